This design comes from an exercise in tuning for small area and a short achievable clock period on the open sky130 flow, not from production work. Function was checked by simulation only, so behaviour that the tests miss may differ from the original. The runs stand in the order in which they began. Some may have run side by side, so a run need not build on the results above it, and the first need not be the original design. The series may have gaps, and a smaller design here may also do less where the tests do not look. Power is estimated from default activity; no workload was simulated.

[flow/config.mk]
export PLATFORM = sky130hd
export DESIGN_NAME = formula
export DESIGN_NICKNAME = formula
export VERILOG_FILES = /design/flow/design.v
export SDC_FILE = /design/flow/constraint.sdc
export NUM_CORES = 4
export LEC_CHECK = 0
export ABC_CLOCK_PERIOD_IN_PS = 7000
export CAP_MARGIN = 20
export CORE_MARGIN = 2
export CORE_UTILIZATION = 40
export SETUP_SLACK_MARGIN = 0.2
export SLEW_MARGIN = 20
[flow/constraint.sdc]
create_clock -name core_clock -period 8.0 [get_ports {clk}]
set_input_delay 1.6000 -clock core_clock [delete_from_list [all_inputs] [get_ports {clk}]]
set_output_delay 1.6000 -clock core_clock [all_outputs]
set_load 0.01 [all_outputs]
[flow/design.v]
module formula #(
    parameter int N = 32  
) (
    input logic clk,
    input logic rstn,
    input logic i_valid,
    input logic signed [N-1 : 0] a,
    input logic signed [N-1 : 0] b,
    input logic signed [N-1 : 0] c,
    input logic signed [N-1 : 0] d,
    output logic o_valid,
    output logic signed [N-1 : 0] q
);
    localparam int N_SUB1 =     N + 1;   
    localparam int N_MUL1 =     N + 2;   
    localparam int N_ADD1 =     N + 2;   
    localparam int N_MUL2 = 2 * N + 3;   
    localparam int N_MUL3 =     N + 2;   
    localparam int N_SUB2 = 2 * N + 4;   
    localparam int N_DIV  = 2 * N + 3;   
    localparam signed [N-1:0] MAX_VAL =  (1 << (N - 1)) - 1;
    localparam signed [N-1:0] MIN_VAL = -(1 << (N - 1));
    logic valid2;
    logic valid3;
    logic valid4;
    logic valid5;
    logic valid6;
    logic signed [N_SUB1-1:0] w_sub1;
    logic signed [N_MUL1-1:0] w_mul1;
    logic signed [N_MUL3-1:0] w_mul3;
    assign w_sub1 = a - b;
    assign w_mul1 = 3 * c;
    assign w_mul3 = 4 * d;
    logic signed [N_MUL1-1:0] r_mul1;
    logic signed [N_SUB1-1:0] r1_sub1;
    logic signed [N_MUL3-1:0] r1_mul3;
    always_ff @(posedge clk) begin
        if (!rstn) begin
            r1_sub1 <= '0;
            r_mul1  <= '0;
            r1_mul3 <= '0;
            valid2  <= '0;
        end else begin
            r1_sub1 <= w_sub1;
            r_mul1  <= w_mul1;
            r1_mul3 <= w_mul3;
            valid2  <= i_valid;
        end
    end
    logic signed [N_ADD1-1:0] w_add1;
    assign w_add1 = r_mul1 + N_ADD1'(1);
    logic signed [N_ADD1-1:0] r_add1;
    logic signed [N_SUB1-1:0] r2_sub1;
    logic signed [N_MUL3-1:0] r2_mul3;
    always_ff @(posedge clk) begin
        if (!rstn) begin
            r2_sub1 <= '0;
            r_add1  <= '0;
            r2_mul3 <= '0;
            valid3  <= '0;
        end else begin
            r2_sub1 <= r1_sub1;
            r_add1  <= w_add1;
            r2_mul3 <= r1_mul3;
            valid3  <= valid2;
        end
    end
    logic signed [N_MUL2-1:0]  w_mul2;
    assign w_mul2 = r2_sub1 * r_add1;
    logic signed [N_MUL2-1:0] r_mul2;
    logic signed [N_MUL3-1:0] r3_mul3;
    always_ff @(posedge clk) begin
        if (!rstn) begin
            r_mul2  <= '0;
            r3_mul3 <= '0;
            valid4  <= '0;
        end else begin
            r_mul2  <= w_mul2;
            r3_mul3 <= r2_mul3;
            valid4  <= valid3;
        end
    end
    logic signed [N_SUB2-1:0] w_sub2;
    assign w_sub2 = {{N_SUB2-N_MUL2{r_mul2[N_MUL2-1]}}, r_mul2} -
                    {{N_SUB2-N_MUL3{r3_mul3[N_MUL3-1]}}, r3_mul3};
    logic signed [N_SUB2-1:0] r_sub2;
    always_ff @(posedge clk) begin
        if (!rstn) begin
            r_sub2 <= '0;
            valid5 <= '0;
        end else begin
            r_sub2 <= w_sub2;
            valid5 <= valid4;
        end
    end
    logic signed [N_DIV-1:0] w_div;
    assign w_div = r_sub2 >>> 1;
	 logic signed [N_DIV-1:0] r_div;
    always_ff @(posedge clk) begin
        if (!rstn) begin
            r_div  <= '0;
            valid6 <= '0;
        end else begin
            r_div  <= w_div;
            valid6 <= valid5;
        end
    end
    logic signed [N-1:0] saturated_q;
    always_comb begin
        if (r_div > MAX_VAL) begin
            saturated_q = MAX_VAL;
        end else if (r_div < MIN_VAL) begin
            saturated_q = MIN_VAL;
        end else begin
            saturated_q = r_div[N-1:0];
        end
    end
    assign q = saturated_q;
    assign o_valid = valid6;
endmodule
[flow/run.sh]
#!/bin/bash
# synth_recipe.tcl (not shown) runs the flow's synth.tcl, then flattens the netlist and writes it again
# the make line also repeats each setting of config.mk as NAME=value (left out here)
make -C /OpenROAD-flow-scripts/flow DESIGN_CONFIG=/design/flow/config.mk WORK_HOME=/design/flow/orfs CLKGATE_MAP_FILE= SYNTH_SCRIPT=/design/flow/synth_recipe.tcl finish
==> run notes, run 1 <==
Final Setup Violations 0; Tightest Hold Check Type reg2reg; f_max 131 MHz; die width 388 µm; CP required 8560 ps; Chip Height 388 µm; Hold WS 426 ps; status finished clean; final hold vios 0; gr usage total 0.215; Cell Rows 140; Post-Syn Nets 8084; share of post-route cells with drive strength above 1 0.0841; Reg area 8790 µm²; largest net degree at the start of global routing 124; Total Nets Final 8314; Avg Inst Size Synth 9.22 µm²; top cell types by occurrence after synthesis inv_1 (1202), fa_1 (1179), and2_1 (807); vias in the first global route 46.6k; max incr delay on CP 600 ps; clock latency on the worst-skew pair 640 ps; total number of vias 43.4k; clk sink count 435; CTS H-tree depth 2; maximum vdd drop 0.187 mV; Clock Root Buffer clkbuf_16; final critical-path required period 7640 ps; RePlAce Congestion 0.904; Synth cell types 75; DR pass1 iterations 5; ys async rst share 0; CTS Hold Bufs 0; drt drc 0; register bit count reported by yosys 435; TNS Setup 0 ps; final-report max-slew violation count 0; multi-input logic area 45100 µm²; first-pass GRT wire length 255000 µm; PwrDens 194 nW/µm²; synthesized instance count 6396; Yosys top cell area share 0.400; CTS tree yes; port bufs 163; crit path DAT 8210 ps; Worst-path clk slew 70 ps; CORE AREA 146000 µm²; max-cap violations 0; routed length per instance 19.4 µm; Critical Path Most Common Cell fa_1; simple-gate share of the synthesized area 0.180; most common cell in the netlist inv_1; grt total ovfl 0; Layout area overhead 15.3%; vias per std cell 5.06; Slowest-stage cell, CP fa_1; I/O Pins 164; drt initial violations 2326; Leakage 0.0335 µW; number of synthesized flops with an enable pin 0; Synth area leaders fa_1 (40%), dfxtp_1 (15%), and2_1 (8.6%), ha_1 (8.0%), inv_1 (7.6%); xor/xnor share of the synthesized area 0.0282; Longest Clk Path Bufs 3; RSZ-0062 raised after global routing true; Post-Synth Adder-Cell Area 0.480; Yosys top cell by area fa_1; post-synthesis sequential area ratio 0.148; cell area after synthesis 59000 µm²; WS Path Type reg2reg; DP HPWL 129000 µm; slew margin rel. 0.370; mux share of post-synthesis cell area 0.000509; ys flop type dfxtp_1; starting density of the core 0.404; startpoint class of the critical path register; DRT antenna net count 0; period utilization 0.955; total wire length 167000 µm; TritonCTS buffer count 48; fill count 14.1k; Final Skew 25.8 ps; Compound-Gate Fraction of Synth Area 0.0673; CP delay by family, top adder cells; combinational family with the most area after synthesis adder cells; Slew @ Worst Pin 945 ps; critical path capture point type register; CP Buf/Inv Count 7; die area 151000 µm²; initial antenna violation count 10; synthesis warning total 1; Crit Path Max Fanout 8
-- cells by family after synthesis --
| family | after synthesis |
|---|---|
| AOI/OAI and AO/OA | 602 |
| adders and majority gates | 1557 |
| and+or+nand+nor | 2097 |
| xor gates and xnor gates | 190 |
| muxes | 3 |
| buffers and inverters | 1512 |
| DFF | 435 |
-- final cells by class --
cell class,count,share of cell area
well taps,1917,0.0353
diodes,6,0.000221
flip-flops and latches,435,0.129
multi-input cells,4449,0.664
inverters,1202,0.0665
clock inverters,23,0.00550
repair buffers,490,0.0795
clock buffers,63,0.0200
-- cell usage in the layout, fill, tap and decap left out, drive strengths merged, types with 7 or more instances in the layout --
cell / n
nand4: 46
nor3b: 8
nand3: 53
a2111oi: 8
or2: 7
xnor2: 89
or3: 18
clkdlybuf4s50: 162
xor2: 101
a21oi: 174
and2: 808
nor4: 16
or4: 8
nand2b: 36
o21bai: 21
o21ai: 106
inv: 1204
a211oi: 27
a31oi: 18
nand2: 698
o31ai: 16
nor3: 46
buf: 309
clkbuf: 82
fa: 1179
nor2: 282
a21o: 120
o211ai: 22
clkinv: 11
bufinv: 7
dfxtp: 435
o21a: 22
and3: 38
ha: 378
nor2b: 22
-- routing by layer --
| layer | track usage | vias to the layer above | share of wire |
|---|---|---|---|
| li1 | - | 19800 | - |
| met1 | 0.273 | 22200 | 0.40 |
| met3 | 0.0217 | 312 | 0.057 |
| met5 | 0 | - | 0.00026 |
| met4 | 0.0631 | 6 | 0.043 |
| met2 | 0.387 | 1114 | 0.50 |
-- path summary, 6_finish.rpt --
check             startpoint    endpoint  slack [ps]  depth (start not counted)
setup / recovery  r_add1[19]  r_mul2[65]         360                         26
hold / removal    r_sub2[61]   r_div[60]         430                          1
setup reg to reg  r_add1[19]  r_mul2[65]         360                         26
hold reg to reg   r_sub2[61]   r_div[60]         430                          1
-- metrics by stage --
stage	area (µm²)	setup slack, ps	utilization	power [µW]	std cells
after floorplan	59000	310	-	7830	6396
after global placement	64800	-107	0.443	10400	8441
after detailed placement	64800	-224	0.443	10400	8441
after global routing	68000	129	0.465	14300	8581
after CTS	66600	167	0.456	12900	8528
final	68000	356	0.466	13200	8585
-- power by group --
group / internal (µW) / switching (µW) / leakage, µW
Combinational: 3450 / 4550 / 0.0290
Sequential: 2590 / 195 / 0.00361
Clock: 1440 / 984 / 0.000849
Total: 7470 / 5730 / 0.0335
-- registers in the layout, indices dropped and copies added (netlist names) --
signal   cells
valid6       1
r_add1      34
r3_mul3     32
r2_mul3     32
valid4       1
r2_sub1     33
valid5       1
r1_mul3     32
valid3       1
valid2       1
r_mul1      34
r_mul2      66
r_sub2      67
r_div       67
r1_sub1     33
-- what timing repair did --
action / 4_1_cts / 5_1_grt
setup endpoints to repair: 12 / 26
pin swaps: 8 / 86
resized for setup: 23 / 158
setup buffers: 1 / 33
gates cloned: 0 / 18
==> run 2, diff against run 1 <==
==> flow/design.v (replaced) <==
module formula #(
    parameter int N = 32  
) (
    input logic clk,
    input logic rstn,
    input logic i_valid,
    input logic signed [N-1 : 0] a,
    input logic signed [N-1 : 0] b,
    input logic signed [N-1 : 0] c,
    input logic signed [N-1 : 0] d,
    output logic o_valid,
    output logic signed [N-1 : 0] q
);
    logic [4:1] v;
    always_ff @(posedge clk) begin
        if (!rstn) v <= '0;
        else v <= {v[3:1], i_valid};
    end
    assign o_valid = v[4];
    logic [32:0] s_w, s_r;
    logic [33:0] x_w;
    logic [34:0] xe;
    logic [16:0] one_w, two_w, neg_w, one_r, two_r, neg_r;
    logic [31:0] d_r;
    assign s_w = {a[31], a} - {b[31], b};
    assign x_w = {{2{c[31]}}, c} + {c[31], c, 1'b0} + 34'd1;
    assign xe = {x_w, 1'b0};
    for (genvar k = 0; k < 17; k++) begin : g_enc
        assign one_w[k] = xe[2*k+1] ^ xe[2*k];
        assign two_w[k] = (xe[2*k+2] & ~xe[2*k+1] & ~xe[2*k]) | (~xe[2*k+2] & xe[2*k+1] & xe[2*k]);
        assign neg_w[k] = xe[2*k+2];
    end
    always_ff @(posedge clk) begin
        s_r   <= s_w;
        d_r   <= d;
        one_r <= one_w;
        two_r <= two_w;
        neg_r <= neg_w;
    end
    logic [33:0] se;
    assign se = {s_r[32], s_r};
    logic [33:0] pp [17];
    for (genvar k = 0; k < 17; k++) begin : g_pp
        assign pp[k] = (({34{one_r[k]}} & se) | ({34{two_r[k]}} & {se[32:0], 1'b0})) ^ {34{neg_r[k]}};
    end
    logic t1, t2, t3, t4, t5, t6, t7, t8, t9, t10, t11, t12, t13, t14, t15, t16, t17, t18, t19, t20, t21, t22, t23, t24, t25, t26, t27, t28, t29, t30, t31, t32, t33, t34, t35, t36, t37, t38, t39, t40, t41, t42, t43, t44, t45, t46, t47, t48, t49, t50, t51, t52, t53, t54, t55, t56, t57, t58, t59, t60, t61, t62, t63, t64, t65, t66, t67, t68, t69, t70, t71, t72, t73, t74, t75, t76, t77, t78, t79, t80, t81, t82, t83, t84, t85, t86, t87, t88, t89, t90, t91, t92, t93, t94, t95, t96, t97, t98, t99, t100, t101, t102, t103, t104, t105, t106, t107, t108, t109, t110, t111, t112, t113, t114, t115, t116, t117, t118, t119, t120, t121, t122, t123, t124, t125, t126, t127, t128, t129, t130, t131, t132, t133, t134, t135, t136, t137, t138, t139, t140, t141, t142, t143, t144, t145, t146, t147, t148, t149, t150, t151, t152, t153, t154, t155, t156, t157, t158, t159, t160, t161, t162, t163, t164, t165, t166, t167, t168, t169, t170, t171, t172, t173, t174, t175, t176, t177, t178, t179, t180, t181, t182, t183, t184, t185, t186, t187, t188, t189, t190, t191, t192, t193, t194, t195, t196, t197, t198, t199, t200, t201, t202, t203, t204, t205, t206, t207, t208, t209, t210, t211, t212, t213, t214, t215, t216, t217, t218, t219, t220, t221, t222, t223, t224, t225, t226, t227, t228, t229, t230, t231, t232, t233, t234, t235, t236, t237, t238, t239, t240, t241, t242, t243, t244, t245, t246, t247, t248, t249, t250, t251, t252, t253, t254, t255, t256, t257, t258, t259, t260, t261, t262, t263, t264, t265, t266, t267, t268, t269, t270, t271, t272, t273, t274, t275, t276, t277, t278, t279, t280, t281, t282, t283, t284, t285, t286, t287, t288, t289, t290, t291, t292, t293, t294, t295, t296, t297, t298, t299, t300, t301, t302, t303, t304, t305, t306, t307, t308, t309, t310, t311, t312, t313, t314, t315, t316, t317, t318, t319, t320, t321, t322, t323, t324, t325, t326, t327, t328, t329, t330, t331, t332, t333, t334, t335, t336, t337, t338, t339, t340, t341, t342, t343, t344, t345, t346, t347, t348, t349, t350, t351, t352, t353, t354, t355, t356, t357, t358, t359, t360, t361, t362, t363, t364, t365, t366, t367, t368, t369, t370, t371, t372, t373, t374, t375, t376, t377, t378, t379, t380, t381, t382, t383, t384, t385, t386, t387, t388, t389, t390, t391, t392, t393, t394, t395, t396, t397, t398, t399, t400, t401, t402, t403, t404, t405, t406, t407, t408, t409, t410, t411, t412, t413, t414, t415, t416, t417, t418, t419, t420, t421, t422, t423, t424, t425, t426, t427, t428, t429, t430, t431, t432, t433, t434, t435, t436, t437, t438, t439, t440, t441, t442, t443, t444, t445, t446, t447, t448, t449, t450, t451, t452, t453, t454, t455, t456, t457, t458, t459, t460, t461, t462, t463, t464, t465, t466, t467, t468, t469, t470, t471, t472, t473, t474, t475, t476, t477, t478, t479, t480, t481, t482, t483, t484, t485, t486, t487, t488, t489, t490, t491, t492, t493, t494, t495, t496, t497, t498, t499, t500, t501, t502, t503, t504, t505, t506, t507, t508, t509, t510, t511, t512, t513, t514, t515, t516, t517, t518, t519, t520, t521, t522, t523, t524, t525, t526, t527, t528, t529, t530, t531, t532, t533, t534, t535, t536, t537, t538, t539, t540, t541, t542, t543, t544, t545, t546, t547, t548, t549, t550, t551, t552, t553, t554, t555, t556, t557, t558, t559, t560, t561, t562, t563, t564, t565, t566, t567, t568, t569, t570, t571, t572, t573, t574, t575, t576, t577, t578, t579, t580, t581, t582, t583, t584, t585, t586, t587, t588, t589, t590, t591, t592, t593, t594, t595, t596, t597, t598, t599, t600, t601, t602, t603, t604, t605, t606, t607, t608, t609, t610, t611, t612, t613, t614, t615, t616, t617, t618, t619, t620, t621, t622, t623, t624, t625, t626, t627, t628, t629, t630, t631, t632, t633, t634, t635, t636, t637, t638, t639, t640, t641, t642, t643, t644, t645, t646, t647, t648, t649, t650, t651, t652, t653, t654, t655, t656, t657, t658, t659, t660, t661, t662, t663, t664, t665, t666, t667, t668, t669, t670, t671, t672, t673, t674, t675, t676, t677, t678, t679, t680, t681, t682, t683, t684, t685, t686, t687, t688, t689, t690, t691, t692, t693, t694, t695, t696, t697, t698, t699, t700, t701, t702, t703, t704, t705, t706, t707, t708, t709, t710, t711, t712, t713, t714, t715, t716, t717, t718, t719, t720, t721, t722, t723, t724, t725, t726, t727, t728, t729, t730, t731, t732, t733, t734, t735, t736, t737, t738, t739, t740, t741, t742, t743, t744, t745, t746, t747, t748, t749, t750, t751, t752, t753, t754, t755, t756, t757, t758, t759, t760, t761, t762, t763, t764, t765, t766, t767, t768, t769, t770, t771, t772, t773, t774, t775, t776, t777, t778, t779, t780, t781, t782, t783, t784, t785, t786, t787, t788, t789, t790, t791, t792, t793, t794, t795, t796, t797, t798, t799, t800, t801, t802, t803, t804, t805, t806, t807, t808, t809, t810, t811, t812, t813, t814, t815, t816, t817, t818, t819, t820, t821, t822, t823, t824, t825, t826, t827, t828, t829, t830, t831, t832, t833, t834, t835, t836, t837, t838, t839, t840, t841, t842, t843, t844, t845, t846, t847, t848, t849, t850, t851, t852, t853, t854, t855, t856, t857, t858, t859, t860, t861, t862, t863, t864, t865, t866, t867, t868, t869, t870, t871, t872, t873, t874, t875, t876, t877, t878, t879, t880, t881, t882, t883, t884, t885, t886, t887, t888, t889, t890, t891, t892, t893, t894, t895, t896, t897, t898, t899, t900, t901, t902, t903, t904, t905, t906, t907, t908, t909, t910, t911, t912, t913, t914, t915, t916, t917, t918, t919, t920, t921, t922, t923, t924, t925, t926, t927, t928, t929, t930, t931, t932, t933, t934, t935, t936, t937, t938, t939, t940, t941, t942, t943, t944, t945, t946, t947, t948, t949, t950, t951, t952, t953, t954, t955, t956, t957, t958, t959, t960, t961, t962, t963, t964, t965, t966, t967, t968, t969, t970, t971, t972, t973, t974, t975, t976, t977, t978, t979, t980, t981, t982, t983, t984, t985, t986, t987, t988, t989, t990, t991, t992, t993, t994, t995, t996, t997, t998, t999, t1000, t1001, t1002, t1003, t1004, t1005, t1006, t1007, t1008, t1009, t1010, t1011, t1012, t1013, t1014, t1015, t1016, t1017, t1018, t1019, t1020, t1021, t1022, t1023, t1024, t1025, t1026, t1027, t1028, t1029, t1030, t1031, t1032, t1033, t1034, t1035, t1036, t1037, t1038, t1039, t1040, t1041, t1042, t1043, t1044, t1045, t1046, t1047, t1048, t1049, t1050, t1051, t1052, t1053, t1054, t1055, t1056, t1057, t1058, t1059, t1060, t1061, t1062, t1063, t1064, t1065, t1066, t1067, t1068, t1069, t1070, t1071, t1072, t1073, t1074, t1075, t1076, t1077, t1078, t1079, t1080, t1081, t1082, t1083, t1084, t1085, t1086, t1087, t1088, t1089, t1090, t1091, t1092, t1093, t1094, t1095, t1096, t1097, t1098, t1099, t1100, t1101, t1102, t1103, t1104, t1105, t1106, t1107, t1108, t1109, t1110, t1111, t1112, t1113, t1114, t1115, t1116, t1117, t1118, t1119, t1120;
    assign t1 = pp[0][2] ^ pp[1][0] ^ neg_r[1];
    assign t2 = (pp[0][2] & pp[1][0]) | (pp[0][2] & neg_r[1]) | (pp[1][0] & neg_r[1]);
    assign t3 = pp[0][3] ^ pp[1][1] ^ ~d_r[1];
    assign t4 = (pp[0][3] & pp[1][1]) | (pp[0][3] & ~d_r[1]) | (pp[1][1] & ~d_r[1]);
    assign t5 = pp[0][4] ^ pp[1][2] ^ pp[2][0];
    assign t6 = (pp[0][4] & pp[1][2]) | (pp[0][4] & pp[2][0]) | (pp[1][2] & pp[2][0]);
    assign t7 = pp[0][5] ^ pp[1][3] ^ pp[2][1];
    assign t8 = (pp[0][5] & pp[1][3]) | (pp[0][5] & pp[2][1]) | (pp[1][3] & pp[2][1]);
    assign t9 = pp[0][6] ^ pp[1][4] ^ pp[2][2];
    assign t10 = (pp[0][6] & pp[1][4]) | (pp[0][6] & pp[2][2]) | (pp[1][4] & pp[2][2]);
    assign t11 = pp[3][0] ^ neg_r[3] ^ ~d_r[4];
    assign t12 = (pp[3][0] & neg_r[3]) | (pp[3][0] & ~d_r[4]) | (neg_r[3] & ~d_r[4]);
    assign t13 = pp[0][7] ^ pp[1][5] ^ pp[2][3];
    assign t14 = (pp[0][7] & pp[1][5]) | (pp[0][7] & pp[2][3]) | (pp[1][5] & pp[2][3]);
    assign t15 = pp[0][8] ^ pp[1][6] ^ pp[2][4];
    assign t16 = (pp[0][8] & pp[1][6]) | (pp[0][8] & pp[2][4]) | (pp[1][6] & pp[2][4]);
    assign t17 = pp[3][2] ^ pp[4][0] ^ neg_r[4];
    assign t18 = (pp[3][2] & pp[4][0]) | (pp[3][2] & neg_r[4]) | (pp[4][0] & neg_r[4]);
    assign t19 = pp[0][9] ^ pp[1][7] ^ pp[2][5];
    assign t20 = (pp[0][9] & pp[1][7]) | (pp[0][9] & pp[2][5]) | (pp[1][7] & pp[2][5]);
    assign t21 = pp[3][3] ^ pp[4][1] ^ ~d_r[7];
    assign t22 = (pp[3][3] & pp[4][1]) | (pp[3][3] & ~d_r[7]) | (pp[4][1] & ~d_r[7]);
    assign t23 = pp[0][10] ^ pp[1][8] ^ pp[2][6];
    assign t24 = (pp[0][10] & pp[1][8]) | (pp[0][10] & pp[2][6]) | (pp[1][8] & pp[2][6]);
    assign t25 = pp[3][4] ^ pp[4][2] ^ pp[5][0];
    assign t26 = (pp[3][4] & pp[4][2]) | (pp[3][4] & pp[5][0]) | (pp[4][2] & pp[5][0]);
    assign t27 = pp[0][11] ^ pp[1][9] ^ pp[2][7];
    assign t28 = (pp[0][11] & pp[1][9]) | (pp[0][11] & pp[2][7]) | (pp[1][9] & pp[2][7]);
    assign t29 = pp[3][5] ^ pp[4][3] ^ pp[5][1];
    assign t30 = (pp[3][5] & pp[4][3]) | (pp[3][5] & pp[5][1]) | (pp[4][3] & pp[5][1]);
    assign t31 = pp[0][12] ^ pp[1][10] ^ pp[2][8];
    assign t32 = (pp[0][12] & pp[1][10]) | (pp[0][12] & pp[2][8]) | (pp[1][10] & pp[2][8]);
    assign t33 = pp[3][6] ^ pp[4][4] ^ pp[5][2];
    assign t34 = (pp[3][6] & pp[4][4]) | (pp[3][6] & pp[5][2]) | (pp[4][4] & pp[5][2]);
    assign t35 = pp[6][0] ^ neg_r[6] ^ ~d_r[10];
    assign t36 = (pp[6][0] & neg_r[6]) | (pp[6][0] & ~d_r[10]) | (neg_r[6] & ~d_r[10]);
    assign t37 = pp[0][13] ^ pp[1][11] ^ pp[2][9];
    assign t38 = (pp[0][13] & pp[1][11]) | (pp[0][13] & pp[2][9]) | (pp[1][11] & pp[2][9]);
    assign t39 = pp[3][7] ^ pp[4][5] ^ pp[5][3];
    assign t40 = (pp[3][7] & pp[4][5]) | (pp[3][7] & pp[5][3]) | (pp[4][5] & pp[5][3]);
    assign t41 = pp[0][14] ^ pp[1][12] ^ pp[2][10];
    assign t42 = (pp[0][14] & pp[1][12]) | (pp[0][14] & pp[2][10]) | (pp[1][12] & pp[2][10]);
    assign t43 = pp[3][8] ^ pp[4][6] ^ pp[5][4];
    assign t44 = (pp[3][8] & pp[4][6]) | (pp[3][8] & pp[5][4]) | (pp[4][6] & pp[5][4]);
    assign t45 = pp[6][2] ^ pp[7][0] ^ neg_r[7];
    assign t46 = (pp[6][2] & pp[7][0]) | (pp[6][2] & neg_r[7]) | (pp[7][0] & neg_r[7]);
    assign t47 = pp[0][15] ^ pp[1][13] ^ pp[2][11];
    assign t48 = (pp[0][15] & pp[1][13]) | (pp[0][15] & pp[2][11]) | (pp[1][13] & pp[2][11]);
    assign t49 = pp[3][9] ^ pp[4][7] ^ pp[5][5];
    assign t50 = (pp[3][9] & pp[4][7]) | (pp[3][9] & pp[5][5]) | (pp[4][7] & pp[5][5]);
    assign t51 = pp[6][3] ^ pp[7][1] ^ ~d_r[13];
    assign t52 = (pp[6][3] & pp[7][1]) | (pp[6][3] & ~d_r[13]) | (pp[7][1] & ~d_r[13]);
    assign t53 = pp[0][16] ^ pp[1][14] ^ pp[2][12];
    assign t54 = (pp[0][16] & pp[1][14]) | (pp[0][16] & pp[2][12]) | (pp[1][14] & pp[2][12]);
    assign t55 = pp[3][10] ^ pp[4][8] ^ pp[5][6];
    assign t56 = (pp[3][10] & pp[4][8]) | (pp[3][10] & pp[5][6]) | (pp[4][8] & pp[5][6]);
    assign t57 = pp[6][4] ^ pp[7][2] ^ pp[8][0];
    assign t58 = (pp[6][4] & pp[7][2]) | (pp[6][4] & pp[8][0]) | (pp[7][2] & pp[8][0]);
    assign t59 = pp[0][17] ^ pp[1][15] ^ pp[2][13];
    assign t60 = (pp[0][17] & pp[1][15]) | (pp[0][17] & pp[2][13]) | (pp[1][15] & pp[2][13]);
    assign t61 = pp[3][11] ^ pp[4][9] ^ pp[5][7];
    assign t62 = (pp[3][11] & pp[4][9]) | (pp[3][11] & pp[5][7]) | (pp[4][9] & pp[5][7]);
    assign t63 = pp[6][5] ^ pp[7][3] ^ pp[8][1];
    assign t64 = (pp[6][5] & pp[7][3]) | (pp[6][5] & pp[8][1]) | (pp[7][3] & pp[8][1]);
    assign t65 = pp[0][18] ^ pp[1][16] ^ pp[2][14];
    assign t66 = (pp[0][18] & pp[1][16]) | (pp[0][18] & pp[2][14]) | (pp[1][16] & pp[2][14]);
    assign t67 = pp[3][12] ^ pp[4][10] ^ pp[5][8];
    assign t68 = (pp[3][12] & pp[4][10]) | (pp[3][12] & pp[5][8]) | (pp[4][10] & pp[5][8]);
    assign t69 = pp[6][6] ^ pp[7][4] ^ pp[8][2];
    assign t70 = (pp[6][6] & pp[7][4]) | (pp[6][6] & pp[8][2]) | (pp[7][4] & pp[8][2]);
    assign t71 = pp[9][0] ^ neg_r[9] ^ ~d_r[16];
    assign t72 = (pp[9][0] & neg_r[9]) | (pp[9][0] & ~d_r[16]) | (neg_r[9] & ~d_r[16]);
    assign t73 = pp[0][19] ^ pp[1][17] ^ pp[2][15];
    assign t74 = (pp[0][19] & pp[1][17]) | (pp[0][19] & pp[2][15]) | (pp[1][17] & pp[2][15]);
    assign t75 = pp[3][13] ^ pp[4][11] ^ pp[5][9];
    assign t76 = (pp[3][13] & pp[4][11]) | (pp[3][13] & pp[5][9]) | (pp[4][11] & pp[5][9]);
    assign t77 = pp[6][7] ^ pp[7][5] ^ pp[8][3];
    assign t78 = (pp[6][7] & pp[7][5]) | (pp[6][7] & pp[8][3]) | (pp[7][5] & pp[8][3]);
    assign t79 = pp[0][20] ^ pp[1][18] ^ pp[2][16];
    assign t80 = (pp[0][20] & pp[1][18]) | (pp[0][20] & pp[2][16]) | (pp[1][18] & pp[2][16]);
    assign t81 = pp[3][14] ^ pp[4][12] ^ pp[5][10];
    assign t82 = (pp[3][14] & pp[4][12]) | (pp[3][14] & pp[5][10]) | (pp[4][12] & pp[5][10]);
    assign t83 = pp[6][8] ^ pp[7][6] ^ pp[8][4];
    assign t84 = (pp[6][8] & pp[7][6]) | (pp[6][8] & pp[8][4]) | (pp[7][6] & pp[8][4]);
    assign t85 = pp[9][2] ^ pp[10][0] ^ neg_r[10];
    assign t86 = (pp[9][2] & pp[10][0]) | (pp[9][2] & neg_r[10]) | (pp[10][0] & neg_r[10]);
    assign t87 = pp[0][21] ^ pp[1][19] ^ pp[2][17];
    assign t88 = (pp[0][21] & pp[1][19]) | (pp[0][21] & pp[2][17]) | (pp[1][19] & pp[2][17]);
    assign t89 = pp[3][15] ^ pp[4][13] ^ pp[5][11];
    assign t90 = (pp[3][15] & pp[4][13]) | (pp[3][15] & pp[5][11]) | (pp[4][13] & pp[5][11]);
    assign t91 = pp[6][9] ^ pp[7][7] ^ pp[8][5];
    assign t92 = (pp[6][9] & pp[7][7]) | (pp[6][9] & pp[8][5]) | (pp[7][7] & pp[8][5]);
    assign t93 = pp[9][3] ^ pp[10][1] ^ ~d_r[19];
    assign t94 = (pp[9][3] & pp[10][1]) | (pp[9][3] & ~d_r[19]) | (pp[10][1] & ~d_r[19]);
    assign t95 = pp[0][22] ^ pp[1][20] ^ pp[2][18];
    assign t96 = (pp[0][22] & pp[1][20]) | (pp[0][22] & pp[2][18]) | (pp[1][20] & pp[2][18]);
    assign t97 = pp[3][16] ^ pp[4][14] ^ pp[5][12];
    assign t98 = (pp[3][16] & pp[4][14]) | (pp[3][16] & pp[5][12]) | (pp[4][14] & pp[5][12]);
    assign t99 = pp[6][10] ^ pp[7][8] ^ pp[8][6];
    assign t100 = (pp[6][10] & pp[7][8]) | (pp[6][10] & pp[8][6]) | (pp[7][8] & pp[8][6]);
    assign t101 = pp[9][4] ^ pp[10][2] ^ pp[11][0];
    assign t102 = (pp[9][4] & pp[10][2]) | (pp[9][4] & pp[11][0]) | (pp[10][2] & pp[11][0]);
    assign t103 = pp[0][23] ^ pp[1][21] ^ pp[2][19];
    assign t104 = (pp[0][23] & pp[1][21]) | (pp[0][23] & pp[2][19]) | (pp[1][21] & pp[2][19]);
    assign t105 = pp[3][17] ^ pp[4][15] ^ pp[5][13];
    assign t106 = (pp[3][17] & pp[4][15]) | (pp[3][17] & pp[5][13]) | (pp[4][15] & pp[5][13]);
    assign t107 = pp[6][11] ^ pp[7][9] ^ pp[8][7];
    assign t108 = (pp[6][11] & pp[7][9]) | (pp[6][11] & pp[8][7]) | (pp[7][9] & pp[8][7]);
    assign t109 = pp[9][5] ^ pp[10][3] ^ pp[11][1];
    assign t110 = (pp[9][5] & pp[10][3]) | (pp[9][5] & pp[11][1]) | (pp[10][3] & pp[11][1]);
    assign t111 = pp[0][24] ^ pp[1][22] ^ pp[2][20];
    assign t112 = (pp[0][24] & pp[1][22]) | (pp[0][24] & pp[2][20]) | (pp[1][22] & pp[2][20]);
    assign t113 = pp[3][18] ^ pp[4][16] ^ pp[5][14];
    assign t114 = (pp[3][18] & pp[4][16]) | (pp[3][18] & pp[5][14]) | (pp[4][16] & pp[5][14]);
    assign t115 = pp[6][12] ^ pp[7][10] ^ pp[8][8];
    assign t116 = (pp[6][12] & pp[7][10]) | (pp[6][12] & pp[8][8]) | (pp[7][10] & pp[8][8]);
    assign t117 = pp[9][6] ^ pp[10][4] ^ pp[11][2];
    assign t118 = (pp[9][6] & pp[10][4]) | (pp[9][6] & pp[11][2]) | (pp[10][4] & pp[11][2]);
    assign t119 = pp[12][0] ^ neg_r[12] ^ ~d_r[22];
    assign t120 = (pp[12][0] & neg_r[12]) | (pp[12][0] & ~d_r[22]) | (neg_r[12] & ~d_r[22]);
    assign t121 = pp[0][25] ^ pp[1][23] ^ pp[2][21];
    assign t122 = (pp[0][25] & pp[1][23]) | (pp[0][25] & pp[2][21]) | (pp[1][23] & pp[2][21]);
    assign t123 = pp[3][19] ^ pp[4][17] ^ pp[5][15];
    assign t124 = (pp[3][19] & pp[4][17]) | (pp[3][19] & pp[5][15]) | (pp[4][17] & pp[5][15]);
    assign t125 = pp[6][13] ^ pp[7][11] ^ pp[8][9];
    assign t126 = (pp[6][13] & pp[7][11]) | (pp[6][13] & pp[8][9]) | (pp[7][11] & pp[8][9]);
    assign t127 = pp[9][7] ^ pp[10][5] ^ pp[11][3];
    assign t128 = (pp[9][7] & pp[10][5]) | (pp[9][7] & pp[11][3]) | (pp[10][5] & pp[11][3]);
    assign t129 = pp[0][26] ^ pp[1][24] ^ pp[2][22];
    assign t130 = (pp[0][26] & pp[1][24]) | (pp[0][26] & pp[2][22]) | (pp[1][24] & pp[2][22]);
    assign t131 = pp[3][20] ^ pp[4][18] ^ pp[5][16];
    assign t132 = (pp[3][20] & pp[4][18]) | (pp[3][20] & pp[5][16]) | (pp[4][18] & pp[5][16]);
    assign t133 = pp[6][14] ^ pp[7][12] ^ pp[8][10];
    assign t134 = (pp[6][14] & pp[7][12]) | (pp[6][14] & pp[8][10]) | (pp[7][12] & pp[8][10]);
    assign t135 = pp[9][8] ^ pp[10][6] ^ pp[11][4];
    assign t136 = (pp[9][8] & pp[10][6]) | (pp[9][8] & pp[11][4]) | (pp[10][6] & pp[11][4]);
    assign t137 = pp[12][2] ^ pp[13][0] ^ neg_r[13];
    assign t138 = (pp[12][2] & pp[13][0]) | (pp[12][2] & neg_r[13]) | (pp[13][0] & neg_r[13]);
    assign t139 = pp[0][27] ^ pp[1][25] ^ pp[2][23];
    assign t140 = (pp[0][27] & pp[1][25]) | (pp[0][27] & pp[2][23]) | (pp[1][25] & pp[2][23]);
    assign t141 = pp[3][21] ^ pp[4][19] ^ pp[5][17];
    assign t142 = (pp[3][21] & pp[4][19]) | (pp[3][21] & pp[5][17]) | (pp[4][19] & pp[5][17]);
    assign t143 = pp[6][15] ^ pp[7][13] ^ pp[8][11];
    assign t144 = (pp[6][15] & pp[7][13]) | (pp[6][15] & pp[8][11]) | (pp[7][13] & pp[8][11]);
    assign t145 = pp[9][9] ^ pp[10][7] ^ pp[11][5];
    assign t146 = (pp[9][9] & pp[10][7]) | (pp[9][9] & pp[11][5]) | (pp[10][7] & pp[11][5]);
    assign t147 = pp[12][3] ^ pp[13][1] ^ ~d_r[25];
    assign t148 = (pp[12][3] & pp[13][1]) | (pp[12][3] & ~d_r[25]) | (pp[13][1] & ~d_r[25]);
    assign t149 = pp[0][28] ^ pp[1][26] ^ pp[2][24];
    assign t150 = (pp[0][28] & pp[1][26]) | (pp[0][28] & pp[2][24]) | (pp[1][26] & pp[2][24]);
    assign t151 = pp[3][22] ^ pp[4][20] ^ pp[5][18];
    assign t152 = (pp[3][22] & pp[4][20]) | (pp[3][22] & pp[5][18]) | (pp[4][20] & pp[5][18]);
    assign t153 = pp[6][16] ^ pp[7][14] ^ pp[8][12];
    assign t154 = (pp[6][16] & pp[7][14]) | (pp[6][16] & pp[8][12]) | (pp[7][14] & pp[8][12]);
    assign t155 = pp[9][10] ^ pp[10][8] ^ pp[11][6];
    assign t156 = (pp[9][10] & pp[10][8]) | (pp[9][10] & pp[11][6]) | (pp[10][8] & pp[11][6]);
    assign t157 = pp[12][4] ^ pp[13][2] ^ pp[14][0];
    assign t158 = (pp[12][4] & pp[13][2]) | (pp[12][4] & pp[14][0]) | (pp[13][2] & pp[14][0]);
    assign t159 = pp[0][29] ^ pp[1][27] ^ pp[2][25];
    assign t160 = (pp[0][29] & pp[1][27]) | (pp[0][29] & pp[2][25]) | (pp[1][27] & pp[2][25]);
    assign t161 = pp[3][23] ^ pp[4][21] ^ pp[5][19];
    assign t162 = (pp[3][23] & pp[4][21]) | (pp[3][23] & pp[5][19]) | (pp[4][21] & pp[5][19]);
    assign t163 = pp[6][17] ^ pp[7][15] ^ pp[8][13];
    assign t164 = (pp[6][17] & pp[7][15]) | (pp[6][17] & pp[8][13]) | (pp[7][15] & pp[8][13]);
    assign t165 = pp[9][11] ^ pp[10][9] ^ pp[11][7];
    assign t166 = (pp[9][11] & pp[10][9]) | (pp[9][11] & pp[11][7]) | (pp[10][9] & pp[11][7]);
    assign t167 = pp[12][5] ^ pp[13][3] ^ pp[14][1];
    assign t168 = (pp[12][5] & pp[13][3]) | (pp[12][5] & pp[14][1]) | (pp[13][3] & pp[14][1]);
    assign t169 = pp[0][30] ^ pp[1][28] ^ pp[2][26];
    assign t170 = (pp[0][30] & pp[1][28]) | (pp[0][30] & pp[2][26]) | (pp[1][28] & pp[2][26]);
    assign t171 = pp[3][24] ^ pp[4][22] ^ pp[5][20];
    assign t172 = (pp[3][24] & pp[4][22]) | (pp[3][24] & pp[5][20]) | (pp[4][22] & pp[5][20]);
    assign t173 = pp[6][18] ^ pp[7][16] ^ pp[8][14];
    assign t174 = (pp[6][18] & pp[7][16]) | (pp[6][18] & pp[8][14]) | (pp[7][16] & pp[8][14]);
    assign t175 = pp[9][12] ^ pp[10][10] ^ pp[11][8];
    assign t176 = (pp[9][12] & pp[10][10]) | (pp[9][12] & pp[11][8]) | (pp[10][10] & pp[11][8]);
    assign t177 = pp[12][6] ^ pp[13][4] ^ pp[14][2];
    assign t178 = (pp[12][6] & pp[13][4]) | (pp[12][6] & pp[14][2]) | (pp[13][4] & pp[14][2]);
    assign t179 = pp[15][0] ^ neg_r[15] ^ ~d_r[28];
    assign t180 = (pp[15][0] & neg_r[15]) | (pp[15][0] & ~d_r[28]) | (neg_r[15] & ~d_r[28]);
    assign t181 = pp[0][31] ^ pp[1][29] ^ pp[2][27];
    assign t182 = (pp[0][31] & pp[1][29]) | (pp[0][31] & pp[2][27]) | (pp[1][29] & pp[2][27]);
    assign t183 = pp[3][25] ^ pp[4][23] ^ pp[5][21];
    assign t184 = (pp[3][25] & pp[4][23]) | (pp[3][25] & pp[5][21]) | (pp[4][23] & pp[5][21]);
    assign t185 = pp[6][19] ^ pp[7][17] ^ pp[8][15];
    assign t186 = (pp[6][19] & pp[7][17]) | (pp[6][19] & pp[8][15]) | (pp[7][17] & pp[8][15]);
    assign t187 = pp[9][13] ^ pp[10][11] ^ pp[11][9];
    assign t188 = (pp[9][13] & pp[10][11]) | (pp[9][13] & pp[11][9]) | (pp[10][11] & pp[11][9]);
    assign t189 = pp[12][7] ^ pp[13][5] ^ pp[14][3];
    assign t190 = (pp[12][7] & pp[13][5]) | (pp[12][7] & pp[14][3]) | (pp[13][5] & pp[14][3]);
    assign t191 = pp[0][32] ^ pp[1][30] ^ pp[2][28];
    assign t192 = (pp[0][32] & pp[1][30]) | (pp[0][32] & pp[2][28]) | (pp[1][30] & pp[2][28]);
    assign t193 = pp[3][26] ^ pp[4][24] ^ pp[5][22];
    assign t194 = (pp[3][26] & pp[4][24]) | (pp[3][26] & pp[5][22]) | (pp[4][24] & pp[5][22]);
    assign t195 = pp[6][20] ^ pp[7][18] ^ pp[8][16];
    assign t196 = (pp[6][20] & pp[7][18]) | (pp[6][20] & pp[8][16]) | (pp[7][18] & pp[8][16]);
    assign t197 = pp[9][14] ^ pp[10][12] ^ pp[11][10];
    assign t198 = (pp[9][14] & pp[10][12]) | (pp[9][14] & pp[11][10]) | (pp[10][12] & pp[11][10]);
    assign t199 = pp[12][8] ^ pp[13][6] ^ pp[14][4];
    assign t200 = (pp[12][8] & pp[13][6]) | (pp[12][8] & pp[14][4]) | (pp[13][6] & pp[14][4]);
    assign t201 = pp[15][2] ^ pp[16][0] ^ neg_r[16];
    assign t202 = (pp[15][2] & pp[16][0]) | (pp[15][2] & neg_r[16]) | (pp[16][0] & neg_r[16]);
    assign t203 = ~pp[0][33] ^ pp[1][31] ^ pp[2][29];
    assign t204 = (~pp[0][33] & pp[1][31]) | (~pp[0][33] & pp[2][29]) | (pp[1][31] & pp[2][29]);
    assign t205 = pp[3][27] ^ pp[4][25] ^ pp[5][23];
    assign t206 = (pp[3][27] & pp[4][25]) | (pp[3][27] & pp[5][23]) | (pp[4][25] & pp[5][23]);
    assign t207 = pp[6][21] ^ pp[7][19] ^ pp[8][17];
    assign t208 = (pp[6][21] & pp[7][19]) | (pp[6][21] & pp[8][17]) | (pp[7][19] & pp[8][17]);
    assign t209 = pp[9][15] ^ pp[10][13] ^ pp[11][11];
    assign t210 = (pp[9][15] & pp[10][13]) | (pp[9][15] & pp[11][11]) | (pp[10][13] & pp[11][11]);
    assign t211 = pp[12][9] ^ pp[13][7] ^ pp[14][5];
    assign t212 = (pp[12][9] & pp[13][7]) | (pp[12][9] & pp[14][5]) | (pp[13][7] & pp[14][5]);
    assign t213 = pp[15][3] ^ pp[16][1] ^ d_r[31];
    assign t214 = (pp[15][3] & pp[16][1]) | (pp[15][3] & d_r[31]) | (pp[16][1] & d_r[31]);
    assign t215 = pp[1][32] ^ pp[2][30] ^ pp[3][28];
    assign t216 = (pp[1][32] & pp[2][30]) | (pp[1][32] & pp[3][28]) | (pp[2][30] & pp[3][28]);
    assign t217 = pp[4][26] ^ pp[5][24] ^ pp[6][22];
    assign t218 = (pp[4][26] & pp[5][24]) | (pp[4][26] & pp[6][22]) | (pp[5][24] & pp[6][22]);
    assign t219 = pp[7][20] ^ pp[8][18] ^ pp[9][16];
    assign t220 = (pp[7][20] & pp[8][18]) | (pp[7][20] & pp[9][16]) | (pp[8][18] & pp[9][16]);
    assign t221 = pp[10][14] ^ pp[11][12] ^ pp[12][10];
    assign t222 = (pp[10][14] & pp[11][12]) | (pp[10][14] & pp[12][10]) | (pp[11][12] & pp[12][10]);
    assign t223 = pp[13][8] ^ pp[14][6] ^ pp[15][4];
    assign t224 = (pp[13][8] & pp[14][6]) | (pp[13][8] & pp[15][4]) | (pp[14][6] & pp[15][4]);
    assign t225 = ~pp[1][33] ^ pp[2][31] ^ pp[3][29];
    assign t226 = (~pp[1][33] & pp[2][31]) | (~pp[1][33] & pp[3][29]) | (pp[2][31] & pp[3][29]);
    assign t227 = pp[4][27] ^ pp[5][25] ^ pp[6][23];
    assign t228 = (pp[4][27] & pp[5][25]) | (pp[4][27] & pp[6][23]) | (pp[5][25] & pp[6][23]);
    assign t229 = pp[7][21] ^ pp[8][19] ^ pp[9][17];
    assign t230 = (pp[7][21] & pp[8][19]) | (pp[7][21] & pp[9][17]) | (pp[8][19] & pp[9][17]);
    assign t231 = pp[10][15] ^ pp[11][13] ^ pp[12][11];
    assign t232 = (pp[10][15] & pp[11][13]) | (pp[10][15] & pp[12][11]) | (pp[11][13] & pp[12][11]);
    assign t233 = pp[13][9] ^ pp[14][7] ^ pp[15][5];
    assign t234 = (pp[13][9] & pp[14][7]) | (pp[13][9] & pp[15][5]) | (pp[14][7] & pp[15][5]);
    assign t235 = pp[2][32] ^ pp[3][30] ^ pp[4][28];
    assign t236 = (pp[2][32] & pp[3][30]) | (pp[2][32] & pp[4][28]) | (pp[3][30] & pp[4][28]);
    assign t237 = pp[5][26] ^ pp[6][24] ^ pp[7][22];
    assign t238 = (pp[5][26] & pp[6][24]) | (pp[5][26] & pp[7][22]) | (pp[6][24] & pp[7][22]);
    assign t239 = pp[8][20] ^ pp[9][18] ^ pp[10][16];
    assign t240 = (pp[8][20] & pp[9][18]) | (pp[8][20] & pp[10][16]) | (pp[9][18] & pp[10][16]);
    assign t241 = pp[11][14] ^ pp[12][12] ^ pp[13][10];
    assign t242 = (pp[11][14] & pp[12][12]) | (pp[11][14] & pp[13][10]) | (pp[12][12] & pp[13][10]);
    assign t243 = pp[14][8] ^ pp[15][6] ^ pp[16][4];
    assign t244 = (pp[14][8] & pp[15][6]) | (pp[14][8] & pp[16][4]) | (pp[15][6] & pp[16][4]);
    assign t245 = ~pp[2][33] ^ pp[3][31] ^ pp[4][29];
    assign t246 = (~pp[2][33] & pp[3][31]) | (~pp[2][33] & pp[4][29]) | (pp[3][31] & pp[4][29]);
    assign t247 = pp[5][27] ^ pp[6][25] ^ pp[7][23];
    assign t248 = (pp[5][27] & pp[6][25]) | (pp[5][27] & pp[7][23]) | (pp[6][25] & pp[7][23]);
    assign t249 = pp[8][21] ^ pp[9][19] ^ pp[10][17];
    assign t250 = (pp[8][21] & pp[9][19]) | (pp[8][21] & pp[10][17]) | (pp[9][19] & pp[10][17]);
    assign t251 = pp[11][15] ^ pp[12][13] ^ pp[13][11];
    assign t252 = (pp[11][15] & pp[12][13]) | (pp[11][15] & pp[13][11]) | (pp[12][13] & pp[13][11]);
    assign t253 = pp[14][9] ^ pp[15][7] ^ pp[16][5];
    assign t254 = (pp[14][9] & pp[15][7]) | (pp[14][9] & pp[16][5]) | (pp[15][7] & pp[16][5]);
    assign t255 = pp[3][32] ^ pp[4][30] ^ pp[5][28];
    assign t256 = (pp[3][32] & pp[4][30]) | (pp[3][32] & pp[5][28]) | (pp[4][30] & pp[5][28]);
    assign t257 = pp[6][26] ^ pp[7][24] ^ pp[8][22];
    assign t258 = (pp[6][26] & pp[7][24]) | (pp[6][26] & pp[8][22]) | (pp[7][24] & pp[8][22]);
    assign t259 = pp[9][20] ^ pp[10][18] ^ pp[11][16];
    assign t260 = (pp[9][20] & pp[10][18]) | (pp[9][20] & pp[11][16]) | (pp[10][18] & pp[11][16]);
    assign t261 = pp[12][14] ^ pp[13][12] ^ pp[14][10];
    assign t262 = (pp[12][14] & pp[13][12]) | (pp[12][14] & pp[14][10]) | (pp[13][12] & pp[14][10]);
    assign t263 = pp[15][8] ^ pp[16][6] ^ 1'b1;
    assign t264 = (pp[15][8] & pp[16][6]) | (pp[15][8] & 1'b1) | (pp[16][6] & 1'b1);
    assign t265 = ~pp[3][33] ^ pp[4][31] ^ pp[5][29];
    assign t266 = (~pp[3][33] & pp[4][31]) | (~pp[3][33] & pp[5][29]) | (pp[4][31] & pp[5][29]);
    assign t267 = pp[6][27] ^ pp[7][25] ^ pp[8][23];
    assign t268 = (pp[6][27] & pp[7][25]) | (pp[6][27] & pp[8][23]) | (pp[7][25] & pp[8][23]);
    assign t269 = pp[9][21] ^ pp[10][19] ^ pp[11][17];
    assign t270 = (pp[9][21] & pp[10][19]) | (pp[9][21] & pp[11][17]) | (pp[10][19] & pp[11][17]);
    assign t271 = pp[12][15] ^ pp[13][13] ^ pp[14][11];
    assign t272 = (pp[12][15] & pp[13][13]) | (pp[12][15] & pp[14][11]) | (pp[13][13] & pp[14][11]);
    assign t273 = pp[4][32] ^ pp[5][30] ^ pp[6][28];
    assign t274 = (pp[4][32] & pp[5][30]) | (pp[4][32] & pp[6][28]) | (pp[5][30] & pp[6][28]);
    assign t275 = pp[7][26] ^ pp[8][24] ^ pp[9][22];
    assign t276 = (pp[7][26] & pp[8][24]) | (pp[7][26] & pp[9][22]) | (pp[8][24] & pp[9][22]);
    assign t277 = pp[10][20] ^ pp[11][18] ^ pp[12][16];
    assign t278 = (pp[10][20] & pp[11][18]) | (pp[10][20] & pp[12][16]) | (pp[11][18] & pp[12][16]);
    assign t279 = pp[13][14] ^ pp[14][12] ^ pp[15][10];
    assign t280 = (pp[13][14] & pp[14][12]) | (pp[13][14] & pp[15][10]) | (pp[14][12] & pp[15][10]);
    assign t281 = ~pp[4][33] ^ pp[5][31] ^ pp[6][29];
    assign t282 = (~pp[4][33] & pp[5][31]) | (~pp[4][33] & pp[6][29]) | (pp[5][31] & pp[6][29]);
    assign t283 = pp[7][27] ^ pp[8][25] ^ pp[9][23];
    assign t284 = (pp[7][27] & pp[8][25]) | (pp[7][27] & pp[9][23]) | (pp[8][25] & pp[9][23]);
    assign t285 = pp[10][21] ^ pp[11][19] ^ pp[12][17];
    assign t286 = (pp[10][21] & pp[11][19]) | (pp[10][21] & pp[12][17]) | (pp[11][19] & pp[12][17]);
    assign t287 = pp[13][15] ^ pp[14][13] ^ pp[15][11];
    assign t288 = (pp[13][15] & pp[14][13]) | (pp[13][15] & pp[15][11]) | (pp[14][13] & pp[15][11]);
    assign t289 = pp[5][32] ^ pp[6][30] ^ pp[7][28];
    assign t290 = (pp[5][32] & pp[6][30]) | (pp[5][32] & pp[7][28]) | (pp[6][30] & pp[7][28]);
    assign t291 = pp[8][26] ^ pp[9][24] ^ pp[10][22];
    assign t292 = (pp[8][26] & pp[9][24]) | (pp[8][26] & pp[10][22]) | (pp[9][24] & pp[10][22]);
    assign t293 = pp[11][20] ^ pp[12][18] ^ pp[13][16];
    assign t294 = (pp[11][20] & pp[12][18]) | (pp[11][20] & pp[13][16]) | (pp[12][18] & pp[13][16]);
    assign t295 = pp[14][14] ^ pp[15][12] ^ pp[16][10];
    assign t296 = (pp[14][14] & pp[15][12]) | (pp[14][14] & pp[16][10]) | (pp[15][12] & pp[16][10]);
    assign t297 = ~pp[5][33] ^ pp[6][31] ^ pp[7][29];
    assign t298 = (~pp[5][33] & pp[6][31]) | (~pp[5][33] & pp[7][29]) | (pp[6][31] & pp[7][29]);
    assign t299 = pp[8][27] ^ pp[9][25] ^ pp[10][23];
    assign t300 = (pp[8][27] & pp[9][25]) | (pp[8][27] & pp[10][23]) | (pp[9][25] & pp[10][23]);
    assign t301 = pp[11][21] ^ pp[12][19] ^ pp[13][17];
    assign t302 = (pp[11][21] & pp[12][19]) | (pp[11][21] & pp[13][17]) | (pp[12][19] & pp[13][17]);
    assign t303 = pp[14][15] ^ pp[15][13] ^ pp[16][11];
    assign t304 = (pp[14][15] & pp[15][13]) | (pp[14][15] & pp[16][11]) | (pp[15][13] & pp[16][11]);
    assign t305 = pp[6][32] ^ pp[7][30] ^ pp[8][28];
    assign t306 = (pp[6][32] & pp[7][30]) | (pp[6][32] & pp[8][28]) | (pp[7][30] & pp[8][28]);
    assign t307 = pp[9][26] ^ pp[10][24] ^ pp[11][22];
    assign t308 = (pp[9][26] & pp[10][24]) | (pp[9][26] & pp[11][22]) | (pp[10][24] & pp[11][22]);
    assign t309 = pp[12][20] ^ pp[13][18] ^ pp[14][16];
    assign t310 = (pp[12][20] & pp[13][18]) | (pp[12][20] & pp[14][16]) | (pp[13][18] & pp[14][16]);
    assign t311 = pp[15][14] ^ pp[16][12] ^ 1'b1;
    assign t312 = (pp[15][14] & pp[16][12]) | (pp[15][14] & 1'b1) | (pp[16][12] & 1'b1);
    assign t313 = ~pp[6][33] ^ pp[7][31] ^ pp[8][29];
    assign t314 = (~pp[6][33] & pp[7][31]) | (~pp[6][33] & pp[8][29]) | (pp[7][31] & pp[8][29]);
    assign t315 = pp[9][27] ^ pp[10][25] ^ pp[11][23];
    assign t316 = (pp[9][27] & pp[10][25]) | (pp[9][27] & pp[11][23]) | (pp[10][25] & pp[11][23]);
    assign t317 = pp[12][21] ^ pp[13][19] ^ pp[14][17];
    assign t318 = (pp[12][21] & pp[13][19]) | (pp[12][21] & pp[14][17]) | (pp[13][19] & pp[14][17]);
    assign t319 = pp[7][32] ^ pp[8][30] ^ pp[9][28];
    assign t320 = (pp[7][32] & pp[8][30]) | (pp[7][32] & pp[9][28]) | (pp[8][30] & pp[9][28]);
    assign t321 = pp[10][26] ^ pp[11][24] ^ pp[12][22];
    assign t322 = (pp[10][26] & pp[11][24]) | (pp[10][26] & pp[12][22]) | (pp[11][24] & pp[12][22]);
    assign t323 = pp[13][20] ^ pp[14][18] ^ pp[15][16];
    assign t324 = (pp[13][20] & pp[14][18]) | (pp[13][20] & pp[15][16]) | (pp[14][18] & pp[15][16]);
    assign t325 = ~pp[7][33] ^ pp[8][31] ^ pp[9][29];
    assign t326 = (~pp[7][33] & pp[8][31]) | (~pp[7][33] & pp[9][29]) | (pp[8][31] & pp[9][29]);
    assign t327 = pp[10][27] ^ pp[11][25] ^ pp[12][23];
    assign t328 = (pp[10][27] & pp[11][25]) | (pp[10][27] & pp[12][23]) | (pp[11][25] & pp[12][23]);
    assign t329 = pp[13][21] ^ pp[14][19] ^ pp[15][17];
    assign t330 = (pp[13][21] & pp[14][19]) | (pp[13][21] & pp[15][17]) | (pp[14][19] & pp[15][17]);
    assign t331 = pp[8][32] ^ pp[9][30] ^ pp[10][28];
    assign t332 = (pp[8][32] & pp[9][30]) | (pp[8][32] & pp[10][28]) | (pp[9][30] & pp[10][28]);
    assign t333 = pp[11][26] ^ pp[12][24] ^ pp[13][22];
    assign t334 = (pp[11][26] & pp[12][24]) | (pp[11][26] & pp[13][22]) | (pp[12][24] & pp[13][22]);
    assign t335 = pp[14][20] ^ pp[15][18] ^ pp[16][16];
    assign t336 = (pp[14][20] & pp[15][18]) | (pp[14][20] & pp[16][16]) | (pp[15][18] & pp[16][16]);
    assign t337 = ~pp[8][33] ^ pp[9][31] ^ pp[10][29];
    assign t338 = (~pp[8][33] & pp[9][31]) | (~pp[8][33] & pp[10][29]) | (pp[9][31] & pp[10][29]);
    assign t339 = pp[11][27] ^ pp[12][25] ^ pp[13][23];
    assign t340 = (pp[11][27] & pp[12][25]) | (pp[11][27] & pp[13][23]) | (pp[12][25] & pp[13][23]);
    assign t341 = pp[14][21] ^ pp[15][19] ^ pp[16][17];
    assign t342 = (pp[14][21] & pp[15][19]) | (pp[14][21] & pp[16][17]) | (pp[15][19] & pp[16][17]);
    assign t343 = pp[9][32] ^ pp[10][30] ^ pp[11][28];
    assign t344 = (pp[9][32] & pp[10][30]) | (pp[9][32] & pp[11][28]) | (pp[10][30] & pp[11][28]);
    assign t345 = pp[12][26] ^ pp[13][24] ^ pp[14][22];
    assign t346 = (pp[12][26] & pp[13][24]) | (pp[12][26] & pp[14][22]) | (pp[13][24] & pp[14][22]);
    assign t347 = pp[15][20] ^ pp[16][18] ^ 1'b1;
    assign t348 = (pp[15][20] & pp[16][18]) | (pp[15][20] & 1'b1) | (pp[16][18] & 1'b1);
    assign t349 = ~pp[9][33] ^ pp[10][31] ^ pp[11][29];
    assign t350 = (~pp[9][33] & pp[10][31]) | (~pp[9][33] & pp[11][29]) | (pp[10][31] & pp[11][29]);
    assign t351 = pp[12][27] ^ pp[13][25] ^ pp[14][23];
    assign t352 = (pp[12][27] & pp[13][25]) | (pp[12][27] & pp[14][23]) | (pp[13][25] & pp[14][23]);
    assign t353 = pp[10][32] ^ pp[11][30] ^ pp[12][28];
    assign t354 = (pp[10][32] & pp[11][30]) | (pp[10][32] & pp[12][28]) | (pp[11][30] & pp[12][28]);
    assign t355 = pp[13][26] ^ pp[14][24] ^ pp[15][22];
    assign t356 = (pp[13][26] & pp[14][24]) | (pp[13][26] & pp[15][22]) | (pp[14][24] & pp[15][22]);
    assign t357 = ~pp[10][33] ^ pp[11][31] ^ pp[12][29];
    assign t358 = (~pp[10][33] & pp[11][31]) | (~pp[10][33] & pp[12][29]) | (pp[11][31] & pp[12][29]);
    assign t359 = pp[13][27] ^ pp[14][25] ^ pp[15][23];
    assign t360 = (pp[13][27] & pp[14][25]) | (pp[13][27] & pp[15][23]) | (pp[14][25] & pp[15][23]);
    assign t361 = pp[11][32] ^ pp[12][30] ^ pp[13][28];
    assign t362 = (pp[11][32] & pp[12][30]) | (pp[11][32] & pp[13][28]) | (pp[12][30] & pp[13][28]);
    assign t363 = pp[14][26] ^ pp[15][24] ^ pp[16][22];
    assign t364 = (pp[14][26] & pp[15][24]) | (pp[14][26] & pp[16][22]) | (pp[15][24] & pp[16][22]);
    assign t365 = ~pp[11][33] ^ pp[12][31] ^ pp[13][29];
    assign t366 = (~pp[11][33] & pp[12][31]) | (~pp[11][33] & pp[13][29]) | (pp[12][31] & pp[13][29]);
    assign t367 = pp[14][27] ^ pp[15][25] ^ pp[16][23];
    assign t368 = (pp[14][27] & pp[15][25]) | (pp[14][27] & pp[16][23]) | (pp[15][25] & pp[16][23]);
    assign t369 = pp[12][32] ^ pp[13][30] ^ pp[14][28];
    assign t370 = (pp[12][32] & pp[13][30]) | (pp[12][32] & pp[14][28]) | (pp[13][30] & pp[14][28]);
    assign t371 = pp[15][26] ^ pp[16][24] ^ 1'b1;
    assign t372 = (pp[15][26] & pp[16][24]) | (pp[15][26] & 1'b1) | (pp[16][24] & 1'b1);
    assign t373 = ~pp[12][33] ^ pp[13][31] ^ pp[14][29];
    assign t374 = (~pp[12][33] & pp[13][31]) | (~pp[12][33] & pp[14][29]) | (pp[13][31] & pp[14][29]);
    assign t375 = pp[13][32] ^ pp[14][30] ^ pp[15][28];
    assign t376 = (pp[13][32] & pp[14][30]) | (pp[13][32] & pp[15][28]) | (pp[14][30] & pp[15][28]);
    assign t377 = ~pp[13][33] ^ pp[14][31] ^ pp[15][29];
    assign t378 = (~pp[13][33] & pp[14][31]) | (~pp[13][33] & pp[15][29]) | (pp[14][31] & pp[15][29]);
    assign t379 = pp[14][32] ^ pp[15][30] ^ pp[16][28];
    assign t380 = (pp[14][32] & pp[15][30]) | (pp[14][32] & pp[16][28]) | (pp[15][30] & pp[16][28]);
    assign t381 = ~pp[14][33] ^ pp[15][31] ^ pp[16][29];
    assign t382 = (~pp[14][33] & pp[15][31]) | (~pp[14][33] & pp[16][29]) | (pp[15][31] & pp[16][29]);
    assign t383 = pp[15][32] ^ pp[16][30] ^ 1'b1;
    assign t384 = (pp[15][32] & pp[16][30]) | (pp[15][32] & 1'b1) | (pp[16][30] & 1'b1);
    assign t385 = ~d_r[0] ^ 1'b1 ^ t1;
    assign t386 = (~d_r[0] & 1'b1) | (~d_r[0] & t1) | (1'b1 & t1);
    assign t387 = neg_r[2] ^ ~d_r[2] ^ t5;
    assign t388 = (neg_r[2] & ~d_r[2]) | (neg_r[2] & t5) | (~d_r[2] & t5);
    assign t389 = ~d_r[3] ^ t7 ^ t6;
    assign t390 = (~d_r[3] & t7) | (~d_r[3] & t6) | (t7 & t6);
    assign t391 = t9 ^ t11 ^ t8;
    assign t392 = (t9 & t11) | (t9 & t8) | (t11 & t8);
    assign t393 = pp[3][1] ^ ~d_r[5] ^ t13;
    assign t394 = (pp[3][1] & ~d_r[5]) | (pp[3][1] & t13) | (~d_r[5] & t13);
    assign t395 = ~d_r[6] ^ t15 ^ t17;
    assign t396 = (~d_r[6] & t15) | (~d_r[6] & t17) | (t15 & t17);
    assign t397 = t19 ^ t21 ^ t16;
    assign t398 = (t19 & t21) | (t19 & t16) | (t21 & t16);
    assign t399 = neg_r[5] ^ ~d_r[8] ^ t23;
    assign t400 = (neg_r[5] & ~d_r[8]) | (neg_r[5] & t23) | (~d_r[8] & t23);
    assign t401 = t25 ^ t20 ^ t22;
    assign t402 = (t25 & t20) | (t25 & t22) | (t20 & t22);
    assign t403 = ~d_r[9] ^ t27 ^ t29;
    assign t404 = (~d_r[9] & t27) | (~d_r[9] & t29) | (t27 & t29);
    assign t405 = t31 ^ t33 ^ t35;
    assign t406 = (t31 & t33) | (t31 & t35) | (t33 & t35);
    assign t407 = pp[6][1] ^ ~d_r[11] ^ t37;
    assign t408 = (pp[6][1] & ~d_r[11]) | (pp[6][1] & t37) | (~d_r[11] & t37);
    assign t409 = t39 ^ t32 ^ t34;
    assign t410 = (t39 & t32) | (t39 & t34) | (t32 & t34);
    assign t411 = ~d_r[12] ^ t41 ^ t43;
    assign t412 = (~d_r[12] & t41) | (~d_r[12] & t43) | (t41 & t43);
    assign t413 = t45 ^ t38 ^ t40;
    assign t414 = (t45 & t38) | (t45 & t40) | (t38 & t40);
    assign t415 = t47 ^ t49 ^ t51;
    assign t416 = (t47 & t49) | (t47 & t51) | (t49 & t51);
    assign t417 = t42 ^ t44 ^ t46;
    assign t418 = (t42 & t44) | (t42 & t46) | (t44 & t46);
    assign t419 = neg_r[8] ^ ~d_r[14] ^ t53;
    assign t420 = (neg_r[8] & ~d_r[14]) | (neg_r[8] & t53) | (~d_r[14] & t53);
    assign t421 = t55 ^ t57 ^ t48;
    assign t422 = (t55 & t57) | (t55 & t48) | (t57 & t48);
    assign t423 = ~d_r[15] ^ t59 ^ t61;
    assign t424 = (~d_r[15] & t59) | (~d_r[15] & t61) | (t59 & t61);
    assign t425 = t63 ^ t54 ^ t56;
    assign t426 = (t63 & t54) | (t63 & t56) | (t54 & t56);
    assign t427 = t65 ^ t67 ^ t69;
    assign t428 = (t65 & t67) | (t65 & t69) | (t67 & t69);
    assign t429 = t71 ^ t60 ^ t62;
    assign t430 = (t71 & t60) | (t71 & t62) | (t60 & t62);
    assign t431 = pp[9][1] ^ ~d_r[17] ^ t73;
    assign t432 = (pp[9][1] & ~d_r[17]) | (pp[9][1] & t73) | (~d_r[17] & t73);
    assign t433 = t75 ^ t77 ^ t66;
    assign t434 = (t75 & t77) | (t75 & t66) | (t77 & t66);
    assign t435 = t68 ^ t70 ^ t72;
    assign t436 = (t68 & t70) | (t68 & t72) | (t70 & t72);
    assign t437 = ~d_r[18] ^ t79 ^ t81;
    assign t438 = (~d_r[18] & t79) | (~d_r[18] & t81) | (t79 & t81);
    assign t439 = t83 ^ t85 ^ t74;
    assign t440 = (t83 & t85) | (t83 & t74) | (t85 & t74);
    assign t441 = t87 ^ t89 ^ t91;
    assign t442 = (t87 & t89) | (t87 & t91) | (t89 & t91);
    assign t443 = t93 ^ t80 ^ t82;
    assign t444 = (t93 & t80) | (t93 & t82) | (t80 & t82);
    assign t445 = neg_r[11] ^ ~d_r[20] ^ t95;
    assign t446 = (neg_r[11] & ~d_r[20]) | (neg_r[11] & t95) | (~d_r[20] & t95);
    assign t447 = t97 ^ t99 ^ t101;
    assign t448 = (t97 & t99) | (t97 & t101) | (t99 & t101);
    assign t449 = t88 ^ t90 ^ t92;
    assign t450 = (t88 & t90) | (t88 & t92) | (t90 & t92);
    assign t451 = ~d_r[21] ^ t103 ^ t105;
    assign t452 = (~d_r[21] & t103) | (~d_r[21] & t105) | (t103 & t105);
    assign t453 = t107 ^ t109 ^ t96;
    assign t454 = (t107 & t109) | (t107 & t96) | (t109 & t96);
    assign t455 = t98 ^ t100 ^ t102;
    assign t456 = (t98 & t100) | (t98 & t102) | (t100 & t102);
    assign t457 = t111 ^ t113 ^ t115;
    assign t458 = (t111 & t113) | (t111 & t115) | (t113 & t115);
    assign t459 = t117 ^ t119 ^ t104;
    assign t460 = (t117 & t119) | (t117 & t104) | (t119 & t104);
    assign t461 = t106 ^ t108 ^ t110;
    assign t462 = (t106 & t108) | (t106 & t110) | (t108 & t110);
    assign t463 = pp[12][1] ^ ~d_r[23] ^ t121;
    assign t464 = (pp[12][1] & ~d_r[23]) | (pp[12][1] & t121) | (~d_r[23] & t121);
    assign t465 = t123 ^ t125 ^ t127;
    assign t466 = (t123 & t125) | (t123 & t127) | (t125 & t127);
    assign t467 = t112 ^ t114 ^ t116;
    assign t468 = (t112 & t114) | (t112 & t116) | (t114 & t116);
    assign t469 = ~d_r[24] ^ t129 ^ t131;
    assign t470 = (~d_r[24] & t129) | (~d_r[24] & t131) | (t129 & t131);
    assign t471 = t133 ^ t135 ^ t137;
    assign t472 = (t133 & t135) | (t133 & t137) | (t135 & t137);
    assign t473 = t122 ^ t124 ^ t126;
    assign t474 = (t122 & t124) | (t122 & t126) | (t124 & t126);
    assign t475 = t139 ^ t141 ^ t143;
    assign t476 = (t139 & t141) | (t139 & t143) | (t141 & t143);
    assign t477 = t145 ^ t147 ^ t130;
    assign t478 = (t145 & t147) | (t145 & t130) | (t147 & t130);
    assign t479 = t132 ^ t134 ^ t136;
    assign t480 = (t132 & t134) | (t132 & t136) | (t134 & t136);
    assign t481 = neg_r[14] ^ ~d_r[26] ^ t149;
    assign t482 = (neg_r[14] & ~d_r[26]) | (neg_r[14] & t149) | (~d_r[26] & t149);
    assign t483 = t151 ^ t153 ^ t155;
    assign t484 = (t151 & t153) | (t151 & t155) | (t153 & t155);
    assign t485 = t157 ^ t140 ^ t142;
    assign t486 = (t157 & t140) | (t157 & t142) | (t140 & t142);
    assign t487 = t144 ^ t146 ^ t148;
    assign t488 = (t144 & t146) | (t144 & t148) | (t146 & t148);
    assign t489 = ~d_r[27] ^ t159 ^ t161;
    assign t490 = (~d_r[27] & t159) | (~d_r[27] & t161) | (t159 & t161);
    assign t491 = t163 ^ t165 ^ t167;
    assign t492 = (t163 & t165) | (t163 & t167) | (t165 & t167);
    assign t493 = t150 ^ t152 ^ t154;
    assign t494 = (t150 & t152) | (t150 & t154) | (t152 & t154);
    assign t495 = t169 ^ t171 ^ t173;
    assign t496 = (t169 & t171) | (t169 & t173) | (t171 & t173);
    assign t497 = t175 ^ t177 ^ t179;
    assign t498 = (t175 & t177) | (t175 & t179) | (t177 & t179);
    assign t499 = t160 ^ t162 ^ t164;
    assign t500 = (t160 & t162) | (t160 & t164) | (t162 & t164);
    assign t501 = pp[15][1] ^ ~d_r[29] ^ t181;
    assign t502 = (pp[15][1] & ~d_r[29]) | (pp[15][1] & t181) | (~d_r[29] & t181);
    assign t503 = t183 ^ t185 ^ t187;
    assign t504 = (t183 & t185) | (t183 & t187) | (t185 & t187);
    assign t505 = t189 ^ t170 ^ t172;
    assign t506 = (t189 & t170) | (t189 & t172) | (t170 & t172);
    assign t507 = t174 ^ t176 ^ t178;
    assign t508 = (t174 & t176) | (t174 & t178) | (t176 & t178);
    assign t509 = ~d_r[30] ^ t191 ^ t193;
    assign t510 = (~d_r[30] & t191) | (~d_r[30] & t193) | (t191 & t193);
    assign t511 = t195 ^ t197 ^ t199;
    assign t512 = (t195 & t197) | (t195 & t199) | (t197 & t199);
    assign t513 = t201 ^ t182 ^ t184;
    assign t514 = (t201 & t182) | (t201 & t184) | (t182 & t184);
    assign t515 = t186 ^ t188 ^ t190;
    assign t516 = (t186 & t188) | (t186 & t190) | (t188 & t190);
    assign t517 = t203 ^ t205 ^ t207;
    assign t518 = (t203 & t205) | (t203 & t207) | (t205 & t207);
    assign t519 = t209 ^ t211 ^ t213;
    assign t520 = (t209 & t211) | (t209 & t213) | (t211 & t213);
    assign t521 = t192 ^ t194 ^ t196;
    assign t522 = (t192 & t194) | (t192 & t196) | (t194 & t196);
    assign t523 = t198 ^ t200 ^ t202;
    assign t524 = (t198 & t200) | (t198 & t202) | (t200 & t202);
    assign t525 = pp[16][2] ^ 1'b1 ^ t215;
    assign t526 = (pp[16][2] & 1'b1) | (pp[16][2] & t215) | (1'b1 & t215);
    assign t527 = t217 ^ t219 ^ t221;
    assign t528 = (t217 & t219) | (t217 & t221) | (t219 & t221);
    assign t529 = t223 ^ t204 ^ t206;
    assign t530 = (t223 & t204) | (t223 & t206) | (t204 & t206);
    assign t531 = t208 ^ t210 ^ t212;
    assign t532 = (t208 & t210) | (t208 & t212) | (t210 & t212);
    assign t533 = pp[16][3] ^ t225 ^ t227;
    assign t534 = (pp[16][3] & t225) | (pp[16][3] & t227) | (t225 & t227);
    assign t535 = t229 ^ t231 ^ t233;
    assign t536 = (t229 & t231) | (t229 & t233) | (t231 & t233);
    assign t537 = t216 ^ t218 ^ t220;
    assign t538 = (t216 & t218) | (t216 & t220) | (t218 & t220);
    assign t539 = 1'b1 ^ t235 ^ t237;
    assign t540 = (1'b1 & t235) | (1'b1 & t237) | (t235 & t237);
    assign t541 = t239 ^ t241 ^ t243;
    assign t542 = (t239 & t241) | (t239 & t243) | (t241 & t243);
    assign t543 = t226 ^ t228 ^ t230;
    assign t544 = (t226 & t228) | (t226 & t230) | (t228 & t230);
    assign t545 = t245 ^ t247 ^ t249;
    assign t546 = (t245 & t247) | (t245 & t249) | (t247 & t249);
    assign t547 = t251 ^ t253 ^ t236;
    assign t548 = (t251 & t253) | (t251 & t236) | (t253 & t236);
    assign t549 = t238 ^ t240 ^ t242;
    assign t550 = (t238 & t240) | (t238 & t242) | (t240 & t242);
    assign t551 = t255 ^ t257 ^ t259;
    assign t552 = (t255 & t257) | (t255 & t259) | (t257 & t259);
    assign t553 = t261 ^ t263 ^ t246;
    assign t554 = (t261 & t263) | (t261 & t246) | (t263 & t246);
    assign t555 = t248 ^ t250 ^ t252;
    assign t556 = (t248 & t250) | (t248 & t252) | (t250 & t252);
    assign t557 = pp[15][9] ^ pp[16][7] ^ t265;
    assign t558 = (pp[15][9] & pp[16][7]) | (pp[15][9] & t265) | (pp[16][7] & t265);
    assign t559 = t267 ^ t269 ^ t271;
    assign t560 = (t267 & t269) | (t267 & t271) | (t269 & t271);
    assign t561 = t256 ^ t258 ^ t260;
    assign t562 = (t256 & t258) | (t256 & t260) | (t258 & t260);
    assign t563 = pp[16][8] ^ 1'b1 ^ t273;
    assign t564 = (pp[16][8] & 1'b1) | (pp[16][8] & t273) | (1'b1 & t273);
    assign t565 = t275 ^ t277 ^ t279;
    assign t566 = (t275 & t277) | (t275 & t279) | (t277 & t279);
    assign t567 = t266 ^ t268 ^ t270;
    assign t568 = (t266 & t268) | (t266 & t270) | (t268 & t270);
    assign t569 = pp[16][9] ^ t281 ^ t283;
    assign t570 = (pp[16][9] & t281) | (pp[16][9] & t283) | (t281 & t283);
    assign t571 = t285 ^ t287 ^ t274;
    assign t572 = (t285 & t287) | (t285 & t274) | (t287 & t274);
    assign t573 = t276 ^ t278 ^ t280;
    assign t574 = (t276 & t278) | (t276 & t280) | (t278 & t280);
    assign t575 = 1'b1 ^ t289 ^ t291;
    assign t576 = (1'b1 & t289) | (1'b1 & t291) | (t289 & t291);
    assign t577 = t293 ^ t295 ^ t282;
    assign t578 = (t293 & t295) | (t293 & t282) | (t295 & t282);
    assign t579 = t284 ^ t286 ^ t288;
    assign t580 = (t284 & t286) | (t284 & t288) | (t286 & t288);
    assign t581 = t297 ^ t299 ^ t301;
    assign t582 = (t297 & t299) | (t297 & t301) | (t299 & t301);
    assign t583 = t303 ^ t290 ^ t292;
    assign t584 = (t303 & t290) | (t303 & t292) | (t290 & t292);
    assign t585 = t305 ^ t307 ^ t309;
    assign t586 = (t305 & t307) | (t305 & t309) | (t307 & t309);
    assign t587 = t311 ^ t298 ^ t300;
    assign t588 = (t311 & t298) | (t311 & t300) | (t298 & t300);
    assign t589 = pp[15][15] ^ pp[16][13] ^ t313;
    assign t590 = (pp[15][15] & pp[16][13]) | (pp[15][15] & t313) | (pp[16][13] & t313);
    assign t591 = t315 ^ t317 ^ t306;
    assign t592 = (t315 & t317) | (t315 & t306) | (t317 & t306);
    assign t593 = t308 ^ t310 ^ t312;
    assign t594 = (t308 & t310) | (t308 & t312) | (t310 & t312);
    assign t595 = pp[16][14] ^ 1'b1 ^ t319;
    assign t596 = (pp[16][14] & 1'b1) | (pp[16][14] & t319) | (1'b1 & t319);
    assign t597 = t321 ^ t323 ^ t314;
    assign t598 = (t321 & t323) | (t321 & t314) | (t323 & t314);
    assign t599 = pp[16][15] ^ t325 ^ t327;
    assign t600 = (pp[16][15] & t325) | (pp[16][15] & t327) | (t325 & t327);
    assign t601 = t329 ^ t320 ^ t322;
    assign t602 = (t329 & t320) | (t329 & t322) | (t320 & t322);
    assign t603 = 1'b1 ^ t331 ^ t333;
    assign t604 = (1'b1 & t331) | (1'b1 & t333) | (t331 & t333);
    assign t605 = t335 ^ t326 ^ t328;
    assign t606 = (t335 & t326) | (t335 & t328) | (t326 & t328);
    assign t607 = t337 ^ t339 ^ t341;
    assign t608 = (t337 & t339) | (t337 & t341) | (t339 & t341);
    assign t609 = t332 ^ t334 ^ t336;
    assign t610 = (t332 & t334) | (t332 & t336) | (t334 & t336);
    assign t611 = t343 ^ t345 ^ t347;
    assign t612 = (t343 & t345) | (t343 & t347) | (t345 & t347);
    assign t613 = t338 ^ t340 ^ t342;
    assign t614 = (t338 & t340) | (t338 & t342) | (t340 & t342);
    assign t615 = pp[15][21] ^ pp[16][19] ^ t349;
    assign t616 = (pp[15][21] & pp[16][19]) | (pp[15][21] & t349) | (pp[16][19] & t349);
    assign t617 = t351 ^ t344 ^ t346;
    assign t618 = (t351 & t344) | (t351 & t346) | (t344 & t346);
    assign t619 = pp[16][20] ^ 1'b1 ^ t353;
    assign t620 = (pp[16][20] & 1'b1) | (pp[16][20] & t353) | (1'b1 & t353);
    assign t621 = t355 ^ t350 ^ t352;
    assign t622 = (t355 & t350) | (t355 & t352) | (t350 & t352);
    assign t623 = pp[16][21] ^ t357 ^ t359;
    assign t624 = (pp[16][21] & t357) | (pp[16][21] & t359) | (t357 & t359);
    assign t625 = 1'b1 ^ t361 ^ t363;
    assign t626 = (1'b1 & t361) | (1'b1 & t363) | (t361 & t363);
    assign t627 = t365 ^ t367 ^ t362;
    assign t628 = (t365 & t367) | (t365 & t362) | (t367 & t362);
    assign t629 = t369 ^ t371 ^ t366;
    assign t630 = (t369 & t371) | (t369 & t366) | (t371 & t366);
    assign t631 = pp[15][27] ^ pp[16][25] ^ t373;
    assign t632 = (pp[15][27] & pp[16][25]) | (pp[15][27] & t373) | (pp[16][25] & t373);
    assign t633 = pp[16][26] ^ 1'b1 ^ t375;
    assign t634 = (pp[16][26] & 1'b1) | (pp[16][26] & t375) | (1'b1 & t375);
    assign t635 = pp[16][27] ^ t377 ^ t376;
    assign t636 = (pp[16][27] & t377) | (pp[16][27] & t376) | (t377 & t376);
    assign t637 = 1'b1 ^ t379 ^ t378;
    assign t638 = (1'b1 & t379) | (1'b1 & t378) | (t379 & t378);
    assign t639 = ~pp[15][33] ^ pp[16][31] ^ t384;
    assign t640 = (~pp[15][33] & pp[16][31]) | (~pp[15][33] & t384) | (pp[16][31] & t384);
    assign t641 = t3 ^ t2 ^ t386;
    assign t642 = (t3 & t2) | (t3 & t386) | (t2 & t386);
    assign t643 = t10 ^ t12 ^ t393;
    assign t644 = (t10 & t12) | (t10 & t393) | (t12 & t393);
    assign t645 = t14 ^ t395 ^ t394;
    assign t646 = (t14 & t395) | (t14 & t394) | (t395 & t394);
    assign t647 = t18 ^ t397 ^ t396;
    assign t648 = (t18 & t397) | (t18 & t396) | (t397 & t396);
    assign t649 = t399 ^ t401 ^ t398;
    assign t650 = (t399 & t401) | (t399 & t398) | (t401 & t398);
    assign t651 = t24 ^ t26 ^ t403;
    assign t652 = (t24 & t26) | (t24 & t403) | (t26 & t403);
    assign t653 = t28 ^ t30 ^ t405;
    assign t654 = (t28 & t30) | (t28 & t405) | (t30 & t405);
    assign t655 = t36 ^ t407 ^ t409;
    assign t656 = (t36 & t407) | (t36 & t409) | (t407 & t409);
    assign t657 = t411 ^ t413 ^ t408;
    assign t658 = (t411 & t413) | (t411 & t408) | (t413 & t408);
    assign t659 = t415 ^ t417 ^ t412;
    assign t660 = (t415 & t417) | (t415 & t412) | (t417 & t412);
    assign t661 = t50 ^ t52 ^ t419;
    assign t662 = (t50 & t52) | (t50 & t419) | (t52 & t419);
    assign t663 = t421 ^ t416 ^ t418;
    assign t664 = (t421 & t416) | (t421 & t418) | (t416 & t418);
    assign t665 = t58 ^ t423 ^ t425;
    assign t666 = (t58 & t423) | (t58 & t425) | (t423 & t425);
    assign t667 = t64 ^ t427 ^ t429;
    assign t668 = (t64 & t427) | (t64 & t429) | (t427 & t429);
    assign t669 = t431 ^ t433 ^ t435;
    assign t670 = (t431 & t433) | (t431 & t435) | (t433 & t435);
    assign t671 = t76 ^ t78 ^ t437;
    assign t672 = (t76 & t78) | (t76 & t437) | (t78 & t437);
    assign t673 = t439 ^ t432 ^ t434;
    assign t674 = (t439 & t432) | (t439 & t434) | (t432 & t434);
    assign t675 = t84 ^ t86 ^ t441;
    assign t676 = (t84 & t86) | (t84 & t441) | (t86 & t441);
    assign t677 = t443 ^ t438 ^ t440;
    assign t678 = (t443 & t438) | (t443 & t440) | (t438 & t440);
    assign t679 = t94 ^ t445 ^ t447;
    assign t680 = (t94 & t445) | (t94 & t447) | (t445 & t447);
    assign t681 = t449 ^ t442 ^ t444;
    assign t682 = (t449 & t442) | (t449 & t444) | (t442 & t444);
    assign t683 = t451 ^ t453 ^ t455;
    assign t684 = (t451 & t453) | (t451 & t455) | (t453 & t455);
    assign t685 = t446 ^ t448 ^ t450;
    assign t686 = (t446 & t448) | (t446 & t450) | (t448 & t450);
    assign t687 = t457 ^ t459 ^ t461;
    assign t688 = (t457 & t459) | (t457 & t461) | (t459 & t461);
    assign t689 = t452 ^ t454 ^ t456;
    assign t690 = (t452 & t454) | (t452 & t456) | (t454 & t456);
    assign t691 = t118 ^ t120 ^ t463;
    assign t692 = (t118 & t120) | (t118 & t463) | (t120 & t463);
    assign t693 = t465 ^ t467 ^ t458;
    assign t694 = (t465 & t467) | (t465 & t458) | (t467 & t458);
    assign t695 = t128 ^ t469 ^ t471;
    assign t696 = (t128 & t469) | (t128 & t471) | (t469 & t471);
    assign t697 = t473 ^ t464 ^ t466;
    assign t698 = (t473 & t464) | (t473 & t466) | (t464 & t466);
    assign t699 = t138 ^ t475 ^ t477;
    assign t700 = (t138 & t475) | (t138 & t477) | (t475 & t477);
    assign t701 = t479 ^ t470 ^ t472;
    assign t702 = (t479 & t470) | (t479 & t472) | (t470 & t472);
    assign t703 = t481 ^ t483 ^ t485;
    assign t704 = (t481 & t483) | (t481 & t485) | (t483 & t485);
    assign t705 = t487 ^ t476 ^ t478;
    assign t706 = (t487 & t476) | (t487 & t478) | (t476 & t478);
    assign t707 = t156 ^ t158 ^ t489;
    assign t708 = (t156 & t158) | (t156 & t489) | (t158 & t489);
    assign t709 = t491 ^ t493 ^ t482;
    assign t710 = (t491 & t493) | (t491 & t482) | (t493 & t482);
    assign t711 = t484 ^ t486 ^ t488;
    assign t712 = (t484 & t486) | (t484 & t488) | (t486 & t488);
    assign t713 = t166 ^ t168 ^ t495;
    assign t714 = (t166 & t168) | (t166 & t495) | (t168 & t495);
    assign t715 = t497 ^ t499 ^ t490;
    assign t716 = (t497 & t499) | (t497 & t490) | (t499 & t490);
    assign t717 = t492 ^ t494;
    assign t718 = t492 & t494;
    assign t719 = t180 ^ t501 ^ t503;
    assign t720 = (t180 & t501) | (t180 & t503) | (t501 & t503);
    assign t721 = t505 ^ t507 ^ t496;
    assign t722 = (t505 & t507) | (t505 & t496) | (t507 & t496);
    assign t723 = t498 ^ t500;
    assign t724 = t498 & t500;
    assign t725 = t509 ^ t511 ^ t513;
    assign t726 = (t509 & t511) | (t509 & t513) | (t511 & t513);
    assign t727 = t515 ^ t502 ^ t504;
    assign t728 = (t515 & t502) | (t515 & t504) | (t502 & t504);
    assign t729 = t506 ^ t508;
    assign t730 = t506 & t508;
    assign t731 = t517 ^ t519 ^ t521;
    assign t732 = (t517 & t519) | (t517 & t521) | (t519 & t521);
    assign t733 = t523 ^ t510 ^ t512;
    assign t734 = (t523 & t510) | (t523 & t512) | (t510 & t512);
    assign t735 = t514 ^ t516;
    assign t736 = t514 & t516;
    assign t737 = t214 ^ t525 ^ t527;
    assign t738 = (t214 & t525) | (t214 & t527) | (t525 & t527);
    assign t739 = t529 ^ t531 ^ t518;
    assign t740 = (t529 & t531) | (t529 & t518) | (t531 & t518);
    assign t741 = t520 ^ t522 ^ t524;
    assign t742 = (t520 & t522) | (t520 & t524) | (t522 & t524);
    assign t743 = t222 ^ t224 ^ t533;
    assign t744 = (t222 & t224) | (t222 & t533) | (t224 & t533);
    assign t745 = t535 ^ t537 ^ t526;
    assign t746 = (t535 & t537) | (t535 & t526) | (t537 & t526);
    assign t747 = t528 ^ t530 ^ t532;
    assign t748 = (t528 & t530) | (t528 & t532) | (t530 & t532);
    assign t749 = t232 ^ t234 ^ t539;
    assign t750 = (t232 & t234) | (t232 & t539) | (t234 & t539);
    assign t751 = t541 ^ t543 ^ t534;
    assign t752 = (t541 & t543) | (t541 & t534) | (t543 & t534);
    assign t753 = t536 ^ t538;
    assign t754 = t536 & t538;
    assign t755 = t244 ^ t545 ^ t547;
    assign t756 = (t244 & t545) | (t244 & t547) | (t545 & t547);
    assign t757 = t549 ^ t540 ^ t542;
    assign t758 = (t549 & t540) | (t549 & t542) | (t540 & t542);
    assign t759 = t254 ^ t551 ^ t553;
    assign t760 = (t254 & t551) | (t254 & t553) | (t551 & t553);
    assign t761 = t555 ^ t546 ^ t548;
    assign t762 = (t555 & t546) | (t555 & t548) | (t546 & t548);
    assign t763 = t262 ^ t264 ^ t557;
    assign t764 = (t262 & t264) | (t262 & t557) | (t264 & t557);
    assign t765 = t559 ^ t561 ^ t552;
    assign t766 = (t559 & t561) | (t559 & t552) | (t561 & t552);
    assign t767 = t272 ^ t563 ^ t565;
    assign t768 = (t272 & t563) | (t272 & t565) | (t563 & t565);
    assign t769 = t567 ^ t558 ^ t560;
    assign t770 = (t567 & t558) | (t567 & t560) | (t558 & t560);
    assign t771 = t569 ^ t571 ^ t573;
    assign t772 = (t569 & t571) | (t569 & t573) | (t571 & t573);
    assign t773 = t564 ^ t566 ^ t568;
    assign t774 = (t564 & t566) | (t564 & t568) | (t566 & t568);
    assign t775 = t575 ^ t577 ^ t579;
    assign t776 = (t575 & t577) | (t575 & t579) | (t577 & t579);
    assign t777 = t570 ^ t572 ^ t574;
    assign t778 = (t570 & t572) | (t570 & t574) | (t572 & t574);
    assign t779 = t294 ^ t296 ^ t581;
    assign t780 = (t294 & t296) | (t294 & t581) | (t296 & t581);
    assign t781 = t583 ^ t576 ^ t578;
    assign t782 = (t583 & t576) | (t583 & t578) | (t576 & t578);
    assign t783 = t302 ^ t304 ^ t585;
    assign t784 = (t302 & t304) | (t302 & t585) | (t304 & t585);
    assign t785 = t587 ^ t582 ^ t584;
    assign t786 = (t587 & t582) | (t587 & t584) | (t582 & t584);
    assign t787 = t589 ^ t591 ^ t593;
    assign t788 = (t589 & t591) | (t589 & t593) | (t591 & t593);
    assign t789 = t316 ^ t318 ^ t595;
    assign t790 = (t316 & t318) | (t316 & t595) | (t318 & t595);
    assign t791 = t597 ^ t590 ^ t592;
    assign t792 = (t597 & t590) | (t597 & t592) | (t590 & t592);
    assign t793 = t324 ^ t599 ^ t601;
    assign t794 = (t324 & t599) | (t324 & t601) | (t599 & t601);
    assign t795 = t330 ^ t603 ^ t605;
    assign t796 = (t330 & t603) | (t330 & t605) | (t603 & t605);
    assign t797 = t607 ^ t609 ^ t604;
    assign t798 = (t607 & t609) | (t607 & t604) | (t609 & t604);
    assign t799 = t611 ^ t613 ^ t608;
    assign t800 = (t611 & t613) | (t611 & t608) | (t613 & t608);
    assign t801 = t348 ^ t615 ^ t617;
    assign t802 = (t348 & t615) | (t348 & t617) | (t615 & t617);
    assign t803 = t619 ^ t621 ^ t616;
    assign t804 = (t619 & t621) | (t619 & t616) | (t621 & t616);
    assign t805 = t354 ^ t356 ^ t623;
    assign t806 = (t354 & t356) | (t354 & t623) | (t356 & t623);
    assign t807 = t358 ^ t360 ^ t625;
    assign t808 = (t358 & t360) | (t358 & t625) | (t360 & t625);
    assign t809 = t364 ^ t627 ^ t626;
    assign t810 = (t364 & t627) | (t364 & t626) | (t627 & t626);
    assign t811 = t368 ^ t629 ^ t628;
    assign t812 = (t368 & t629) | (t368 & t628) | (t629 & t628);
    assign t813 = t370 ^ t372 ^ t631;
    assign t814 = (t370 & t372) | (t370 & t631) | (t372 & t631);
    assign t815 = t374 ^ t633 ^ t632;
    assign t816 = (t374 & t633) | (t374 & t632) | (t633 & t632);
    assign t817 = t381 ^ t380 ^ t638;
    assign t818 = (t381 & t380) | (t381 & t638) | (t380 & t638);
    assign t819 = pp[16][32] ^ 1'b1 ^ t640;
    assign t820 = (pp[16][32] & 1'b1) | (pp[16][32] & t640) | (1'b1 & t640);
    assign t821 = t4 ^ t387 ^ t642;
    assign t822 = (t4 & t387) | (t4 & t642) | (t387 & t642);
    assign t823 = t400 ^ t402 ^ t651;
    assign t824 = (t400 & t402) | (t400 & t651) | (t402 & t651);
    assign t825 = t404 ^ t653 ^ t652;
    assign t826 = (t404 & t653) | (t404 & t652) | (t653 & t652);
    assign t827 = t406 ^ t655 ^ t654;
    assign t828 = (t406 & t655) | (t406 & t654) | (t655 & t654);
    assign t829 = t410 ^ t657 ^ t656;
    assign t830 = (t410 & t657) | (t410 & t656) | (t657 & t656);
    assign t831 = t414 ^ t659 ^ t658;
    assign t832 = (t414 & t659) | (t414 & t658) | (t659 & t658);
    assign t833 = t661 ^ t663 ^ t660;
    assign t834 = (t661 & t663) | (t661 & t660) | (t663 & t660);
    assign t835 = t420 ^ t422 ^ t665;
    assign t836 = (t420 & t422) | (t420 & t665) | (t422 & t665);
    assign t837 = t424 ^ t426 ^ t667;
    assign t838 = (t424 & t426) | (t424 & t667) | (t426 & t667);
    assign t839 = t428 ^ t430 ^ t669;
    assign t840 = (t428 & t430) | (t428 & t669) | (t430 & t669);
    assign t841 = t436 ^ t671 ^ t673;
    assign t842 = (t436 & t671) | (t436 & t673) | (t671 & t673);
    assign t843 = t675 ^ t677 ^ t672;
    assign t844 = (t675 & t677) | (t675 & t672) | (t677 & t672);
    assign t845 = t679 ^ t681 ^ t676;
    assign t846 = (t679 & t681) | (t679 & t676) | (t681 & t676);
    assign t847 = t683 ^ t685 ^ t680;
    assign t848 = (t683 & t685) | (t683 & t680) | (t685 & t680);
    assign t849 = t687 ^ t689 ^ t684;
    assign t850 = (t687 & t689) | (t687 & t684) | (t689 & t684);
    assign t851 = t460 ^ t462 ^ t691;
    assign t852 = (t460 & t462) | (t460 & t691) | (t462 & t691);
    assign t853 = t693 ^ t688 ^ t690;
    assign t854 = (t693 & t688) | (t693 & t690) | (t688 & t690);
    assign t855 = t468 ^ t695 ^ t697;
    assign t856 = (t468 & t695) | (t468 & t697) | (t695 & t697);
    assign t857 = t692 ^ t694;
    assign t858 = t692 & t694;
    assign t859 = t474 ^ t699 ^ t701;
    assign t860 = (t474 & t699) | (t474 & t701) | (t699 & t701);
    assign t861 = t696 ^ t698;
    assign t862 = t696 & t698;
    assign t863 = t480 ^ t703 ^ t705;
    assign t864 = (t480 & t703) | (t480 & t705) | (t703 & t705);
    assign t865 = t700 ^ t702;
    assign t866 = t700 & t702;
    assign t867 = t707 ^ t709 ^ t711;
    assign t868 = (t707 & t709) | (t707 & t711) | (t709 & t711);
    assign t869 = t704 ^ t706;
    assign t870 = t704 & t706;
    assign t871 = t713 ^ t715 ^ t717;
    assign t872 = (t713 & t715) | (t713 & t717) | (t715 & t717);
    assign t873 = t708 ^ t710 ^ t712;
    assign t874 = (t708 & t710) | (t708 & t712) | (t710 & t712);
    assign t875 = t719 ^ t721 ^ t723;
    assign t876 = (t719 & t721) | (t719 & t723) | (t721 & t723);
    assign t877 = t714 ^ t716 ^ t718;
    assign t878 = (t714 & t716) | (t714 & t718) | (t716 & t718);
    assign t879 = t725 ^ t727 ^ t729;
    assign t880 = (t725 & t727) | (t725 & t729) | (t727 & t729);
    assign t881 = t720 ^ t722 ^ t724;
    assign t882 = (t720 & t722) | (t720 & t724) | (t722 & t724);
    assign t883 = t731 ^ t733 ^ t735;
    assign t884 = (t731 & t733) | (t731 & t735) | (t733 & t735);
    assign t885 = t726 ^ t728 ^ t730;
    assign t886 = (t726 & t728) | (t726 & t730) | (t728 & t730);
    assign t887 = t737 ^ t739 ^ t741;
    assign t888 = (t737 & t739) | (t737 & t741) | (t739 & t741);
    assign t889 = t732 ^ t734 ^ t736;
    assign t890 = (t732 & t734) | (t732 & t736) | (t734 & t736);
    assign t891 = t743 ^ t745 ^ t747;
    assign t892 = (t743 & t745) | (t743 & t747) | (t745 & t747);
    assign t893 = t738 ^ t740 ^ t742;
    assign t894 = (t738 & t740) | (t738 & t742) | (t740 & t742);
    assign t895 = t749 ^ t751 ^ t753;
    assign t896 = (t749 & t751) | (t749 & t753) | (t751 & t753);
    assign t897 = t744 ^ t746 ^ t748;
    assign t898 = (t744 & t746) | (t744 & t748) | (t746 & t748);
    assign t899 = t544 ^ t755 ^ t757;
    assign t900 = (t544 & t755) | (t544 & t757) | (t755 & t757);
    assign t901 = t750 ^ t752 ^ t754;
    assign t902 = (t750 & t752) | (t750 & t754) | (t752 & t754);
    assign t903 = t550 ^ t759 ^ t761;
    assign t904 = (t550 & t759) | (t550 & t761) | (t759 & t761);
    assign t905 = t756 ^ t758;
    assign t906 = t756 & t758;
    assign t907 = t554 ^ t556 ^ t763;
    assign t908 = (t554 & t556) | (t554 & t763) | (t556 & t763);
    assign t909 = t765 ^ t760 ^ t762;
    assign t910 = (t765 & t760) | (t765 & t762) | (t760 & t762);
    assign t911 = t562 ^ t767 ^ t769;
    assign t912 = (t562 & t767) | (t562 & t769) | (t767 & t769);
    assign t913 = t764 ^ t766;
    assign t914 = t764 & t766;
    assign t915 = t771 ^ t773 ^ t768;
    assign t916 = (t771 & t773) | (t771 & t768) | (t773 & t768);
    assign t917 = t775 ^ t777 ^ t772;
    assign t918 = (t775 & t777) | (t775 & t772) | (t777 & t772);
    assign t919 = t580 ^ t779 ^ t781;
    assign t920 = (t580 & t779) | (t580 & t781) | (t779 & t781);
    assign t921 = t783 ^ t785 ^ t780;
    assign t922 = (t783 & t785) | (t783 & t780) | (t785 & t780);
    assign t923 = t586 ^ t588 ^ t787;
    assign t924 = (t586 & t588) | (t586 & t787) | (t588 & t787);
    assign t925 = t594 ^ t789 ^ t791;
    assign t926 = (t594 & t789) | (t594 & t791) | (t789 & t791);
    assign t927 = t596 ^ t598 ^ t793;
    assign t928 = (t596 & t598) | (t596 & t793) | (t598 & t793);
    assign t929 = t600 ^ t602 ^ t795;
    assign t930 = (t600 & t602) | (t600 & t795) | (t602 & t795);
    assign t931 = t606 ^ t797 ^ t796;
    assign t932 = (t606 & t797) | (t606 & t796) | (t797 & t796);
    assign t933 = t610 ^ t799 ^ t798;
    assign t934 = (t610 & t799) | (t610 & t798) | (t799 & t798);
    assign t935 = t612 ^ t614 ^ t801;
    assign t936 = (t612 & t614) | (t612 & t801) | (t614 & t801);
    assign t937 = t618 ^ t803 ^ t802;
    assign t938 = (t618 & t803) | (t618 & t802) | (t803 & t802);
    assign t939 = t620 ^ t622 ^ t805;
    assign t940 = (t620 & t622) | (t620 & t805) | (t622 & t805);
    assign t941 = t624 ^ t807 ^ t806;
    assign t942 = (t624 & t807) | (t624 & t806) | (t807 & t806);
    assign t943 = t630 ^ t813 ^ t812;
    assign t944 = (t630 & t813) | (t630 & t812) | (t813 & t812);
    assign t945 = t635 ^ t634 ^ t816;
    assign t946 = (t635 & t634) | (t635 & t816) | (t634 & t816);
    assign t947 = t383 ^ t382 ^ t818;
    assign t948 = (t383 & t382) | (t383 & t818) | (t382 & t818);
    logic [180:0] m_w, m_r;
    assign m_w = {t820, ~pp[16][33], t819, t948, t639, t947, t817, t946, t636, t637, t945, t944, t814, t815, t943, t810, t811, t942, t808, t809, t940, t941, t938, t939, t804, t936, t937, t934, t935, t800, t932, t933, t930, t931, t928, t929, t794, t926, t927, t792, t790, t924, t925, t788, t922, t923, t786, t784, t920, t921, t782, t918, t919, t778, t776, t916, t917, t774, t914, t912, t915, t770, t910, t908, t913, t911, t906, t904, t909, t907, t902, t900, t905, t903, t898, t896, t901, t899, t894, t892, t897, t895, t890, t888, t893, t891, t886, t884, t889, t887, t882, t880, t885, t883, t878, t876, t881, t879, t874, t872, t877, t875, t870, t868, t873, t871, t866, t864, t869, t867, t862, t860, t865, t863, t858, t856, t861, t859, t854, t852, t857, t855, t850, t853, t851, t848, t849, t686, t846, t847, t682, t844, t845, t678, t842, t843, t674, t840, t841, t670, t838, t839, t668, t836, t837, t666, t834, t835, t664, t662, t832, t833, t830, t831, t828, t829, t826, t827, t824, t825, t823, t650, t648, t649, t646, t647, t644, t645, t643, t392, t390, t391, t822, t388, t389, t821, t641, t385, pp[0][1], neg_r[0], pp[0][0]};
    always_ff @(posedge clk) m_r <= m_w;
    assign t949 = m_r[6] ^ m_r[7] ^ m_r[8];
    assign t950 = (m_r[6] & m_r[7]) | (m_r[6] & m_r[8]) | (m_r[7] & m_r[8]);
    assign t951 = m_r[31] ^ m_r[32] ^ m_r[33];
    assign t952 = (m_r[31] & m_r[32]) | (m_r[31] & m_r[33]) | (m_r[32] & m_r[33]);
    assign t953 = m_r[35] ^ m_r[36] ^ m_r[37];
    assign t954 = (m_r[35] & m_r[36]) | (m_r[35] & m_r[37]) | (m_r[36] & m_r[37]);
    assign t955 = m_r[38] ^ m_r[39] ^ m_r[40];
    assign t956 = (m_r[38] & m_r[39]) | (m_r[38] & m_r[40]) | (m_r[39] & m_r[40]);
    assign t957 = m_r[41] ^ m_r[42] ^ m_r[43];
    assign t958 = (m_r[41] & m_r[42]) | (m_r[41] & m_r[43]) | (m_r[42] & m_r[43]);
    assign t959 = m_r[44] ^ m_r[45] ^ m_r[46];
    assign t960 = (m_r[44] & m_r[45]) | (m_r[44] & m_r[46]) | (m_r[45] & m_r[46]);
    assign t961 = m_r[47] ^ m_r[48] ^ m_r[49];
    assign t962 = (m_r[47] & m_r[48]) | (m_r[47] & m_r[49]) | (m_r[48] & m_r[49]);
    assign t963 = m_r[50] ^ m_r[51] ^ m_r[52];
    assign t964 = (m_r[50] & m_r[51]) | (m_r[50] & m_r[52]) | (m_r[51] & m_r[52]);
    assign t965 = m_r[53] ^ m_r[54] ^ m_r[55];
    assign t966 = (m_r[53] & m_r[54]) | (m_r[53] & m_r[55]) | (m_r[54] & m_r[55]);
    assign t967 = m_r[56] ^ m_r[57] ^ m_r[58];
    assign t968 = (m_r[56] & m_r[57]) | (m_r[56] & m_r[58]) | (m_r[57] & m_r[58]);
    assign t969 = m_r[59] ^ m_r[60] ^ m_r[61];
    assign t970 = (m_r[59] & m_r[60]) | (m_r[59] & m_r[61]) | (m_r[60] & m_r[61]);
    assign t971 = m_r[63] ^ m_r[64] ^ m_r[65];
    assign t972 = (m_r[63] & m_r[64]) | (m_r[63] & m_r[65]) | (m_r[64] & m_r[65]);
    assign t973 = m_r[67] ^ m_r[68] ^ m_r[69];
    assign t974 = (m_r[67] & m_r[68]) | (m_r[67] & m_r[69]) | (m_r[68] & m_r[69]);
    assign t975 = m_r[71] ^ m_r[72] ^ m_r[73];
    assign t976 = (m_r[71] & m_r[72]) | (m_r[71] & m_r[73]) | (m_r[72] & m_r[73]);
    assign t977 = m_r[75] ^ m_r[76] ^ m_r[77];
    assign t978 = (m_r[75] & m_r[76]) | (m_r[75] & m_r[77]) | (m_r[76] & m_r[77]);
    assign t979 = m_r[79] ^ m_r[80] ^ m_r[81];
    assign t980 = (m_r[79] & m_r[80]) | (m_r[79] & m_r[81]) | (m_r[80] & m_r[81]);
    assign t981 = m_r[83] ^ m_r[84] ^ m_r[85];
    assign t982 = (m_r[83] & m_r[84]) | (m_r[83] & m_r[85]) | (m_r[84] & m_r[85]);
    assign t983 = m_r[87] ^ m_r[88] ^ m_r[89];
    assign t984 = (m_r[87] & m_r[88]) | (m_r[87] & m_r[89]) | (m_r[88] & m_r[89]);
    assign t985 = m_r[91] ^ m_r[92] ^ m_r[93];
    assign t986 = (m_r[91] & m_r[92]) | (m_r[91] & m_r[93]) | (m_r[92] & m_r[93]);
    assign t987 = m_r[95] ^ m_r[96] ^ m_r[97];
    assign t988 = (m_r[95] & m_r[96]) | (m_r[95] & m_r[97]) | (m_r[96] & m_r[97]);
    assign t989 = m_r[99] ^ m_r[100] ^ m_r[101];
    assign t990 = (m_r[99] & m_r[100]) | (m_r[99] & m_r[101]) | (m_r[100] & m_r[101]);
    assign t991 = m_r[103] ^ m_r[104] ^ m_r[105];
    assign t992 = (m_r[103] & m_r[104]) | (m_r[103] & m_r[105]) | (m_r[104] & m_r[105]);
    assign t993 = m_r[107] ^ m_r[108] ^ m_r[109];
    assign t994 = (m_r[107] & m_r[108]) | (m_r[107] & m_r[109]) | (m_r[108] & m_r[109]);
    assign t995 = m_r[111] ^ m_r[112] ^ m_r[113];
    assign t996 = (m_r[111] & m_r[112]) | (m_r[111] & m_r[113]) | (m_r[112] & m_r[113]);
    assign t997 = m_r[115] ^ m_r[116] ^ m_r[117];
    assign t998 = (m_r[115] & m_r[116]) | (m_r[115] & m_r[117]) | (m_r[116] & m_r[117]);
    assign t999 = m_r[119] ^ m_r[120] ^ m_r[121];
    assign t1000 = (m_r[119] & m_r[120]) | (m_r[119] & m_r[121]) | (m_r[120] & m_r[121]);
    assign t1001 = m_r[123] ^ m_r[124] ^ m_r[125];
    assign t1002 = (m_r[123] & m_r[124]) | (m_r[123] & m_r[125]) | (m_r[124] & m_r[125]);
    assign t1003 = m_r[126] ^ m_r[127] ^ m_r[128];
    assign t1004 = (m_r[126] & m_r[127]) | (m_r[126] & m_r[128]) | (m_r[127] & m_r[128]);
    assign t1005 = m_r[130] ^ m_r[131] ^ m_r[132];
    assign t1006 = (m_r[130] & m_r[131]) | (m_r[130] & m_r[132]) | (m_r[131] & m_r[132]);
    assign t1007 = m_r[133] ^ m_r[134] ^ m_r[135];
    assign t1008 = (m_r[133] & m_r[134]) | (m_r[133] & m_r[135]) | (m_r[134] & m_r[135]);
    assign t1009 = m_r[137] ^ m_r[138] ^ m_r[139];
    assign t1010 = (m_r[137] & m_r[138]) | (m_r[137] & m_r[139]) | (m_r[138] & m_r[139]);
    assign t1011 = m_r[140] ^ m_r[141] ^ m_r[142];
    assign t1012 = (m_r[140] & m_r[141]) | (m_r[140] & m_r[142]) | (m_r[141] & m_r[142]);
    assign t1013 = m_r[144] ^ m_r[145] ^ m_r[146];
    assign t1014 = (m_r[144] & m_r[145]) | (m_r[144] & m_r[146]) | (m_r[145] & m_r[146]);
    assign t1015 = m_r[151] ^ m_r[152] ^ m_r[153];
    assign t1016 = (m_r[151] & m_r[152]) | (m_r[151] & m_r[153]) | (m_r[152] & m_r[153]);
    assign t1017 = m_r[156] ^ m_r[157] ^ m_r[158];
    assign t1018 = (m_r[156] & m_r[157]) | (m_r[156] & m_r[158]) | (m_r[157] & m_r[158]);
    assign t1019 = m_r[161] ^ m_r[162] ^ m_r[163];
    assign t1020 = (m_r[161] & m_r[162]) | (m_r[161] & m_r[163]) | (m_r[162] & m_r[163]);
    assign t1021 = m_r[167] ^ m_r[168] ^ m_r[169];
    assign t1022 = (m_r[167] & m_r[168]) | (m_r[167] & m_r[169]) | (m_r[168] & m_r[169]);
    assign t1023 = m_r[171] ^ m_r[172] ^ m_r[173];
    assign t1024 = (m_r[171] & m_r[172]) | (m_r[171] & m_r[173]) | (m_r[172] & m_r[173]);
    assign t1025 = m_r[9] ^ m_r[10] ^ t950;
    assign t1026 = (m_r[9] & m_r[10]) | (m_r[9] & t950) | (m_r[10] & t950);
    assign t1027 = m_r[11] ^ m_r[12];
    assign t1028 = m_r[11] & m_r[12];
    assign t1029 = m_r[13] ^ m_r[14];
    assign t1030 = m_r[13] & m_r[14];
    assign t1031 = m_r[15] ^ m_r[16];
    assign t1032 = m_r[15] & m_r[16];
    assign t1033 = m_r[17] ^ m_r[18];
    assign t1034 = m_r[17] & m_r[18];
    assign t1035 = m_r[19] ^ m_r[20];
    assign t1036 = m_r[19] & m_r[20];
    assign t1037 = m_r[21] ^ m_r[22];
    assign t1038 = m_r[21] & m_r[22];
    assign t1039 = m_r[23] ^ m_r[24];
    assign t1040 = m_r[23] & m_r[24];
    assign t1041 = m_r[25] ^ m_r[26];
    assign t1042 = m_r[25] & m_r[26];
    assign t1043 = m_r[27] ^ m_r[28];
    assign t1044 = m_r[27] & m_r[28];
    assign t1045 = m_r[29] ^ m_r[30];
    assign t1046 = m_r[29] & m_r[30];
    assign t1047 = m_r[34] ^ t951;
    assign t1048 = m_r[34] & t951;
    assign t1049 = t953 ^ t952;
    assign t1050 = t953 & t952;
    assign t1051 = t955 ^ t954;
    assign t1052 = t955 & t954;
    assign t1053 = t957 ^ t956;
    assign t1054 = t957 & t956;
    assign t1055 = t959 ^ t958;
    assign t1056 = t959 & t958;
    assign t1057 = t961 ^ t960;
    assign t1058 = t961 & t960;
    assign t1059 = t963 ^ t962;
    assign t1060 = t963 & t962;
    assign t1061 = t965 ^ t964;
    assign t1062 = t965 & t964;
    assign t1063 = t967 ^ t966;
    assign t1064 = t967 & t966;
    assign t1065 = m_r[62] ^ t969 ^ t968;
    assign t1066 = (m_r[62] & t969) | (m_r[62] & t968) | (t969 & t968);
    assign t1067 = m_r[66] ^ t971 ^ t970;
    assign t1068 = (m_r[66] & t971) | (m_r[66] & t970) | (t971 & t970);
    assign t1069 = m_r[70] ^ t973 ^ t972;
    assign t1070 = (m_r[70] & t973) | (m_r[70] & t972) | (t973 & t972);
    assign t1071 = m_r[74] ^ t975 ^ t974;
    assign t1072 = (m_r[74] & t975) | (m_r[74] & t974) | (t975 & t974);
    assign t1073 = m_r[78] ^ t977 ^ t976;
    assign t1074 = (m_r[78] & t977) | (m_r[78] & t976) | (t977 & t976);
    assign t1075 = m_r[82] ^ t979 ^ t978;
    assign t1076 = (m_r[82] & t979) | (m_r[82] & t978) | (t979 & t978);
    assign t1077 = m_r[86] ^ t981 ^ t980;
    assign t1078 = (m_r[86] & t981) | (m_r[86] & t980) | (t981 & t980);
    assign t1079 = m_r[90] ^ t983 ^ t982;
    assign t1080 = (m_r[90] & t983) | (m_r[90] & t982) | (t983 & t982);
    assign t1081 = m_r[94] ^ t985 ^ t984;
    assign t1082 = (m_r[94] & t985) | (m_r[94] & t984) | (t985 & t984);
    assign t1083 = m_r[98] ^ t987 ^ t986;
    assign t1084 = (m_r[98] & t987) | (m_r[98] & t986) | (t987 & t986);
    assign t1085 = m_r[102] ^ t989 ^ t988;
    assign t1086 = (m_r[102] & t989) | (m_r[102] & t988) | (t989 & t988);
    assign t1087 = m_r[106] ^ t991 ^ t990;
    assign t1088 = (m_r[106] & t991) | (m_r[106] & t990) | (t991 & t990);
    assign t1089 = m_r[110] ^ t993 ^ t992;
    assign t1090 = (m_r[110] & t993) | (m_r[110] & t992) | (t993 & t992);
    assign t1091 = m_r[114] ^ t995 ^ t994;
    assign t1092 = (m_r[114] & t995) | (m_r[114] & t994) | (t995 & t994);
    assign t1093 = m_r[118] ^ t997 ^ t996;
    assign t1094 = (m_r[118] & t997) | (m_r[118] & t996) | (t997 & t996);
    assign t1095 = m_r[122] ^ t999 ^ t998;
    assign t1096 = (m_r[122] & t999) | (m_r[122] & t998) | (t999 & t998);
    assign t1097 = t1001 ^ t1000;
    assign t1098 = t1001 & t1000;
    assign t1099 = m_r[129] ^ t1003 ^ t1002;
    assign t1100 = (m_r[129] & t1003) | (m_r[129] & t1002) | (t1003 & t1002);
    assign t1101 = t1005 ^ t1004;
    assign t1102 = t1005 & t1004;
    assign t1103 = m_r[136] ^ t1007 ^ t1006;
    assign t1104 = (m_r[136] & t1007) | (m_r[136] & t1006) | (t1007 & t1006);
    assign t1105 = t1009 ^ t1008;
    assign t1106 = t1009 & t1008;
    assign t1107 = m_r[143] ^ t1011 ^ t1010;
    assign t1108 = (m_r[143] & t1011) | (m_r[143] & t1010) | (t1011 & t1010);
    assign t1109 = t1013 ^ t1012;
    assign t1110 = t1013 & t1012;
    assign t1111 = m_r[147] ^ m_r[148] ^ t1014;
    assign t1112 = (m_r[147] & m_r[148]) | (m_r[147] & t1014) | (m_r[148] & t1014);
    assign t1113 = m_r[149] ^ m_r[150];
    assign t1114 = m_r[149] & m_r[150];
    assign t1115 = m_r[154] ^ m_r[155] ^ t1016;
    assign t1116 = (m_r[154] & m_r[155]) | (m_r[154] & t1016) | (m_r[155] & t1016);
    assign t1117 = m_r[159] ^ m_r[160] ^ t1018;
    assign t1118 = (m_r[159] & m_r[160]) | (m_r[159] & t1018) | (m_r[160] & t1018);
    assign t1119 = m_r[164] ^ m_r[165] ^ t1020;
    assign t1120 = (m_r[164] & m_r[165]) | (m_r[164] & t1020) | (m_r[165] & t1020);
    logic [65:0] ra, rb, t;
    assign ra = {m_r[179], m_r[178], m_r[176], m_r[175], m_r[174], t1023, m_r[170], t1021, m_r[166], t1119, t1019, t1117, t1017, t1115, t1015, t1113, t1111, t1109, t1107, t1105, t1103, t1101, t1099, t1097, t1095, t1093, t1091, t1089, t1087, t1085, t1083, t1081, t1079, t1077, t1075, t1073, t1071, t1069, t1067, t1065, t1063, t1061, t1059, t1057, t1055, t1053, t1051, t1049, t1047, t1045, t1043, t1041, t1039, t1037, t1035, t1033, t1031, t1029, t1027, t1025, t949, m_r[5], m_r[4], m_r[3], m_r[2], m_r[0]};
    assign rb = {m_r[180], 1'b0, m_r[177], 1'b0, t1024, 1'b0, t1022, 1'b0, t1120, 1'b0, t1118, 1'b0, t1116, 1'b0, t1114, t1112, t1110, t1108, t1106, t1104, t1102, t1100, t1098, t1096, t1094, t1092, t1090, t1088, t1086, t1084, t1082, t1080, t1078, t1076, t1074, t1072, t1070, t1068, t1066, t1064, t1062, t1060, t1058, t1056, t1054, t1052, t1050, t1048, t1046, t1044, t1042, t1040, t1038, t1036, t1034, t1032, t1030, t1028, t1026, 1'b0, 1'b0, 1'b0, 1'b0, 1'b0, 1'b0, m_r[1]};
    assign t = ra + rb;
    logic [32:0] lo;
    assign lo = {1'b0, ra[31:0]} + {1'b0, rb[31:0]};
    logic [33:0] hx, hy, hp, hg, ho;
    assign hx = ra[65:32];
    assign hy = rb[65:32];
    assign hp = hx ^ hy;
    assign hg = hx & hy;
    assign ho = hx | hy;
    logic all_p, eq_0, eq_m2, in_range;
    assign all_p = &hp;
    assign eq_0 = ~hp[0] & (&(ho[32:0] ~^ hp[33:1]));
    assign eq_m2 = ~hp[0] & (ho[0] ~^ ~hp[1]) & (&(hg[32:1] ~^ ~hp[33:2]));
    assign in_range = all_p | (lo[32] ? eq_m2 : eq_0);
    logic ovf, sgn;
    assign ovf = ~in_range;
    assign sgn = t[65];
    logic [31:0] t_r;
    logic ovf_r, sgn_r;
    always_ff @(posedge clk) begin
        t_r   <= t[32:1];
        ovf_r <= ovf;
        sgn_r <= sgn;
    end
    logic [31:0] q_w, q_r;
    assign q_w = ovf_r ? {sgn_r, {31{~sgn_r}}} : t_r;
    always_ff @(posedge clk) q_r <= q_w;
    assign q = q_r;
endmodule
==> run notes, run 2 <==
status finished clean (unchanged); CORE AREA 94900 µm² (was 146000 µm²); Crit Path Max Fanout 27 (was 8); I/O Pins 164 (unchanged); Resize count post-CTS 0 (was 23); gr usage total 0.247 (was 0.215); routed length per instance 23.3 µm (was 19.4 µm); most common cell in the netlist inv_1 (unchanged); final critical-path required period 4470 ps (was 7640 ps); CP startpoint neg_r[11] (was r_add1[19]); crit path DAT 4940 ps (was 8210 ps); share of post-route cells with drive strength above 1 0.0523 (was 0.0841); worst slack, placed 3110 ps (was -224 ps); combinational family with the most area after synthesis adder cells (unchanged); DR pass1 iterations 8 (was 5); drt drc 0 (unchanged); initial antenna violation count 1 (was 10); cell area after synthesis 38300 µm² (was 59000 µm²); Chip Height 313 µm (was 388 µm); Reg-to-Reg Start neg_r[11] (was r_add1[19]); first-pass GRT wire length 186000 µm (was 255000 µm); die area 98200 µm² (was 151000 µm²); gr busiest metal met2 (unchanged); xor/xnor share of the synthesized area 0.161 (was 0.0282); Total Nets Final 4767 (was 8314); Final Setup Violations 0 (unchanged); Slew @ Worst Pin 1240 ps (was 945 ps); die width 313 µm (was 388 µm); antenna cell count 0 (was 6); final-report max-slew violation count 0 (unchanged); total number of vias 29.5k (was 43.4k); RePlAce Congestion 0.868 (was 0.904); starting density of the core 0.403 (was 0.404); drt initial violations 3244 (was 2326); vias in the first global route 30.6k (was 46.6k); total wire length 122000 µm (was 167000 µm); slew margin rel. 0.174 (was 0.370); Layout area overhead 9.85% (was 15.3%); Yosys top cell area share 0.266 (was 0.400); RSZ-0062 raised after global routing false (was true); post-synthesis sequential area ratio 0.192 (was 0.148); HP Start v[3] (was r_sub2[61]); register bit count reported by yosys 367 (was 435); max reg flops 181; ys flop type dfxtp_1 (unchanged); largest register by flop count m_r; Final Skew 14.1 ps (was 25.8 ps); Synth area leaders fa_1 (27%), dfxtp_1 (19%), a22oi_1 (11%), xor2_1 (9.7%), ha_1 (6.6%) (was fa_1 (40%), dfxtp_1 (15%), and2_1 (8.6%), ha_1 (8.0%), inv_1 (7.6%)); mux share of post-synthesis cell area 0.00438 (was 0.000509); Avg Inst Size Synth 9.48 µm² (was 9.22 µm²); Compound-Gate Fraction of Synth Area 0.167 (was 0.0673); met1 GRT Util 0.327 (was 0.273); f_max 224 MHz (was 131 MHz); port bufs 163 (unchanged); critical path capture point type register (unchanged); Post-Synth Adder-Cell Area 0.332 (was 0.480); grt total ovfl 0 (unchanged); Tightest Hold Check Type reg2reg (unchanged); synthesized instance count 4038 (was 6396); CTS H-tree depth 2 (unchanged); CTS Hold Bufs 0 (unchanged); postcts setup bufs 0 (was 1); post-layout util 0.443 (was 0.466); Post-Syn Nets 4879 (was 8084); leading cell type in the layout, fill and taps excluded inv_1 (unchanged); Clock Root Buffer clkbuf_16 (unchanged); setup ws final 3530 ps (was 356 ps); Final Instance Count excl. Fillers 5225 (was 8585); startpoint class of the critical path register (unchanged); top flop regs m_r: 181 flops, s_r: 33 flops (was r_div: 67 flops, r_sub2: 67 flops, r_mul2: 66 flops); Placed Instances 5145 (was 8441); clock latency on the worst-skew pair 600 ps (was 640 ps); simple-gate share of the synthesized area 0.0462 (was 0.180); DP HPWL 76300 µm (was 129000 µm); synthesis warning total 2 (was 1); Synth cell types 75 (unchanged); DRT antenna net count 0 (unchanged); Cell Rows 113 (was 140); CP required 8460 ps (was 8560 ps); Worst-path clk slew 60 ps (was 70 ps); Yosys top cell by area fa_1 (unchanged); top cell types by occurrence after synthesis inv_1 (633), a22oi_1 (544), fa_1 (508) (was inv_1 (1202), fa_1 (1179), and2_1 (807)); TNS Setup 0 ps (unchanged); met2 Use GR 0.368 (was 0.387); max-cap violations 0 (unchanged); met3 track demand over resource 0.0827 (was 0.0217); CTS tree yes (unchanged); clk sink count 367 (was 435); most frequent cells in the layout inv_1 (633), a22oi_1 (544), fa_1 (508), xor2_1 (423), dfxtp_1 (303) (was inv_1 (1186), fa_1 (1160), and2_1 (799), nand2_1 (695), dfxtp_1 (406)); final hold vios 0 (unchanged); vias per std cell 5.64 (was 5.06); ys async rst share 0 (unchanged); Longest Clk Path Bufs 3 (unchanged); WS Path Type reg2reg (unchanged); period utilization 0.559 (was 0.955); number of synthesized flops with an enable pin 0 (unchanged); largest net degree at the start of global routing 36 (was 124); TritonCTS buffer count 44 (was 48)
==> run 2: cell types whose count changed after synthesis, moves of 80 or more <==
cell,delta
a21oi_1,-86
xnor2_1,+193
xor2_1,+322
nand2_1,-600
a21o_1,-80
and2_1,-796
nor2_1,-216
a22oi_1,+544
fa_1,-671
inv_1,-569
ha_1,-176
==> run 2: worst paths after layout <==
kind | end | slack (ps) | cells after the start
worst max-delay path | m_r[75] | 3530 | 7
worst min register to register | v[4] | 420 | 1
worst max register to register | m_r[75] | 3530 | 7
worst min-delay path | v[4] | 420 | 1
==> run 2: logic make-up (layout without fill, tap and decap cells) <==
kind of cell / after synthesis / after routing
XOR/XNOR: 705 / 705
AO/OA/AOI/OAI: 897 / 897
buffers and inverters: 996 / 918
AND/OR/NAND/NOR: 347 / 347
flip-flops: 367 / 367
adder cells (fa/ha/maj): 710 / 710
multiplexers: 16 / 16
==> run 2: metrics by stage <==
stage	area (µm²)	hold slack (ps)
5_1_grt	42000	452
6_report	42000	423
3_5_place_dp	40500	423
2_1_floorplan	38300	329
3_3_place_gp	40500	412
4_1_cts	42000	430
==> run 2: layer usage <==
metal,vias up,share of wire
met5,-,0
met4,0,0.046
met3,430,0.12
met2,1768,0.42
met1,14300,0.41
li1,13000,-
==> run 2: worst max-delay path, cell delays in order, from the launching register on <==
cell and delay, ps:
dfxtp_1 1020, inv_2 740, xnor2_1 410, fa_1 490
fa_1 550, fa_1 560, inv_1 80, fa_1 490
==> run 2: cell type report <==
| class | count | area (µm²) |
|---|---|---|
| repair buffers | 202 | 1920 |
| inverters | 636 | 2390 |
| multi-input cells | 2675 | 27200 |
| clock inverters | 25 | 323 |
| clock buffers | 55 | 1210 |
| well taps | 1265 | 1580 |
| flip-flops and latches | 367 | 7430 |
| fillers | 9145 | 52800 |
Power of run 2 is left out: the tool's default activity adds up to more than one toggle a clock period on the data nets, which glitch-free logic cannot reach.
==> run 3, diff against run 2 <==
--- a/flow/config.mk
+++ b/flow/config.mk
@@ -9,5 +9,5 @@
 export CAP_MARGIN = 20
 export CORE_MARGIN = 2
 export CORE_UTILIZATION = 40
-export SETUP_SLACK_MARGIN = 0.2
+export SETUP_SLACK_MARGIN = 4.5
 export SLEW_MARGIN = 20
==> run notes, run 3 <==
largest net degree at the start of global routing 36 (unchanged); DRT antenna net count 0 (unchanged); share of post-route cells with drive strength above 1 0.121 (was 0.0523); Avg Inst Size Synth 9.48 µm² (unchanged); DP HPWL 76000 µm (was 76300 µm); Synth area leaders fa_1 (27%), dfxtp_1 (19%), a22oi_1 (11%), xor2_1 (9.7%), ha_1 (6.6%) (unchanged); CORE AREA 94900 µm² (unchanged); WS Path Type reg2reg (unchanged); Layout area overhead 17.4% (was 9.85%); Worst-path clk slew 70 ps (was 60 ps); routed length per instance 25.4 µm (was 23.3 µm); TritonCTS buffer count 46 (was 44); top cell types by occurrence after synthesis inv_1 (633), a22oi_1 (544), fa_1 (508) (unchanged); Final Setup Violations 0 (unchanged); TNS Setup 0 ps (unchanged); clk sink count 367 (unchanged); final hold vios 0 (unchanged); RSZ-0062 raised after global routing true (was false); Yosys top cell by area fa_1 (unchanged); synthesis warning total 2 (unchanged); number of synthesized flops with an enable pin 0 (unchanged); register bit count reported by yosys 367 (unchanged); final-report max-slew violation count 0 (unchanged); status finished clean (unchanged); Longest Clk Path Bufs 3 (unchanged); RePlAce Congestion 0.864 (was 0.868); first-pass GRT wire length 190000 µm (was 186000 µm); port bufs 163 (unchanged); f_max 281 MHz (was 224 MHz); clock latency on the worst-skew pair 630 ps (was 600 ps); DR pass1 iterations 7 (was 8); fill count 8796 (was 9145); Final Skew 57.3 ps (was 14.1 ps); CP required 8470 ps (was 8460 ps); most frequent cells in the layout inv_1 (625), a22oi_1 (543), fa_1 (496), xor2_1 (421), dfxtp_1 (303) (was inv_1 (633), a22oi_1 (544), fa_1 (508), xor2_1 (423), dfxtp_1 (303)); total wire length 135000 µm (was 122000 µm); max reg flops 181 (unchanged); CTS H-tree depth 2 (unchanged); crit path DAT 4030 ps (was 4940 ps); synthesized instance count 4038 (unchanged); Chip Height 313 µm (unchanged); drt initial violations 3488 (was 3244); drt drc 0 (unchanged); cell area after synthesis 38300 µm² (unchanged); die width 313 µm (unchanged); Post-Syn Nets 4879 (unchanged); Crit Path Max Fanout 33 (was 27); I/O Pins 164 (unchanged); CTS tree yes (unchanged); period utilization 0.446 (was 0.559); post-synthesis sequential area ratio 0.192 (unchanged); Cell Rows 113 (unchanged); Tightest Hold Check Type reg2reg (unchanged); final critical-path required period 3560 ps (was 4470 ps); Slew @ Worst Pin 688 ps (was 1240 ps); Clock Root Buffer clkbuf_16 (unchanged); Total Nets Final 4871 (was 4767); vias per std cell 5.79 (was 5.64); critical path capture point type register (unchanged); vias in the first global route 31.0k (was 30.6k); ys flop type dfxtp_1 (unchanged); starting density of the core 0.403 (unchanged); initial antenna violation count 1 (unchanged); top flop regs m_r: 181 flops, s_r: 33 flops (unchanged); ys async rst share 0 (unchanged); largest register by flop count m_r (unchanged); grt total ovfl 0 (unchanged); slew margin rel. 0.537 (was 0.174); leading cell type in the layout, fill and taps excluded inv_1 (unchanged); die area 98200 µm² (unchanged); max-cap violations 0 (unchanged); Yosys top cell area share 0.266 (unchanged); startpoint class of the critical path register (unchanged); total number of vias 30.9k (was 29.5k); Synth cell types 75 (unchanged); gr usage total 0.252 (was 0.247); most common cell in the netlist inv_1 (unchanged); CTS Hold Bufs 0 (unchanged)
## run 3: cell counts after synthesis
No cell type changed its count.
## run 3: what timing repair did
item,in CTS,in global routing
pin swaps,51,90
endpoints found under the hold margin,0,0
buffers inserted,33,60
setup endpoints to repair,175,94
resized for setup,217,174
## run 3: worst paths after layout
| check | start | endpoint | slack [ps] | cells after the start |
|---|---|---|---|---|
| worst max-delay path | two_r[7] | m_r[54] | 4440 | 7 |
| worst min-delay path | t_r[10] | q_r[10] | 430 | 2 |
| worst max register to register | two_r[7] | m_r[54] | 4440 | 7 |
| worst min register to register | t_r[10] | q_r[10] | 430 | 2 |
## run 3: metrics by stage
step                       util  setup WS (ps)  hold slack, ps  std cells  area [µm²]
final                     0.474           4440             432       5334       44900
after global routing      0.474           4400             447       5333       44900
after CTS                 0.458           4440             434       5273       43500
after detailed placement  0.431           3140             420       5154       40900
after global placement    0.431           3200             412       5154       40900
after floorplan               -           4160             329       4038       38600
## run 3: final cells by class
| cell class | count | area, µm² | share of cell area |
|---|---|---|---|
| Antenna cell | 1 | 2.50 | 0.0000557 |
| Clock buffer | 57 | 1330 | 0.0295 |
| Clock inverter | 29 | 322 | 0.00716 |
| Inverter | 636 | 2400 | 0.0534 |
| Multi-Input combinational cell | 2675 | 28400 | 0.632 |
| Sequential cell | 367 | 7520 | 0.167 |
| Tap cell | 1265 | 1580 | 0.0352 |
| Timing Repair Buffer | 304 | 3390 | 0.0755 |
## run 3: per-layer routing
metal / up-vias / wire length (µm) / share of wire / GRT usage
met3: 578 / 18900 / 0.14 / 0.0786
met1: 15000 / 51100 / 0.38 / 0.334
met5: - / 0 / 0 / 0
met2: 2122 / 57100 / 0.42 / 0.385
met4: 0 / 8210 / 0.061 / 0.0997
li1: 13200 / - / - / -
## run 3: cells by family (layout without fill, tap and decap cells)
kind of cell / Yosys count / count (layout) / synth area share
muxes: 16 / 16 / 0.00438
DFF: 367 / 367 / 0.192
xor gates and xnor gates: 705 / 705 / 0.161
adders and majority gates: 710 / 710 / 0.332
other: 0 / 1 / 0
buffers and inverters: 996 / 1026 / 0.0979
AOI/OAI and AO/OA: 897 / 897 / 0.167
and+or+nand+nor: 347 / 347 / 0.0462
## run 3: critical path: stages, from the launching register on
cell,delay (ps)
dfxtp_4,770
a22oi_1,180
xor2_1,190
fa_1,530
fa_1,670
inv_1,100
fa_1,510
fa_1,470
Power of run 3 is left out for the same reason.
==> run 4, diff against run 3 <==
==> flow/flow/run.sh (new file) <==
#!/bin/bash
# Own flow: the standard synthesis, then a polarity pass on the full adders
# (flow/fapol.py, which only removes or moves inverters and swaps gates for
# their complemented twins; registers are untouched), then the standard layout.
set -euo pipefail
W=$(pwd)
R=$W/orfs/results/$FLOW_PLATFORM/formula/base
bash standard.sh synth > $W/synth.log 2>&1
cp $R/1_2_yosys.v $W/1_2_yosys.std.v
FAPOL_MOVES=2000000 python3 $W/flow/fapol.py $W/1_2_yosys.std.v $W/1_2_yosys.pol.v > $W/fapol.log 2>&1
cp $W/1_2_yosys.pol.v $R/1_2_yosys.v
rm -f $R/1_synth.odb $R/1_synth.sdc
bash standard.sh finish > $W/finish.log 2>&1
==> flow/flow/fapol.py (new file) <==
#!/usr/bin/env python3
"""Remove inverters between full adders in a mapped sky130hd netlist.

A full adder is self-dual: FA(~a, ~b, ~c) = (~sum, ~cout).  Yosys's extract_fa
picks input/output polarities for each full adder on its own, which leaves
inverters between adders.  This pass chooses, for every fa cell, whether to use
it in complemented form (its inputs and outputs all inverted) so that as few
signals as possible need an inverted copy, then rebuilds the inverters.
Registers and every other cell are left as they are.

usage: fapol.py IN.v OUT.v
"""
import re, sys, os, collections
sys.path.insert(0, os.path.dirname(os.path.abspath(__file__)))
import twins as twmod
LIB = os.environ.get('LIB', '/OpenROAD-flow-scripts/flow/platforms/sky130hd/lib/sky130_fd_sc_hd__tt_025C_1v80.lib')
DONT = set(os.environ.get('DONT_USE', '').split())
TW, _ = twmod.twins(LIB)
def twin_ok(t):
    n = t.replace('sky130_fd_sc_hd__', '')
    if n not in TW: return False
    if re.match(r'(buf|clk|dly|inv|ebuf|einv|lpflow|probe|conb)', n): return False
    if 'sky130_fd_sc_hd__' + TW[n][0] in DONT: return False
    return True
INV_AREA = 3.7536

src = open(sys.argv[1]).read()
m = re.search(r'^module .*?;\n', src, re.S | re.M)
head_end = m.end()
cell_re = re.compile(r'^\s*(sky130_fd_sc_hd__\w+)\s+(\S+)\s*\((.*?)\);\n', re.S | re.M)
pin_re = re.compile(r'\.(\w+)\(\s*((?:\\\S+\s)|[^()]*?)\s*\)')

cells = []
first = None
last = None
for cm in cell_re.finditer(src):
    if first is None: first = cm.start()
    last = cm.end()
    pins = [(p, n.strip()) for p, n in pin_re.findall(cm.group(3))]
    cells.append([cm.group(1), cm.group(2), pins])
pre = src[:first]
post = src[last:]
assert 'assign' not in src[first:last]

OUT = {'X', 'Y', 'Q', 'Q_N', 'SUM', 'COUT', 'HI', 'LO'}
def is_inv(t):
    return re.match(r'sky130_fd_sc_hd__(clk)?inv_\d+$', t) is not None
def is_fa(t):
    return re.match(r'sky130_fd_sc_hd__fa_\d+$', t) is not None

# driver of each net
drv = {}
for i, (t, n, pins) in enumerate(cells):
    for p, net in pins:
        if p in OUT:
            drv[net] = (i, p)

# root of a net through inverters: (root net, parity)
def root(net):
    par = 0
    seen = 0
    while net in drv and is_inv(cells[drv[net][0]][0]):
        ci = drv[net][0]
        net = dict(cells[ci][2])['A']
        par ^= 1
        seen += 1
        assert seen < 1000
    return net, par

# consumers: (cell index, pin) with (root, parity); skip inverters themselves
cons = collections.defaultdict(list)   # root -> list of [ci, pin, parity]
ports_out = set()
for i, (t, n, pins) in enumerate(cells):
    if is_inv(t): continue
    for p, net in pins:
        if p in OUT: continue
        r, par = root(net)
        cons[r].append([i, p, par])
# output ports / nets read outside cells: any net with no cell load but used as a port
outs = re.findall(r'^\s*output\s+(?:\[(\d+):(\d+)\]\s+)?(\w+);', src[:first], re.M)
port_nets = []
for hi, lo, name in outs:
    if hi:
        for k in range(int(lo), int(hi) + 1):
            port_nets.append(f'{name}[{k}]')
    else:
        port_nets.append(name)
for pn in port_nets:
    r, par = root(pn)
    cons[r].append([None, pn, par])

fa_ids = [i for i, c in enumerate(cells) if is_fa(c[0])]
tw_ids = [i for i, c in enumerate(cells) if twin_ok(c[0])]
flip = {i: 0 for i in fa_ids + tw_ids}
tw_delta = {i: TW[cells[i][0].replace('sky130_fd_sc_hd__', '')][3] for i in tw_ids}
fa_set = set(fa_ids)
# roots touched by each fa
fa_in_roots = {}
for i in fa_ids:
    fa_in_roots[i] = [root(net)[0] for p, net in cells[i][2] if p not in OUT]
fa_out_roots = {i: [net for p, net in cells[i][2] if p in OUT] for i in fa_ids}
for i in tw_ids:
    fa_in_roots[i] = []
    fa_out_roots[i] = [net for p, net in cells[i][2] if p in OUT]

def root_flip(r):
    if r in drv:
        ci = drv[r][0]
        if ci in flip: return flip[ci]
    return 0

def need_inv(r):
    """1 if some consumer of root r needs the value opposite to what r carries"""
    sf = root_flip(r)
    for ci, p, par in cons[r]:
        want = par ^ (flip.get(ci, 0) if ci in fa_set else 0)
        if want ^ sf:
            return 1
    return 0

def local_cost(i):
    rs = set(fa_in_roots[i]) | set(fa_out_roots[i])
    return INV_AREA * sum(need_inv(r) for r in rs) + (tw_delta[i] if i in tw_delta and flip[i] else 0)

before = sum(need_inv(r) for r in cons)
import random, math
random.seed(1)
nodes = fa_ids + tw_ids
moves = int(os.environ.get('FAPOL_MOVES', '400000'))
T0, T1 = 6.0, 0.05
for mv in range(moves):
    T = T0 * (T1 / T0) ** (mv / moves)
    i = random.choice(nodes)
    c0 = local_cost(i)
    flip[i] ^= 1
    d = local_cost(i) - c0
    if d > 1e-9 and random.random() >= math.exp(-d / T):
        flip[i] ^= 1
for it in range(20):
    changed = 0
    for i in nodes:
        c0 = local_cost(i)
        flip[i] ^= 1
        c1 = local_cost(i)
        if c1 < c0 - 1e-6:
            changed += 1
        else:
            flip[i] ^= 1
    if not changed: break
after = sum(need_inv(r) for r in cons)
ninv_before = sum(1 for c in cells if is_inv(c[0]))
sys.stderr.write(f'fapol: {len(fa_ids)} fa, {len(tw_ids)} twins, {sum(flip[i] for i in fa_ids)} fa flipped, {sum(flip[i] for i in tw_ids)} twins flipped, area delta {sum(tw_delta[i] for i in tw_ids if flip[i]):.1f}, '
                 f'inverted roots {before} -> {after}, inverters before {ninv_before}\n')

# rebuild: drop every inverter whose output is consumed only through roots (all of them),
# add one inv_1 per root that needs an inverted copy
newcells = []
newwires = []
inv_net = {}
k = 0
def inv_of(r):
    global k
    if r not in inv_net:
        k += 1
        nn = f'fapol_n{k}'
        inv_net[r] = nn
        newwires.append(nn)
        newcells.append(['sky130_fd_sc_hd__inv_1', f'fapol_inv{k}', [('A', r), ('Y', nn)]])
    return inv_net[r]

port_assign = []
for r, lst in cons.items():
    sf = root_flip(r)
    for ci, p, par in lst:
        want = par ^ (flip.get(ci, 0) if ci in fa_set else 0)
        net = inv_of(r) if (want ^ sf) else r
        if ci is None:
            if net != p:
                port_assign.append((p, net))
        else:
            pins = cells[ci][2]
            for j, (pp, nn) in enumerate(pins):
                if pp == p:
                    pins[j] = (pp, net)
# a port net that is itself an inverter output keeps that inverter's name; handle by
# keeping port nets driven: if a port net's driver was an inverter we dropped, we
# drive it with a buffer from the chosen net.
for p, net in port_assign:
    k += 1
    newcells.append(['sky130_fd_sc_hd__buf_1', f'fapol_buf{k}', [('A', net), ('X', p)]])

for i in tw_ids:
    if flip[i]:
        n = cells[i][0].replace('sky130_fd_sc_hd__', '')
        nt, po, pn, _ = TW[n]
        cells[i][0] = 'sky130_fd_sc_hd__' + nt
        cells[i][2] = [(pn if p == po else p, net) for p, net in cells[i][2]]
out = [pre.rstrip('\n') + '\n']
for nn in newwires:
    out.append(f'  wire {nn};\n')
for t, n, pins in cells + newcells:
    if is_inv(t) and not n.startswith('fapol_'):
        continue
    ps = ',\n'.join(f'    .{p}({net}' + (' ' if net.startswith('\\') else '') + ')' for p, net in pins)
    out.append(f'  {t} {n} (\n{ps}\n  );\n')
out.append(post)
open(sys.argv[2], 'w').write(''.join(out))
sys.stderr.write(f'fapol: inverters after {len(inv_net)}, port buffers {len(port_assign)}\n')
==> flow/flow/twins.py (new file) <==
"""Cells of the sky130hd library that compute the complement of each other's function."""
import re, itertools

def parse_fn(s):
    toks = re.findall(r'[A-Za-z_]\w*|[()!&|^*+\']', s)
    pos = [0]
    def peek():
        return toks[pos[0]] if pos[0] < len(toks) else None
    def take():
        t = toks[pos[0]]; pos[0] += 1; return t
    def orx():
        a = xorx()
        while peek() in ('|', '+'):
            take(); b = xorx(); a = ('|', a, b)
        return a
    def xorx():
        a = andx()
        while peek() == '^':
            take(); b = andx(); a = ('^', a, b)
        return a
    def andx():
        a = unary()
        while peek() in ('&', '*') or (peek() is not None and (re.match(r'\w', peek()) or peek() in ('(', '!'))):
            if peek() in ('&', '*'): take()
            b = unary(); a = ('&', a, b)
        return a
    def unary():
        t = peek()
        if t == '!':
            take(); return ('!', unary())
        if t == '(':
            take(); a = orx(); assert take() == ')'
            e = a
        else:
            e = take()
        while peek() == "'":
            take(); e = ('!', e)
        return e
    e = orx()
    assert pos[0] == len(toks), s
    return e

def ev(e, env):
    if isinstance(e, str): return env[e]
    if e[0] == '!': return 1 - ev(e[1], env)
    a, b = ev(e[1], env), ev(e[2], env)
    return a & b if e[0] == '&' else a | b if e[0] == '|' else a ^ b

def load(lib):
    txt = open(lib).read()
    parts = re.split(r'\n\s*cell \("sky130_fd_sc_hd__', txt)
    info = {}
    for p in parts[1:]:
        name = p[:p.index('"')]
        if 'ff (' in p or 'latch (' in p or 'statetable' in p: continue
        pins = re.split(r'\n\s*pin \("', p)
        ins, outs = [], []
        for q in pins[1:]:
            pn = q[:q.index('"')]
            d = re.search(r'direction : "(\w+)"', q)
            if not d: continue
            if d.group(1) == 'input': ins.append(pn)
            elif d.group(1) == 'output':
                f = re.search(r'\bfunction : "([^"]*)"', q)
                outs.append((pn, f.group(1) if f else None))
        if len(outs) != 1 or outs[0][1] is None or not ins: continue
        area = float(re.search(r'area : ([\d.]+)', p).group(1))
        ins = sorted(ins)
        e = parse_fn(outs[0][1])
        tt = 0
        for k, vals in enumerate(itertools.product((0, 1), repeat=len(ins))):
            tt |= ev(e, dict(zip(ins, vals))) << k
        info[name] = (tuple(ins), outs[0][0], tt, area)
    return info

def twins(lib, dont_use=()):
    info = load(lib)
    by = {}
    for n, (ins, o, tt, a) in info.items():
        if n in dont_use: continue
        by.setdefault((ins, tt), []).append(n)
    tw = {}
    for n, (ins, o, tt, a) in info.items():
        if n in dont_use: continue
        full = (1 << (1 << len(ins))) - 1
        cand = by.get((ins, tt ^ full), [])
        if not cand: continue
        suf = n.rsplit('_', 1)[1]
        same = [c for c in cand if c.rsplit('_', 1)[1] == suf]
        pick = same[0] if same else min(cand, key=lambda c: info[c][3])
        tw[n] = (pick, info[n][1], info[pick][1], info[pick][3] - info[n][3])
    return tw, info

if __name__ == '__main__':
    import sys
    tw, info = twins(sys.argv[1])
    for k in sorted(tw):
        print(k, tw[k])
==> flow/standard.sh (new file) <==
#!/bin/bash
# synth_recipe.tcl (not shown) runs the flow's synth.tcl, then flattens the netlist and writes it again
# the make line also repeats each setting of config.mk as NAME=value (left out here)
make -C /OpenROAD-flow-scripts/flow DESIGN_CONFIG=/design/flow/config.mk WORK_HOME=/design/flow/orfs CLKGATE_MAP_FILE= SYNTH_SCRIPT=/design/flow/synth_recipe.tcl "${@:-finish}"
removed: flow/run.sh
==> run notes, run 4 <==
CTS Hold Bufs 0 (unchanged); WHS Endpoint v[4] (was q_r[10]); top flop regs m_r: 181 flops, s_r: 33 flops (unchanged); Clock Root Buffer clkbuf_16 (unchanged); clk sink count 367 (unchanged); slew margin rel. 0.429 (was 0.537); Crit Path Max Fanout 4 (was 33); I/O Pins 164 (unchanged); total wire length 125000 µm (was 135000 µm); Tightest Hold Check Type reg2reg (unchanged); vias per std cell 6.01 (was 5.79); final critical-path required period 3520 ps (was 3560 ps); synthesis warning total 2 (unchanged); CP required 8490 ps (was 8470 ps); Slew @ Worst Pin 857 ps (was 688 ps); Hold WS 429 ps (was 432 ps); RSZ-0062 raised after global routing true (unchanged); synthesized instance count 3645 (was 4038); final hold vios 0 (unchanged); f_max 284 MHz (was 281 MHz); cell area after synthesis 36800 µm² (was 38300 µm²); Avg Inst Size Synth 10.1 µm² (was 9.48 µm²); Longest Clk Path Bufs 3 (unchanged); most frequent cells in the layout a22oi_1 (544), xnor2_1 (505), fa_1 (500), dfxtp_1 (298), inv_1 (228) (was inv_1 (625), a22oi_1 (543), fa_1 (496), xor2_1 (421), dfxtp_1 (303)); Reg-to-Reg Start m_r[8] (was two_r[7]); Cell Rows 111 (was 113); DP HPWL 74400 µm (was 76000 µm); critical path capture point type register (unchanged); TNS Setup 0 ps (unchanged); Final Skew 19.7 ps (was 57.3 ps); port bufs 163 (unchanged); first-pass GRT wire length 183000 µm (was 190000 µm); clock latency on the worst-skew pair 620 ps (was 630 ps); leading cell type in the layout, fill and taps excluded a22oi_1 (was inv_1); CTS H-tree depth 2 (unchanged); hold path cells 1 (was 2); R2R cell count 13 (was 7); Layout area overhead 15.7% (was 17.4%); fin area 42500 µm² (was 44900 µm²); starting density of the core 0.402 (was 0.403); CTS tree yes (unchanged); worst r2r dst ovf_r (was m_r[54]); CORE AREA 91400 µm² (was 94900 µm²); placed inst area 39100 µm² (was 40900 µm²); RePlAce Congestion 0.878 (was 0.864); Total Nets Final 4450 (was 4871); startpoint class of the critical path register (unchanged); initial antenna violation count 1 (unchanged); final-report max-slew violation count 0 (unchanged); share of post-route cells with drive strength above 1 0.124 (was 0.121); gr usage total 0.254 (was 0.252); Final Setup Violations 0 (unchanged); grt total ovfl 0 (unchanged); status finished clean (unchanged); CP startpoint m_r[8] (was two_r[7]); period utilization 0.440 (was 0.446); max-cap violations 0 (unchanged); total number of vias 29.0k (was 30.9k); die area 94400 µm² (was 98200 µm²); r2r setup slk 4480 ps (was 4440 ps); DRT antenna net count 0 (unchanged); largest register by flop count m_r (unchanged); drt initial violations 3473 (was 3488); crit path DAT 4010 ps (was 4030 ps); DR pass1 iterations 6 (was 7); drt drc 0 (unchanged); post-layout util 0.466 (was 0.474); largest net degree at the start of global routing 36 (unchanged); vias in the first global route 29.7k (was 31.0k); routed length per instance 25.9 µm (was 25.4 µm); TritonCTS buffer count 44 (was 46); die width 307 µm (was 313 µm); HP Start v[3] (was t_r[10]); WS Path Type reg2reg (unchanged); Worst-path clk slew 60 ps (was 70 ps); Chip Height 307 µm (was 313 µm); Post-Syn Nets 4486 (was 4879); max reg flops 181 (unchanged)
## run 4: area by class of cell
class | count | area (µm²)
fillers | 8498 | 48800
multi-input cells | 2675 | 28200
flip-flops and latches | 367 | 7550
repair buffers | 278 | 2740
well taps | 1186 | 1480
clock buffers | 60 | 1260
inverters | 243 | 930
clock inverters | 22 | 338
diodes | 1 | 2.50
## run 4: how the worst max path moves through the flow
stage | endpoint | slack, ps | cells after the start
2_1_floorplan | two_r[16] | 4190 | 10
3_3_place_gp | two_r[16] | 3330 | 12
3_5_place_dp | one_r[15] | 3270 | 10
4_1_cts | ovf_r | 4390 | 13
5_1_grt | ovf_r | 4390 | 13
6_report | ovf_r | 4480 | 13
## run 4: worst max-delay path: stages (launching register included)
cell,delay [ps]
dfxtp_2,320
fa_2,380
fa_2,380
ha_4,180
a2111o_1,400
a31o_4,230
inv_4,70
o221ai_4,120
a22o_4,280
a211o_4,370
buf_6,130
a211o_4,350
mux2i_1,150
nor2_1,50
## run 4: what timing repair did
item / in CTS / in global routing
setup buffers: 42 / 33
endpoints found under the setup margin: 185 / 73
resized for setup: 252 / 117
pin swaps: 63 / 53
## run 4: metal layers
metal / GRT usage / wire (µm) / vias to the layer above
li1: - / - / 12300
met1: 0.334 / 49100 / 14300
met2: 0.386 / 54000 / 1918
met3: 0.0804 / 15900 / 450
met4: 0.107 / 6040 / 4
met5: 0 / 66 / -
## run 4: metrics by stage
stage | setup WS [ps] | cells
floorplan | 4190 | 3645
global placement | 3330 | 4674
detailed placement | 3270 | 4674
CTS | 4390 | 4798
global route | 4390 | 4831
finish | 4480 | 4832
Power of run 4 is left out for the same reason.
==> run 5, diff against run 4 <==
==> flow/flow/run.sh (replaced) <==
#!/bin/bash
# Own flow: the standard synthesis, then a polarity pass on the full adders
# (flow/fapol.py, which only removes or moves inverters and swaps gates for
# their complemented twins; registers are untouched), then the standard layout
# with buf_2 as the port buffer and no CTS dummy loads.
set -euo pipefail
W=$(pwd)
R=$W/orfs/results/$FLOW_PLATFORM/formula/base
bash standard.sh synth > $W/synth.log 2>&1
cp $R/1_2_yosys.v $W/1_2_yosys.std.v
FAPOL_MOVES=2000000 python3 $W/flow/fapol.py $W/1_2_yosys.std.v $W/1_2_yosys.pol.v > $W/fapol.log 2>&1
cp $W/1_2_yosys.pol.v $R/1_2_yosys.v
rm -f $R/1_synth.odb $R/1_synth.sdc
bash standard.sh finish \
  "BUFFER_PORTS_ARGS=-buffer_cell sky130_fd_sc_hd__buf_2" \
  "CTS_ARGS=-sink_clustering_enable -repair_clock_nets -dont_use_dummy_load" \
  > $W/finish.log 2>&1
==> run notes, run 5 <==
synthesis warning total 2 (unchanged); placed inst area 38300 µm² (was 39100 µm²); max reg flops 181 (unchanged); Layout area overhead 11.0% (was 15.7%); Placed Instances 4676 (was 4674); die width 307 µm (unchanged); largest net degree at the start of global routing 36 (unchanged); initial antenna violation count 1 (unchanged); DR pass1 iterations 8 (was 6); Total Nets Final 4432 (was 4450); DRT antenna net count 0 (unchanged); fill count 8614 (was 8498); Final Instance Count excl. Fillers 4776 (was 4832); die area 94400 µm² (unchanged); f_max 283 MHz (was 284 MHz); top flop regs m_r: 181 flops, s_r: 33 flops (unchanged); CTS Hold Bufs 0 (unchanged); DP HPWL 75100 µm (was 74400 µm); clock latency on the worst-skew pair 610 ps (was 620 ps); TNS Setup 0 ps (unchanged); most frequent cells in the layout a22oi_1 (544), xnor2_1 (505), fa_1 (499), dfxtp_1 (298), inv_1 (233) (was a22oi_1 (544), xnor2_1 (505), fa_1 (500), dfxtp_1 (298), inv_1 (228)); share of post-route cells with drive strength above 1 0.139 (was 0.124); final hold vios 0 (unchanged); Chip Height 307 µm (unchanged); starting density of the core 0.402 (unchanged); clk sink count 367 (unchanged); status finished clean (unchanged); Post-Syn Nets 4486 (unchanged); cell area after synthesis 36800 µm² (unchanged); I/O Pins 164 (unchanged); CP Buf/Inv Count 0 (was 2); drt initial violations 3388 (was 3473); vias per std cell 6.05 (was 6.01); CP delay by family, top adder cells (was compound AO/OA/AOI/OAI gates); RePlAce Congestion 0.886 (was 0.878); CP required 8470 ps (was 8490 ps); Slowest-stage cell, CP dfxtp_4 (was a2111o_1); total number of vias 28.9k (was 29.0k); RSZ-0062 raised after global routing true (unchanged); routed length per instance 26.5 µm (was 25.9 µm); slew margin rel. 0.438 (was 0.429); Slew @ Worst Pin 843 ps (was 857 ps); max-cap violations 0 (unchanged); total wire length 126000 µm (was 125000 µm); Final Setup Violations 0 (unchanged); synthesized instance count 3645 (unchanged); max incr delay on CP 770 ps (was 400 ps); Clock Root Buffer clkbuf_16 (unchanged); Reg area 7550 µm² (about the same); startpoint class of the critical path register (unchanged); Avg Inst Size Synth 10.1 µm² (unchanged); CORE AREA 91400 µm² (unchanged); WS Path Type reg2reg (unchanged); crit-path cells a22oi_1, xor2_2, fa_1, fa_1, fa_2, fa_1 (was fa_2, fa_2, ha_4, a2111o_1, a31o_4, inv_4, o221ai_4, a22o_4, a211o_4, buf_6, a211o_4, mux2i_1, nor2_1); Tightest Hold Check Type reg2reg (unchanged); final-report max-slew violation count 0 (unchanged); multi-input logic area 27900 µm² (was 28200 µm²); Worst-path clk slew 60 ps (about the same); period utilization 0.442 (was 0.440); fin area 40800 µm² (was 42500 µm²); drt drc 0 (unchanged); first-pass GRT wire length 183000 µm (about the same); Cell Rows 111 (unchanged); Final Skew 36.7 ps (was 19.7 ps); CTS H-tree depth 2 (unchanged); Crit Path Max Fanout 34 (was 4); port bufs 163 (unchanged); gr usage total 0.255 (was 0.254); TritonCTS buffer count 46 (was 44); Critical Path Most Common Cell fa_1; CTS tree yes (unchanged); leading cell type in the layout, fill and taps excluded a22oi_1 (unchanged); vias in the first global route 29.7k (about the same); crit path DAT 4010 ps (about the same); Longest Clk Path Bufs 3 (unchanged); largest register by flop count m_r (unchanged); final critical-path required period 3540 ps (was 3520 ps); grt total ovfl 0 (unchanged); critical path capture point type register (unchanged)
==> run 5: cell count changes in the layout (fill, tap and decap cells not counted), moves of 7 or more <==
cell,before,now
clkbuf_8,12,1
dlygate4sd2_1,7,0
ha_4,34,18
clkdlybuf4s50_1,124,0
buf_2,8,153
a21oi_1,67,76
bufinv_16,7,0
ha_1,164,180
dlymetal6s2s_1,9,0
buf_4,81,65
==> run 5: routing by layer <==
| layer | GRT usage | share of wire | vias to the layer above |
|---|---|---|---|
| met5 | 0.00258 | 0.00032 | - |
| met4 | 0.111 | 0.054 | 4 |
| met2 | 0.385 | 0.42 | 1984 |
| li1 | - | - | 12200 |
| met1 | 0.333 | 0.38 | 14100 |
| met3 | 0.0835 | 0.14 | 515 |
==> run 5: stage by stage <==
step	hold slack, ps	util	setup WS (ps)
after floorplan	329	-	4190
after global placement	413	0.419	3790
after detailed placement	418	0.419	3730
after CTS	431	0.438	4420
after global routing	440	0.447	4350
final	424	0.447	4460
==> run 5: path summary, 6_finish.rpt <==
check,start,end,slack [ps],depth (start not counted)
min reg2reg,t_r[16],q_r[16],420,2
max,s_r[4],m_r[45],4460,6
min,t_r[16],q_r[16],420,2
max reg2reg,s_r[4],m_r[45],4460,6
==> run 5: area by class of cell <==
type,count,share of cell area
Timing Repair Buffer,258,0.0457
Multi-Input combinational cell,2675,0.682
Clock buffer,46,0.0282
Inverter,243,0.0229
Antenna cell,1,0.0000613
Sequential cell,367,0.185
Tap cell,1186,0.0363
==> run 5: worst reg2reg max path, cell delays in order (launching register included) <==
cell     delay (ps)
dfxtp_4         770
a22oi_1         260
xor2_2          210
fa_1            510
fa_1            650
fa_2            520
fa_1            490
==> run 5: timing repair <==
| action | CTS | global route |
|---|---|---|
| pin swaps | 30 | 52 |
| gates resized for setup | 119 | 72 |
| cloned | 0 | 0 |
| setup buffers | 21 | 32 |
| endpoints found under the setup margin | 149 | 62 |
Power of run 5 is left out for the same reason.
==> run 6, diff against run 5 <==
--- a/flow/design.v
+++ b/flow/design.v
@@ -23,7 +23,7 @@
     logic [16:0] one_w, two_w, neg_w, one_r, two_r, neg_r;
     logic [31:0] d_r;
     assign s_w = {a[31], a} - {b[31], b};
-    assign x_w = {{2{c[31]}}, c} + {c[31], c, 1'b0} + 34'd1;
+    assign x_w = {{2{c[31]}}, c} + {c[31], c, 1'b1};
     assign xe = {x_w, 1'b0};
     for (genvar k = 0; k < 17; k++) begin : g_enc
         assign one_w[k] = xe[2*k+1] ^ xe[2*k];
--- a/flow/config.mk
+++ b/flow/config.mk
@@ -5,6 +5,7 @@
 export SDC_FILE = /design/flow/constraint.sdc
 export NUM_CORES = 4
 export LEC_CHECK = 0
+export ABC_AREA = 1
 export ABC_CLOCK_PERIOD_IN_PS = 7000
 export CAP_MARGIN = 20
 export CORE_MARGIN = 2
==> run notes, run 6 <==
vias per std cell 5.68 (was 6.05); die area 96300 µm² (was 94400 µm²); grt total ovfl 0 (unchanged); WS Path Type reg2reg (unchanged); DRT antenna net count 0 (unchanged); placed inst area 39400 µm² (was 38300 µm²); Longest Clk Path Bufs 3 (unchanged); f_max 285 MHz (was 283 MHz); share of post-route cells with drive strength above 1 0.0927 (was 0.139); I/O Pins 164 (unchanged); routed length per instance 23.6 µm (was 26.5 µm); final critical-path required period 3510 ps (was 3540 ps); CP required 8410 ps (was 8470 ps); Crit Path Max Fanout 34 (unchanged); largest register by flop count m_r (unchanged); Slowest-stage cell, CP fa_1 (was dfxtp_4); CTS H-tree depth 2 (unchanged); die width 310 µm (was 307 µm); Metal-1 WL 50000 µm (was 48600 µm); metal3 WL 16200 µm (was 17300 µm); clk sink count 367 (unchanged); TNS Setup 0 ps (unchanged); total wire length 130000 µm (was 126000 µm); final-report max-slew violation count 0 (unchanged); final hold vios 0 (unchanged); Layout area overhead 9.54% (was 11.0%); total number of vias 31.4k (was 28.9k); crit-path cells clkinv_1, buf_6, o22ai_1, xor2_1, fa_1, fa_1, fa_1, fa_1 (was a22oi_1, xor2_2, fa_1, fa_1, fa_2, fa_1); Post-Syn Nets 5078 (was 4486); fill count 9056 (was 8614); port bufs 163 (unchanged); Total Nets Final 5114 (was 4432); Final Skew 94.9 ps (was 36.7 ps); max-cap violations 0 (unchanged); worst slack, placed 3990 ps (was 3730 ps); slew margin rel. 0.303 (was 0.438); Cell Rows 112 (was 111); Chip Height 310 µm (was 307 µm); RSZ-0062 raised after global routing true (unchanged); Avg Inst Size Synth 8.86 µm² (was 10.1 µm²); starting density of the core 0.403 (was 0.402); startpoint class of the critical path register (unchanged); fin area 41100 µm² (was 40800 µm²); max incr delay on CP 740 ps (was 770 ps); Clock Root Buffer clkbuf_16 (unchanged); CTS Hold Bufs 0 (unchanged); largest net degree at the start of global routing 35 (was 36); drt initial violations 3744 (was 3388); crit path DAT 3920 ps (was 4010 ps); max reg flops 181 (unchanged); synthesis warning total 2 (unchanged); TritonCTS buffer count 45 (was 46); status finished clean (unchanged); setup ws final 4490 ps (was 4460 ps); cell area after synthesis 37500 µm² (was 36800 µm²); top flop regs m_r: 181 flops, s_r: 33 flops (unchanged); first-pass GRT wire length 197000 µm (was 183000 µm); routed wl met2 54900 µm (was 53600 µm); CTS tree yes (unchanged); antenna cell count 0 (was 1); DR pass1 iterations 8 (unchanged); most frequent cells in the layout nand2_1 (605), o22ai_1 (544), fa_1 (503), inv_1 (444), xnor2_1 (439) (was a22oi_1 (544), xnor2_1 (505), fa_1 (499), dfxtp_1 (298), inv_1 (233)); Final Setup Violations 0 (unchanged); leading cell type in the layout, fill and taps excluded nand2_1 (was a22oi_1); Hold WS 418 ps (was 424 ps); DP HPWL 91000 µm (was 75100 µm); Tightest Hold Check Type reg2reg (unchanged); Critical Path Most Common Cell fa_1 (unchanged); critical path capture point type register (unchanged); vias in the first global route 32.0k (was 29.7k); synthesized instance count 4237 (was 3645); initial antenna violation count 6 (was 1); Worst-path clk slew 60 ps (about the same); drt drc 0 (unchanged); RePlAce Congestion 0.933 (was 0.886); gr usage total 0.273 (was 0.255); CORE AREA 93200 µm² (was 91400 µm²); Slew @ Worst Pin 1050 ps (was 843 ps); period utilization 0.439 (was 0.442); top sig layer met5 (unchanged); clock latency on the worst-skew pair 610 ps (about the same)
run 6: worst max-delay path: cells and delay by family (launching register included):
| kind | cells | cell delay [ps] |
|---|---|---|
| fa+ha+maj | 4 | 2210 |
| buf+inv | 2 | 400 |
| flops | 1 | 300 |
| xor+xnor | 1 | 190 |
| compound gates | 1 | 170 |
run 6: worst paths after layout:
check,from,end,slack (ps),cells after the start
min reg2reg,t_r[18],q_r[18],420,2
max reg2reg,s_r[14],m_r[91],4490,8
max,s_r[14],m_r[91],4490,8
min,t_r[18],q_r[18],420,2
run 6: routing by layer:
metal / track usage / vias to the layer above
li1: - / 13800
met1: 0.343 / 14900
met2: 0.409 / 2064
met3: 0.0882 / 570
met4: 0.161 / 12
met5: 0 / -
run 6: stage by stage:
step	cells	util
4_1_cts	5521	0.438
5_1_grt	5525	0.441
2_1_floorplan	4237	-
3_3_place_gp	5462	0.423
3_5_place_dp	5462	0.423
6_report	5525	0.441
run 6: repair_timing:
| item | CTS | global route |
|---|---|---|
| setup endpoints to repair | 122 | 45 |
| pin swaps | 0 | 1 |
| resized for setup | 54 | 82 |
| buffers inserted | 14 | 4 |
run 6: layout make-up:
| class | count | area (µm²) | share of cell area |
|---|---|---|---|
| multi-input cells | 3127 | 27400 | 0.666 |
| flip-flops and latches | 367 | 7390 | 0.180 |
| inverters | 480 | 1910 | 0.0464 |
| repair buffers | 252 | 1720 | 0.0419 |
| well taps | 1254 | 1570 | 0.0382 |
| clock buffers | 45 | 1130 | 0.0274 |
Power of run 6 is left out for the same reason.
==> run 7, diff against run 6 <==
--- a/flow/design.v
+++ b/flow/design.v
@@ -11,12 +11,12 @@
     output logic o_valid,
     output logic signed [N-1 : 0] q
 );
-    logic [4:1] v;
+    logic [3:1] v;
     always_ff @(posedge clk) begin
         if (!rstn) v <= '0;
-        else v <= {v[3:1], i_valid};
+        else v <= {v[2:1], i_valid};
     end
-    assign o_valid = v[4];
+    assign o_valid = v[3];
     logic [32:0] s_w, s_r;
     logic [33:0] x_w;
     logic [34:0] xe;
@@ -1194,8 +1194,7 @@
         ovf_r <= ovf;
         sgn_r <= sgn;
     end
-    logic [31:0] q_w, q_r;
+    logic [31:0] q_w;
     assign q_w = ovf_r ? {sgn_r, {31{~sgn_r}}} : t_r;
-    always_ff @(posedge clk) q_r <= q_w;
-    assign q = q_r;
+    assign q = q_w;
 endmodule
==> run notes, run 7 <==
status finished clean (unchanged); drt drc 0 (unchanged); top flop regs m_r: 181 flops, s_r: 33 flops (unchanged); hold path cells 1 (was 2); Hold WS 424 ps (was 418 ps); grt total ovfl 0 (unchanged); Final Setup Violations 0 (unchanged); Post-Syn Nets 5034 (was 5078); WS Path Type reg2reg (unchanged); vias per std cell 5.81 (was 5.68); antenna cell count 0 (unchanged); DP HPWL 92600 µm (was 91000 µm); Chip Height 307 µm (was 310 µm); Crit Path Max Fanout 34 (unchanged); TritonCTS buffer count 42 (was 45); CORE AREA 91400 µm² (was 93200 µm²); f_max 287 MHz (was 285 MHz); max-cap violations 0 (unchanged); crit path DAT 3900 ps (was 3920 ps); vias in the first global route 32.2k (was 32.0k); period utilization 0.435 (was 0.439); multi-input logic area 27500 µm² (was 27400 µm²); Cell Rows 111 (was 112); fill count 8991 (was 9056); initial antenna violation count 1 (was 6); HP Start v[2] (was t_r[18]); TNS Setup 0 ps (unchanged); total number of vias 31.4k (about the same); gr usage total 0.279 (was 0.273); leading cell type in the layout, fill and taps excluded nand2_1 (unchanged); worst r2r dst m_r[115] (was m_r[91]); fin area 40400 µm² (was 41100 µm²); CTS tree yes (unchanged); Longest Clk Path Bufs 3 (unchanged); most frequent cells in the layout nand2_1 (603), o22ai_1 (541), fa_1 (499), inv_1 (437), xnor2_1 (426) (was nand2_1 (605), o22ai_1 (544), fa_1 (503), inv_1 (444), xnor2_1 (439)); Worst-path clk slew 60 ps (about the same); crit-path cells inv_1, buf_4, o22ai_1, xor2_1, fa_1, fa_1, fa_1, fa_1 (was clkinv_1, buf_6, o22ai_1, xor2_1, fa_1, fa_1, fa_1, fa_1); drt initial violations 3325 (was 3744); clk sink count 334 (was 367); port bufs 163 (unchanged); Total Nets Final 5063 (was 5114); DR pass1 iterations 8 (unchanged); first-pass GRT wire length 198000 µm (was 197000 µm); Reg-to-Reg Start s_r[26] (was s_r[14]); max incr delay on CP 720 ps (was 740 ps); slew margin rel. 0.364 (was 0.303); starting density of the core 0.403 (about the same); die area 94500 µm² (was 96300 µm²); final hold vios 0 (unchanged); r2r setup slk 4520 ps (was 4490 ps); clock latency on the worst-skew pair 580 ps (was 610 ps); synthesized instance count 4193 (was 4237); total wire length 132000 µm (was 130000 µm); die width 307 µm (was 310 µm); DRT antenna net count 0 (unchanged); startpoint class of the critical path register (unchanged); Clock Root Buffer clkbuf_16 (unchanged); CTS H-tree depth 2 (unchanged); Final Skew 42.3 ps (was 94.9 ps); Slew @ Worst Pin 950 ps (was 1050 ps); placed inst area 38600 µm² (was 39400 µm²); WHS Endpoint v[3] (was q_r[18]); routed length per instance 24.4 µm (was 23.6 µm); max reg flops 181 (unchanged); Reg area 6730 µm² (was 7390 µm²); synthesis warning total 2 (unchanged); worst slack, placed 3960 ps (was 3990 ps); Critical Path Most Common Cell fa_1 (unchanged); final-report max-slew violation count 0 (unchanged); Layout area overhead 9.69% (was 9.54%); Avg Inst Size Synth 8.78 µm² (was 8.86 µm²); largest net degree at the start of global routing 35 (unchanged); share of post-route cells with drive strength above 1 0.0976 (was 0.0927); largest register by flop count m_r (unchanged); CTS Hold Bufs 0 (unchanged); R2R cell count 8 (unchanged); cell area after synthesis 36800 µm² (was 37500 µm²); critical path capture point type register (unchanged); Tightest Hold Check Type reg2reg (unchanged); RePlAce Congestion 0.941 (was 0.933); final critical-path required period 3480 ps (was 3510 ps); Slowest-stage cell, CP fa_1 (unchanged); CP required 8420 ps (was 8410 ps); RSZ-0062 raised after global routing false (was true); setup ws final 4520 ps (was 4490 ps); I/O Pins 164 (unchanged)
==> run 7: per-stage QoR <==
step                utilization  cells
CTS                       0.438   5404
global route              0.442   5406
finish                    0.442   5406
floorplan                     -   4193
detailed placement        0.422   5341
global placement          0.422   5341
==> run 7: worst max-delay path: cells and delay by family, from the launching register on <==
| family | cells | cell delay, ps |
|---|---|---|
| xor+xnor | 1 | 190 |
| flops | 1 | 290 |
| compound gates | 1 | 190 |
| buf+inv | 2 | 480 |
| fa+ha+maj | 4 | 2160 |
==> run 7: worst max path at each step <==
| stage | slack, ps | startpoint | cells after the start | to |
|---|---|---|---|---|
| floorplan | 4520 | neg_r[7] | 9 | m_r[27] |
| global placement | 3930 | neg_r[10] | 6 | m_r[157] |
| detailed placement | 3960 | neg_r[10] | 6 | m_r[157] |
| CTS | 4500 | s_r[30] | 8 | m_r[75] |
| global route | 4500 | one_r[15] | 8 | m_r[91] |
| finish | 4520 | s_r[26] | 8 | m_r[115] |
==> run 7: layout make-up <==
cell class / count / area share
well taps: 1186 / 0.0367
repair buffers: 246 / 0.0413
inverters: 477 / 0.0478
flip-flops and latches: 334 / 0.167
clock buffers: 42 / 0.0260
multi-input cells: 3119 / 0.681
repair inverters: 2 / 0.000372
==> run 7: per-layer routing <==
metal / track usage / wire [µm]
met4: 0.176 / 10100
met2: 0.416 / 55200
met1: 0.350 / 50300
met5: 0.00672 / 167
met3: 0.0864 / 16200
==> run 7: repair_timing <==
item | 4_1_cts | 5_1_grt
gates cloned | 2 | 0
pin swaps | 0 | 1
gates resized for setup | 79 | 95
setup endpoints to repair | 157 | 81
buffers inserted | 19 | 2
Power of run 7 is left out for the same reason.
==> run 8, diff against run 7 <==
--- a/flow/config.mk
+++ b/flow/config.mk
@@ -10,5 +10,5 @@
 export CAP_MARGIN = 20
 export CORE_MARGIN = 2
 export CORE_UTILIZATION = 40
-export SETUP_SLACK_MARGIN = 4.5
+export SETUP_SLACK_MARGIN = 4.35
 export SLEW_MARGIN = 20
==> run notes, run 8 <==
Tightest Hold Check Type reg2reg (unchanged); RePlAce Congestion 0.941 (unchanged); CORE AREA 91400 µm² (unchanged); crit path DAT 4120 ps (was 3900 ps); Slowest-stage cell, CP xnor2_1 (was fa_1); RSZ-0062 raised after global routing true (was false); Total Nets Final 5058 (was 5063); status finished clean (unchanged); max incr delay on CP 610 ps (was 720 ps); port bufs 163 (unchanged); critical path capture point type register (unchanged); Layout area overhead 8.62% (was 9.69%); leading cell type in the layout, fill and taps excluded nand2_1 (unchanged); Reg-to-Reg Start neg_r[10] (was s_r[26]); Crit Path Max Fanout 24 (was 34); total number of vias 31.3k (was 31.4k); worst r2r dst m_r[157] (was m_r[115]); clock latency on the worst-skew pair 590 ps (was 580 ps); vias per std cell 5.79 (was 5.81); WS Path Type reg2reg (unchanged); Longest Clk Path Bufs 3 (unchanged); top flop regs m_r: 181 flops, s_r: 33 flops (unchanged); Chip Height 307 µm (unchanged); r2r setup slk 4330 ps (was 4520 ps); largest register by flop count m_r (unchanged); f_max 273 MHz (was 287 MHz); multi-input logic area 27400 µm² (was 27500 µm²); DRT antenna net count 0 (unchanged); synthesized instance count 4193 (unchanged); first-pass GRT wire length 198000 µm (about the same); TritonCTS buffer count 42 (unchanged); gr usage total 0.279 (about the same); routed length per instance 24.5 µm (was 24.4 µm); clk sink count 334 (unchanged); CP delay by family, top adder cells (unchanged); starting density of the core 0.403 (unchanged); WHS Endpoint v[3] (unchanged); CTS H-tree depth 2 (unchanged); cell area after synthesis 36800 µm² (unchanged); Worst-path clk slew 60 ps (about the same); Reg area 6710 µm² (was 6730 µm²); drt drc 0 (unchanged); Final Setup Violations 0 (unchanged); final-report max-slew violation count 0 (unchanged); die area 94500 µm² (unchanged); hold path cells 1 (unchanged); final hold vios 0 (unchanged); die width 307 µm (unchanged); Clock Root Buffer clkbuf_16 (unchanged); vias in the first global route 32.1k (was 32.2k); final critical-path required period 3670 ps (was 3480 ps); DR pass1 iterations 8 (unchanged); fill count 9049 (was 8991); largest net degree at the start of global routing 35 (unchanged); I/O Pins 164 (unchanged); R2R cell count 6 (was 8); max-cap violations 0 (unchanged); period utilization 0.459 (was 0.435); Final Skew 43.1 ps (was 42.3 ps); Avg Inst Size Synth 8.78 µm² (unchanged); Slew @ Worst Pin 1030 ps (was 950 ps); synthesis warning total 2 (unchanged); TNS Setup 0 ps (unchanged); Critical Path Most Common Cell fa_1 (unchanged); startpoint class of the critical path register (unchanged); Cell Rows 111 (unchanged); initial antenna violation count 4 (was 1); HP Start v[2] (unchanged); crit-path cells inv_4, xnor2_1, fa_1, fa_1, fa_1, fa_1 (was inv_1, buf_4, o22ai_1, xor2_1, fa_1, fa_1, fa_1, fa_1); total wire length 132000 µm (about the same); max reg flops 181 (unchanged); CP required 8450 ps (was 8420 ps); CTS tree yes (unchanged); slew margin rel. 0.312 (was 0.364); Post-Syn Nets 5034 (unchanged); grt total ovfl 0 (unchanged); CP Buf/Inv Count 1 (was 2); most frequent cells in the layout nand2_1 (603), o22ai_1 (545), fa_1 (508), inv_1 (437), xnor2_1 (432) (was nand2_1 (603), o22ai_1 (541), fa_1 (499), inv_1 (437), xnor2_1 (426)); DP HPWL 92600 µm (unchanged); drt initial violations 3470 (was 3325); share of post-route cells with drive strength above 1 0.0906 (was 0.0976)
## run 8: worst max-delay path by stage
stage | from | to | cells past startpoint
after floorplan | neg_r[7] | m_r[27] | 9
after global placement | neg_r[10] | m_r[157] | 6
after detailed placement | neg_r[10] | m_r[157] | 6
after CTS | s_r[16] | m_r[128] | 7
after global routing | s_r[32] | m_r[120] | 6
final | neg_r[10] | m_r[157] | 6
## run 8: through the flow
step | setup WS, ps | area (µm²) | hold WS [ps] | instances | utilization
after floorplan | 4520 | 36800 | 329 | 4193 | -
after global placement | 3930 | 38600 | 413 | 5341 | 0.422
after detailed placement | 3960 | 38600 | 415 | 5341 | 0.422
after CTS | 4350 | 39900 | 426 | 5401 | 0.436
after global routing | 4320 | 40000 | 444 | 5403 | 0.438
final | 4330 | 40000 | 424 | 5404 | 0.438
## run 8: routing by layer
metal,GRT usage,part of all wire,routed length (µm)
met5,0.00724,0.00078,103
met4,0.180,0.077,10200
met3,0.0897,0.13,17000
met2,0.414,0.42,55000
met1,0.347,0.38,50100
## run 8: final cells by class
cell class / count / area share
Sequential cell: 334 / 0.168
Multi-Input combinational cell: 3119 / 0.684
Timing Repair Buffer: 241 / 0.0367
Antenna cell: 3 / 0.000188
Timing Repair inverter: 2 / 0.000313
Clock buffer: 42 / 0.0263
Inverter: 477 / 0.0472
Tap cell: 1186 / 0.0371
## run 8: repair_timing
action,in CTS,in global routing
resized for setup,45,37
endpoints found under the hold margin,0,0
cloned,2,0
setup buffers,16,0
hold buffers,0,0
endpoints found under the setup margin,136,62
Power of run 8 is left out for the same reason.

==> separate check: timing with driven ports <==
The results above use ideal ports. As a check the final layouts listed here were re-extracted and re-timed, cells and wires unchanged.
Step 1, drivers: a clkbuf_16 drives clk and a buf_2 each remaining input, both assumed.
Step 2, shift: input delay + t, output delay - t, t = (earliest + latest rising clock arrival at the registers) / 2. This alone moves slack from input paths to output paths.
Slacks: no drivers / after step 1 / after step 2; pairs: no drivers / after step 1.
run	t, ns	setup WS [ns]	pins driven straight from the clock port
run 1	0.701	0.356 / 0.356 / 0.356	1
run 2	0.662	3.526 / 3.526 / 3.077	1
run 3	0.664	4.436 / 4.436 / 3.823	1
run 4	0.669	4.479 / 4.479 / 3.884	1
run 5	0.654	4.460 / 4.460 / 3.854	1
run 6	0.639	4.486 / 4.486 / 4.396	1
run 7	0.635	4.521 / 4.521 / 4.269	1
run 8	0.631	4.332 / 4.332 / 4.280	1
After both steps setup and hold are still met in every run listed. The setup slack of run 3, which loses most, moves by 0.000 ns with the drivers and by -0.613 ns with both steps.
